Source: an optimization exercise on an open RTL-to-GDS flow (aim: small area). Production flows keep margins and buffers that such runs may drop.
RTL that was checked went through simulation tests only; none was proved equivalent to the original.
The runs stand in the order in which they began. Some may have run side by side, so a run need not build on the results above it, and the first need not be the original design.
Not every run is shown, and edits may drop behaviour that the tests do not exercise.
Function not checked in run 1: the RTL went through the layout flow alone.
Power and IR drop assume default switching activity.

==> design/flow/design.v <==
module fifo #(
    parameter WIDTH         = 32,
    parameter DEPTH         = 64
)(
    input   logic                       clk,
    input   logic                       i_push,
    input   logic [WIDTH-1:0]           i_wdata,
    input   logic                       i_pop,
    output  logic [WIDTH-1:0]           o_rdata,
    output  logic                       o_full,
    output  logic                       o_empty,
    input   logic                       rst_n                
);
    localparam  PTR_W   = $clog2(DEPTH);
    logic [WIDTH-1:0]               mem [DEPTH];
    logic [PTR_W:0]                 wptr, rptr;
    always_comb begin
        o_empty     = 0;
        o_full      = 0;
        if (wptr[PTR_W-1:0] == rptr[PTR_W-1:0]) begin
            if (wptr[PTR_W] != rptr[PTR_W]) o_full = 1;
            else                            o_empty = 1;
        end 
    end
    assign o_rdata      = mem[rptr[PTR_W-1:0]];
    always_ff @ (posedge clk, negedge rst_n) begin
        if (~rst_n) begin
            for (int i = 0; i < DEPTH; i++)
                mem[i]                  <= '0;
            wptr                    <= '0;
        end else begin
            if (~o_full && i_push) begin
                mem[wptr[PTR_W-1:0]]    <= i_wdata;
                wptr                    <= wptr + 1'b1;
            end
        end
    end
    always_ff @ (posedge clk, negedge rst_n) begin
        if (~rst_n) begin
            rptr                    <= '0;
        end else begin
            if (~o_empty && i_pop) begin
                rptr                    <= rptr + 1'b1;
            end
        end
    end
endmodule
module uart_tx #(
    parameter DATA_WIDTH    = 8
)(
    input   logic                       clk,
    input   logic                       i_tx_en,
    input   logic [DATA_WIDTH-1:0]      i_tx_data,
    input   logic                       i_cfg_parity,
    input   logic [1:0]                 i_cfg_bits,
    input   logic [1:0]                 i_cfg_baud,
    output  logic                       o_tx_serial,
    output  logic                       o_tx_busy,
    output  logic                       o_tx_done,
    input   logic                       rst_n                
);
    enum {IDLE, START, DATA, PARITY, STOP} state;
    logic [15:0]                    baud_cnt;
    logic [15:0]                    baud_cnt_lmt;
    logic [2:0]                     bit_cnt;
    logic [2:0]                     bit_lmt;
    logic [7:0]                     tx_data_reg;
    logic                           tx_parity_reg;
    always_comb begin
        baud_cnt_lmt        = '0;
        case (i_cfg_baud)
            2'b00: baud_cnt_lmt     = 14'd867;       
            2'b01: baud_cnt_lmt     = 14'd5207;      
            2'b10: baud_cnt_lmt     = 14'd10415;     
        endcase
    end
    always_comb begin
        case (i_cfg_bits)
            2'b00: bit_lmt          = 3'd4;
            2'b01: bit_lmt          = 3'd5;
            2'b10: bit_lmt          = 3'd6;
            2'b11: bit_lmt          = 3'd7;
        endcase
    end
    always_comb begin
        o_tx_serial = 1'b1;
        case (state)
            IDLE:   o_tx_serial = 1'b1;
            START:  o_tx_serial = 1'b0;
            DATA:   o_tx_serial = tx_data_reg[bit_cnt];
            PARITY: o_tx_serial = tx_parity_reg;
            STOP:   o_tx_serial = 1'b1;
        endcase
    end
    assign o_tx_busy    = ~(state == IDLE);
    always_ff @ (posedge clk, negedge rst_n) begin
        if (~rst_n) begin
            state           <= IDLE;
            baud_cnt        <= '0;
            bit_cnt         <= '0;  
            tx_data_reg     <= '0;
            tx_parity_reg   <= 0; 
            o_tx_done       <= 1'b0; 
        end else begin
            case (state)
                IDLE: begin
                    o_tx_done       <= 1'b0;
                    if (~o_tx_busy && i_tx_en) begin
                        tx_data_reg     <= i_tx_data;
                        tx_parity_reg   <= 1'b0;
                        state           <= START;                        
                    end
                end
                START: begin
                    if (baud_cnt == baud_cnt_lmt) begin
                        baud_cnt        <= '0;
                        state           <= DATA;                        
                    end else begin
                        baud_cnt        <= baud_cnt + 1'b1;
                    end
                end
                DATA: begin
                    if (baud_cnt == baud_cnt_lmt) begin
                        baud_cnt        <= '0;
                        tx_parity_reg   <= tx_parity_reg ^ tx_data_reg[bit_cnt];
                        if (bit_cnt == bit_lmt) begin
                            bit_cnt         <= '0;
                            state           <= (i_cfg_parity) ? PARITY : STOP;
                        end else begin
                            bit_cnt         <= bit_cnt +1'b1;
                        end                      
                    end else begin
                        baud_cnt        <= baud_cnt + 1'b1;
                    end
                end
                PARITY: begin
                    if (baud_cnt == baud_cnt_lmt) begin
                        baud_cnt        <= '0;
                        state           <= STOP;                        
                    end else begin
                        baud_cnt        <= baud_cnt + 1'b1;
                    end
                end
                STOP: begin
                    if (baud_cnt == baud_cnt_lmt) begin
                        baud_cnt        <= '0;
                        state           <= IDLE;
                        o_tx_done       <= 1'b1;                        
                    end else begin
                        baud_cnt        <= baud_cnt + 1'b1;
                    end
                end
            endcase
        end
    end
endmodule
module uart_rx #(
    parameter DATA_WIDTH    = 8
)(
    input   logic                       clk,
    input   logic                       i_rx_en,
    input   logic                       i_rx_serial,
    input   logic                       i_cfg_parity,
    input   logic [1:0]                 i_cfg_bits,
    input   logic [1:0]                 i_cfg_baud,
    output  logic [DATA_WIDTH-1:0]      o_rx_data,
    output  logic                       o_rx_busy,
    output  logic                       o_rx_done,
    input   logic                       rst_n                
);
    enum {IDLE, START, DATA, PARITY, STOP} state;
    logic [15:0]                    baud_cnt;
    logic [15:0]                    baud_cnt_lmt;
    logic [2:0]                     bit_cnt;
    logic [2:0]                     bit_lmt;
    logic [7:0]                     rx_data_reg;
    logic                           rx_parity_err;
    always_comb begin
        baud_cnt_lmt        = '0;
        case (i_cfg_baud)
            2'b00: baud_cnt_lmt     = 14'd867;       
            2'b01: baud_cnt_lmt     = 14'd5207;      
            2'b10: baud_cnt_lmt     = 14'd10415;     
        endcase
    end
    always_comb begin
        case (i_cfg_bits)
            2'b00: bit_lmt          = 3'd4;
            2'b01: bit_lmt          = 3'd5;
            2'b10: bit_lmt          = 3'd6;
            2'b11: bit_lmt          = 3'd7;
        endcase
    end
    assign o_rx_busy    = ~(state == IDLE);
    always_ff @ (posedge clk, negedge rst_n) begin
        if (~rst_n) begin
            state           <= IDLE;
            baud_cnt        <= '0;
            bit_cnt         <= '0;  
            o_rx_data         <= '0;
            rx_data_reg     <= '0;
            rx_parity_err   <= 1'b0; 
            o_rx_done       <= 1'b0;
        end else begin
            case (state)
                IDLE: begin
                    rx_parity_err       <= 1'b0;
                    o_rx_done           <= 1'b0;
                    if (~o_rx_busy && i_rx_en && ~i_rx_serial) begin
                        state           <= START;
                    end
                end
                START: begin
                    if (baud_cnt == baud_cnt_lmt[13:1]) begin
                        baud_cnt        <= '0;
                        if (~i_rx_serial) state           <= DATA;
                    end else begin
                        baud_cnt        <= baud_cnt + 1'b1;
                    end
                end
                DATA: begin
                    if (baud_cnt == baud_cnt_lmt) begin
                        baud_cnt        <= '0;
                        rx_data_reg[bit_cnt] <= i_rx_serial;
                        rx_parity_err   <= rx_parity_err ^ i_rx_serial;
                        if (bit_cnt == bit_lmt) begin
                            bit_cnt         <= '0;
                            state           <= (i_cfg_parity) ? PARITY : STOP;
                        end else begin
                            bit_cnt         <= bit_cnt +1'b1;
                        end                      
                    end else begin
                        baud_cnt        <= baud_cnt + 1'b1;
                    end
                end
                PARITY: begin
                    if (baud_cnt == baud_cnt_lmt) begin
                        baud_cnt        <= '0;
                        state           <= STOP;
                        rx_parity_err   <= rx_parity_err ^ i_rx_serial;
                    end else begin
                        baud_cnt        <= baud_cnt + 1'b1;
                    end
                end
                STOP: begin
                    if (baud_cnt == baud_cnt_lmt + baud_cnt_lmt[13:1]) begin
                        baud_cnt        <= '0;
                        state           <= IDLE;
                        o_rx_data       <= rx_data_reg;
                        o_rx_done       <= 1'b1;
                    end else begin
                        baud_cnt        <= baud_cnt + 1'b1;
                    end
                end
            endcase
        end
    end
endmodule
module uart_fifo_top (
    input  logic        clk,
    input  logic        rst_n,
    input  logic        cfg_parity,
    input  logic [1:0]  cfg_bits,
    input  logic [1:0]  cfg_baud,
    input  logic        tx_push,
    input  logic [7:0]  tx_wdata,
    output logic        tx_full,
    output logic        tx_empty,
    output logic        tx_serial,
    output logic        tx_busy,
    output logic        tx_done,
    input  logic        rx_en,
    input  logic        rx_serial,
    input  logic        rx_pop,
    output logic [7:0]  rx_rdata,
    output logic        rx_full,
    output logic        rx_empty,
    output logic        rx_busy,
    output logic        rx_done
);
    logic [7:0] tx_fifo_rdata;
    logic       tx_start;
    logic [7:0] rx_data;
    assign tx_start = ~tx_empty & ~tx_busy;
    fifo #(.WIDTH(8), .DEPTH(64)) u_tx_fifo (
        .clk     (clk),
        .i_push  (tx_push),
        .i_wdata (tx_wdata),
        .i_pop   (tx_start),
        .o_rdata (tx_fifo_rdata),
        .o_full  (tx_full),
        .o_empty (tx_empty),
        .rst_n   (rst_n)
    );
    uart_tx #(.DATA_WIDTH(8)) u_uart_tx (
        .clk          (clk),
        .i_tx_en      (tx_start),
        .i_tx_data    (tx_fifo_rdata),
        .i_cfg_parity (cfg_parity),
        .i_cfg_bits   (cfg_bits),
        .i_cfg_baud   (cfg_baud),
        .o_tx_serial  (tx_serial),
        .o_tx_busy    (tx_busy),
        .o_tx_done    (tx_done),
        .rst_n        (rst_n)
    );
    uart_rx #(.DATA_WIDTH(8)) u_uart_rx (
        .clk          (clk),
        .i_rx_en      (rx_en),
        .i_rx_serial  (rx_serial),
        .i_cfg_parity (cfg_parity),
        .i_cfg_bits   (cfg_bits),
        .i_cfg_baud   (cfg_baud),
        .o_rx_data    (rx_data),
        .o_rx_busy    (rx_busy),
        .o_rx_done    (rx_done),
        .rst_n        (rst_n)
    );
    fifo #(.WIDTH(8), .DEPTH(64)) u_rx_fifo (
        .clk     (clk),
        .i_push  (rx_done),
        .i_wdata (rx_data),
        .i_pop   (rx_pop),
        .o_rdata (rx_rdata),
        .o_full  (rx_full),
        .o_empty (rx_empty),
        .rst_n   (rst_n)
    );
endmodule
==> design/flow/run.sh <==
#!/bin/bash
# synth_recipe.tcl (not shown) runs the flow's synth.tcl, then flattens the netlist and writes it again
# the make line also repeats each setting of config.mk as NAME=value (left out here)
make -C /OpenROAD-flow-scripts/flow DESIGN_CONFIG=/design/flow/config.mk WORK_HOME=/design/flow/orfs CLKGATE_MAP_FILE= SYNTH_SCRIPT=/design/flow/synth_recipe.tcl finish
==> design/flow/config.mk <==
export PLATFORM = sky130hd
export DESIGN_NAME = uart_fifo_top
export DESIGN_NICKNAME = uart_fifo_top
export VERILOG_FILES = /design/flow/design.v
export SDC_FILE = /design/flow/constraint.sdc
export NUM_CORES = 4
export LEC_CHECK = 0
export CAP_MARGIN = 20
export CORE_MARGIN = 2
export CORE_UTILIZATION = 40
export SLEW_MARGIN = 20
==> design/flow/constraint.sdc <==
create_clock -name core_clock -period 10.0 [get_ports {clk}]
set_input_delay 2.0000 -clock core_clock [delete_from_list [all_inputs] [get_ports {clk}]]
set_output_delay 2.0000 -clock core_clock [all_outputs]
set_load 0.01 [all_outputs]
==> results of run 1 <==
## worst max-delay path, cell delays in order (launching register included)
cell and delay (ps):
dfrtp_1 440, buf_4 270, nand2b_1 430, nor2_1 410, a22oi_1 600, nand2_1 100
nor4_1 690, nand4_1 470, mux2_2 400, clkdlybuf4s50_1 480
## metal layers
| layer | vias to the layer above | part of all wire (%) | global-route usage [%] |
|---|---|---|---|
| met2 | 2282 | 43 | 46.0 |
| met3 | 662 | 9.7 | 7.91 |
| met5 | - | 0.031 | 0 |
| met4 | 10 | 6.8 | 16.9 |
| li1 | 15500 | - | - |
| met1 | 20000 | 40 | 41.7 |
## layout make-up
class | count | area share, %
clock buffers | 179 | 5.95
clock inverters | 42 | 1.06
repair buffers | 163 | 2.30
diodes | 2 | 0.00853
inverters | 38 | 0.243
well taps | 1742 | 3.72
multi-input cells | 2729 | 38.8
flip-flops and latches | 1123 | 48.0
## Yosys cell counts (22+ instances only)
cell | number | area share [%]
and3_1 | 91 | 1.1
nand2_1 | 188 | 1.4
o21ai_0 | 41 | 0.40
a2111oi_0 | 24 | 0.41
a32oi_1 | 56 | 0.95
inv_1 | 36 | 0.26
a21oi_1 | 31 | 0.30
nand4_1 | 94 | 1.1
xnor2_1 | 41 | 0.69
nand3_1 | 96 | 0.93
buf_1 | 25 | 0.18
nor4_1 | 34 | 0.41
nand2b_1 | 22 | 0.27
nor2_2 | 45 | 0.54
clkbuf_1 | 178 | 1.3
buf_2 | 28 | 0.27
dfrtp_1 | 1123 | 54
mux2_2 | 1040 | 23
nor2_1 | 220 | 1.6
a22oi_1 | 347 | 5.0
xor2_1 | 41 | 0.69
ha_1 | 29 | 0.70
nor3_1 | 37 | 0.36
## final timing paths
kind | startpoint | to | slack, ps | cells past startpoint
max | u_rx_fifo.rptr[4] | rx_rdata[2] | 2950 | 9
min | u_uart_rx.rx_data_reg[4] | u_uart_rx.o_rx_data[4] | 470 | 2
max reg2reg | u_tx_fifo.rptr[0] | u_uart_tx.tx_data_reg[6] | 5280 | 11
min reg2reg | u_uart_rx.rx_data_reg[4] | u_uart_rx.o_rx_data[4] | 470 | 2
max in group asynchronous | rst_n | u_rx_fifo.mem[33][7] | 6570 | 3
min in group asynchronous | rst_n | u_uart_rx.baud_cnt[9] | 1250 | 1
## logic make-up after synthesis
kind of cell / count (synthesis) / synth area share (%)
AOI/OAI and AO/OA: 603 / 8.74
buffers and inverters: 284 / 2.25
muxes: 1056 / 22.9
and+or+nand+nor: 959 / 9.83
xor gates and xnor gates: 82 / 1.38
adders and majority gates: 29 / 0.699
DFF: 1123 / 54.1
## power groups by stage
| stage | Sequential, mW | Combinational [mW] | Clock [mW] |
|---|---|---|---|
| CTS | 5.63 | 1.86 | 4.73 |
| global placement | 5.69 | 1.82 | 0 |
| global route | 5.73 | 2.00 | 4.92 |
| finish | 5.66 | 1.90 | 4.68 |
| detailed placement | 5.72 | 1.85 | 0 |
| floorplan | 5.56 | 1.33 | 0 |
==> impl_metrics.env, run 1 <==
export IMPL_outcome="complete, no violations"
export IMPL_cap_violations=0
export IMPL_rows=132
export IMPL_yosys_warnings=4
export IMPL_dieArea_mm2=0.133
export IMPL_grt_pass1_vias=37300
export IMPL_pwr_share_clk_pct=38.2
export IMPL_cts_tree="yes"
export IMPL_postCtsSetupRepairBufs=0
export IMPL_post_place_cells=5793
export IMPL_cp_arrival_ps=5050
export IMPL_drc=0
export IMPL_synth_flop_cell="dfrtp_1"
export IMPL_p_sw_mw=3.49
export IMPL_ant_nets=0
export IMPL_insertion_delay_ps=800
export IMPL_stdcell_count=6018
export IMPL_stdcell_area_mm2=0.0586
export IMPL_placed_cell_area_mm2=0.0545
export IMPL_final_util_pct=45.4
export IMPL_vdd_drop_max_uv=164
export IMPL_grt_start_max_net_pins=173
export IMPL_p_seq_share_pct=46.2
export IMPL_syn_area_per_cell_um2=12.5
export IMPL_via_count=38400
export IMPL_worst_pin_slew_ps=1220
export IMPL_cts_root_buf="clkbuf_16"
export IMPL_worst_ep_required_time_ps=8000
export IMPL_clock_skew_ps=44.9
export IMPL_antenna_found_initial=8
export IMPL_fillers=11800
export IMPL_setup_ws_ps=2950
export IMPL_dp_hpwl_um=141000
export IMPL_synth_area_mm2=0.0519
export IMPL_grt_overflow_total=0
export IMPL_netlist_instances=4136
export IMPL_setup_tns_ps=0
export IMPL_gp_congestion=1.09
export IMPL_max_slew_margin_rel_pct=16.8
export IMPL_synth_seq_cells=1123
export IMPL_setup_viol_count_final=0
export IMPL_ctsResizeCount=0
export IMPL_nNetsFinal=4220
export IMPL_wirelength_um=207000
export IMPL_crit_type="reg -> out"
export IMPL_cts_buffer_depth=3
export IMPL_finalMaxSlewViolations=0
export IMPL_ioPinCount=36
export IMPL_hold_buffers=0
export IMPL_grtUsageTotal_pct=31.1
export IMPL_fin_crit_ps=7050
export IMPL_syn2layout_area_growth_pct=13.0
export IMPL_holdWs_ps=469
export IMPL_total_power_mw=12.2
export IMPL_synth_seq_area_share_pct=54.1
export IMPL_hold_violations=0
export IMPL_grt_pass1_wl_um=292000
export IMPL_internal_power_mw=8.74
export IMPL_p_sw_share_pct=28.6
export IMPL_cts_buffers=117
export IMPL_endpoint_kind="output pin"
export IMPL_fp_dieW_um=364
export IMPL_initial_utilization_pct=40.2
export IMPL_synth_edff_count=0
export IMPL_h_tree_depth=3
export IMPL_p_leak_nw=27.3
export IMPL_rsz0062_at_grt="false"
export IMPL_fin_crit_sh_pct=70.5
export IMPL_final_cell_mix="dfrtp_1 (1,114), mux2_2 (1,040), a22oi_1 (347), nor2_1 (201), nand2_1 (188)"
export IMPL_final_common_cell="dfrtp_1"
export IMPL_cts_sinks=1123
export IMPL_clk_pin_slew_ps=60
export IMPL_drive_gt1_share_pct=35.2
export IMPL_firstDrtPassIters=7
export IMPL_power_density_mw_per_mm2=209
export IMPL_async_flop_share_pct=100
export IMPL_drt_iter0_drc=5574
export IMPL_clock_fmax_mhz=142
export IMPL_coreArea_mm2=0.129
export IMPL_io_buffers=35
export IMPL_cp_max_fo=25
export IMPL_seqCellArea_mm2=0.0281
export IMPL_multiInputGateArea_mm2=0.0227
export IMPL_place_ws_ps=3930
export IMPL_hold_path_class="reg -> reg"
export IMPL_via_per_inst=6.38
export IMPL_synth_nets=4184
export IMPL_pwr_share_comb_pct=15.5
export IMPL_die_h_um=364
export IMPL_top_regs="u_rx_fifo.mem (512), u_tx_fifo.mem (512)"
export IMPL_ys_types=79
export IMPL_crit_path_start_kind="flip-flop"
export IMPL_wl_per_cell_um=34.5
==> inputs of run 2 (changes only) <==
==> design/flow/design.v (replaced) <==
module fifo_row #(
    parameter WIDTH = 8
)(
    input   logic                       clk,
    input   logic                       i_we,
    input   logic                       i_keep,
    input   logic [WIDTH-1:0]           i_d,
    output  logic [WIDTH-1:0]           o_q
);
    always_ff @ (posedge clk)
        o_q <= ({WIDTH{i_we}} & i_d) | ({WIDTH{i_keep}} & o_q);
endmodule
module fifo_wdec (
    input   logic [5:0]                 i_ptr,
    input   logic                       i_en,
    output  logic [63:0]                o_we,
    output  logic [63:0]                o_keep
);
    always_comb begin
        for (int k = 0; k < 64; k++) begin
            o_we[k]   = i_en & (i_ptr == k);
            o_keep[k] = ~(i_en & (i_ptr == k));
        end
    end
endmodule
module fifo_sel8 #(
    parameter WIDTH = 8
)(
    input   logic [7:0]                 i_sel_n,
    input   logic [8*WIDTH-1:0]         i_d,
    output  logic [WIDTH-1:0]           o_y
);
    logic [8*WIDTH-1:0] t;
    genvar k;
    generate
        for (k = 0; k < 8; k++) begin : g_t
            assign t[k*WIDTH +: WIDTH] = {WIDTH{i_sel_n[k]}} | i_d[k*WIDTH +: WIDTH];
        end
    endgenerate
    assign o_y = t[0*WIDTH +: WIDTH] & t[1*WIDTH +: WIDTH] & t[2*WIDTH +: WIDTH] & t[3*WIDTH +: WIDTH]
               & t[4*WIDTH +: WIDTH] & t[5*WIDTH +: WIDTH] & t[6*WIDTH +: WIDTH] & t[7*WIDTH +: WIDTH];
endmodule
module fifo #(
    parameter WIDTH         = 32,
    parameter DEPTH         = 64
)(
    input   logic                       clk,
    input   logic                       i_push,
    input   logic [WIDTH-1:0]           i_wdata,
    input   logic                       i_pop,
    output  logic [WIDTH-1:0]           o_rdata,
    output  logic                       o_full,
    output  logic                       o_empty,
    input   logic                       rst_n
);
    localparam  PTR_W   = 6;
    logic [PTR_W:0]                 wptr, rptr;
    logic [WIDTH*64-1:0]            mem;
    logic                           same;
    assign same     = (wptr[PTR_W-1:0] == rptr[PTR_W-1:0]);
    assign o_full   = same & (wptr[PTR_W] ^ rptr[PTR_W]);
    assign o_empty  = same & ~(wptr[PTR_W] ^ rptr[PTR_W]);
    logic                           wen, ren;
    assign wen      = i_push & ~o_full;
    assign ren      = i_pop & ~o_empty;
    logic [63:0]                    we, keep;
    fifo_wdec u_wdec (.i_ptr(wptr[PTR_W-1:0]), .i_en(wen), .o_we(we), .o_keep(keep));
    genvar i;
    generate
        for (i = 0; i < 64; i++) begin : g_row
            fifo_row #(.WIDTH(WIDTH)) u_row (
                .clk    (clk),
                .i_we   (we[i]),
                .i_keep (keep[i]),
                .i_d    (i_wdata),
                .o_q    (mem[i*WIDTH +: WIDTH])
            );
        end
    endgenerate
    logic [7:0]                     rlo_n, rhi_n;
    always_comb begin
        for (int k = 0; k < 8; k++) begin
            rlo_n[k] = (rptr[2:0] != k);
            rhi_n[k] = (rptr[5:3] != k);
        end
    end
    logic [8*WIDTH-1:0]             part;
    generate
        for (i = 0; i < 8; i++) begin : g_grp
            fifo_sel8 #(.WIDTH(WIDTH)) u_sel (
                .i_sel_n(rlo_n),
                .i_d    (mem[i*8*WIDTH +: 8*WIDTH]),
                .o_y    (part[i*WIDTH +: WIDTH])
            );
        end
    endgenerate
    fifo_sel8 #(.WIDTH(WIDTH)) u_sel_top (.i_sel_n(rhi_n), .i_d(part), .o_y(o_rdata));
    always_ff @ (posedge clk, negedge rst_n) begin
        if (~rst_n)     wptr <= '0;
        else if (wen)   wptr <= wptr + 1'b1;
    end
    always_ff @ (posedge clk, negedge rst_n) begin
        if (~rst_n)     rptr <= '0;
        else if (ren)   rptr <= rptr + 1'b1;
    end
endmodule
module uart_tx #(
    parameter DATA_WIDTH    = 8
)(
    input   logic                       clk,
    input   logic                       i_tx_en,
    input   logic [DATA_WIDTH-1:0]      i_tx_data,
    input   logic                       i_cfg_parity,
    input   logic [1:0]                 i_cfg_bits,
    input   logic [1:0]                 i_cfg_baud,
    output  logic                       o_tx_serial,
    output  logic                       o_tx_busy,
    output  logic                       o_tx_done,
    input   logic                       rst_n
);
    localparam logic [2:0] IDLE = 3'd0, START = 3'd1, DATA = 3'd2, PARITY = 3'd3, STOP = 3'd4;
    logic [2:0]     state;
    logic [13:0]    baud_cnt;
    logic [2:0]     bit_cnt;
    logic [7:0]     tx_data_reg;
    logic           tx_parity_reg;
    logic           tick;
    always_comb begin
        case (i_cfg_baud)
            2'd0:    tick = (baud_cnt == 14'd867);
            2'd1:    tick = (baud_cnt == 14'd5207);
            2'd2:    tick = (baud_cnt == 14'd10415);
            default: tick = 1'b1;
        endcase
    end
    logic           last_bit;
    assign last_bit = bit_cnt[2] & (bit_cnt[1:0] == i_cfg_bits);
    logic           cur_bit;
    assign cur_bit  = tx_data_reg[bit_cnt];
    assign o_tx_busy = (state != IDLE);
    always_comb begin
        case (state)
            START:   o_tx_serial = 1'b0;
            DATA:    o_tx_serial = cur_bit;
            PARITY:  o_tx_serial = tx_parity_reg;
            default: o_tx_serial = 1'b1;
        endcase
    end
    always_ff @ (posedge clk, negedge rst_n) begin
        if (~rst_n) begin
            state           <= IDLE;
            baud_cnt        <= '0;
            bit_cnt         <= '0;
            tx_data_reg     <= '0;
            tx_parity_reg   <= 1'b0;
            o_tx_done       <= 1'b0;
        end else begin
            o_tx_done       <= (state == STOP) & tick;
            if (state == IDLE || tick) baud_cnt <= '0;
            else                       baud_cnt <= baud_cnt + 1'b1;
            case (state)
                IDLE: begin
                    if (i_tx_en) begin
                        tx_data_reg     <= i_tx_data;
                        tx_parity_reg   <= 1'b0;
                        state           <= START;
                    end
                end
                START: begin
                    if (tick) state <= DATA;
                end
                DATA: begin
                    if (tick) begin
                        tx_parity_reg   <= tx_parity_reg ^ cur_bit;
                        if (last_bit) begin
                            bit_cnt     <= '0;
                            state       <= i_cfg_parity ? PARITY : STOP;
                        end else begin
                            bit_cnt     <= bit_cnt + 1'b1;
                        end
                    end
                end
                PARITY: begin
                    if (tick) state <= STOP;
                end
                default: begin
                    if (tick) state <= IDLE;
                end
            endcase
        end
    end
endmodule
module uart_rx #(
    parameter DATA_WIDTH    = 8
)(
    input   logic                       clk,
    input   logic                       i_rx_en,
    input   logic                       i_rx_serial,
    input   logic                       i_cfg_parity,
    input   logic [1:0]                 i_cfg_bits,
    input   logic [1:0]                 i_cfg_baud,
    output  logic [DATA_WIDTH-1:0]      o_rx_data,
    output  logic                       o_rx_busy,
    output  logic                       o_rx_done,
    input   logic                       rst_n
);
    localparam logic [2:0] IDLE = 3'd0, START = 3'd1, DATA = 3'd2, PARITY = 3'd3, STOP = 3'd4;
    logic [2:0]     state;
    logic [13:0]    baud_cnt;
    logic [2:0]     bit_cnt;
    logic           tick;
    always_comb begin
        tick = 1'b1;
        case (i_cfg_baud)
            2'd0: case (state)
                    START:   tick = (baud_cnt == 14'd433);
                    STOP:    tick = (baud_cnt == 14'd1300);
                    default: tick = (baud_cnt == 14'd867);
                  endcase
            2'd1: case (state)
                    START:   tick = (baud_cnt == 14'd2603);
                    STOP:    tick = (baud_cnt == 14'd7810);
                    default: tick = (baud_cnt == 14'd5207);
                  endcase
            2'd2: case (state)
                    START:   tick = (baud_cnt == 14'd5207);
                    STOP:    tick = (baud_cnt == 14'd15622);
                    default: tick = (baud_cnt == 14'd10415);
                  endcase
            default: tick = 1'b1;
        endcase
    end
    logic           last_bit;
    assign last_bit = bit_cnt[2] & (bit_cnt[1:0] == i_cfg_bits);
    assign o_rx_busy = (state != IDLE);
    always_ff @ (posedge clk, negedge rst_n) begin
        if (~rst_n) begin
            state           <= IDLE;
            baud_cnt        <= '0;
            bit_cnt         <= '0;
            o_rx_data       <= '0;
            o_rx_done       <= 1'b0;
        end else begin
            o_rx_done       <= (state == STOP) & tick;
            if (state == IDLE || tick) baud_cnt <= '0;
            else                       baud_cnt <= baud_cnt + 1'b1;
            case (state)
                IDLE: begin
                    if (i_rx_en && ~i_rx_serial) state <= START;
                end
                START: begin
                    if (tick && ~i_rx_serial) state <= DATA;
                end
                DATA: begin
                    if (tick) begin
                        o_rx_data[bit_cnt] <= i_rx_serial;
                        if (last_bit) begin
                            bit_cnt     <= '0;
                            state       <= i_cfg_parity ? PARITY : STOP;
                        end else begin
                            bit_cnt     <= bit_cnt + 1'b1;
                        end
                    end
                end
                PARITY: begin
                    if (tick) state <= STOP;
                end
                default: begin
                    if (tick) state <= IDLE;
                end
            endcase
        end
    end
endmodule
module uart_fifo_top (
    input  logic        clk,
    input  logic        rst_n,
    input  logic        cfg_parity,
    input  logic [1:0]  cfg_bits,
    input  logic [1:0]  cfg_baud,
    input  logic        tx_push,
    input  logic [7:0]  tx_wdata,
    output logic        tx_full,
    output logic        tx_empty,
    output logic        tx_serial,
    output logic        tx_busy,
    output logic        tx_done,
    input  logic        rx_en,
    input  logic        rx_serial,
    input  logic        rx_pop,
    output logic [7:0]  rx_rdata,
    output logic        rx_full,
    output logic        rx_empty,
    output logic        rx_busy,
    output logic        rx_done
);
    logic [7:0] tx_fifo_rdata;
    logic       tx_start;
    logic [7:0] rx_data;
    assign tx_start = ~tx_empty & ~tx_busy;
    fifo #(.WIDTH(8), .DEPTH(64)) u_tx_fifo (
        .clk     (clk),
        .i_push  (tx_push),
        .i_wdata (tx_wdata),
        .i_pop   (tx_start),
        .o_rdata (tx_fifo_rdata),
        .o_full  (tx_full),
        .o_empty (tx_empty),
        .rst_n   (rst_n)
    );
    uart_tx #(.DATA_WIDTH(8)) u_uart_tx (
        .clk          (clk),
        .i_tx_en      (tx_start),
        .i_tx_data    (tx_fifo_rdata),
        .i_cfg_parity (cfg_parity),
        .i_cfg_bits   (cfg_bits),
        .i_cfg_baud   (cfg_baud),
        .o_tx_serial  (tx_serial),
        .o_tx_busy    (tx_busy),
        .o_tx_done    (tx_done),
        .rst_n        (rst_n)
    );
    uart_rx #(.DATA_WIDTH(8)) u_uart_rx (
        .clk          (clk),
        .i_rx_en      (rx_en),
        .i_rx_serial  (rx_serial),
        .i_cfg_parity (cfg_parity),
        .i_cfg_bits   (cfg_bits),
        .i_cfg_baud   (cfg_baud),
        .o_rx_data    (rx_data),
        .o_rx_busy    (rx_busy),
        .o_rx_done    (rx_done),
        .rst_n        (rst_n)
    );
    fifo #(.WIDTH(8), .DEPTH(64)) u_rx_fifo (
        .clk     (clk),
        .i_push  (rx_done),
        .i_wdata (rx_data),
        .i_pop   (rx_pop),
        .o_rdata (rx_rdata),
        .o_full  (rx_full),
        .o_empty (rx_empty),
        .rst_n   (rst_n)
    );
endmodule
--- a/design/flow/config.mk
+++ b/design/flow/config.mk
@@ -9,3 +9,5 @@
 export CORE_MARGIN = 2
 export CORE_UTILIZATION = 40
 export SLEW_MARGIN = 20
+export SYNTH_HIERARCHICAL = 1
+export SYNTH_MINIMUM_KEEP_SIZE = 0
==> run 2 against run 1 <==
Against the previous run:
- global-route usage shrank 7.7 points
- final cell count shrank 10%
- synthesized area shrank 12%
- utilization shrank 2.4 points
- register-to-register slack gained 950 ps
- hold slack gained 1.2 ps
- first-iteration DRC count shrank 29%
- clock power shrank 6.8%
- critical path depth is the same
- still clean
- critical path type unchanged
- maximum frequency grew 5.5%
- die area shrank 12%
==> impl_metrics.env, run 2 <==
export IMPL_stdcell_count=5418
export IMPL_critical_path_top_delay_family="buffers and inverters"
export IMPL_synthTopCellsByCount="a22o_1 (1,024), dfxtp_1 (1,024), o22ai_1 (578)"
export IMPL_reg2reg_depth=9
export IMPL_cp_depth=9
export IMPL_setup_ws_ps=3320
export IMPL_place_ws_ps=4190
export IMPL_cp_slowest_cell="clkdlybuf4s50_1"
export IMPL_reg2reg_from="u_tx_fifo.rptr[2]"
export IMPL_final_util_pct=43.0
export IMPL_initial_utilization_pct=40.4
export IMPL_rsz0062_at_grt="false"
export IMPL_coreArea_mm2=0.113
export IMPL_cts_buffer_depth=3
export IMPL_crit_path_start_kind="flip-flop"
export IMPL_insertion_delay_ps=730
export IMPL_top_regs="u_rx_fifo.g_row.u_row.o_q (512), u_tx_fifo.g_row.u_row.o_q (512)"
export IMPL_async_flop_share_pct=7.83
export IMPL_ant_nets=0
export IMPL_cp_startpoint="u_rx_fifo.rptr[2]"
export IMPL_cpPeakStageDelay_ps=630
export IMPL_synth_nets=4162
export IMPL_yosys_warnings=11
export IMPL_via_count=34500
export IMPL_firstDrtPassIters=6
export IMPL_h_tree_depth=3
export IMPL_clk_pin_slew_ps=60
export IMPL_post_place_cells=5208
export IMPL_netlist_instances=4119
export IMPL_cts_tree="yes"
export IMPL_antenna_found_initial=0
export IMPL_worst_ep_required_time_ps=8000
export IMPL_crit_buf_inv=4
export IMPL_clock_fmax_mhz=150
export IMPL_finalMaxSlewViolations=0
export IMPL_r2r_end="u_uart_tx.tx_data_reg[0]"
export IMPL_fp_dieW_um=341
export IMPL_ctsResizeCount=0
export IMPL_crit_chain="inv_1 -> ha_1 -> inv_2 -> buf_4 -> o22ai_1 -> nor4_2 -> o22ai_1 -> nor4_2 -> clkdlybuf4s50_1"
export IMPL_setup_viol_count_final=0
export IMPL_postCtsSetupRepairBufs=0
export IMPL_power_density_mw_per_mm2=333
export IMPL_drt_iter0_drc=3955
export IMPL_io_buffers=35
export IMPL_cap_violations=0
export IMPL_final_cell_mix="a22o_1 (1,024), dfxtp_1 (1,024), o22ai_1 (578), nor2_1 (189), nand2_1 (165)"
export IMPL_wl_per_cell_um=26.1
export IMPL_cp_max_fo=33
export IMPL_hold_buffers=0
export IMPL_endpoint_kind="output pin"
export IMPL_rows=123
export IMPL_synth_edff_count=0
export IMPL_synth_area_mm2=0.0455
export IMPL_via_per_inst=6.37
export IMPL_grt_start_max_net_pins=66
export IMPL_max_slew_margin_rel_pct=16.0
export IMPL_yosysTopAreaCell="dfxtp_1"
export IMPL_grt_overflow_total=0
export IMPL_syn2layout_area_growth_pct=6.48
export IMPL_die_h_um=341
export IMPL_synth_seq_cells=1111
export IMPL_crit_path_end="rx_rdata[4]"
export IMPL_nNetsFinal=3865
export IMPL_wirelength_um=141000
export IMPL_drc=0
export IMPL_total_power_mw=16.1
export IMPL_drive_gt1_share_pct=12.1
export IMPL_p_leak_nw=18.4
export IMPL_synth_top_area_share_pct=45.1
export IMPL_synth_seq_area_share_pct=49.9
export IMPL_grtUsageTotal_pct=23.3
export IMPL_syn_area_per_cell_um2=11.0
export IMPL_cts_sinks=1111
export IMPL_worst_pin_slew_ps=1260
export IMPL_fin_crit_ps=6680
export IMPL_hold_path_class="reg -> reg"
export IMPL_setup_tns_ps=0
export IMPL_dp_hpwl_um=84500
export IMPL_outcome="complete, no violations"
export IMPL_grt_pass1_vias=32500
export IMPL_vdd_drop_max_uv=236
export IMPL_grt_pass1_wl_um=212000
export IMPL_crit_type="reg -> out"
export IMPL_yosys_top_cells_area="dfxtp_1 (45%), a22o_1 (20%), o22ai_1 (8.0%)"
export IMPL_synth_flop_cell="dfxtp_1"
export IMPL_ys_types=79
export IMPL_ioPinCount=36
export IMPL_cp_arrival_ps=4680
export IMPL_rrSetupSlack_ps=6230
export IMPL_clock_skew_ps=33.1
export IMPL_cts_root_buf="clkbuf_16"
export IMPL_fin_crit_sh_pct=66.8
export IMPL_gp_congestion=0.870
export IMPL_dieArea_mm2=0.116
export IMPL_hold_violations=0
export IMPL_cts_buffers=112
run 2: per-module statistics from Yosys, one instance, submodules excluded, excerpt:
module,cells inside,flops+latches,times used
fifo_wdec,195,0,2
uart_fifo_top,1,0,1
run 2: through the flow:
stage	cell area [um^2]	hold WS, ps
after floorplan	45500	440
after global placement	44600	452
after detailed placement	44600	454
after CTS	48400	473
after global routing	48400	478
final	48400	471
run 2: routing by layer:
metal	GRT usage, %	part of all wire (%)
met5	0	0
met4	9.46	4.2
met3	3.87	7.7
met2	34.9	43
met1	33.3	45
run 2: area by class of cell:
class                   count  area [um^2]
inverters                  31          116
well taps                1500         1880
fillers                 10700        64200
clock buffers             176         3410
diodes                      1         2.50
clock inverters            33          429
flip-flops and latches   1111        22700
repair buffers             70          581
multi-input cells        2496        19300
run 2: how the worst min path moves through the flow:
stage,from,endpoint,slack [ps],depth (start not counted)
6_report,u_tx_fifo.g_row[47].u_row.o_q[0],u_tx_fifo.g_row[47].u_row.o_q[0],470,1
5_1_grt,u_tx_fifo.g_row[23].u_row.o_q[7],u_tx_fifo.g_row[23].u_row.o_q[7],480,1
4_1_cts,u_tx_fifo.g_row[27].u_row.o_q[4],u_tx_fifo.g_row[27].u_row.o_q[4],470,1
3_5_place_dp,u_tx_fifo.g_row[24].u_row.o_q[6],u_tx_fifo.g_row[24].u_row.o_q[6],450,1
3_3_place_gp,u_tx_fifo.g_row[40].u_row.o_q[6],u_tx_fifo.g_row[40].u_row.o_q[6],450,1
2_1_floorplan,u_tx_fifo.g_row[0].u_row.o_q[6],u_tx_fifo.g_row[0].u_row.o_q[6],440,1
run 2: worst reg2reg max path, delay by kind of cell (launching register included):
family / cells / cell delay (ps)
flops: 1 / 620
buf+inv: 3 / 1230
simple gates: 2 / 820
fa+ha+maj: 1 / 270
compound gates: 2 / 580
mux: 1 / 190
run 2: power breakdown:
part | leakage (nW) | switching [mW] | total (mW) | internal (mW)
clock | 1.88 | 1.81 | 4.36 | 2.55
sequential | 9.44 | 0.730 | 6.13 | 5.40
combinational | 7.07 | 3.40 | 5.64 | 2.24
run 2: cell families (layout without fill, tap and decap cells):
kind of cell | after synthesis | count (layout) | synth area share [%]
compound gates | 1668 | 1668 | 28.9
xor+xnor | 66 | 66 | 1.34
fa+ha+maj | 24 | 24 | 0.661
buf+inv | 512 | 310 | 7.79
flops | 1111 | 1111 | 49.9
mux | 21 | 21 | 0.575
other cells | 0 | 1 | 0
simple gates | 717 | 717 | 10.8
==> inputs of run 3 (changes only) <==
--- a/design/flow/config.mk
+++ b/design/flow/config.mk
@@ -8,6 +8,7 @@
 export CAP_MARGIN = 20
 export CORE_MARGIN = 2
 export CORE_UTILIZATION = 40
+export CTS_BUF_LIST = sky130_fd_sc_hd__clkbuf_4
 export SLEW_MARGIN = 20
 export SYNTH_HIERARCHICAL = 1
 export SYNTH_MINIMUM_KEEP_SIZE = 0
==> run 3 against run 2 <==
Against the previous run:
- utilization shrank 0.25 points
- final cell count grew 5.2%
- flip-flop and latch count is the same
- count of clock-buffer cells in the layout grew 258
- synthesized area is the same
- critical path type unchanged
- sequential power is essentially flat
- still clean on timing, DRC and antenna
- non-clock buffer count is the same
- routed wire length grew 1.0%
- combinational power is essentially flat
- critical path depth is the same
==> impl_metrics.env, run 3 <==
export IMPL_synth_flop_cell="dfxtp_1"
export IMPL_clock_fmax_mhz=142
export IMPL_cts_root_buf="clkbuf_4"
export IMPL_grt_pass1_wl_um=214000
export IMPL_max_slew_margin_rel_pct=18.0
export IMPL_grt_start_max_net_pins=66
export IMPL_gp_congestion=0.870
export IMPL_drt_iter0_drc=3807
export IMPL_finalMaxSlewViolations=0
export IMPL_die_h_um=341
export IMPL_fp_dieW_um=341
export IMPL_synth_edff_count=0
export IMPL_worst_pin_slew_ps=1230
export IMPL_wirelength_um=143000
export IMPL_insertion_delay_ps=1180
export IMPL_wl_per_cell_um=25.1
export IMPL_grt_overflow_total=0
export IMPL_antenna_found_initial=2
export IMPL_reg2reg_from="u_tx_fifo.rptr[2]"
export IMPL_hold_start="u_tx_fifo.g_row[41].u_row.o_q[2]"
export IMPL_setup_tns_ps=0
export IMPL_cpPeakStageDelay_ps=630
export IMPL_crit_path_start_kind="flip-flop"
export IMPL_synth_seq_area_share_pct=49.9
export IMPL_drive_gt1_share_pct=17.8
export IMPL_cts_buffer_depth=4
export IMPL_r2r_end="u_uart_tx.tx_data_reg[0]"
export IMPL_initial_utilization_pct=40.4
export IMPL_dp_hpwl_um=84500
export IMPL_rsz0062_at_grt="false"
export IMPL_top_regs="u_rx_fifo.g_row.u_row.o_q (512), u_tx_fifo.g_row.u_row.o_q (512)"
export IMPL_io_buffers=35
export IMPL_dieArea_mm2=0.116
export IMPL_yosysTopAreaCell="dfxtp_1"
export IMPL_postCtsSetupRepairBufs=0
export IMPL_fillers=10900
export IMPL_setup_viol_count_final=0
export IMPL_via_per_inst=6.28
export IMPL_clock_skew_ps=93.0
export IMPL_nNetsFinal=4057
export IMPL_rows=123
export IMPL_h_tree_depth=5
export IMPL_cp_slowest_cell="clkdlybuf4s50_1"
export IMPL_grtUsageTotal_pct=23.7
export IMPL_hold_violations=0
export IMPL_endpoint_kind="output pin"
export IMPL_async_flop_share_pct=7.83
export IMPL_fin_crit_ps=7020
export IMPL_reg2reg_depth=9
export IMPL_synth_seq_cells=1111
export IMPL_critical_path_top_delay_family="buffers and inverters"
export IMPL_outcome="complete, no violations"
export IMPL_syn2layout_area_growth_pct=5.85
export IMPL_crit_type="reg -> out"
export IMPL_grt_pass1_vias=34100
export IMPL_p_leak_nw=18.6
export IMPL_holdPathStages=1
export IMPL_clk_pin_slew_ps=70
export IMPL_hold_path_class="reg -> reg"
export IMPL_power_density_mw_per_mm2=325
export IMPL_worst_ep_required_time_ps=8000
export IMPL_synth_top_area_share_pct=45.1
export IMPL_hold_buffers=0
export IMPL_synthTopCellsByCount="a22o_1 (1,024), dfxtp_1 (1,024), o22ai_1 (578)"
export IMPL_synth_area_mm2=0.0455
export IMPL_crit_buf_inv=4
export IMPL_yosys_top_cells_area="dfxtp_1 (45%), a22o_1 (20%), o22ai_1 (8.0%)"
export IMPL_drc=0
export IMPL_final_cell_mix="a22o_1 (1,024), dfxtp_1 (1,024), o22ai_1 (578), clkbuf_4 (434), nor2_1 (189)"
export IMPL_cts_tree="yes"
export IMPL_placed_cell_area_mm2=0.0446
export IMPL_synth_nets=4162
export IMPL_firstDrtPassIters=5
export IMPL_via_count=35800
export IMPL_rrSetupSlack_ps=6270
export IMPL_crit_chain="inv_1 -> ha_1 -> inv_2 -> buf_4 -> o22ai_1 -> nor4_2 -> o22ai_1 -> nor4_2 -> clkdlybuf4s50_1"
export IMPL_yosys_warnings=11
export IMPL_cts_buffers=304
export IMPL_ctsResizeCount=0
export IMPL_ys_types=79
export IMPL_min_to="u_tx_fifo.g_row[41].u_row.o_q[2]"
export IMPL_fin_crit_sh_pct=70.2
export IMPL_coreArea_mm2=0.113
export IMPL_cp_arrival_ps=5020
export IMPL_cap_violations=0
export IMPL_cp_max_fo=33
export IMPL_vdd_drop_max_uv=231
export IMPL_netlist_instances=4119
export IMPL_cts_sinks=1111
export IMPL_stdcell_area_mm2=0.0481
export IMPL_syn_area_per_cell_um2=11.0
export IMPL_ant_nets=0
export IMPL_ioPinCount=36
run 3: cell types whose count changed in the layout (fill, tap and decap cells not counted), sizes merged:
cell	delta
clkbuf	+258
clkinvlp	-2
diode	+2
bufinv	-5
clkinv	+28
run 3: how the worst max path moves through the flow:
stage / start / to / slack, ps / depth (start not counted)
3_5_place_dp: u_rx_fifo.rptr[2] / rx_rdata[4] / 4190 / 9
6_report: u_rx_fifo.rptr[2] / rx_rdata[4] / 2980 / 9
2_1_floorplan: u_rx_fifo.rptr[0] / rx_rdata[0] / 6010 / 8
4_1_cts: u_rx_fifo.rptr[2] / rx_rdata[4] / 2900 / 9
3_3_place_gp: u_rx_fifo.rptr[2] / rx_rdata[4] / 4210 / 9
5_1_grt: u_rx_fifo.rptr[2] / rx_rdata[5] / 2730 / 9
run 3: final cells by class:
cell class                 count  area, um^2  share of cell area [%]
antenna                        3        7.51                  0.0156
clock buffer                 434        3260                    6.77
clock inverter                54         290                   0.603
inverter                      31         116                   0.242
multi-input combinational   2496       19300                    40.1
sequential                  1111       22700                    47.1
tap                         1500        1880                    3.90
timing repair buffer          70         581                    1.21
run 3: report_power, final:
part	internal (mW)	switching [mW]	total, mW	leakage [nW]
Clock	2.05	1.83	3.88	2.14
Sequential	5.39	0.730	6.12	9.44
Combinational	2.24	3.39	5.64	7.07
run 3: routing by layer:
layer	vias up	part of all wire [%]	GRT usage [%]	wire length [um]
met5	-	0	0	0
met4	0	4.0	11.5	5750
met3	313	8.3	4.86	11800
met2	1841	43	34.8	62100
met1	17600	44	33.1	63200
li1	16000	-	-	-
run 3: per-stage QoR:
| stage | total power [mW] | util (%) | hold WS, ps | std cells | setup slack [ps] |
|---|---|---|---|---|---|
| finish | 15.6 | 42.7 | 470 | 5699 | 2980 |
| global route | 16.4 | 42.7 | 480 | 5699 | 2730 |
| CTS | 15.6 | 42.7 | 472 | 5696 | 2900 |
| detailed placement | 11.7 | 39.6 | 454 | 5208 | 4190 |
| global placement | 11.6 | 39.5 | 452 | 5208 | 4210 |
| floorplan | 10.1 | - | 440 | 4119 | 6010 |
run 3: kinds of logic after synthesis:
| logic type | after synthesis | synth area share (%) |
|---|---|---|
| AO/OA/AOI/OAI | 1668 | 28.9 |
| flip-flops | 1111 | 49.9 |
| AND/OR/NAND/NOR | 717 | 10.8 |
| buffers and inverters | 512 | 7.79 |
| XOR/XNOR | 66 | 1.34 |
| adder cells (fa/ha/maj) | 24 | 0.661 |
| multiplexers | 21 | 0.575 |
run 3: modules after synthesis, one instance, submodules excluded, a selection:
module | area [um^2] | times used | cells inside | flip-flops and latches
fifo_wdec | 1070 | 2 | 195 | 0
uart_fifo_top | 3.75 | 1 | 1 | 0
==> inputs of run 4 (changes only) <==
--- a/design/flow/design.v
+++ b/design/flow/design.v
@@ -120,16 +120,19 @@
 );
     localparam logic [2:0] IDLE = 3'd0, START = 3'd1, DATA = 3'd2, PARITY = 3'd3, STOP = 3'd4;
     logic [2:0]     state;
-    logic [13:0]    baud_cnt;
+    logic [13:0]    baud_cnt;        
     logic [2:0]     bit_cnt;
     logic [7:0]     tx_data_reg;
     logic           tx_parity_reg;
+    function automatic logic has(input logic [13:0] c, input logic [13:0] v);
+        has = ((c & v) == v);
+    endfunction
     logic           tick;
     always_comb begin
         case (i_cfg_baud)
-            2'd0:    tick = (baud_cnt == 14'd867);
-            2'd1:    tick = (baud_cnt == 14'd5207);
-            2'd2:    tick = (baud_cnt == 14'd10415);
+            2'd0:    tick = has(baud_cnt, 14'd867);
+            2'd1:    tick = has(baud_cnt, 14'd5207);
+            2'd2:    tick = has(baud_cnt, 14'd10415);
             default: tick = 1'b1;
         endcase
     end
@@ -146,32 +149,32 @@
             default: o_tx_serial = 1'b1;
         endcase
     end
+    always_ff @ (posedge clk) begin
+        if (state == IDLE || tick) baud_cnt <= '0;
+        else                       baud_cnt <= baud_cnt + 1'b1;
+        if (state == IDLE) begin
+            tx_data_reg     <= i_tx_data;
+            tx_parity_reg   <= 1'b0;
+        end else if (state == DATA && tick) begin
+            tx_parity_reg   <= tx_parity_reg ^ cur_bit;
+        end
+    end
     always_ff @ (posedge clk, negedge rst_n) begin
         if (~rst_n) begin
             state           <= IDLE;
-            baud_cnt        <= '0;
             bit_cnt         <= '0;
-            tx_data_reg     <= '0;
-            tx_parity_reg   <= 1'b0;
             o_tx_done       <= 1'b0;
         end else begin
             o_tx_done       <= (state == STOP) & tick;
-            if (state == IDLE || tick) baud_cnt <= '0;
-            else                       baud_cnt <= baud_cnt + 1'b1;
             case (state)
                 IDLE: begin
-                    if (i_tx_en) begin
-                        tx_data_reg     <= i_tx_data;
-                        tx_parity_reg   <= 1'b0;
-                        state           <= START;
-                    end
+                    if (i_tx_en) state <= START;
                 end
                 START: begin
                     if (tick) state <= DATA;
                 end
                 DATA: begin
                     if (tick) begin
-                        tx_parity_reg   <= tx_parity_reg ^ cur_bit;
                         if (last_bit) begin
                             bit_cnt     <= '0;
                             state       <= i_cfg_parity ? PARITY : STOP;
@@ -206,26 +209,32 @@
 );
     localparam logic [2:0] IDLE = 3'd0, START = 3'd1, DATA = 3'd2, PARITY = 3'd3, STOP = 3'd4;
     logic [2:0]     state;
-    logic [13:0]    baud_cnt;
+    logic [13:0]    baud_cnt;        
     logic [2:0]     bit_cnt;
+    logic [4:0]     data_lo;         
+    logic [7:5]     data_hi;         
+    assign o_rx_data = {data_hi, data_lo};
+    function automatic logic has(input logic [13:0] c, input logic [13:0] v);
+        has = ((c & v) == v);
+    endfunction
     logic           tick;
     always_comb begin
         tick = 1'b1;
         case (i_cfg_baud)
             2'd0: case (state)
-                    START:   tick = (baud_cnt == 14'd433);
-                    STOP:    tick = (baud_cnt == 14'd1300);
-                    default: tick = (baud_cnt == 14'd867);
+                    START:   tick = has(baud_cnt, 14'd433);
+                    STOP:    tick = has(baud_cnt, 14'd1300);
+                    default: tick = has(baud_cnt, 14'd867);
                   endcase
             2'd1: case (state)
-                    START:   tick = (baud_cnt == 14'd2603);
-                    STOP:    tick = (baud_cnt == 14'd7810);
-                    default: tick = (baud_cnt == 14'd5207);
+                    START:   tick = has(baud_cnt, 14'd2603);
+                    STOP:    tick = has(baud_cnt, 14'd7810);
+                    default: tick = has(baud_cnt, 14'd5207);
                   endcase
             2'd2: case (state)
-                    START:   tick = (baud_cnt == 14'd5207);
-                    STOP:    tick = (baud_cnt == 14'd15622);
-                    default: tick = (baud_cnt == 14'd10415);
+                    START:   tick = has(baud_cnt, 14'd5207);
+                    STOP:    tick = has(baud_cnt, 14'd15622);
+                    default: tick = has(baud_cnt, 14'd10415);
                   endcase
             default: tick = 1'b1;
         endcase
@@ -233,17 +242,20 @@
     logic           last_bit;
     assign last_bit = bit_cnt[2] & (bit_cnt[1:0] == i_cfg_bits);
     assign o_rx_busy = (state != IDLE);
+    always_ff @ (posedge clk) begin
+        if (state == IDLE || tick) baud_cnt <= '0;
+        else                       baud_cnt <= baud_cnt + 1'b1;
+        for (int k = 0; k < 5; k++)
+            if (state == DATA && tick && bit_cnt == k) data_lo[k] <= i_rx_serial;
+    end
     always_ff @ (posedge clk, negedge rst_n) begin
         if (~rst_n) begin
             state           <= IDLE;
-            baud_cnt        <= '0;
             bit_cnt         <= '0;
-            o_rx_data       <= '0;
+            data_hi         <= '0;
             o_rx_done       <= 1'b0;
         end else begin
             o_rx_done       <= (state == STOP) & tick;
-            if (state == IDLE || tick) baud_cnt <= '0;
-            else                       baud_cnt <= baud_cnt + 1'b1;
             case (state)
                 IDLE: begin
                     if (i_rx_en && ~i_rx_serial) state <= START;
@@ -253,7 +265,8 @@
                 end
                 DATA: begin
                     if (tick) begin
-                        o_rx_data[bit_cnt] <= i_rx_serial;
+                        for (int k = 5; k < 8; k++)
+                            if (bit_cnt == k) data_hi[k] <= i_rx_serial;
                         if (last_bit) begin
                             bit_cnt     <= '0;
                             state       <= i_cfg_parity ? PARITY : STOP;
--- a/design/flow/config.mk
+++ b/design/flow/config.mk
@@ -8,7 +8,9 @@
 export CAP_MARGIN = 20
 export CORE_MARGIN = 2
 export CORE_UTILIZATION = 40
-export CTS_BUF_LIST = sky130_fd_sc_hd__clkbuf_4
+export CTS_BUF_LIST = sky130_fd_sc_hd__clkbuf_16
+export CTS_CLUSTER_DIAMETER = 100
+export CTS_CLUSTER_SIZE = 30
 export SLEW_MARGIN = 20
 export SYNTH_HIERARCHICAL = 1
 export SYNTH_MINIMUM_KEEP_SIZE = 0
==> run 4 against run 3 <==
Against the previous run:
- still clean on timing, DRC and antenna
- sequential power is essentially flat
- first-iteration DRC count shrank 2.1%
- synthesized cell count shrank 1.7%
- setup slack gained 400 ps
- maximum frequency grew 6.1%
- utilization shrank 1.9 points
- routed wire length shrank 3.9%
- die area shrank 1.3%
- non-clock buffer count grew 8
- count of clock-buffer cells in the layout shrank 390
- critical path depth is the same
- final cell count shrank 8.7%
- critical endpoint unchanged
- largest power group unchanged
==> impl_metrics.env, run 4 <==
export IMPL_ant_nets=0
export IMPL_multiInputGateArea_mm2=0.0188
export IMPL_synth_edff_count=13
export IMPL_synth_top_area_share_pct=47.0
export IMPL_cp_max_fo=33
export IMPL_fp_dieW_um=339
export IMPL_fin_crit_ps=6620
export IMPL_max_slew_margin_rel_pct=17.4
export IMPL_netlist_instances=4047
export IMPL_ys_types=76
export IMPL_synth_xor_area_share_pct=1.32
export IMPL_grt_overflow_total=0
export IMPL_outcome="complete, no violations"
export IMPL_grt_start_max_net_pins=65
export IMPL_synth_area_mm2=0.0449
export IMPL_placed_cell_area_mm2=0.0440
export IMPL_cts_sinks=1111
export IMPL_finalMaxSlewViolations=0
export IMPL_initial_utilization_pct=40.4
export IMPL_clk_pin_slew_ps=120
export IMPL_hold_path_class="reg -> reg"
export IMPL_vdd_drop_max_uv=186
export IMPL_final_cell_mix="dfxtp_1 (1,053), a22o_1 (1,025), o22ai_1 (579), nor2_1 (181), nand2_1 (160)"
export IMPL_ioPinCount=36
export IMPL_grt_pass1_wl_um=207000
export IMPL_synth_flop_cell="dfxtp_1"
export IMPL_coreArea_mm2=0.111
export IMPL_wl_per_cell_um=26.4
export IMPL_yosys_top_cells_area="dfxtp_1 (47%), a22o_1 (20%), o22ai_1 (8.1%)"
export IMPL_die_h_um=339
export IMPL_fillers=10600
export IMPL_clock_skew_ps=27.2
export IMPL_synth_top_family_by_area="compound AO/OA/AOI/OAI gates"
export IMPL_drt_iter0_drc=3728
export IMPL_synth_seq_area_share_pct=50.4
export IMPL_cts_buffer_depth=3
export IMPL_syn_area_per_cell_um2=11.1
export IMPL_synth_seq_cells=1111
export IMPL_power_density_mw_per_mm2=304
export IMPL_top_regs="u_rx_fifo.g_row.u_row.o_q (512), u_tx_fifo.g_row.u_row.o_q (512)"
export IMPL_synth_compound_area_share_pct=28.9
export IMPL_syn2layout_area_growth_pct=0.923
export IMPL_yosys_warnings=11
export IMPL_rows=122
export IMPL_grtUsageTotal_pct=22.8
export IMPL_yosysTopAreaCell="dfxtp_1"
export IMPL_via_per_inst=6.41
export IMPL_yosys_area_share_simple_pct=10.5
export IMPL_firstDrtPassIters=5
export IMPL_drive_gt1_share_pct=9.23
export IMPL_h_tree_depth=2
export IMPL_crit_type="reg -> out"
export IMPL_synthTopCellsByCount="dfxtp_1 (1,053), a22o_1 (1,025), o22ai_1 (579)"
export IMPL_io_buffers=35
export IMPL_endpoint_kind="output pin"
export IMPL_dp_hpwl_um=85300
export IMPL_hold_buffers=0
export IMPL_yosysMostFrequentCell="dfxtp_1"
export IMPL_synth_mux_area_share_pct=0.513
export IMPL_n_antenna_cell=0
export IMPL_cts_root_buf="clkbuf_16"
export IMPL_cts_tree="yes"
export IMPL_synth_nets=4089
export IMPL_synthAdderAreaFrac_pct=0.641
export IMPL_dieArea_mm2=0.115
export IMPL_postCtsSetupRepairBufs=0
export IMPL_cts_buffers=44
export IMPL_seqCellArea_mm2=0.0226
export IMPL_fin_crit_sh_pct=66.2
export IMPL_worst_pin_slew_ps=1240
export IMPL_rsz0062_at_grt="false"
export IMPL_insertion_delay_ps=680
export IMPL_cap_violations=0
export IMPL_stdcell_area_mm2=0.0453
export IMPL_via_count=33400
export IMPL_setup_tns_ps=0
export IMPL_final_common_cell="dfxtp_1"
export IMPL_p_leak_nw=16.8
export IMPL_hold_violations=0
export IMPL_nNetsFinal=3741
export IMPL_crit_path_start_kind="flip-flop"
export IMPL_ctsResizeCount=0
export IMPL_gp_congestion=0.865
export IMPL_antenna_found_initial=0
export IMPL_grt_pass1_vias=31700
export IMPL_clock_fmax_mhz=151
export IMPL_async_flop_share_pct=4.05
export IMPL_cp_arrival_ps=4620
export IMPL_drc=0
export IMPL_wirelength_um=137000
export IMPL_worst_ep_required_time_ps=8000
export IMPL_setup_viol_count_final=0
[run 4: cell count changes after synthesis, moves of 7 or more]
cell and delta:
nand4_1 +8, dfrtp_1 -42, o211ai_1 -7, dfxtp_1 +29, nor2_1 -8, edfxtp_1 +13
[run 4: power breakdown]
group / total [mW] / switching [mW] / internal [mW]
Sequential: 6.10 / 0.671 / 5.43
Clock: 2.29 / 1.44 / 0.850
Combinational: 5.39 / 3.14 / 2.24
[run 4: area by class of cell]
class | count | share of cell area, %
Tap cell | 1488 | 4.11
Multi-Input combinational cell | 2438 | 41.6
Clock buffer | 44 | 2.43
Clock inverter | 18 | 0.359
Sequential cell | 1111 | 49.9
Timing Repair Buffer | 78 | 1.40
Inverter | 26 | 0.216
[run 4: critical path, stage by stage (launching register included)]
cell	delay (ps)
dfrtp_1	580
inv_1	190
ha_1	250
inv_2	460
buf_4	480
o22ai_1	160
nor4_2	490
o22ai_1	290
nor4_2	420
clkdlybuf4s50_1	610
[run 4: path summary, 6_finish.rpt]
kind	from	end	slack, ps	depth (start not counted)
worst max-delay path	u_rx_fifo.rptr[2]	rx_rdata[4]	3380	9
worst min-delay path	u_uart_tx.baud_cnt[0]	u_uart_tx.baud_cnt[0]	450	1
worst max register to register	u_tx_fifo.wptr[0]	u_tx_fifo.g_row[9].u_row.o_q[5]	6440	7
worst min register to register	u_uart_tx.baud_cnt[0]	u_uart_tx.baud_cnt[0]	450	1
max in group asynchronous	rst_n	u_uart_rx.data_hi[7]	8060	2
min in group asynchronous	rst_n	u_tx_fifo.rptr[6]	1410	2
[run 4: logic make-up after synthesis]
group                    count (synthesis)
XOR/XNOR                                64
adder cells (fa/ha/maj)                 23
multiplexers                            17
buffers and inverters                  498
AO/OA/AOI/OAI                         1648
flip-flops                            1111
AND/OR/NAND/NOR                        686
[run 4: metal layers]
layer  wire length (um)  track usage (%)  up-vias
li1                   -                -    15000
met1              61400             32.0    16700
met2              60500             35.0     1394
met3               9680             3.39      261
met4               5720             9.28        2
met5                 58            0.625        -
[run 4: per-stage QoR]
step	power, mW	worst slack (ps)	utilization [%]	hold WS [ps]	std cells
2_1_floorplan	9.98	6010	-	418	4047
3_3_place_gp	11.4	4240	39.7	437	5140
3_5_place_dp	11.5	4200	39.7	441	5140
4_1_cts	13.7	3460	40.8	459	5202
5_1_grt	14.4	3280	40.8	480	5203
6_report	13.8	3380	40.8	453	5203
[run 4: modules after synthesis (local to each module, per instance), excerpt]
module	cells inside	times used	cell area, um^2
fifo_wdec	195	2	1070
uart_fifo_top	1	1	3.75
==> inputs of run 5 (changes only) <==
--- a/design/flow/config.mk
+++ b/design/flow/config.mk
@@ -10,7 +10,7 @@
 export CORE_UTILIZATION = 40
 export CTS_BUF_LIST = sky130_fd_sc_hd__clkbuf_16
 export CTS_CLUSTER_DIAMETER = 100
-export CTS_CLUSTER_SIZE = 30
+export CTS_CLUSTER_SIZE = 24
 export SLEW_MARGIN = 20
 export SYNTH_HIERARCHICAL = 1
 export SYNTH_MINIMUM_KEEP_SIZE = 0
==> run 5 against run 4 <==
Against the previous run:
- via count is 0.24% higher
- non-clock buffer count did not move
- maximum frequency increased by 0.52%
==> impl_metrics.env, run 5 <==
export IMPL_via_count=33400
export IMPL_synth_nets=4089
export IMPL_place_ws_ps=4200
export IMPL_yosys_warnings=11
export IMPL_hold_start="u_uart_tx.baud_cnt[0]"
export IMPL_dp_hpwl_um=85300
export IMPL_finalMaxSlewViolations=0
export IMPL_netlist_instances=4047
export IMPL_cp_startpoint="u_rx_fifo.rptr[2]"
export IMPL_wl_per_cell_um=26.4
export IMPL_initial_utilization_pct=40.4
export IMPL_insertion_delay_ps=690
export IMPL_fp_dieW_um=339
export IMPL_yosys_area_share_simple_pct=10.5
export IMPL_wirelength_um=138000
export IMPL_total_power_mw=14.0
export IMPL_top_regs="u_rx_fifo.g_row.u_row.o_q (512), u_tx_fifo.g_row.u_row.o_q (512)"
export IMPL_synth_top_family_by_area="compound AO/OA/AOI/OAI gates"
export IMPL_yosys_top_cells_area="dfxtp_1 (47%), a22o_1 (20%), o22ai_1 (8.1%)"
export IMPL_p_sw_mw=5.30
export IMPL_internal_power_mw=8.66
export IMPL_async_flop_share_pct=4.05
export IMPL_crit_path_start_kind="flip-flop"
export IMPL_pwr_share_comb_pct=38.6
export IMPL_worst_ep_required_time_ps=8000
export IMPL_setup_tns_ps=0
export IMPL_synth_xor_area_share_pct=1.32
export IMPL_grtUsageTotal_pct=22.9
export IMPL_clock_fmax_mhz=152
export IMPL_grt_pass1_vias=31800
export IMPL_p_leak_nw=16.9
export IMPL_synth_top_area_share_pct=47.0
export IMPL_ctsResizeCount=0
export IMPL_drt_iter0_drc=3695
export IMPL_stdcell_count=5211
export IMPL_max_slew_margin_rel_pct=20.2
export IMPL_setup_viol_count_final=0
export IMPL_cts_buffers=54
export IMPL_clk_pin_slew_ps=100
export IMPL_placed_cell_area_mm2=0.0440
export IMPL_cp_max_fo=33
export IMPL_cts_root_buf="clkbuf_16"
export IMPL_die_h_um=339
export IMPL_coreArea_mm2=0.111
export IMPL_holdPathStages=1
export IMPL_h_tree_depth=2
export IMPL_worst_pin_slew_ps=1190
export IMPL_fillers=10600
export IMPL_crit_type="reg -> out"
export IMPL_final_cell_mix="dfxtp_1 (1,053), a22o_1 (1,025), o22ai_1 (579), nor2_1 (181), nand2_1 (160)"
export IMPL_hold_path_class="reg -> reg"
export IMPL_grt_pass1_wl_um=208000
export IMPL_io_buffers=35
export IMPL_postCtsSetupRepairBufs=0
export IMPL_hold_buffers=0
export IMPL_fin_crit_sh_pct=65.9
export IMPL_fin_crit_ps=6590
export IMPL_cts_buffer_depth=3
export IMPL_ys_types=76
export IMPL_final_common_cell="dfxtp_1"
export IMPL_outcome="complete, no violations"
export IMPL_synthTopCellsByCount="dfxtp_1 (1,053), a22o_1 (1,025), o22ai_1 (579)"
export IMPL_synth_seq_area_share_pct=50.4
export IMPL_hold_violations=0
export IMPL_cts_sinks=1111
export IMPL_n_antenna_cell=0
export IMPL_synth_flop_cell="dfxtp_1"
export IMPL_syn2layout_area_growth_pct=1.42
export IMPL_gp_congestion=0.865
export IMPL_antenna_found_initial=0
export IMPL_cts_tree="yes"
export IMPL_synth_seq_cells=1111
export IMPL_p_seq_share_pct=43.7
export IMPL_grt_overflow_total=0
export IMPL_synth_compound_area_share_pct=28.9
export IMPL_stdcell_area_mm2=0.0455
export IMPL_synth_mux_area_share_pct=0.513
export IMPL_yosysTopAreaCell="dfxtp_1"
export IMPL_endpoint_kind="output pin"
export IMPL_setup_ws_ps=3410
export IMPL_p_sw_share_pct=38.0
export IMPL_pwr_share_clk_pct=17.7
export IMPL_cap_violations=0
export IMPL_nNetsFinal=3751
export IMPL_rsz0062_at_grt="false"
export IMPL_reg2reg_from="u_tx_fifo.wptr[0]"
export IMPL_synth_area_mm2=0.0449
export IMPL_via_per_inst=6.42
export IMPL_vdd_drop_max_uv=171
export IMPL_yosysMostFrequentCell="dfxtp_1"
export IMPL_firstDrtPassIters=5
export IMPL_cp_arrival_ps=4590
export IMPL_drc=0
export IMPL_ant_nets=0
export IMPL_syn_area_per_cell_um2=11.1
export IMPL_synthAdderAreaFrac_pct=0.641
export IMPL_post_place_cells=5140
export IMPL_ioPinCount=36
export IMPL_drive_gt1_share_pct=9.43
export IMPL_reg2reg_depth=7
export IMPL_clock_skew_ps=40.5
export IMPL_dieArea_mm2=0.115
export IMPL_rows=122
export IMPL_synth_edff_count=13
export IMPL_power_density_mw_per_mm2=307
export IMPL_grt_start_max_net_pins=65
==> run 5: kinds of logic (layout without fill, tap and decap cells) <==
family                     Yosys count  after routing
AOI/OAI and AO/OA                 1648           1648
DFF                               1111           1111
and+or+nand+nor                    686            686
buffers and inverters              498            174
xor gates and xnor gates            64             64
adders and majority gates           23             23
muxes                               17             17
==> run 5: path summary, 6_finish.rpt <==
path,end,slack [ps]
setup / recovery,rx_rdata[7],3410
hold / removal,u_uart_tx.baud_cnt[0],450
setup reg to reg,u_tx_fifo.g_row[9].u_row.o_q[1],6390
hold reg to reg,u_uart_tx.baud_cnt[0],450
max in group asynchronous,u_uart_rx.data_hi[7],8050
min in group asynchronous,u_tx_fifo.rptr[6],1390
==> run 5: layer usage <==
| layer | vias to the layer above | global-route usage (%) | routed length (um) | share of wire, % |
|---|---|---|---|---|
| li1 | 15000 | - | - | - |
| met1 | 16700 | 31.9 | 60900 | 44 |
| met2 | 1454 | 35.3 | 60700 | 44 |
| met3 | 262 | 3.80 | 10600 | 7.7 |
| met4 | 2 | 8.94 | 5490 | 4.0 |
| met5 | - | 0.292 | 52 | 0.038 |
==> run 5: area by class of cell <==
cell class | count | area (um^2) | share of cell area (%)
repair buffers | 78 | 636 | 1.40
flip-flops and latches | 1111 | 22600 | 49.7
well taps | 1488 | 1860 | 4.09
clock buffers | 54 | 1350 | 2.97
inverters | 26 | 97.6 | 0.214
clock inverters | 16 | 138 | 0.302
multi-input cells | 2438 | 18800 | 41.4
==> run 5: modules after synthesis, one instance, submodules excluded, a selection <==
module	cell area [um^2]	times used	cells inside	flops+latches
fifo_wdec	1070	2	195	0
uart_fifo_top	3.75	1	1	0
==> run 5: per-stage QoR <==
| stage | hold WS, ps | util [%] |
|---|---|---|
| finish | 451 | 41.0 |
| CTS | 456 | 41.0 |
| global route | 477 | 41.0 |
| floorplan | 418 | - |
| detailed placement | 441 | 39.7 |
| global placement | 437 | 39.7 |
==> run 5: power groups by stage <==
| stage | Combinational [mW] | Sequential (mW) | Clock, mW |
|---|---|---|---|
| 3_3_place_gp | 5.24 | 6.15 | 0 |
| 6_report | 5.39 | 6.10 | 2.47 |
| 3_5_place_dp | 5.32 | 6.15 | 0 |
| 2_1_floorplan | 4.01 | 5.97 | 0 |
| 5_1_grt | 5.72 | 6.20 | 2.67 |
| 4_1_cts | 5.32 | 6.07 | 2.52 |
==> run 5: critical path, stage by stage (launching register included) <==
cell             delay, ps
dfrtp_1                580
inv_1                  180
ha_1                   250
inv_2                  450
buf_4                  480
o22ai_1                160
nor4_2                 410
o22ai_1                260
nor4_2                 490
clkdlybuf4s50_1        630
==> inputs of run 6 (changes only) <==
--- a/design/flow/config.mk
+++ b/design/flow/config.mk
@@ -8,9 +8,9 @@
 export CAP_MARGIN = 20
 export CORE_MARGIN = 2
 export CORE_UTILIZATION = 40
-export CTS_BUF_LIST = sky130_fd_sc_hd__clkbuf_16
-export CTS_CLUSTER_DIAMETER = 100
-export CTS_CLUSTER_SIZE = 24
+export CTS_BUF_LIST = sky130_fd_sc_hd__clkbuf_8
+export CTS_CLUSTER_DIAMETER = 80
+export CTS_CLUSTER_SIZE = 16
 export SLEW_MARGIN = 20
 export SYNTH_HIERARCHICAL = 1
 export SYNTH_MINIMUM_KEEP_SIZE = 0
==> run 6 against run 5 <==
Against the previous run:
- still clean on timing, DRC and antenna
- routed wire length up 0.27%
- flip-flop and latch count unchanged
- combinational power barely moved
- setup slack worse by 90 ps
- critical path depth unchanged
- via count rose by 0.33%
- global-route usage is 0.11 points higher
- first-iteration DRC count is 2.6% lower
- critical path type unchanged
- highest routed layer unchanged
==> impl_metrics.env, run 6 <==
export IMPL_outcome="complete, no violations"
export IMPL_cp_slowest_cell="clkdlybuf4s50_1"
export IMPL_nNetsFinal=3778
export IMPL_cap_violations=0
export IMPL_firstDrtPassIters=6
export IMPL_synthTopCellsByCount="dfxtp_1 (1,053), a22o_1 (1,025), o22ai_1 (579)"
export IMPL_yosysTopAreaCell="dfxtp_1"
export IMPL_coreArea_mm2=0.111
export IMPL_synth_area_mm2=0.0449
export IMPL_yosys_top_cells_area="dfxtp_1 (47%), a22o_1 (20%), o22ai_1 (8.1%)"
export IMPL_p_sw_mw=5.28
export IMPL_synth_flop_cell="dfxtp_1"
export IMPL_dieArea_mm2=0.115
export IMPL_power_density_mw_per_mm2=303
export IMPL_final_util_pct=40.8
export IMPL_fp_dieW_um=339
export IMPL_dp_hpwl_um=85300
export IMPL_grtUsageTotal_pct=23.0
export IMPL_setup_ws_ps=3320
export IMPL_top_regs="u_rx_fifo.g_row.u_row.o_q (512), u_tx_fifo.g_row.u_row.o_q (512)"
export IMPL_ant_nets=0
export IMPL_worst_pin_slew_ps=1300
export IMPL_via_per_inst=6.40
export IMPL_holdWs_ps=451
export IMPL_vdd_drop_max_uv=176
export IMPL_synth_top_area_share_pct=47.0
export IMPL_setup_tns_ps=0
export IMPL_total_power_mw=13.7
export IMPL_hold_buffers=0
export IMPL_grt_pass1_vias=32100
export IMPL_die_h_um=339
export IMPL_drc=0
export IMPL_crit_type="reg -> out"
export IMPL_synth_edff_count=13
export IMPL_cpPeakStageDelay_ps=610
export IMPL_wirelength_um=138000
export IMPL_insertion_delay_ps=760
export IMPL_cts_root_buf="clkbuf_8"
export IMPL_crit_path_start_kind="flip-flop"
export IMPL_clock_skew_ps=55.4
export IMPL_grt_overflow_total=0
export IMPL_cp_arrival_ps=4680
export IMPL_cts_tree="yes"
export IMPL_clock_fmax_mhz=150
export IMPL_final_common_cell="dfxtp_1"
export IMPL_place_ws_ps=4200
export IMPL_setup_viol_count_final=0
export IMPL_wl_per_cell_um=26.3
export IMPL_synth_seq_cells=1111
export IMPL_max_slew_margin_rel_pct=13.0
export IMPL_synth_nets=4089
export IMPL_drive_gt1_share_pct=10.2
export IMPL_internal_power_mw=8.43
export IMPL_hold_violations=0
export IMPL_pwr_share_comb_pct=39.3
export IMPL_cts_buffer_depth=3
export IMPL_yosys_warnings=11
export IMPL_final_cell_mix="dfxtp_1 (1,053), a22o_1 (1,025), o22ai_1 (579), nor2_1 (181), nand2_1 (160)"
export IMPL_io_buffers=35
export IMPL_crit_buf_inv=4
export IMPL_yosysMostFrequentCell="dfxtp_1"
export IMPL_finalMaxSlewViolations=0
export IMPL_endpoint_kind="output pin"
export IMPL_syn2layout_area_growth_pct=0.906
export IMPL_drt_iter0_drc=3598
export IMPL_syn_area_per_cell_um2=11.1
export IMPL_hold_path_class="reg -> reg"
export IMPL_h_tree_depth=3
export IMPL_ioPinCount=36
export IMPL_pwr_share_clk_pct=16.2
export IMPL_cp_max_fo=33
export IMPL_grt_pass1_wl_um=208000
export IMPL_antenna_found_initial=1
export IMPL_netlist_instances=4047
export IMPL_synth_seq_area_share_pct=50.4
export IMPL_rows=122
export IMPL_p_leak_nw=16.9
export IMPL_worst_ep_required_time_ps=8000
export IMPL_initial_utilization_pct=40.4
export IMPL_clk_pin_slew_ps=120
export IMPL_ys_types=76
export IMPL_rsz0062_at_grt="false"
export IMPL_ctsResizeCount=0
export IMPL_fillers=10700
export IMPL_p_sw_share_pct=38.5
export IMPL_fin_crit_sh_pct=66.8
export IMPL_p_seq_share_pct=44.5
export IMPL_gp_congestion=0.865
export IMPL_via_count=33600
export IMPL_fin_crit_ps=6680
export IMPL_cts_sinks=1111
export IMPL_grt_start_max_net_pins=65
export IMPL_cts_buffers=81
export IMPL_critical_path_top_delay_family="buffers and inverters"
export IMPL_async_flop_share_pct=4.05
export IMPL_crit_chain="inv_1 -> ha_1 -> inv_2 -> buf_4 -> o22ai_1 -> nor4_2 -> o22ai_1 -> nor4_2 -> clkdlybuf4s50_1"
export IMPL_postCtsSetupRepairBufs=0
-- run 6: cell counts after synthesis --
No cell type changed its count.
-- run 6: cells by family after synthesis --
family | Yosys count | synth area share [%]
AOI/OAI and AO/OA | 1648 | 28.9
xor gates and xnor gates | 64 | 1.32
adders and majority gates | 23 | 0.641
buffers and inverters | 498 | 7.75
DFF | 1111 | 50.4
muxes | 17 | 0.513
and+or+nand+nor | 686 | 10.5
-- run 6: area by class of cell --
type / instances / area, um^2 / area share [%]
Timing Repair Buffer: 78 / 636 / 1.40
Clock buffer: 82 / 1130 / 2.49
Multi-Input combinational cell: 2438 / 18800 / 41.6
Inverter: 26 / 97.6 / 0.216
Tap cell: 1488 / 1860 / 4.11
Clock inverter: 20 / 123 / 0.271
Antenna cell: 2 / 5.00 / 0.0111
Sequential cell: 1111 / 22600 / 49.9
-- run 6: routing by layer --
| layer | vias up | global-route usage, % | share of wire (%) |
|---|---|---|---|
| li1 | 15100 | - | - |
| met1 | 16700 | 31.9 | 44 |
| met2 | 1494 | 34.8 | 44 |
| met3 | 287 | 4.02 | 7.5 |
| met4 | 4 | 10.7 | 4.6 |
| met5 | - | 0.667 | 0.075 |
-- run 6: power groups by stage --
stage,Combinational [mW],Clock [mW],Sequential [mW]
2_1_floorplan,4.01,0,5.97
3_3_place_gp,5.24,0,6.15
3_5_place_dp,5.32,0,6.15
4_1_cts,5.32,2.28,6.07
5_1_grt,5.71,2.44,6.20
6_report,5.40,2.22,6.10
-- run 6: final timing paths --
check	cells past startpoint	slack (ps)	start	end
hold reg to reg	1	450	u_uart_tx.baud_cnt[0]	u_uart_tx.baud_cnt[0]
max in group asynchronous	2	8130	rst_n	u_uart_rx.data_hi[5]
min in group asynchronous	2	1320	rst_n	u_tx_fifo.rptr[6]
setup reg to reg	7	6360	u_tx_fifo.wptr[0]	u_tx_fifo.g_row[9].u_row.o_q[1]
setup / recovery	9	3320	u_rx_fifo.rptr[2]	rx_rdata[4]
hold / removal	1	450	u_uart_tx.baud_cnt[0]	u_uart_tx.baud_cnt[0]
-- run 6: Yosys stat by module (local to each module, per instance), a selection --
module | area, um^2 | times used | cells
fifo_wdec | 1070 | 2 | 195
uart_fifo_top | 3.75 | 1 | 1
-- run 6: per-stage QoR --
| stage | area, um^2 | cells |
|---|---|---|
| floorplan | 44900 | 4047 |
| global placement | 44000 | 5140 |
| detailed placement | 44000 | 5140 |
| CTS | 45300 | 5242 |
| global route | 45300 | 5245 |
| finish | 45300 | 5245 |
-- run 6: worst reg2reg max path, cell delays in order (launching register included) --
cell	delay, ps
dfrtp_1	1050
xnor2_1	220
nand4_4	170
o21ai_4	130
inv_1	220
or3b_1	710
nor2_1	810
a22o_1	270
==> inputs of run 7 (changes only) <==
==> design/flow/flow/run.sh (new file) <==
#!/bin/bash
# Standard layout, with one extra step after placement-time resizing: every
# logic cell and register is set to the smallest drive strength of its own
# function, and the port buffers to buf_1 (the later repair steps upsize
# whatever then needs it). Each tool's output goes to a log of its own.
set -euo pipefail
R=orfs/results/${FLOW_PLATFORM}/uart_fifo_top/base
bash standard.sh synth > synth.log 2>&1
bash standard.sh 3_4_place_resized > place.log 2>&1
RESULTS=$R openroad -no_init -exit flow/downsize.tcl > downsize.log 2>&1
bash standard.sh finish > finish.log 2>&1
==> design/flow/flow/downsize.tcl (new file) <==
# Set every logic cell and register of the placed design to the smallest
# cell of the same function (same name but the drive-strength suffix), and
# the port buffers to buf_1.
set odb $::env(RESULTS)/3_4_place_resized.odb
read_db $odb
set db [ord::get_db]
set block [ord::get_db_block]
set skip {^sky130_fd_sc_hd__(tap|fill|decap|diode|conb|clk|buf|inv|dly|lpflow|probe)}
set saved 0
set n 0
foreach inst [$block getInsts] {
    set m [$inst getMaster]
    set name [$m getName]
    set iname [$inst getName]
    if {[regexp {^(input|output)[0-9]+$} $iname] && [regexp {^sky130_fd_sc_hd__(buf|clkbuf|clkdlybuf4s[0-9]+)_[0-9]+$} $name]} {
        set best [$db findMaster sky130_fd_sc_hd__buf_1]
    } elseif {[regexp $skip $name]} {
        continue
    } elseif {[regexp {^(sky130_fd_sc_hd__\w+?)_(\d+)$} $name -> fam drv]} {
        set best $m
        foreach d {0 1 2} {
            set c [$db findMaster ${fam}_$d]
            if {$c ne "NULL" && $c ne "" && [$c getWidth] < [$best getWidth]} {
                set best $c
            }
        }
    } else {
        continue
    }
    if {[$best getName] ne $name} {
        set saved [expr {$saved + [$m getWidth] - [$best getWidth]}]
        incr n
        puts "swap $iname $name -> [$best getName]"
        $inst swapMaster $best
    }
}
puts "downsized $n instances, width saved [expr {$saved / 1000.0}] um"
write_db $odb
==> design/flow/standard.sh (new file) <==
#!/bin/bash
# synth_recipe.tcl (not shown) runs the flow's synth.tcl, then flattens the netlist and writes it again
# the make line also repeats each setting of config.mk as NAME=value (left out here)
make -C /OpenROAD-flow-scripts/flow DESIGN_CONFIG=/design/flow/config.mk WORK_HOME=/design/flow/orfs CLKGATE_MAP_FILE= SYNTH_SCRIPT=/design/flow/synth_recipe.tcl "${@:-finish}"
--- a/design/flow/config.mk
+++ b/design/flow/config.mk
@@ -7,10 +7,10 @@
 export LEC_CHECK = 0
 export CAP_MARGIN = 20
 export CORE_MARGIN = 2
-export CORE_UTILIZATION = 40
-export CTS_BUF_LIST = sky130_fd_sc_hd__clkbuf_8
+export CORE_UTILIZATION = 60
+export CTS_BUF_LIST = sky130_fd_sc_hd__clkbuf_16
 export CTS_CLUSTER_DIAMETER = 80
-export CTS_CLUSTER_SIZE = 16
+export CTS_CLUSTER_SIZE = 28
 export SLEW_MARGIN = 20
 export SYNTH_HIERARCHICAL = 1
 export SYNTH_MINIMUM_KEEP_SIZE = 0
removed: design/flow/run.sh
==> run 7 against run 6 <==
Against the previous run:
- final cell count decreased by 10%
- setup slack better by 430 ps
- synthesized cell count is the same
- global-route usage up 11 points
- largest cell class unchanged
- design area shrank 3.8%
- utilization rose by 18 points
- first-iteration DRC count is 16% higher
- still clean on timing, DRC and antenna
- flip-flop and latch count stayed put
- synthesized area unchanged
- combinational power decreased by about 10%
==> impl_metrics.env, run 7 <==
export IMPL_via_count=34400
export IMPL_yosysMostFrequentCell="dfxtp_1"
export IMPL_firstDrtPassIters=6
export IMPL_clock_skew_ps=33.9
export IMPL_grt_pass1_vias=32300
export IMPL_cp_max_fo=64
export IMPL_wirelength_um=138000
export IMPL_h_tree_depth=2
export IMPL_postCtsSetupRepairBufs=0
export IMPL_crit_chain="ha_1 -> ha_1 -> inv_2 -> buf_4 -> o22ai_1 -> nor4_1 -> o22ai_1 -> nor4_1 -> buf_1"
export IMPL_crit_buf_inv=3
export IMPL_rsz0062_at_grt="false"
export IMPL_synth_edff_count=13
export IMPL_final_util_pct=58.7
export IMPL_cts_tree="yes"
export IMPL_place_ws_ps=4590
export IMPL_dp_hpwl_um=87200
export IMPL_critical_path_top_delay_family="simple AND/OR/NAND/NOR gates"
export IMPL_cpPeakStageDelay_ps=710
export IMPL_nNetsFinal=3754
export IMPL_n_antenna_cell=0
export IMPL_synth_nets=4089
export IMPL_drive_gt1_share_pct=4.18
export IMPL_ys_types=76
export IMPL_clk_pin_slew_ps=100
export IMPL_async_flop_share_pct=4.05
export IMPL_grtUsageTotal_pct=34.4
export IMPL_gp_congestion=0.944
export IMPL_via_per_inst=7.30
export IMPL_yosysTopAreaCell="dfxtp_1"
export IMPL_setup_viol_count_final=0
export IMPL_dieArea_mm2=0.0770
export IMPL_vdd_drop_max_uv=202
export IMPL_crit_path_start_kind="flip-flop"
export IMPL_antenna_found_initial=0
export IMPL_hold_start="u_uart_tx.tx_parity_reg"
export IMPL_synth_top_area_share_pct=47.0
export IMPL_endpoint_kind="output pin"
export IMPL_fp_dieW_um=277
export IMPL_worst_ep_required_time_ps=8000
export IMPL_io_buffers=35
export IMPL_worst_pin_slew_ps=1220
export IMPL_synth_seq_area_share_pct=50.4
export IMPL_syn_area_per_cell_um2=11.1
export IMPL_final_cell_mix="dfxtp_1 (1,053), a22o_1 (1,025), o22ai_1 (580), nor2_1 (189), nand2_1 (172)"
export IMPL_hold_path_class="reg -> reg"
export IMPL_rows=100
export IMPL_final_common_cell="dfxtp_1"
export IMPL_max_slew_margin_rel_pct=17.6
export IMPL_coreArea_mm2=0.0742
export IMPL_ioPinCount=36
export IMPL_power_density_mw_per_mm2=309
export IMPL_r2r_end="u_tx_fifo.g_row[30].u_row.o_q[7]"
export IMPL_grt_overflow_total=0
export IMPL_cts_buffer_depth=3
export IMPL_initial_utilization_pct=60.5
export IMPL_synth_seq_cells=1111
export IMPL_clock_fmax_mhz=160
export IMPL_crit_type="reg -> out"
export IMPL_grt_start_max_net_pins=65
export IMPL_ant_nets=0
export IMPL_holdPathStages=1
export IMPL_cts_buffers=49
export IMPL_yosys_warnings=11
export IMPL_top_regs="u_rx_fifo.g_row.u_row.o_q (512), u_tx_fifo.g_row.u_row.o_q (512)"
export IMPL_cts_root_buf="clkbuf_16"
export IMPL_setup_ws_ps=3750
export IMPL_fillers=6228
export IMPL_synth_flop_cell="dfxtp_1"
export IMPL_p_leak_nw=16.6
export IMPL_yosys_top_cells_area="dfxtp_1 (47%), a22o_1 (20%), o22ai_1 (8.1%)"
export IMPL_die_h_um=277
export IMPL_hold_buffers=0
export IMPL_reg2reg_depth=7
export IMPL_hold_violations=0
export IMPL_outcome="complete, no violations"
export IMPL_cts_sinks=1111
export IMPL_reg2reg_from="u_tx_fifo.wptr[0]"
export IMPL_drt_iter0_drc=4159
export IMPL_insertion_delay_ps=660
export IMPL_setup_tns_ps=0
export IMPL_cp_slowest_cell="nor4_1"
export IMPL_min_to="u_uart_tx.tx_parity_reg"
export IMPL_netlist_instances=4047
export IMPL_finalMaxSlewViolations=0
export IMPL_synthTopCellsByCount="dfxtp_1 (1,053), a22o_1 (1,025), o22ai_1 (579)"
export IMPL_rrSetupSlack_ps=5580
export IMPL_ctsResizeCount=0
export IMPL_cap_violations=0
export IMPL_holdWs_ps=454
export IMPL_fin_crit_ps=6250
export IMPL_grt_pass1_wl_um=207000
export IMPL_wl_per_cell_um=29.4
export IMPL_syn2layout_area_growth_pct=-2.97
export IMPL_synth_area_mm2=0.0449
export IMPL_cp_arrival_ps=4250
export IMPL_drc=0
export IMPL_fin_crit_sh_pct=62.5
## run 7: final cells by class
cell class / count / area (um^2) / share of cell area, %
Inverter: 26 / 97.6 / 0.224
Sequential cell: 1111 / 22600 / 51.9
Timing Repair Buffer: 86 / 507 / 1.16
Tap cell: 969 / 1210 / 2.78
Multi-Input combinational cell: 2438 / 17600 / 40.5
Clock inverter: 20 / 165 / 0.379
Clock buffer: 53 / 1330 / 3.05
## run 7: how the worst max path moves through the flow
stage / slack, ps / cells past startpoint / startpoint / to
after floorplan: 6010 / 8 / u_rx_fifo.rptr[0] / rx_rdata[0]
after global placement: 4430 / 9 / u_rx_fifo.rptr[2] / rx_rdata[2]
after detailed placement: 4590 / 9 / u_rx_fifo.rptr[0] / rx_rdata[2]
after CTS: 3860 / 9 / u_rx_fifo.rptr[0] / rx_rdata[2]
after global routing: 3620 / 9 / u_rx_fifo.rptr[0] / rx_rdata[2]
final: 3750 / 9 / u_rx_fifo.rptr[0] / rx_rdata[2]
## run 7: Yosys stat by module (local to each module, per instance), a selection
module / cells / times used
fifo_wdec: 195 / 2
uart_fifo_top: 1 / 1
## run 7: routing by layer
metal	global-route usage (%)	wire length [um]	vias to the layer above	share of wire, %
met2	53.5	61600	1921	44
met5	0	0	-	0
met4	17.8	8040	0	5.8
met3	5.69	11500	353	8.3
met1	46.2	57400	17100	41
li1	-	-	15000	-
## run 7: logic make-up after synthesis
| family | count (synthesis) | synth area share, % |
|---|---|---|
| AO/OA/AOI/OAI | 1648 | 28.9 |
| AND/OR/NAND/NOR | 686 | 10.5 |
| buffers and inverters | 498 | 7.75 |
| multiplexers | 17 | 0.513 |
| flip-flops | 1111 | 50.4 |
| adder cells (fa/ha/maj) | 23 | 0.641 |
| XOR/XNOR | 64 | 1.32 |
## run 7: per-stage QoR
stage	instance area [um^2]	instances	total power, mW
2_1_floorplan	44900	4047	9.98
3_3_place_gp	43400	4623	11.4
3_5_place_dp	42000	4623	10.9
4_1_cts	43400	4696	13.3
5_1_grt	43500	4703	13.9
6_report	43500	4703	13.4
## run 7: power by group
part / total [mW] / switching (mW) / leakage (nW) / internal (mW)
combinational: 4.85 / 3.00 / 6.62 / 1.86
clock: 2.44 / 1.45 / 0.751 / 0.985
sequential: 6.14 / 0.716 / 9.26 / 5.43
==> inputs of run 8 (changes only) <==
--- a/design/flow/config.mk
+++ b/design/flow/config.mk
@@ -7,10 +7,10 @@
 export LEC_CHECK = 0
 export CAP_MARGIN = 20
 export CORE_MARGIN = 2
-export CORE_UTILIZATION = 60
+export CORE_UTILIZATION = 40
 export CTS_BUF_LIST = sky130_fd_sc_hd__clkbuf_16
-export CTS_CLUSTER_DIAMETER = 80
-export CTS_CLUSTER_SIZE = 28
+export CTS_CLUSTER_DIAMETER = 100
+export CTS_CLUSTER_SIZE = 24
 export SLEW_MARGIN = 20
 export SYNTH_HIERARCHICAL = 1
 export SYNTH_MINIMUM_KEEP_SIZE = 0
==> run 8 against run 7 <==
Against the previous run:
- synthesized area unchanged
- die area increased by 49%
- utilization decreased by 19 points
- largest power group unchanged
- synthesized cell count unchanged
- critical endpoint is now rx_rdata[4]
- still clean on timing, DRC and antenna
==> impl_metrics.env, run 8 <==
export IMPL_outcome="complete, no violations"
export IMPL_cts_sinks=1111
export IMPL_cts_root_buf="clkbuf_16"
export IMPL_clock_fmax_mhz=156
export IMPL_yosysTopAreaCell="dfxtp_1"
export IMPL_hold_path_class="reg -> reg"
export IMPL_synth_edff_count=13
export IMPL_power_density_mw_per_mm2=302
export IMPL_drive_gt1_share_pct=4.23
export IMPL_grt_start_max_net_pins=65
export IMPL_hold_buffers=0
export IMPL_p_seq_share_pct=45.6
export IMPL_insertion_delay_ps=690
export IMPL_pwr_share_comb_pct=35.7
export IMPL_firstDrtPassIters=5
export IMPL_yosysMostFrequentCell="dfxtp_1"
export IMPL_worst_ep_required_time_ps=8000
export IMPL_hold_violations=0
export IMPL_coreArea_mm2=0.111
export IMPL_postCtsSetupRepairBufs=0
export IMPL_clock_skew_ps=28.8
export IMPL_yosys_warnings=11
export IMPL_wirelength_um=139000
export IMPL_dieArea_mm2=0.115
export IMPL_synth_nets=4089
export IMPL_synth_seq_cells=1111
export IMPL_holdWs_ps=457
export IMPL_crit_type="reg -> out"
export IMPL_synth_seq_area_share_pct=50.4
export IMPL_clk_pin_slew_ps=100
export IMPL_initial_utilization_pct=40.4
export IMPL_fin_crit_sh_pct=64.0
export IMPL_async_flop_share_pct=4.05
export IMPL_rows=122
export IMPL_setup_tns_ps=0
export IMPL_yosys_top_cells_area="dfxtp_1 (47%), a22o_1 (20%), o22ai_1 (8.1%)"
export IMPL_max_slew_margin_rel_pct=23.9
export IMPL_min_to="u_uart_tx.baud_cnt[0]"
export IMPL_worst_pin_slew_ps=1130
export IMPL_grt_pass1_wl_um=208000
export IMPL_internal_power_mw=8.29
export IMPL_fp_dieW_um=339
export IMPL_crit_path_start_kind="flip-flop"
export IMPL_cp_max_fo=33
export IMPL_reg2reg_from="u_rx_fifo.wptr[3]"
export IMPL_synth_area_mm2=0.0449
export IMPL_drc=0
export IMPL_io_buffers=35
export IMPL_p_sw_share_pct=37.9
export IMPL_cp_slowest_cell="nor4_1"
export IMPL_finalMaxSlewViolations=0
export IMPL_reg2reg_depth=7
export IMPL_synthTopCellsByCount="dfxtp_1 (1,053), a22o_1 (1,025), o22ai_1 (579)"
export IMPL_ant_nets=0
export IMPL_crit_chain="ha_1 -> ha_1 -> inv_2 -> buf_4 -> o22ai_1 -> nor4_1 -> o22ai_1 -> nor4_1 -> buf_1"
export IMPL_grt_overflow_total=0
export IMPL_pwr_share_clk_pct=18.7
export IMPL_dp_hpwl_um=85200
export IMPL_synth_flop_cell="dfxtp_1"
export IMPL_die_h_um=339
export IMPL_syn_area_per_cell_um2=11.1
export IMPL_final_common_cell="dfxtp_1"
export IMPL_antenna_found_initial=0
export IMPL_hold_start="u_uart_tx.baud_cnt[0]"
export IMPL_holdPathStages=1
export IMPL_syn2layout_area_growth_pct=-1.44
export IMPL_synth_top_area_share_pct=47.0
export IMPL_grtUsageTotal_pct=23.0
export IMPL_netlist_instances=4047
export IMPL_cts_tree="yes"
export IMPL_ctsResizeCount=0
export IMPL_setup_viol_count_final=0
export IMPL_h_tree_depth=2
export IMPL_rrSetupSlack_ps=5780
export IMPL_top_regs="u_rx_fifo.g_row.u_row.o_q (512), u_tx_fifo.g_row.u_row.o_q (512)"
export IMPL_grt_pass1_vias=31500
export IMPL_ys_types=76
export IMPL_cap_violations=0
export IMPL_p_leak_nw=16.7
export IMPL_gp_congestion=0.865
export IMPL_p_sw_mw=5.06
export IMPL_via_count=33700
export IMPL_r2r_end="u_rx_fifo.g_row[54].u_row.o_q[5]"
export IMPL_final_cell_mix="dfxtp_1 (1,053), a22o_1 (1,025), o22ai_1 (580), nor2_1 (189), nand2_1 (168)"
export IMPL_rsz0062_at_grt="false"
export IMPL_wl_per_cell_um=26.5
export IMPL_fin_crit_ps=6400
export IMPL_cts_buffer_depth=3
export IMPL_drt_iter0_drc=4091
export IMPL_via_per_inst=6.45
export IMPL_cp_arrival_ps=4400
export IMPL_vdd_drop_max_uv=184
export IMPL_ioPinCount=36
export IMPL_endpoint_kind="output pin"
export IMPL_cts_buffers=53
export IMPL_nNetsFinal=3759
export IMPL_cpPeakStageDelay_ps=650
export IMPL_cp_startpoint="u_rx_fifo.rptr[0]"
[run 8: cell count changes in the layout (fill, tap and decap cells not counted), moves of 2 or more]
cell      delta
buf_4        -2
clkbuf_2     +5
clkbuf_4     -3
clkinv_1     -2
clkinv_2     -2
inv_1        +7
inv_12       -2
inv_8        -2
nand2_1      -4
nand2_2      +4
[run 8: through the flow]
step	area (um^2)	std cells	worst slack, ps	power, mW	util, %
floorplan	44900	4047	6010	9.98	-
global placement	44000	5140	4240	11.4	39.7
detailed placement	42600	5140	4020	10.8	38.4
CTS	44100	5212	3270	13.2	39.7
global route	44200	5222	3540	13.9	39.8
finish	44200	5223	3600	13.4	39.8
[run 8: logic make-up (layout without fill, tap and decap cells)]
logic type / after synthesis / count (layout) / share of synthesized area [%]
AO/OA/AOI/OAI: 1648 / 1648 / 28.9
flip-flops: 1111 / 1111 / 50.4
AND/OR/NAND/NOR: 686 / 686 / 10.5
buffers and inverters: 498 / 185 / 7.75
XOR/XNOR: 64 / 64 / 1.32
adder cells (fa/ha/maj): 23 / 23 / 0.641
multiplexers: 17 / 17 / 0.513
other: 0 / 1 / 0
[run 8: area by class of cell]
type / count / area, um^2
Tap cell: 1488 / 1860
Clock buffer: 54 / 1350
Antenna cell: 1 / 2.50
Timing Repair Buffer: 87 / 499
Multi-Input combinational cell: 2438 / 17700
Sequential cell: 1111 / 22600
Fill cell: 10800 / 66800
Inverter: 26 / 97.6
Clock inverter: 18 / 155
[run 8: worst max-delay path: cells and delay by family (launching register included)]
| kind | cells | cell delay (ps) |
|---|---|---|
| adder cells (fa/ha/maj) | 2 | 470 |
| AND/OR/NAND/NOR | 2 | 1150 |
| flip-flops | 1 | 470 |
| buffers and inverters | 3 | 1140 |
| AO/OA/AOI/OAI | 2 | 480 |
[run 8: power groups by stage]
| stage | registers, mW | clock network, mW | logic (mW) |
|---|---|---|---|
| final | 6.09 | 2.50 | 4.76 |
| after global placement | 6.15 | 0 | 5.24 |
| after floorplan | 5.97 | 0 | 4.01 |
| after CTS | 6.06 | 2.54 | 4.63 |
| after detailed placement | 6.14 | 0 | 4.61 |
| after global routing | 6.19 | 2.69 | 5.03 |
[run 8: layer usage]
layer  wire length [um]  track usage [%]
met1              62200             32.8
met2              60100             34.4
met3              10700             3.50
met4               5510             9.38
met5                 49            0.333
[run 8: modules after synthesis (local to each module, per instance), a selection]
module / times used / cells / area, um^2 / flops+latches
uart_fifo_top: 1 / 1 / 3.75 / 0
fifo_wdec: 2 / 195 / 1070 / 0
[run 8: worst max path at each step]
stage	end	slack, ps	cells after the start
after global routing	rx_rdata[3]	3540	9
after global placement	rx_rdata[4]	4240	9
after CTS	rx_rdata[7]	3270	9
final	rx_rdata[4]	3600	9
after detailed placement	rx_rdata[7]	4020	9
after floorplan	rx_rdata[0]	6010	8
==> inputs of run 9 (changes only) <==
--- a/design/flow/config.mk
+++ b/design/flow/config.mk
@@ -7,10 +7,10 @@
 export LEC_CHECK = 0
 export CAP_MARGIN = 20
 export CORE_MARGIN = 2
-export CORE_UTILIZATION = 40
+export CORE_UTILIZATION = 60
 export CTS_BUF_LIST = sky130_fd_sc_hd__clkbuf_16
-export CTS_CLUSTER_DIAMETER = 100
-export CTS_CLUSTER_SIZE = 24
+export CTS_CLUSTER_DIAMETER = 60
+export CTS_CLUSTER_SIZE = 34
 export SLEW_MARGIN = 20
 export SYNTH_HIERARCHICAL = 1
 export SYNTH_MINIMUM_KEEP_SIZE = 0
==> run 9 against run 8 <==
Against the previous run:
- setup slack better by 180 ps
- clock power rose by 35%
- critical endpoint is now rx_rdata[2]
- flip-flop and latch count unchanged
- synthesized area unchanged
- still clean
==> impl_metrics.env, run 9 <==
export IMPL_outcome="complete, no violations"
export IMPL_syn2layout_area_growth_pct=-0.371
export IMPL_rsz0062_at_grt="false"
export IMPL_gp_congestion=0.944
export IMPL_synth_edff_count=13
export IMPL_min_to="u_uart_tx.tx_parity_reg"
export IMPL_p_leak_nw=17.2
export IMPL_r2r_end="u_tx_fifo.g_row[30].u_row.o_q[5]"
export IMPL_yosys_top_cells_area="dfxtp_1 (47%), a22o_1 (20%), o22ai_1 (8.1%)"
export IMPL_yosysMostFrequentCell="dfxtp_1"
export IMPL_ys_types=76
export IMPL_ctsResizeCount=0
export IMPL_nNetsFinal=3781
export IMPL_finalMaxSlewViolations=0
export IMPL_worst_ep_required_time_ps=8000
export IMPL_cts_root_buf="clkbuf_16"
export IMPL_grt_overflow_total=0
export IMPL_io_buffers=35
export IMPL_netlist_instances=4047
export IMPL_syn_area_per_cell_um2=11.1
export IMPL_insertion_delay_ps=660
export IMPL_clk_pin_slew_ps=80
export IMPL_rrSetupSlack_ps=5570
export IMPL_grtUsageTotal_pct=34.6
export IMPL_fin_crit_sh_pct=62.2
export IMPL_endpoint_kind="output pin"
export IMPL_setup_viol_count_final=0
export IMPL_cp_slowest_cell="nor4_1"
export IMPL_postCtsSetupRepairBufs=0
export IMPL_ant_nets=0
export IMPL_wirelength_um=139000
export IMPL_firstDrtPassIters=7
export IMPL_yosysTopAreaCell="dfxtp_1"
export IMPL_max_slew_margin_rel_pct=21.3
export IMPL_wl_per_cell_um=29.2
export IMPL_clock_fmax_mhz=161
export IMPL_cts_buffer_depth=3
export IMPL_holdPathStages=1
export IMPL_synth_nets=4089
export IMPL_antenna_found_initial=1
export IMPL_dp_hpwl_um=87200
export IMPL_drive_gt1_share_pct=5.92
export IMPL_ioPinCount=36
export IMPL_fp_dieW_um=277
export IMPL_fin_crit_ps=6220
export IMPL_cts_tree="yes"
export IMPL_final_util_pct=60.2
export IMPL_synthTopCellsByCount="dfxtp_1 (1,053), a22o_1 (1,025), o22ai_1 (579)"
export IMPL_place_ws_ps=4590
export IMPL_via_per_inst=7.31
export IMPL_cts_sinks=1111
export IMPL_setup_ws_ps=3780
export IMPL_dieArea_mm2=0.0770
export IMPL_synth_seq_cells=1111
export IMPL_cap_violations=0
export IMPL_grt_start_max_net_pins=65
export IMPL_synth_area_mm2=0.0449
export IMPL_reg2reg_from="u_tx_fifo.wptr[0]"
export IMPL_final_common_cell="dfxtp_1"
export IMPL_rows=100
export IMPL_top_regs="u_rx_fifo.g_row.u_row.o_q (512), u_tx_fifo.g_row.u_row.o_q (512)"
export IMPL_cpPeakStageDelay_ps=680
export IMPL_clock_skew_ps=23.0
export IMPL_h_tree_depth=3
export IMPL_coreArea_mm2=0.0742
export IMPL_synth_flop_cell="dfxtp_1"
export IMPL_cp_arrival_ps=4220
export IMPL_synth_top_area_share_pct=47.0
export IMPL_synth_seq_area_share_pct=50.4
export IMPL_die_h_um=277
export IMPL_hold_start="u_uart_tx.tx_parity_reg"
export IMPL_async_flop_share_pct=4.05
export IMPL_hold_buffers=0
export IMPL_vdd_drop_max_uv=201
export IMPL_drc=0
export IMPL_crit_path_start_kind="flip-flop"
export IMPL_cp_max_fo=64
export IMPL_initial_utilization_pct=60.5
export IMPL_yosys_warnings=11
export IMPL_grt_pass1_wl_um=207000
export IMPL_final_cell_mix="dfxtp_1 (1,053), a22o_1 (1,025), o22ai_1 (580), nor2_1 (189), nand2_1 (172)"
export IMPL_hold_violations=0
export IMPL_cts_buffers=76
export IMPL_worst_pin_slew_ps=1180
export IMPL_grt_pass1_vias=32600
export IMPL_power_density_mw_per_mm2=322
export IMPL_hold_path_class="reg -> reg"
export IMPL_setup_tns_ps=0
export IMPL_crit_chain="ha_1 -> ha_1 -> inv_2 -> buf_4 -> o22ai_1 -> nor4_1 -> o22ai_1 -> nor4_1 -> buf_1"
export IMPL_via_count=34900
export IMPL_drt_iter0_drc=4012
export IMPL_reg2reg_depth=7
export IMPL_crit_type="reg -> out"
## run 9: how the worst max path moves through the flow
stage	end	slack [ps]	from
floorplan	rx_rdata[0]	6010	u_rx_fifo.rptr[0]
finish	rx_rdata[2]	3780	u_rx_fifo.rptr[0]
global placement	rx_rdata[2]	4430	u_rx_fifo.rptr[2]
detailed placement	rx_rdata[2]	4590	u_rx_fifo.rptr[0]
CTS	rx_rdata[2]	3870	u_rx_fifo.rptr[0]
global route	rx_rdata[2]	3660	u_rx_fifo.rptr[0]
## run 9: metrics by stage
stage,hold slack [ps],std cells,total power [mW],area (um^2)
2_1_floorplan,418,4047,9.98,44900
6_report,453,4771,14.4,44700
3_3_place_gp,433,4623,11.4,43400
3_5_place_dp,440,4623,10.9,42000
5_1_grt,488,4770,14.9,44700
4_1_cts,458,4763,14.2,44600
## run 9: area by class of cell
| type | instances | area [um^2] |
|---|---|---|
| Tap cell | 969 | 1210 |
| Clock inverter | 62 | 702 |
| Sequential cell | 1111 | 22600 |
| Clock buffer | 78 | 1950 |
| Inverter | 26 | 97.6 |
| Multi-Input combinational cell | 2438 | 17600 |
| Antenna cell | 1 | 2.50 |
| Timing Repair Buffer | 86 | 507 |
| Fill cell | 6144 | 29500 |
## run 9: kinds of logic (layout without fill, tap and decap cells)
family / count (synthesis) / after routing / share of synthesized area (%)
AOI/OAI and AO/OA: 1648 / 1648 / 28.9
xor gates and xnor gates: 64 / 64 / 1.32
adders and majority gates: 23 / 23 / 0.641
buffers and inverters: 498 / 252 / 7.75
DFF: 1111 / 1111 / 50.4
muxes: 17 / 17 / 0.513
other: 0 / 1 / 0
and+or+nand+nor: 686 / 686 / 10.5
## run 9: Yosys stat by module (local to each module, per instance), a selection
module / copies in the design / area [um^2]
fifo_wdec: 2 / 1070
uart_fifo_top: 1 / 3.75
## run 9: metal layers
metal  global-route usage [%]  wire length [um]  vias to the layer above
met2                     53.8             61700                     2078
met1                     45.9             56900                    17200
met3                     6.67             12200                      423
li1                         -                 -                    15100
met4                     18.2              8560                        2
met5                    0.188                11                        -
## run 9: power by group
part           leakage (nW)  internal [mW]  switching, mW
clock                  1.28           1.59           1.79
combinational          6.62           1.86           2.99
sequential             9.26           5.43          0.718
total                  17.2           8.87           5.50
## run 9: worst max-delay path, delay by kind of cell (launching register included)
family                   cells  cell delay [ps]
flip-flops                   1              470
AO/OA/AOI/OAI                2              490
adder cells (fa/ha/maj)      2              490
AND/OR/NAND/NOR              2             1200
buffers and inverters        3              890
==> inputs of run 10 (changes only) <==
--- a/design/flow/design.v
+++ b/design/flow/design.v
@@ -2,24 +2,24 @@
     parameter WIDTH = 8
 )(
     input   logic                       clk,
-    input   logic                       i_we,
-    input   logic                       i_keep,
+    input   logic                       i_we_n,      
+    input   logic                       i_keep_n,    
     input   logic [WIDTH-1:0]           i_d,
     output  logic [WIDTH-1:0]           o_q
 );
     always_ff @ (posedge clk)
-        o_q <= ({WIDTH{i_we}} & i_d) | ({WIDTH{i_keep}} & o_q);
+        o_q <= ~(({WIDTH{i_we_n}} | i_d) & ({WIDTH{i_keep_n}} | o_q));
 endmodule
 module fifo_wdec (
     input   logic [5:0]                 i_ptr,
     input   logic                       i_en,
-    output  logic [63:0]                o_we,
-    output  logic [63:0]                o_keep
+    output  logic [63:0]                o_we_n,
+    output  logic [63:0]                o_keep_n
 );
     always_comb begin
         for (int k = 0; k < 64; k++) begin
-            o_we[k]   = i_en & (i_ptr == k);
-            o_keep[k] = ~(i_en & (i_ptr == k));
+            o_we_n[k]   = ~(i_en & (i_ptr == k));
+            o_keep_n[k] = i_en & (i_ptr == k);
         end
     end
 endmodule
@@ -63,16 +63,23 @@
     logic                           wen, ren;
     assign wen      = i_push & ~o_full;
     assign ren      = i_pop & ~o_empty;
-    logic [63:0]                    we, keep;
-    fifo_wdec u_wdec (.i_ptr(wptr[PTR_W-1:0]), .i_en(wen), .o_we(we), .o_keep(keep));
+    logic                           phase;
+    always_ff @ (posedge clk, negedge rst_n) begin
+        if (~rst_n) phase <= 1'b0;
+        else        phase <= ~phase;
+    end
+    logic [WIDTH-1:0]               wdata;
+    assign wdata    = i_wdata ^ {WIDTH{phase}};
+    logic [63:0]                    we_n, keep_n;
+    fifo_wdec u_wdec (.i_ptr(wptr[PTR_W-1:0]), .i_en(wen), .o_we_n(we_n), .o_keep_n(keep_n));
     genvar i;
     generate
         for (i = 0; i < 64; i++) begin : g_row
             fifo_row #(.WIDTH(WIDTH)) u_row (
                 .clk    (clk),
-                .i_we   (we[i]),
-                .i_keep (keep[i]),
-                .i_d    (i_wdata),
+                .i_we_n   (we_n[i]),
+                .i_keep_n (keep_n[i]),
+                .i_d      (wdata),
                 .o_q    (mem[i*WIDTH +: WIDTH])
             );
         end
@@ -94,7 +101,9 @@
             );
         end
     endgenerate
-    fifo_sel8 #(.WIDTH(WIDTH)) u_sel_top (.i_sel_n(rhi_n), .i_d(part), .o_y(o_rdata));
+    logic [WIDTH-1:0]               rdata;
+    fifo_sel8 #(.WIDTH(WIDTH)) u_sel_top (.i_sel_n(rhi_n), .i_d(part), .o_y(rdata));
+    assign o_rdata  = rdata ^ {WIDTH{phase}};
     always_ff @ (posedge clk, negedge rst_n) begin
         if (~rst_n)     wptr <= '0;
         else if (wen)   wptr <= wptr + 1'b1;
--- a/design/flow/config.mk
+++ b/design/flow/config.mk
@@ -7,10 +7,10 @@
 export LEC_CHECK = 0
 export CAP_MARGIN = 20
 export CORE_MARGIN = 2
-export CORE_UTILIZATION = 60
+export CORE_UTILIZATION = 40
 export CTS_BUF_LIST = sky130_fd_sc_hd__clkbuf_16
-export CTS_CLUSTER_DIAMETER = 60
-export CTS_CLUSTER_SIZE = 34
+export CTS_CLUSTER_DIAMETER = 100
+export CTS_CLUSTER_SIZE = 24
 export SLEW_MARGIN = 20
 export SYNTH_HIERARCHICAL = 1
 export SYNTH_MINIMUM_KEEP_SIZE = 0
==> run 10 against run 9 <==
Against the previous run:
- still clean on timing, DRC and antenna
- clock power shrank 27%
- clock skew grew 6.3 ps
- sequential power shrank 2%
- non-clock buffer count grew 9
- routed wire length grew 1.7%
- flip-flop and latch count grew 2
- via count shrank 3.9%
- design area shrank 5.1%
- count of clock-buffer cells in the layout shrank 23
- setup slack lost 820 ps
==> impl_metrics.env, run 10 <==
export IMPL_outcome="complete, no violations"
export IMPL_ctsResizeCount=0
export IMPL_antenna_found_initial=0
export IMPL_grt_overflow_total=0
export IMPL_synth_area_mm2=0.0493
export IMPL_n_antenna_cell=0
export IMPL_cts_buffers=53
export IMPL_max_slew_margin_rel_pct=26.0
export IMPL_synthTopCellsByCount="dfxtp_1 (1,053), o22ai_2 (1,025), o22ai_1 (579)"
export IMPL_setup_viol_count_final=0
export IMPL_p_sw_share_pct=36.8
export IMPL_ys_types=74
export IMPL_syn_area_per_cell_um2=12.0
export IMPL_pwr_share_comb_pct=29.9
export IMPL_initial_utilization_pct=40.4
export IMPL_postCtsSetupRepairBufs=0
export IMPL_stdcell_count=5409
export IMPL_synth_seq_cells=1113
export IMPL_vdd_drop_max_uv=202
export IMPL_dp_hpwl_um=90500
export IMPL_async_flop_share_pct=4.22
export IMPL_rows=128
export IMPL_pwr_share_clk_pct=20.4
export IMPL_yosysMostFrequentCell="dfxtp_1"
export IMPL_nNetsFinal=3810
export IMPL_via_per_inst=6.20
export IMPL_synth_edff_count=13
export IMPL_synth_seq_area_share_pct=45.9
export IMPL_crit_type="reg -> out"
export IMPL_gp_congestion=0.897
export IMPL_insertion_delay_ps=690
export IMPL_cpPeakStageDelay_ps=760
export IMPL_top_regs="u_rx_fifo.g_row.u_row.o_q (512), u_tx_fifo.g_row.u_row.o_q (512)"
export IMPL_setup_tns_ps=0
export IMPL_yosys_top_cells_area="dfxtp_1 (43%), o22ai_2 (26%), o22ai_1 (7.3%)"
export IMPL_post_place_cells=5327
export IMPL_worst_pin_slew_ps=1110
export IMPL_p_leak_nw=15.0
export IMPL_drt_iter0_drc=3484
export IMPL_final_common_cell="o22ai_1"
export IMPL_cts_sinks=1113
export IMPL_cp_arrival_ps=5040
export IMPL_clock_skew_ps=29.3
export IMPL_cts_tree="yes"
export IMPL_drive_gt1_share_pct=4.49
export IMPL_cts_root_buf="clkbuf_16"
export IMPL_cap_violations=0
export IMPL_fin_crit_ps=7040
export IMPL_ioPinCount=36
export IMPL_internal_power_mw=7.64
export IMPL_hold_buffers=0
export IMPL_synth_top_area_share_pct=42.7
export IMPL_yosys_warnings=11
export IMPL_power_density_mw_per_mm2=285
export IMPL_placed_cell_area_mm2=0.0406
export IMPL_p_seq_share_pct=49.7
export IMPL_crit_chain="inv_1 -> nand2_1 -> buf_4 -> o22ai_1 -> nor4_1 -> o22ai_1 -> nor4_1 -> xor2_1 -> buf_1"
export IMPL_grt_start_max_net_pins=65
export IMPL_firstDrtPassIters=6
export IMPL_cts_buffer_depth=3
export IMPL_drc=0
export IMPL_netlist_instances=4095
export IMPL_io_buffers=35
export IMPL_clk_pin_slew_ps=100
export IMPL_die_h_um=355
export IMPL_finalMaxSlewViolations=0
export IMPL_wirelength_um=142000
export IMPL_coreArea_mm2=0.122
export IMPL_fp_dieW_um=355
export IMPL_h_tree_depth=2
export IMPL_clock_fmax_mhz=142
export IMPL_grt_pass1_wl_um=213000
export IMPL_hold_path_class="reg -> reg"
export IMPL_dieArea_mm2=0.126
export IMPL_yosysTopAreaCell="dfxtp_1"
export IMPL_grt_pass1_vias=32200
export IMPL_endpoint_kind="output pin"
export IMPL_via_count=33500
export IMPL_ant_nets=0
export IMPL_synth_nets=4137
export IMPL_grtUsageTotal_pct=21.6
export IMPL_place_ws_ps=3170
export IMPL_synth_flop_cell="dfxtp_1"
export IMPL_setup_ws_ps=2960
export IMPL_cp_slowest_cell="nand2_1"
export IMPL_stdcell_area_mm2=0.0424
export IMPL_syn2layout_area_growth_pct=-14.0
export IMPL_final_util_pct=34.8
export IMPL_holdWs_ps=449
export IMPL_worst_ep_required_time_ps=8000
export IMPL_final_cell_mix="o22ai_1 (1,604), dfxtp_1 (1,053), nor2_1 (190), nand2_1 (167), nor4_1 (144)"
export IMPL_hold_violations=0
export IMPL_total_power_mw=12.1
export IMPL_cp_max_fo=40
export IMPL_wl_per_cell_um=26.2
export IMPL_crit_path_start_kind="flip-flop"
export IMPL_p_sw_mw=4.45
export IMPL_fin_crit_sh_pct=70.4
export IMPL_rsz0062_at_grt="false"
[run 10: cell families after synthesis]
group | after synthesis | share of synthesized area [%]
AO/OA/AOI/OAI | 1654 | 34.1
XOR/XNOR | 96 | 1.73
adder cells (fa/ha/maj) | 23 | 0.583
buffers and inverters | 504 | 7.73
flip-flops | 1113 | 45.9
multiplexers | 13 | 0.335
AND/OR/NAND/NOR | 692 | 9.60
[run 10: layer usage]
| metal | GRT usage, % | part of all wire, % |
|---|---|---|
| met5 | 0 | 0 |
| met4 | 8.58 | 4.1 |
| met3 | 3.20 | 6.7 |
| met2 | 33.7 | 45 |
| met1 | 30.0 | 44 |
[run 10: worst paths after layout]
check | startpoint | end | slack (ps) | cells past startpoint
worst min register to register | u_tx_fifo.g_row[59].u_row.o_q[6] | u_tx_fifo.g_row[59].u_row.o_q[6] | 450 | 1
worst max-delay path | u_rx_fifo.rptr[2] | rx_rdata[3] | 2960 | 9
max in group asynchronous | rst_n | u_rx_fifo.wptr[6] | 8010 | 2
min in group asynchronous | rst_n | u_tx_fifo.wptr[6] | 1430 | 2
worst min-delay path | u_tx_fifo.g_row[59].u_row.o_q[6] | u_tx_fifo.g_row[59].u_row.o_q[6] | 450 | 1
worst max register to register | u_tx_fifo.rptr[2] | u_uart_tx.tx_data_reg[7] | 5500 | 9
[run 10: worst max-delay path: cells and delay by family (launching register included)]
family | cells | cell delay, ps
compound gates | 2 | 510
xor+xnor | 1 | 190
buf+inv | 3 | 980
flops | 1 | 620
simple gates | 3 | 1990
[run 10: power groups by stage]
stage | Combinational (mW) | Sequential [mW] | Clock (mW)
after global placement | 4.22 | 6.22 | 0
after global routing | 3.82 | 6.12 | 2.67
after CTS | 3.47 | 5.98 | 2.53
after detailed placement | 3.47 | 6.07 | 0
after floorplan | 3.29 | 6.05 | 0
final | 3.62 | 6.01 | 2.47
[run 10: cell type report]
class,instances,area [um^2]
Fill cell,12400,79600
Sequential cell,1113,22600
Multi-Input combinational cell,2478,15500
Tap cell,1625,2030
Clock buffer,55,1380
Timing Repair Buffer,95,664
Inverter,27,101
Clock inverter,16,97.6
[run 10: Yosys stat by module (local to each module, per instance), excerpt]
| module | cells inside | area (um^2) | flops+latches | times used |
|---|---|---|---|---|
| uart_fifo_top | 1 | 3.75 | 0 | 1 |
| fifo_wdec | 195 | 1070 | 0 | 2 |
==> inputs of run 11 (changes only) <==
--- a/design/flow/config.mk
+++ b/design/flow/config.mk
@@ -7,10 +7,10 @@
 export LEC_CHECK = 0
 export CAP_MARGIN = 20
 export CORE_MARGIN = 2
-export CORE_UTILIZATION = 40
+export CORE_UTILIZATION = 55
 export CTS_BUF_LIST = sky130_fd_sc_hd__clkbuf_16
-export CTS_CLUSTER_DIAMETER = 100
-export CTS_CLUSTER_SIZE = 24
+export CTS_CLUSTER_DIAMETER = 150
+export CTS_CLUSTER_SIZE = 30
 export SLEW_MARGIN = 20
 export SYNTH_HIERARCHICAL = 1
 export SYNTH_MINIMUM_KEEP_SIZE = 0
==> run 11 against run 10 <==
Against the previous run:
- still clean
- clock skew up 23 ps
- first-iteration DRC count fell by 4.2%
- utilization grew 12 points
- non-clock buffer count up 3
- synthesized area unchanged
- largest cell class unchanged
- highest routed layer unchanged
==> impl_metrics.env, run 11 <==
export IMPL_clock_fmax_mhz=145
export IMPL_synth_seq_cells=1113
export IMPL_synth_flop_cell="dfxtp_1"
export IMPL_fillers=8350
export IMPL_dp_hpwl_um=94100
export IMPL_rrSetupSlack_ps=5300
export IMPL_cts_root_buf="clkbuf_16"
export IMPL_reg2reg_depth=9
export IMPL_power_density_mw_per_mm2=287
export IMPL_syn_area_per_cell_um2=12.0
export IMPL_wirelength_um=141000
export IMPL_seqCellArea_mm2=0.0226
export IMPL_netlist_instances=4095
export IMPL_rows=109
export IMPL_p_leak_nw=14.8
export IMPL_synth_seq_area_share_pct=45.9
export IMPL_cp_startpoint="u_rx_fifo.rptr[2]"
export IMPL_antenna_found_initial=1
export IMPL_cp_max_fo=41
export IMPL_insertion_delay_ps=650
export IMPL_drive_gt1_share_pct=4.11
export IMPL_rsz0062_at_grt="false"
export IMPL_setup_viol_count_final=0
export IMPL_cap_violations=0
export IMPL_max_slew_margin_rel_pct=14.0
export IMPL_cp_arrival_ps=4910
export IMPL_async_flop_share_pct=4.22
export IMPL_worst_ep_required_time_ps=8000
export IMPL_gp_congestion=0.910
export IMPL_via_per_inst=6.86
export IMPL_setup_tns_ps=0
export IMPL_finalMaxSlewViolations=0
export IMPL_cts_tree="yes"
export IMPL_final_common_cell="o22ai_1"
export IMPL_drt_iter0_drc=3338
export IMPL_hold_path_class="reg -> reg"
export IMPL_top_regs="u_rx_fifo.g_row.u_row.o_q (512), u_tx_fifo.g_row.u_row.o_q (512)"
export IMPL_clk_pin_slew_ps=120
export IMPL_vdd_drop_max_uv=259
export IMPL_outcome="complete, no violations"
export IMPL_yosysMostFrequentCell="dfxtp_1"
export IMPL_ant_nets=0
export IMPL_fp_dieW_um=303
export IMPL_yosysTopAreaCell="dfxtp_1"
export IMPL_coreArea_mm2=0.0886
export IMPL_crit_path_start_kind="flip-flop"
export IMPL_cts_buffer_depth=3
export IMPL_grt_pass1_wl_um=210000
export IMPL_crit_path_end="rx_rdata[2]"
export IMPL_via_count=33900
export IMPL_h_tree_depth=2
export IMPL_dieArea_mm2=0.0921
export IMPL_placed_cell_area_mm2=0.0400
export IMPL_r2r_end="u_uart_tx.tx_data_reg[3]"
export IMPL_drc=0
export IMPL_endpoint_kind="output pin"
export IMPL_nNetsFinal=3803
export IMPL_postCtsSetupRepairBufs=0
export IMPL_synth_edff_count=13
export IMPL_cts_buffers=43
export IMPL_ys_types=74
export IMPL_crit_type="reg -> out"
export IMPL_die_h_um=303
export IMPL_yosys_top_cells_area="dfxtp_1 (43%), o22ai_2 (26%), o22ai_1 (7.3%)"
export IMPL_hold_violations=0
export IMPL_grtUsageTotal_pct=29.8
export IMPL_reg2reg_from="u_tx_fifo.rptr[0]"
export IMPL_holdPathStages=1
export IMPL_grt_start_max_net_pins=65
export IMPL_n_antenna_cell=0
export IMPL_stdcell_area_mm2=0.0415
export IMPL_final_cell_mix="o22ai_1 (1,604), dfxtp_1 (1,053), nor2_1 (190), nand2_1 (171), nor4_1 (143)"
export IMPL_grt_pass1_vias=32300
export IMPL_grt_overflow_total=0
export IMPL_fin_crit_sh_pct=69.1
export IMPL_multiInputGateArea_mm2=0.0155
export IMPL_firstDrtPassIters=8
export IMPL_final_util_pct=46.8
export IMPL_synthTopCellsByCount="dfxtp_1 (1,053), o22ai_2 (1,025), o22ai_1 (579)"
export IMPL_wl_per_cell_um=28.7
export IMPL_clock_skew_ps=52.3
export IMPL_fin_crit_ps=6910
export IMPL_yosys_warnings=11
export IMPL_synth_top_area_share_pct=42.7
export IMPL_synth_area_mm2=0.0493
export IMPL_syn2layout_area_growth_pct=-15.9
export IMPL_initial_utilization_pct=55.6
export IMPL_cts_sinks=1113
export IMPL_synth_nets=4137
export IMPL_io_buffers=35
export IMPL_ioPinCount=36
export IMPL_hold_buffers=0
export IMPL_worst_pin_slew_ps=1280
export IMPL_ctsResizeCount=0
[run 11: Yosys stat by module (local to each module, per instance), excerpt]
module / times used / flops+latches / cells inside
fifo_wdec: 2 / 0 / 195
uart_fifo_top: 1 / 0 / 1
[run 11: critical path, cell delays in order (launching register included)]
cell,delay [ps]
dfrtp_1,630
inv_1,180
ha_1,250
inv_2,710
buf_4,460
o22ai_1,110
nor4_1,610
o22ai_1,220
nor4_1,670
xor2_1,190
buf_1,190
[run 11: stage by stage]
stage          setup WS [ps]  power, mW  std cells  hold slack [ps]
2_1_floorplan           3400       9.34       4095              428
3_3_place_gp            3720       10.5       4869              435
3_5_place_dp            3060       9.63       4869              442
4_1_cts                 2350       11.8       4925              452
5_1_grt                 2990       12.4       4937              465
6_report                3090       11.9       4937              449
[run 11: cell type report]
class,count,area share [%]
tap,1165,3.51
multi-input combinational,2478,37.2
timing repair buffer,98,1.53
clock inverter,11,0.163
clock buffer,45,2.71
sequential,1113,54.6
inverter,27,0.244
[run 11: power by group]
group | switching [mW] | leakage, nW | internal, mW
clock network | 1.38 | 0.619 | 0.825
registers | 0.636 | 9.82 | 5.41
logic | 2.43 | 4.38 | 1.22
total | 4.45 | 14.8 | 7.45
[run 11: kinds of logic after synthesis]
logic type / Yosys count / synth area share, %
compound gates: 1654 / 34.1
xor+xnor: 96 / 1.73
fa+ha+maj: 23 / 0.583
buf+inv: 504 / 7.73
flops: 1113 / 45.9
mux: 13 / 0.335
simple gates: 692 / 9.60
[run 11: worst min-delay path by stage]
stage | slack [ps] | start | endpoint
6_report | 450 | u_tx_fifo.g_row[41].u_row.o_q[2] | u_tx_fifo.g_row[41].u_row.o_q[2]
5_1_grt | 460 | u_tx_fifo.g_row[7].u_row.o_q[6] | u_tx_fifo.g_row[7].u_row.o_q[6]
4_1_cts | 450 | u_tx_fifo.g_row[41].u_row.o_q[2] | u_tx_fifo.g_row[41].u_row.o_q[2]
3_5_place_dp | 440 | u_rx_fifo.g_row[44].u_row.o_q[6] | u_rx_fifo.g_row[44].u_row.o_q[6]
3_3_place_gp | 430 | u_tx_fifo.g_row[52].u_row.o_q[7] | u_tx_fifo.g_row[52].u_row.o_q[7]
2_1_floorplan | 430 | u_rx_fifo.g_row[0].u_row.o_q[0] | u_rx_fifo.g_row[0].u_row.o_q[0]
[run 11: per-layer routing]
layer  vias to the layer above  global-route usage [%]  share of wire (%)  wire (um)
li1                      15300                       -                  -          -
met4                         0                    14.8                5.3       7530
met1                     16700                    37.9                 41      57800
met3                       333                    3.86                6.2       8770
met2                      1583                    49.8                 48      67400
met5                         -                       0                  0          0
==> inputs of run 12 (changes only) <==
--- a/design/flow/design.v
+++ b/design/flow/design.v
@@ -10,18 +10,47 @@
     always_ff @ (posedge clk)
         o_q <= ~(({WIDTH{i_we_n}} | i_d) & ({WIDTH{i_keep_n}} | o_q));
 endmodule
-module fifo_wdec (
-    input   logic [5:0]                 i_ptr,
+module fifo_bit_r (
+    input   logic                       clk,
+    input   logic                       rst_n,
+    input   logic                       i_we_n,
+    input   logic                       i_keep_n,
+    input   logic                       i_d,
+    output  logic                       o_q
+);
+    always_ff @ (posedge clk, negedge rst_n)
+        if (~rst_n) o_q <= 1'b0;
+        else        o_q <= ~((i_we_n | i_d) & (i_keep_n | o_q));
+endmodule
+module fifo_pdec_en (
+    input   logic [2:0]                 i_p,
     input   logic                       i_en,
-    output  logic [63:0]                o_we_n,
-    output  logic [63:0]                o_keep_n
+    output  logic [7:0]                 o_y_n
 );
-    always_comb begin
-        for (int k = 0; k < 64; k++) begin
-            o_we_n[k]   = ~(i_en & (i_ptr == k));
-            o_keep_n[k] = i_en & (i_ptr == k);
-        end
-    end
+    always_comb
+        for (int k = 0; k < 8; k++)
+            o_y_n[k] = ~(i_en & (i_p == k));
+endmodule
+module fifo_pdec (
+    input   logic [2:0]                 i_p,
+    output  logic [7:0]                 o_y_n
+);
+    always_comb
+        for (int k = 0; k < 8; k++)
+            o_y_n[k] = ~(i_p == k);
+endmodule
+module fifo_wsel (
+    input   logic                       i_a_n,
+    input   logic                       i_b_n,
+    output  logic                       o_y
+);
+    assign o_y = ~(i_a_n | i_b_n);
+endmodule
+module fifo_inv (
+    input   logic                       i_a,
+    output  logic                       o_y
+);
+    assign o_y = ~i_a;
 endmodule
 module fifo_sel8 #(
     parameter WIDTH = 8
@@ -63,23 +92,20 @@
     logic                           wen, ren;
     assign wen      = i_push & ~o_full;
     assign ren      = i_pop & ~o_empty;
-    logic                           phase;
-    always_ff @ (posedge clk, negedge rst_n) begin
-        if (~rst_n) phase <= 1'b0;
-        else        phase <= ~phase;
-    end
-    logic [WIDTH-1:0]               wdata;
-    assign wdata    = i_wdata ^ {WIDTH{phase}};
+    logic [7:0]                     wlo_n, whi_n;
+    fifo_pdec_en u_wlo (.i_p(wptr[2:0]), .i_en(wen), .o_y_n(wlo_n));
+    fifo_pdec    u_whi (.i_p(wptr[5:3]), .o_y_n(whi_n));
     logic [63:0]                    we_n, keep_n;
-    fifo_wdec u_wdec (.i_ptr(wptr[PTR_W-1:0]), .i_en(wen), .o_we_n(we_n), .o_keep_n(keep_n));
     genvar i;
     generate
         for (i = 0; i < 64; i++) begin : g_row
+            fifo_wsel u_wsel (.i_a_n(wlo_n[i%8]), .i_b_n(whi_n[i/8]), .o_y(keep_n[i]));
+            fifo_inv  u_winv (.i_a(keep_n[i]), .o_y(we_n[i]));
             fifo_row #(.WIDTH(WIDTH)) u_row (
                 .clk    (clk),
                 .i_we_n   (we_n[i]),
                 .i_keep_n (keep_n[i]),
-                .i_d      (wdata),
+                .i_d      (i_wdata),
                 .o_q    (mem[i*WIDTH +: WIDTH])
             );
         end
@@ -101,9 +127,7 @@
             );
         end
     endgenerate
-    logic [WIDTH-1:0]               rdata;
-    fifo_sel8 #(.WIDTH(WIDTH)) u_sel_top (.i_sel_n(rhi_n), .i_d(part), .o_y(rdata));
-    assign o_rdata  = rdata ^ {WIDTH{phase}};
+    fifo_sel8 #(.WIDTH(WIDTH)) u_sel_top (.i_sel_n(rhi_n), .i_d(part), .o_y(o_rdata));
     always_ff @ (posedge clk, negedge rst_n) begin
         if (~rst_n)     wptr <= '0;
         else if (wen)   wptr <= wptr + 1'b1;
@@ -118,7 +142,8 @@
 )(
     input   logic                       clk,
     input   logic                       i_tx_en,
-    input   logic [DATA_WIDTH-1:0]      i_tx_data,
+    input   logic [DATA_WIDTH-1:0]      i_tx_data,       
+    input   logic                       i_phase,         
     input   logic                       i_cfg_parity,
     input   logic [1:0]                 i_cfg_bits,
     input   logic [1:0]                 i_cfg_baud,
@@ -131,7 +156,7 @@
     logic [2:0]     state;
     logic [13:0]    baud_cnt;        
     logic [2:0]     bit_cnt;
-    logic [7:0]     tx_data_reg;
+    logic [7:0]     tx_data_reg;     
     logic           tx_parity_reg;
     function automatic logic has(input logic [13:0] c, input logic [13:0] v);
         has = ((c & v) == v);
@@ -148,7 +173,7 @@
     logic           last_bit;
     assign last_bit = bit_cnt[2] & (bit_cnt[1:0] == i_cfg_bits);
     logic           cur_bit;
-    assign cur_bit  = tx_data_reg[bit_cnt];
+    assign cur_bit  = tx_data_reg[bit_cnt] ^ i_phase;
     assign o_tx_busy = (state != IDLE);
     always_comb begin
         case (state)
@@ -158,11 +183,19 @@
             default: o_tx_serial = 1'b1;
         endcase
     end
+    logic           idle;
+    assign idle = (state == IDLE);
+    fifo_row #(.WIDTH(8)) u_data (
+        .clk      (clk),
+        .i_we_n   (o_tx_busy),
+        .i_keep_n (idle),
+        .i_d      (i_tx_data),
+        .o_q      (tx_data_reg)
+    );
     always_ff @ (posedge clk) begin
         if (state == IDLE || tick) baud_cnt <= '0;
         else                       baud_cnt <= baud_cnt + 1'b1;
         if (state == IDLE) begin
-            tx_data_reg     <= i_tx_data;
             tx_parity_reg   <= 1'b0;
         end else if (state == DATA && tick) begin
             tx_parity_reg   <= tx_parity_reg ^ cur_bit;
@@ -208,10 +241,11 @@
     input   logic                       clk,
     input   logic                       i_rx_en,
     input   logic                       i_rx_serial,
+    input   logic                       i_phase,         
     input   logic                       i_cfg_parity,
     input   logic [1:0]                 i_cfg_bits,
     input   logic [1:0]                 i_cfg_baud,
-    output  logic [DATA_WIDTH-1:0]      o_rx_data,
+    output  logic [DATA_WIDTH-1:0]      o_rx_data,       
     output  logic                       o_rx_busy,
     output  logic                       o_rx_done,
     input   logic                       rst_n
@@ -220,13 +254,28 @@
     logic [2:0]     state;
     logic [13:0]    baud_cnt;        
     logic [2:0]     bit_cnt;
-    logic [4:0]     data_lo;         
-    logic [7:5]     data_hi;         
-    assign o_rx_data = {data_hi, data_lo};
+    logic           tick;            
+    logic [7:0]     wr;
+    logic           sample;
+    assign sample = i_rx_serial ^ i_phase;
+    genvar k;
+    generate
+        for (k = 0; k < 8; k++) begin : g_bit
+            assign wr[k] = (state == DATA) & tick & (bit_cnt == k);
+            if (k < 5) begin : g_lo
+                fifo_row #(.WIDTH(1)) u_bit (
+                    .clk (clk), .i_we_n (~wr[k]), .i_keep_n (wr[k]),
+                    .i_d (sample), .o_q (o_rx_data[k]));
+            end else begin : g_hi
+                fifo_bit_r u_bit (
+                    .clk (clk), .rst_n (rst_n), .i_we_n (~wr[k]), .i_keep_n (wr[k]),
+                    .i_d (sample), .o_q (o_rx_data[k]));
+            end
+        end
+    endgenerate
     function automatic logic has(input logic [13:0] c, input logic [13:0] v);
         has = ((c & v) == v);
     endfunction
-    logic           tick;
     always_comb begin
         tick = 1'b1;
         case (i_cfg_baud)
@@ -254,14 +303,11 @@
     always_ff @ (posedge clk) begin
         if (state == IDLE || tick) baud_cnt <= '0;
         else                       baud_cnt <= baud_cnt + 1'b1;
-        for (int k = 0; k < 5; k++)
-            if (state == DATA && tick && bit_cnt == k) data_lo[k] <= i_rx_serial;
     end
     always_ff @ (posedge clk, negedge rst_n) begin
         if (~rst_n) begin
             state           <= IDLE;
             bit_cnt         <= '0;
-            data_hi         <= '0;
             o_rx_done       <= 1'b0;
         end else begin
             o_rx_done       <= (state == STOP) & tick;
@@ -274,8 +320,6 @@
                 end
                 DATA: begin
                     if (tick) begin
-                        for (int k = 5; k < 8; k++)
-                            if (bit_cnt == k) data_hi[k] <= i_rx_serial;
                         if (last_bit) begin
                             bit_cnt     <= '0;
                             state       <= i_cfg_parity ? PARITY : STOP;
@@ -319,11 +363,17 @@
     logic [7:0] tx_fifo_rdata;
     logic       tx_start;
     logic [7:0] rx_data;
+    logic [7:0] rx_fifo_rdata;
+    logic       phase;
+    always_ff @ (posedge clk, negedge rst_n) begin
+        if (~rst_n) phase <= 1'b0;
+        else        phase <= ~phase;
+    end
     assign tx_start = ~tx_empty & ~tx_busy;
     fifo #(.WIDTH(8), .DEPTH(64)) u_tx_fifo (
         .clk     (clk),
         .i_push  (tx_push),
-        .i_wdata (tx_wdata),
+        .i_wdata (tx_wdata ^ {8{phase}}),
         .i_pop   (tx_start),
         .o_rdata (tx_fifo_rdata),
         .o_full  (tx_full),
@@ -334,6 +384,7 @@
         .clk          (clk),
         .i_tx_en      (tx_start),
         .i_tx_data    (tx_fifo_rdata),
+        .i_phase      (phase),
         .i_cfg_parity (cfg_parity),
         .i_cfg_bits   (cfg_bits),
         .i_cfg_baud   (cfg_baud),
@@ -346,6 +397,7 @@
         .clk          (clk),
         .i_rx_en      (rx_en),
         .i_rx_serial  (rx_serial),
+        .i_phase      (phase),
         .i_cfg_parity (cfg_parity),
         .i_cfg_bits   (cfg_bits),
         .i_cfg_baud   (cfg_baud),
@@ -359,9 +411,10 @@
         .i_push  (rx_done),
         .i_wdata (rx_data),
         .i_pop   (rx_pop),
-        .o_rdata (rx_rdata),
+        .o_rdata (rx_fifo_rdata),
         .o_full  (rx_full),
         .o_empty (rx_empty),
         .rst_n   (rst_n)
     );
+    assign rx_rdata = rx_fifo_rdata ^ {8{phase}};
 endmodule
==> run 12 against run 11 <==
Against the previous run:
- hold slack better by 1.5 ps
- final cell count down 1.5%
- design area down 2.3%
==> impl_metrics.env, run 12 <==
export IMPL_drt_iter0_drc=3468
export IMPL_hold_buffers=0
export IMPL_synth_mux_area_share_pct=0.349
export IMPL_grt_overflow_total=0
export IMPL_cp_max_fo=48
export IMPL_die_h_um=300
export IMPL_synth_compound_area_share_pct=35.0
export IMPL_vdd_drop_max_uv=267
export IMPL_grt_pass1_vias=31400
export IMPL_grt_start_max_net_pins=65
export IMPL_setup_viol_count_final=0
export IMPL_worst_pin_slew_ps=1200
export IMPL_h_tree_depth=2
export IMPL_wirelength_um=132000
export IMPL_cts_buffer_depth=3
export IMPL_drive_gt1_share_pct=3.13
export IMPL_io_buffers=35
export IMPL_grt_pass1_wl_um=199000
export IMPL_fin_crit_sh_pct=67.7
export IMPL_setup_tns_ps=0
export IMPL_hold_violations=0
export IMPL_final_common_cell="o22ai_1"
export IMPL_outcome="complete, no violations"
export IMPL_synth_area_mm2=0.0483
export IMPL_cts_tree="yes"
export IMPL_via_count=32700
export IMPL_ctsResizeCount=0
export IMPL_async_flop_share_pct=4.14
export IMPL_ant_nets=0
export IMPL_insertion_delay_ps=640
export IMPL_grtUsageTotal_pct=28.2
export IMPL_initial_utilization_pct=55.6
export IMPL_syn2layout_area_growth_pct=-16.2
export IMPL_max_slew_margin_rel_pct=19.8
export IMPL_wl_per_cell_um=27.2
export IMPL_coreArea_mm2=0.0869
export IMPL_rsz0062_at_grt="false"
export IMPL_netlist_instances=3994
export IMPL_synth_flop_cell="dfxtp_1"
export IMPL_gp_congestion=0.912
export IMPL_antenna_found_initial=0
export IMPL_synth_top_area_share_pct=44.1
export IMPL_final_cell_mix="o22ai_1 (1,617), dfxtp_1 (1,062), nor2_1 (190), inv_1 (164), nor4_1 (145)"
export IMPL_final_util_pct=46.6
export IMPL_holdWs_ps=451
export IMPL_via_per_inst=6.73
export IMPL_endpoint_kind="output pin"
export IMPL_postCtsSetupRepairBufs=0
export IMPL_ys_types=61
export IMPL_top_regs="u_rx_fifo.g_row.u_row.o_q (512), u_tx_fifo.g_row.u_row.o_q (512)"
export IMPL_synth_nets=4036
export IMPL_synthAdderAreaFrac_pct=0.595
export IMPL_synthTopCellsByCount="dfxtp_1 (1,066), o22ai_2 (1,033), o22ai_1 (584)"
export IMPL_dp_hpwl_um=83700
export IMPL_synth_seq_area_share_pct=46.5
export IMPL_crit_path_start_kind="flip-flop"
export IMPL_hold_path_class="reg -> reg"
export IMPL_yosys_top_cells_area="dfxtp_1 (44%), o22ai_2 (27%), o22ai_1 (7.6%)"
export IMPL_dieArea_mm2=0.0903
export IMPL_worst_ep_required_time_ps=8000
export IMPL_cap_violations=0
export IMPL_p_leak_nw=14.7
export IMPL_clk_pin_slew_ps=110
export IMPL_yosys_warnings=15
export IMPL_crit_type="reg -> out"
export IMPL_yosysTopAreaCell="dfxtp_1"
export IMPL_firstDrtPassIters=6
export IMPL_rows=108
export IMPL_cp_arrival_ps=4770
export IMPL_fillers=8154
export IMPL_power_density_mw_per_mm2=294
export IMPL_cts_sinks=1112
export IMPL_finalMaxSlewViolations=0
export IMPL_ioPinCount=36
export IMPL_yosysMostFrequentCell="dfxtp_1"
export IMPL_fin_crit_ps=6770
export IMPL_synth_xor_area_share_pct=1.57
export IMPL_fp_dieW_um=300
export IMPL_yosys_area_share_simple_pct=7.46
export IMPL_cts_root_buf="clkbuf_16"
export IMPL_syn_area_per_cell_um2=12.1
export IMPL_synth_edff_count=0
export IMPL_synth_seq_cells=1112
export IMPL_clock_fmax_mhz=148
export IMPL_drc=0
export IMPL_clock_skew_ps=44.3
export IMPL_synth_top_family_by_area="compound AO/OA/AOI/OAI gates"
export IMPL_nNetsFinal=3741
export IMPL_cts_buffers=43
run 12: metrics by stage:
stage	worst slack [ps]	total power, mW	instances	cell area (um^2)
4_1_cts	3250	11.9	4862	40500
5_1_grt	3140	12.4	4862	40500
3_3_place_gp	4020	10.7	4809	47200
6_report	3230	11.9	4863	40500
3_5_place_dp	3970	9.70	4809	39300
2_1_floorplan	3400	9.53	3994	48300
run 12: path summary, 6_finish.rpt:
path	start	to	slack (ps)	depth (start not counted)
max	u_rx_fifo.rptr[0]	rx_rdata[2]	3230	10
min	u_rx_fifo.g_row[25].u_row.o_q[2]	u_rx_fifo.g_row[25].u_row.o_q[2]	450	1
max reg2reg	u_rx_fifo.wptr[4]	u_rx_fifo.g_row[62].u_row.o_q[0]	5720	8
min reg2reg	u_rx_fifo.g_row[25].u_row.o_q[2]	u_rx_fifo.g_row[25].u_row.o_q[2]	450	1
max in group asynchronous	rst_n	u_uart_rx.g_bit[7].g_hi.u_bit.o_q	8050	2
min in group asynchronous	rst_n	u_uart_tx.state[0]	1430	2
run 12: power breakdown:
part / total (mW) / switching [mW] / internal [mW] / leakage (nW)
Sequential: 6.30 / 0.868 / 5.43 / 9.77
Clock: 2.20 / 1.38 / 0.824 / 0.603
Combinational: 3.42 / 2.25 / 1.17 / 4.37
run 12: metal layers:
layer | global-route usage [%] | vias up | share of wire, %
li1 | - | 14800 | -
met1 | 37.9 | 16200 | 43
met2 | 46.4 | 1447 | 47
met3 | 3.67 | 254 | 6.5
met4 | 10.3 | 0 | 3.8
met5 | 0 | - | 0
run 12: modules after synthesis (local to each module, per instance), excerpt:
module	copies in the design	area (um^2)	flops+latches
fifo_pdec_en	2	76.3	0
fifo_wsel	128	3.75	0
fifo_inv	128	3.75	0
fifo_bit_r	3	31.3	1
fifo_pdec	2	60.1	0
uart_fifo_top	1	204	1
run 12: logic make-up after synthesis:
kind of cell,Yosys count
multiplexers,12
AO/OA/AOI/OAI,1661
flip-flops,1112
adder cells (fa/ha/maj),23
buffers and inverters,585
AND/OR/NAND/NOR,518
XOR/XNOR,83
run 12: final cells by class:
| cell class | count | area, um^2 | area share [%] |
|---|---|---|---|
| clock inverter | 8 | 56.3 | 0.139 |
| tap | 1155 | 1450 | 3.57 |
| antenna | 1 | 2.50 | 0.00617 |
| inverter | 161 | 604 | 1.49 |
| timing repair buffer | 84 | 499 | 1.23 |
| multi-input combinational | 2297 | 14300 | 35.3 |
| clock buffer | 45 | 1130 | 2.78 |
| sequential | 1112 | 22500 | 55.5 |
run 12: worst max-delay path: stages, from the launching register on:
cell and delay (ps):
dfrtp_1 480, ha_1 270, ha_1 210, inv_2 280
buf_4 590, o22ai_1 160, nor4_1 740, o22ai_1 170
nor4_1 800, xor2_1 210, buf_1 180
==> inputs of run 13 (changes only) <==
--- a/design/flow/config.mk
+++ b/design/flow/config.mk
@@ -8,7 +8,7 @@
 export CAP_MARGIN = 20
 export CORE_MARGIN = 2
 export CORE_UTILIZATION = 55
-export CTS_BUF_LIST = sky130_fd_sc_hd__clkbuf_16
+export CTS_BUF_LIST = sky130_fd_sc_hd__clkbuf_8 sky130_fd_sc_hd__clkbuf_16
 export CTS_CLUSTER_DIAMETER = 150
 export CTS_CLUSTER_SIZE = 30
 export SLEW_MARGIN = 20
==> run 13 against run 12 <==
Against the previous run:
- still clean
- total power unchanged
- routed wire length unchanged
- register-to-register slack about the same
- synthesized cell count unchanged
- critical path type unchanged
- critical endpoint unchanged
==> impl_metrics.env, run 13 <==
export IMPL_pwr_share_clk_pct=18.5
export IMPL_grt_start_max_net_pins=65
export IMPL_cts_buffer_depth=3
export IMPL_cp_arrival_ps=4770
export IMPL_netlist_instances=3994
export IMPL_ioPinCount=36
export IMPL_gp_congestion=0.912
export IMPL_synth_seq_area_share_pct=46.5
export IMPL_yosysMostFrequentCell="dfxtp_1"
export IMPL_synthTopCellsByCount="dfxtp_1 (1,066), o22ai_2 (1,033), o22ai_1 (584)"
export IMPL_via_count=32700
export IMPL_crit_type="reg -> out"
export IMPL_ant_nets=0
export IMPL_grtUsageTotal_pct=28.2
export IMPL_initial_utilization_pct=55.6
export IMPL_setup_viol_count_final=0
export IMPL_yosys_top_cells_area="dfxtp_1 (44%), o22ai_2 (27%), o22ai_1 (7.6%)"
export IMPL_synth_top_area_share_pct=44.1
export IMPL_ys_types=61
export IMPL_vdd_drop_max_uv=267
export IMPL_wirelength_um=132000
export IMPL_rows=108
export IMPL_power_density_mw_per_mm2=294
export IMPL_p_sw_mw=4.50
export IMPL_fin_crit_sh_pct=67.7
export IMPL_synth_area_mm2=0.0483
export IMPL_holdWs_ps=451
export IMPL_cp_max_fo=48
export IMPL_fp_dieW_um=300
export IMPL_rsz0062_at_grt="false"
export IMPL_clk_pin_slew_ps=110
export IMPL_synth_flop_cell="dfxtp_1"
export IMPL_final_cell_mix="o22ai_1 (1,617), dfxtp_1 (1,062), nor2_1 (190), inv_1 (164), nor4_1 (145)"
export IMPL_insertion_delay_ps=640
export IMPL_nNetsFinal=3741
export IMPL_hold_buffers=0
export IMPL_wl_per_cell_um=27.2
export IMPL_grt_overflow_total=0
export IMPL_clock_skew_ps=44.3
export IMPL_cp_slowest_cell="nor4_1"
export IMPL_dieArea_mm2=0.0903
export IMPL_fin_crit_ps=6770
export IMPL_hold_path_class="reg -> reg"
export IMPL_firstDrtPassIters=6
export IMPL_r2r_end="u_rx_fifo.g_row[62].u_row.o_q[0]"
export IMPL_cts_buffers=43
export IMPL_reg2reg_depth=8
export IMPL_synth_seq_cells=1112
export IMPL_reg2reg_from="u_rx_fifo.wptr[4]"
export IMPL_yosysTopAreaCell="dfxtp_1"
export IMPL_clock_fmax_mhz=148
export IMPL_syn_area_per_cell_um2=12.1
export IMPL_h_tree_depth=2
export IMPL_coreArea_mm2=0.0869
export IMPL_antenna_found_initial=0
export IMPL_worst_pin_slew_ps=1200
export IMPL_hold_violations=0
export IMPL_crit_path_end="rx_rdata[2]"
export IMPL_final_common_cell="o22ai_1"
export IMPL_postCtsSetupRepairBufs=0
export IMPL_endpoint_kind="output pin"
export IMPL_cpPeakStageDelay_ps=800
export IMPL_pwr_share_comb_pct=28.7
export IMPL_outcome="complete, no violations"
export IMPL_drc=0
export IMPL_die_h_um=300
export IMPL_cap_violations=0
export IMPL_internal_power_mw=7.42
export IMPL_grt_pass1_wl_um=199000
export IMPL_yosys_warnings=15
export IMPL_crit_chain="ha_1 -> ha_1 -> inv_2 -> buf_4 -> o22ai_1 -> nor4_1 -> o22ai_1 -> nor4_1 -> xor2_1 -> buf_1"
export IMPL_io_buffers=35
export IMPL_setup_tns_ps=0
export IMPL_synth_edff_count=0
export IMPL_syn2layout_area_growth_pct=-16.2
export IMPL_cts_root_buf="clkbuf_16"
export IMPL_post_place_cells=4809
export IMPL_max_slew_margin_rel_pct=19.8
export IMPL_synth_nets=4036
export IMPL_rrSetupSlack_ps=5720
export IMPL_stdcell_count=4863
export IMPL_grt_pass1_vias=31400
export IMPL_drt_iter0_drc=3468
export IMPL_p_sw_share_pct=37.7
export IMPL_worst_ep_required_time_ps=8000
export IMPL_drive_gt1_share_pct=3.13
export IMPL_cts_tree="yes"
export IMPL_top_regs="u_rx_fifo.g_row.u_row.o_q (512), u_tx_fifo.g_row.u_row.o_q (512)"
export IMPL_cts_sinks=1112
export IMPL_dp_hpwl_um=83700
export IMPL_fillers=8154
export IMPL_async_flop_share_pct=4.14
export IMPL_ctsResizeCount=0
export IMPL_crit_path_start_kind="flip-flop"
export IMPL_finalMaxSlewViolations=0
export IMPL_p_leak_nw=14.7
export IMPL_cp_startpoint="u_rx_fifo.rptr[0]"
export IMPL_p_seq_share_pct=52.8
export IMPL_via_per_inst=6.73
-- run 13: cell counts after synthesis --
Identical to the previous run, type by type.
-- run 13: worst min-delay path by stage --
stage                                startpoint                               end  slack [ps]  cells after the start
5_1_grt        u_rx_fifo.g_row[10].u_row.o_q[4]  u_rx_fifo.g_row[10].u_row.o_q[4]         460                      1
4_1_cts        u_tx_fifo.g_row[49].u_row.o_q[1]  u_tx_fifo.g_row[49].u_row.o_q[1]         460                      1
6_report       u_rx_fifo.g_row[25].u_row.o_q[2]  u_rx_fifo.g_row[25].u_row.o_q[2]         450                      1
2_1_floorplan           u_uart_tx.u_data.o_q[1]           u_uart_tx.u_data.o_q[1]         420                      1
3_5_place_dp            u_uart_tx.u_data.o_q[0]           u_uart_tx.u_data.o_q[0]         440                      1
3_3_place_gp            u_uart_tx.u_data.o_q[7]           u_uart_tx.u_data.o_q[7]         430                      1
-- run 13: cell type report --
type	instances	area [um^2]	area share (%)
repair buffers	84	499	1.23
clock inverters	8	56.3	0.139
diodes	1	2.50	0.00617
clock buffers	45	1130	2.78
inverters	161	604	1.49
flip-flops and latches	1112	22500	55.5
multi-input cells	2297	14300	35.3
well taps	1155	1450	3.57
-- run 13: modules after synthesis, one instance, submodules excluded, excerpt --
| module | flip-flops and latches | times used | cell area [um^2] |
|---|---|---|---|
| fifo_pdec | 0 | 2 | 60.1 |
| uart_fifo_top | 1 | 1 | 204 |
| fifo_pdec_en | 0 | 2 | 76.3 |
| fifo_bit_r | 1 | 3 | 31.3 |
| fifo_inv | 0 | 128 | 3.75 |
| fifo_wsel | 0 | 128 | 3.75 |
-- run 13: cell families after synthesis --
family | after synthesis | share of synthesized area, %
flops | 1112 | 46.5
simple gates | 518 | 7.46
compound gates | 1661 | 35.0
fa+ha+maj | 23 | 0.595
xor+xnor | 83 | 1.57
buf+inv | 585 | 8.47
mux | 12 | 0.349
-- run 13: critical path: cells and delay by family, from the launching register on --
family,cells,cell delay [ps]
AO/OA/AOI/OAI,2,330
flip-flops,1,480
XOR/XNOR,1,210
AND/OR/NAND/NOR,2,1540
adder cells (fa/ha/maj),2,480
buffers and inverters,3,1050
-- run 13: power by group through the flow --
stage / sequential [mW] / combinational, mW / clock (mW)
global placement: 6.52 / 4.17 / 0
finish: 6.30 / 3.42 / 2.20
global route: 6.39 / 3.64 / 2.40
CTS: 6.26 / 3.37 / 2.25
floorplan: 6.38 / 3.15 / 0
detailed placement: 6.34 / 3.36 / 0
-- run 13: metrics by stage --
stage / cell area (um^2) / util [%] / setup slack (ps) / power (mW)
2_1_floorplan: 48300 / - / 3400 / 9.53
3_3_place_gp: 47200 / 54.3 / 4020 / 10.7
3_5_place_dp: 39300 / 45.2 / 3970 / 9.70
4_1_cts: 40500 / 46.6 / 3250 / 11.9
5_1_grt: 40500 / 46.6 / 3140 / 12.4
6_report: 40500 / 46.6 / 3230 / 11.9
-- run 13: metal layers --
| metal | wire [um] | global-route usage (%) | up-vias |
|---|---|---|---|
| met3 | 8550 | 3.67 | 254 |
| met1 | 56900 | 37.9 | 16200 |
| met5 | 0 | 0 | - |
| met2 | 61800 | 46.4 | 1447 |
| met4 | 5070 | 10.3 | 0 |
| li1 | - | - | 14800 |
==> inputs of run 14 (changes only) <==
--- a/design/flow/design.v
+++ b/design/flow/design.v
@@ -10,6 +10,17 @@
     always_ff @ (posedge clk)
         o_q <= ~(({WIDTH{i_we_n}} | i_d) & ({WIDTH{i_keep_n}} | o_q));
 endmodule
+module fifo_row_f #(
+    parameter WIDTH = 8
+)(
+    input   logic                       clk,
+    input   logic                       i_x,
+    input   logic [WIDTH-1:0]           i_y,
+    output  logic [WIDTH-1:0]           o_q
+);
+    always_ff @ (posedge clk)
+        o_q <= ~(o_q | ({WIDTH{i_x}} & i_y));
+endmodule
 module fifo_bit_r (
     input   logic                       clk,
     input   logic                       rst_n,
@@ -71,9 +82,11 @@
 endmodule
 module fifo #(
     parameter WIDTH         = 32,
-    parameter DEPTH         = 64
+    parameter DEPTH         = 64,
+    parameter FORCE         = 0
 )(
     input   logic                       clk,
+    input   logic                       i_pre,
     input   logic                       i_push,
     input   logic [WIDTH-1:0]           i_wdata,
     input   logic                       i_pop,
@@ -92,22 +105,39 @@
     logic                           wen, ren;
     assign wen      = i_push & ~o_full;
     assign ren      = i_pop & ~o_empty;
+    logic                           wsel;
+    generate
+        if (FORCE) begin : g_wsel_f
+            assign wsel = (i_pre & (~o_full | i_pop)) | wen;
+        end else begin : g_wsel
+            assign wsel = wen;
+        end
+    endgenerate
     logic [7:0]                     wlo_n, whi_n;
-    fifo_pdec_en u_wlo (.i_p(wptr[2:0]), .i_en(wen), .o_y_n(wlo_n));
+    fifo_pdec_en u_wlo (.i_p(wptr[2:0]), .i_en(wsel), .o_y_n(wlo_n));
     fifo_pdec    u_whi (.i_p(wptr[5:3]), .o_y_n(whi_n));
     logic [63:0]                    we_n, keep_n;
     genvar i;
     generate
         for (i = 0; i < 64; i++) begin : g_row
             fifo_wsel u_wsel (.i_a_n(wlo_n[i%8]), .i_b_n(whi_n[i/8]), .o_y(keep_n[i]));
-            fifo_inv  u_winv (.i_a(keep_n[i]), .o_y(we_n[i]));
-            fifo_row #(.WIDTH(WIDTH)) u_row (
-                .clk    (clk),
-                .i_we_n   (we_n[i]),
-                .i_keep_n (keep_n[i]),
-                .i_d      (i_wdata),
-                .o_q    (mem[i*WIDTH +: WIDTH])
-            );
+            if (FORCE) begin : g_f
+                fifo_row_f #(.WIDTH(WIDTH)) u_row (
+                    .clk    (clk),
+                    .i_x    (keep_n[i]),
+                    .i_y    (i_wdata),
+                    .o_q    (mem[i*WIDTH +: WIDTH])
+                );
+            end else begin : g_t
+                fifo_inv  u_winv (.i_a(keep_n[i]), .o_y(we_n[i]));
+                fifo_row #(.WIDTH(WIDTH)) u_row (
+                    .clk      (clk),
+                    .i_we_n   (we_n[i]),
+                    .i_keep_n (keep_n[i]),
+                    .i_d      (i_wdata),
+                    .o_q      (mem[i*WIDTH +: WIDTH])
+                );
+            end
         end
     endgenerate
     logic [7:0]                     rlo_n, rhi_n;
@@ -248,6 +278,7 @@
     output  logic [DATA_WIDTH-1:0]      o_rx_data,       
     output  logic                       o_rx_busy,
     output  logic                       o_rx_done,
+    output  logic                       o_rx_done_next,  
     input   logic                       rst_n
 );
     localparam logic [2:0] IDLE = 3'd0, START = 3'd1, DATA = 3'd2, PARITY = 3'd3, STOP = 3'd4;
@@ -300,6 +331,7 @@
     logic           last_bit;
     assign last_bit = bit_cnt[2] & (bit_cnt[1:0] == i_cfg_bits);
     assign o_rx_busy = (state != IDLE);
+    assign o_rx_done_next = (state == STOP) & tick;
     always_ff @ (posedge clk) begin
         if (state == IDLE || tick) baud_cnt <= '0;
         else                       baud_cnt <= baud_cnt + 1'b1;
@@ -310,7 +342,7 @@
             bit_cnt         <= '0;
             o_rx_done       <= 1'b0;
         end else begin
-            o_rx_done       <= (state == STOP) & tick;
+            o_rx_done       <= o_rx_done_next;
             case (state)
                 IDLE: begin
                     if (i_rx_en && ~i_rx_serial) state <= START;
@@ -364,14 +396,16 @@
     logic       tx_start;
     logic [7:0] rx_data;
     logic [7:0] rx_fifo_rdata;
+    logic       rx_done_next;
     logic       phase;
     always_ff @ (posedge clk, negedge rst_n) begin
         if (~rst_n) phase <= 1'b0;
         else        phase <= ~phase;
     end
     assign tx_start = ~tx_empty & ~tx_busy;
-    fifo #(.WIDTH(8), .DEPTH(64)) u_tx_fifo (
+    fifo #(.WIDTH(8), .DEPTH(64), .FORCE(0)) u_tx_fifo (
         .clk     (clk),
+        .i_pre   (1'b0),
         .i_push  (tx_push),
         .i_wdata (tx_wdata ^ {8{phase}}),
         .i_pop   (tx_start),
@@ -404,10 +438,12 @@
         .o_rx_data    (rx_data),
         .o_rx_busy    (rx_busy),
         .o_rx_done    (rx_done),
+        .o_rx_done_next (rx_done_next),
         .rst_n        (rst_n)
     );
-    fifo #(.WIDTH(8), .DEPTH(64)) u_rx_fifo (
+    fifo #(.WIDTH(8), .DEPTH(64), .FORCE(1)) u_rx_fifo (
         .clk     (clk),
+        .i_pre   (rx_done_next),
         .i_push  (rx_done),
         .i_wdata (rx_data),
         .i_pop   (rx_pop),
--- a/design/flow/config.mk
+++ b/design/flow/config.mk
@@ -8,7 +8,7 @@
 export CAP_MARGIN = 20
 export CORE_MARGIN = 2
 export CORE_UTILIZATION = 55
-export CTS_BUF_LIST = sky130_fd_sc_hd__clkbuf_8 sky130_fd_sc_hd__clkbuf_16
+export CTS_BUF_LIST = sky130_fd_sc_hd__clkbuf_16
 export CTS_CLUSTER_DIAMETER = 150
 export CTS_CLUSTER_SIZE = 30
 export SLEW_MARGIN = 20
==> run 14 against run 13 <==
Against the previous run:
- final cell count shrank 3.5%
- first-iteration DRC count down 18%
- maximum frequency down 1.6%
- largest power group unchanged
==> impl_metrics.env, run 14 <==
export IMPL_wirelength_um=119000
export IMPL_cp_arrival_ps=4880
export IMPL_postCtsSetupRepairBufs=0
export IMPL_nNetsFinal=3674
export IMPL_cts_tree="yes"
export IMPL_reg2reg_from="u_uart_rx.state[0]"
export IMPL_cp_max_fo=40
export IMPL_final_cell_mix="o22ai_1 (1,105), dfxtp_1 (1,065), a21oi_1 (516), nor2_1 (188), nor4_1 (147)"
export IMPL_fin_crit_sh_pct=68.8
export IMPL_finalMaxSlewViolations=0
export IMPL_drc=0
export IMPL_power_density_mw_per_mm2=325
export IMPL_vdd_drop_max_uv=210
export IMPL_crit_type="reg -> out"
export IMPL_netlist_instances=3867
export IMPL_worst_pin_slew_ps=1120
export IMPL_syn_area_per_cell_um2=11.4
export IMPL_rsz0062_at_grt="false"
export IMPL_firstDrtPassIters=6
export IMPL_cap_violations=0
export IMPL_hold_path_class="reg -> reg"
export IMPL_hold_violations=0
export IMPL_post_place_cells=4633
export IMPL_crit_path_start_kind="flip-flop"
export IMPL_stdcell_count=4693
export IMPL_syn2layout_area_growth_pct=-10.2
export IMPL_grt_pass1_vias=29500
export IMPL_synth_nets=3909
export IMPL_yosys_warnings=17
export IMPL_ctsResizeCount=0
export IMPL_holdPathStages=1
export IMPL_final_common_cell="o22ai_1"
export IMPL_via_count=30800
export IMPL_p_leak_nw=14.3
export IMPL_ioPinCount=36
export IMPL_top_regs="u_rx_fifo.g_row.g_f.u_row.o_q (512), u_tx_fifo.g_row.g_t.u_row.o_q (512)"
export IMPL_n_antenna_cell=0
export IMPL_drive_gt1_share_pct=3.02
export IMPL_io_buffers=35
export IMPL_ant_nets=0
export IMPL_cts_root_buf="clkbuf_16"
export IMPL_hold_buffers=0
export IMPL_clock_skew_ps=49.3
export IMPL_fp_dieW_um=287
export IMPL_holdWs_ps=413
export IMPL_outcome="complete, no violations"
export IMPL_coreArea_mm2=0.0791
export IMPL_rows=103
export IMPL_wl_per_cell_um=25.5
export IMPL_setup_viol_count_final=0
export IMPL_via_per_inst=6.56
export IMPL_hold_start="u_rx_fifo.g_row[13].g_f.u_row.o_q[3]"
export IMPL_grt_start_max_net_pins=66
export IMPL_cts_buffers=43
export IMPL_synth_area_mm2=0.0440
export IMPL_clock_fmax_mhz=145
export IMPL_dp_hpwl_um=76300
export IMPL_endpoint_kind="output pin"
export IMPL_rrSetupSlack_ps=5100
export IMPL_drt_iter0_drc=2846
export IMPL_clk_pin_slew_ps=110
export IMPL_final_util_pct=49.9
export IMPL_gp_congestion=0.882
export IMPL_antenna_found_initial=0
export IMPL_grt_pass1_wl_um=181000
export IMPL_max_slew_margin_rel_pct=24.6
export IMPL_total_power_mw=12.8
export IMPL_cts_sinks=1112
export IMPL_setup_tns_ps=0
export IMPL_grtUsageTotal_pct=28.1
export IMPL_r2r_end="u_rx_fifo.g_row[11].g_f.u_row.o_q[5]"
export IMPL_h_tree_depth=2
export IMPL_insertion_delay_ps=640
export IMPL_die_h_um=287
export IMPL_reg2reg_depth=11
export IMPL_min_to="u_rx_fifo.g_row[13].g_f.u_row.o_q[3]"
export IMPL_worst_ep_required_time_ps=8000
export IMPL_initial_utilization_pct=55.6
export IMPL_cts_buffer_depth=3
export IMPL_grt_overflow_total=0
export IMPL_fin_crit_ps=6880
export IMPL_fillers=7302
export IMPL_dieArea_mm2=0.0823
-- run 14: worst max-delay path: stages (launching register included) --
cell and delay (ps):
dfrtp_1 520, inv_1 110, ha_1 220, nand2_1 740
buf_4 570, o22ai_1 220, nor4_1 650, o22ai_1 250
nor4_1 530, xor2_1 230, buf_1 170
-- run 14: area by class of cell --
| class | instances | area, um^2 | share of cell area (%) |
|---|---|---|---|
| clock buffers | 45 | 1130 | 2.85 |
| clock inverters | 11 | 67.6 | 0.171 |
| inverters | 95 | 357 | 0.902 |
| multi-input cells | 2300 | 13700 | 34.5 |
| flip-flops and latches | 1112 | 22500 | 56.9 |
| well taps | 1050 | 1310 | 3.32 |
| repair buffers | 80 | 503 | 1.27 |
-- run 14: worst max path at each step --
stage | startpoint | endpoint | slack [ps] | cells after the start
6_report | u_rx_fifo.rptr[0] | rx_rdata[4] | 3120 | 10
4_1_cts | u_rx_fifo.rptr[0] | rx_rdata[5] | 3190 | 10
3_3_place_gp | cfg_baud[1] | u_rx_fifo.g_row[11].g_f.u_row.o_q[7] | 3970 | 10
2_1_floorplan | tx_wdata[5] | u_tx_fifo.g_row[0].g_t.u_row.o_q[5] | 3400 | 2
5_1_grt | u_rx_fifo.rptr[0] | rx_rdata[2] | 2970 | 10
3_5_place_dp | u_rx_fifo.rptr[0] | rx_rdata[5] | 3860 | 10
-- run 14: metrics by stage --
step           area [um^2]  setup WS [ps]
2_1_floorplan        44000           3400
4_1_cts              39400           3190
6_report             39500           3120
3_3_place_gp         43200           3970
5_1_grt              39500           2970
3_5_place_dp         38200           3860
-- run 14: routing by layer --
| layer | up-vias | GRT usage (%) | wire [um] |
|---|---|---|---|
| met5 | - | 0 | 0 |
| met4 | 0 | 10.7 | 4780 |
| met3 | 224 | 3.11 | 6730 |
| met2 | 1239 | 47.3 | 56900 |
| met1 | 15200 | 37.2 | 51100 |
| li1 | 14200 | - | - |
-- run 14: report_power, final --
group          internal, mW  switching [mW]
Sequential             5.40           0.737
Combinational          1.59            2.95
Clock                 0.825            1.35
Total                  7.82            5.03
==> inputs of run 15 (changes only) <==
--- a/design/flow/config.mk
+++ b/design/flow/config.mk
@@ -7,10 +7,10 @@
 export LEC_CHECK = 0
 export CAP_MARGIN = 20
 export CORE_MARGIN = 2
-export CORE_UTILIZATION = 55
+export CORE_UTILIZATION = 65
 export CTS_BUF_LIST = sky130_fd_sc_hd__clkbuf_16
 export CTS_CLUSTER_DIAMETER = 150
-export CTS_CLUSTER_SIZE = 30
+export CTS_CLUSTER_SIZE = 32
 export SLEW_MARGIN = 20
 export SYNTH_HIERARCHICAL = 1
 export SYNTH_MINIMUM_KEEP_SIZE = 0
==> run 15 against run 14 <==
Against the previous run:
- still clean on timing, DRC and antenna
- register-to-register slack worse by 550 ps
- clock skew decreased by 27 ps
- flip-flop and latch count unchanged
- synthesized cell count stayed put
- design area decreased by 0.91%
- via count grew 0.64%
- critical path type unchanged
- critical endpoint is now rx_rdata[2]
- largest cell class unchanged
- largest power group unchanged
==> impl_metrics.env, run 15 <==
export IMPL_outcome="complete, no violations"
export IMPL_wl_met3_um=7640
export IMPL_antenna_found_initial=0
export IMPL_synth_area_mm2=0.0440
export IMPL_h_tree_depth=2
export IMPL_coreArea_mm2=0.0672
export IMPL_crit_type="reg -> out"
export IMPL_power_density_mw_per_mm2=324
export IMPL_fin_crit_sh_pct=67.3
export IMPL_setup_ws_ps=3270
export IMPL_initial_utilization_pct=65.5
export IMPL_via_count=31000
export IMPL_dp_hpwl_um=73300
export IMPL_seqCellArea_mm2=0.0225
export IMPL_cts_buffers=40
export IMPL_rows=95
export IMPL_worst_ep_required_time_ps=8000
export IMPL_finalMaxSlewViolations=0
export IMPL_wl_per_cell_um=25.6
export IMPL_p_leak_nw=14.2
export IMPL_ant_nets=0
export IMPL_clock_fmax_mhz=148
export IMPL_dieArea_mm2=0.0698
export IMPL_top_regs="u_rx_fifo.g_row.g_f.u_row.o_q (512), u_tx_fifo.g_row.g_t.u_row.o_q (512)"
export IMPL_cp_arrival_ps=4730
export IMPL_grt_pass1_wl_um=176000
export IMPL_cp_max_fo=48
export IMPL_hold_violations=0
export IMPL_stdcell_count=4511
export IMPL_multiInputGateArea_mm2=0.0137
export IMPL_grt_overflow_total=0
export IMPL_endpoint_kind="output pin"
export IMPL_drive_gt1_share_pct=2.86
export IMPL_gp_congestion=1.07
export IMPL_hold_buffers=0
export IMPL_io_buffers=35
export IMPL_setup_tns_ps=0
export IMPL_top_layer="met4"
export IMPL_yosys_warnings=17
export IMPL_rsz0062_at_grt="false"
export IMPL_grt_pass1_vias=29000
export IMPL_hold_path_class="reg -> reg"
export IMPL_ctsResizeCount=0
export IMPL_ioPinCount=36
export IMPL_worst_pin_slew_ps=1280
export IMPL_placed_cell_area_mm2=0.0380
export IMPL_synth_nets=3909
export IMPL_clk_pin_slew_ps=120
export IMPL_grtUsageTotal_pct=31.9
export IMPL_max_slew_margin_rel_pct=14.2
export IMPL_cts_tree="yes"
export IMPL_vdd_drop_max_uv=222
export IMPL_stdcell_area_mm2=0.0392
export IMPL_wl_met2_um=52400
export IMPL_cts_root_buf="clkbuf_16"
export IMPL_grt_start_max_net_pins=66
export IMPL_syn2layout_area_growth_pct=-11.0
export IMPL_fillers=5724
export IMPL_netlist_instances=3867
export IMPL_post_place_cells=4457
export IMPL_firstDrtPassIters=6
export IMPL_cap_violations=0
export IMPL_via_per_inst=6.87
export IMPL_insertion_delay_ps=640
export IMPL_final_util_pct=58.3
export IMPL_crit_path_start_kind="flip-flop"
export IMPL_postCtsSetupRepairBufs=0
export IMPL_nNetsFinal=3669
export IMPL_final_common_cell="o22ai_1"
export IMPL_drc=0
export IMPL_cts_buffer_depth=3
export IMPL_clock_skew_ps=22.7
export IMPL_drt_iter0_drc=3495
export IMPL_final_cell_mix="o22ai_1 (1,105), dfxtp_1 (1,066), a21oi_1 (516), nor2_1 (188), nor4_1 (147)"
export IMPL_fin_crit_ps=6730
export IMPL_n_antenna_cell=0
export IMPL_wirelength_um=115000
export IMPL_cts_sinks=1112
export IMPL_wl_met1_um=49900
export IMPL_syn_area_per_cell_um2=11.4
export IMPL_place_ws_ps=3770
export IMPL_setup_viol_count_final=0
export IMPL_die_h_um=264
export IMPL_fp_dieW_um=264
[run 15: path summary, 6_finish.rpt]
kind,from,slack [ps],endpoint,cells after the start
setup / recovery,u_rx_fifo.rptr[0],3270,rx_rdata[2],10
hold / removal,u_rx_fifo.g_row[63].g_f.u_row.o_q[2],410,u_rx_fifo.g_row[63].g_f.u_row.o_q[2],1
setup reg to reg,u_uart_rx.state[0],4550,u_rx_fifo.g_row[50].g_f.u_row.o_q[1],10
hold reg to reg,u_rx_fifo.g_row[63].g_f.u_row.o_q[2],410,u_rx_fifo.g_row[63].g_f.u_row.o_q[2],1
max in group asynchronous,rst_n,8050,u_rx_fifo.rptr[5],2
min in group asynchronous,rst_n,1480,u_uart_tx.o_tx_done,2
[run 15: report_power, final]
| part | internal [mW] | switching, mW | leakage (nW) |
|---|---|---|---|
| sequential | 5.40 | 0.697 | 10.2 |
| combinational | 1.57 | 2.95 | 3.47 |
| clock | 0.757 | 1.33 | 0.567 |
[run 15: critical path, cell delays in order, from the launching register on]
cell and delay, ps:
dfrtp_1 520, inv_1 120, ha_1 230, nand2_1 580, buf_4 600, o22ai_1 200
nor4_1 550, o22ai_1 350, nor4_1 460, xor2_1 240, buf_1 190
[run 15: stage by stage]
step           hold slack [ps]  total power, mW
6_report                   414             12.7
5_1_grt                    423             13.2
4_1_cts                    416             12.6
3_5_place_dp               399             10.6
3_3_place_gp               398             11.7
2_1_floorplan              389             10.2
[run 15: final cells by class]
| type | count | share of cell area, % |
|---|---|---|
| multi-input combinational | 2300 | 34.9 |
| sequential | 1112 | 57.4 |
| tap | 873 | 2.79 |
| inverter | 95 | 0.911 |
| clock buffer | 41 | 2.62 |
| timing repair buffer | 78 | 1.18 |
| clock inverter | 12 | 0.153 |
[run 15: layer usage]
layer  global-route usage, %  vias to the layer above
met2                    50.2                     1369
met4                    14.0                        0
met3                    3.97                      264
met1                    44.1                    15200
met5                       0                        -
li1                        -                    14200
==> inputs of run 16 (changes only) <==
--- a/design/flow/design.v
+++ b/design/flow/design.v
@@ -80,6 +80,15 @@
     assign o_y = t[0*WIDTH +: WIDTH] & t[1*WIDTH +: WIDTH] & t[2*WIDTH +: WIDTH] & t[3*WIDTH +: WIDTH]
                & t[4*WIDTH +: WIDTH] & t[5*WIDTH +: WIDTH] & t[6*WIDTH +: WIDTH] & t[7*WIDTH +: WIDTH];
 endmodule
+module fifo_pdec2_en (
+    input   logic [1:0]                 i_p,
+    input   logic                       i_en,
+    output  logic [3:0]                 o_y_n
+);
+    always_comb
+        for (int k = 0; k < 4; k++)
+            o_y_n[k] = ~(i_en & (i_p == k));
+endmodule
 module fifo #(
     parameter WIDTH         = 32,
     parameter DEPTH         = 64,
@@ -97,6 +106,7 @@
 );
     localparam  PTR_W   = 6;
     logic [PTR_W:0]                 wptr, rptr;
+    logic [PTR_W:0]                 wptr_inc;
     logic [WIDTH*64-1:0]            mem;
     logic                           same;
     assign same     = (wptr[PTR_W-1:0] == rptr[PTR_W-1:0]);
@@ -105,38 +115,61 @@
     logic                           wen, ren;
     assign wen      = i_push & ~o_full;
     assign ren      = i_pop & ~o_empty;
-    logic                           wsel;
-    generate
-        if (FORCE) begin : g_wsel_f
-            assign wsel = (i_pre & (~o_full | i_pop)) | wen;
-        end else begin : g_wsel
-            assign wsel = wen;
-        end
-    endgenerate
-    logic [7:0]                     wlo_n, whi_n;
-    fifo_pdec_en u_wlo (.i_p(wptr[2:0]), .i_en(wsel), .o_y_n(wlo_n));
-    fifo_pdec    u_whi (.i_p(wptr[5:3]), .o_y_n(whi_n));
-    logic [63:0]                    we_n, keep_n;
+    assign wptr_inc = wptr + 1'b1;
     genvar i;
     generate
-        for (i = 0; i < 64; i++) begin : g_row
-            fifo_wsel u_wsel (.i_a_n(wlo_n[i%8]), .i_b_n(whi_n[i/8]), .o_y(keep_n[i]));
-            if (FORCE) begin : g_f
-                fifo_row_f #(.WIDTH(WIDTH)) u_row (
-                    .clk    (clk),
-                    .i_x    (keep_n[i]),
-                    .i_y    (i_wdata),
-                    .o_q    (mem[i*WIDTH +: WIDTH])
-                );
-            end else begin : g_t
-                fifo_inv  u_winv (.i_a(keep_n[i]), .o_y(we_n[i]));
-                fifo_row #(.WIDTH(WIDTH)) u_row (
-                    .clk      (clk),
-                    .i_we_n   (we_n[i]),
-                    .i_keep_n (keep_n[i]),
-                    .i_d      (i_wdata),
-                    .o_q      (mem[i*WIDTH +: WIDTH])
-                );
+        if (FORCE == 2) begin : g_f2
+            logic c63, f_w, f_w1, en_e, en_o, wr_e, wr_o;
+            assign c63  = (wptr_inc[PTR_W-1:0] == rptr[PTR_W-1:0]);
+            assign f_w  = ~o_full | ren;
+            assign f_w1 = ~o_full & (~c63 | ren);
+            assign en_e = wptr[0] ? f_w1 : f_w;
+            assign en_o = wptr[0] ? f_w  : f_w1;
+            assign wr_e = wen & rst_n & ~wptr[0];
+            assign wr_o = wen & rst_n &  wptr[0];
+            logic [WIDTH-1:0] y_e, y_o;
+            assign y_e = i_wdata | {WIDTH{~wr_e}};
+            assign y_o = i_wdata | {WIDTH{~wr_o}};
+            logic [3:0] elo_n, olo_n;
+            logic [7:0] ehi_n, ohi_n;
+            fifo_pdec2_en u_elo (.i_p(wptr_inc[2:1]), .i_en(en_e), .o_y_n(elo_n));
+            fifo_pdec     u_ehi (.i_p(wptr_inc[5:3]), .o_y_n(ehi_n));
+            fifo_pdec2_en u_olo (.i_p(wptr[2:1]),     .i_en(en_o), .o_y_n(olo_n));
+            fifo_pdec     u_ohi (.i_p(wptr[5:3]),     .o_y_n(ohi_n));
+            for (i = 0; i < 64; i++) begin : g_row
+                logic x;
+                if (i % 2 == 0) begin : g_e
+                    fifo_wsel u_wsel (.i_a_n(elo_n[(i/2)%4]), .i_b_n(ehi_n[i/8]), .o_y(x));
+                    fifo_row_f #(.WIDTH(WIDTH)) u_row (
+                        .clk (clk), .i_x (x), .i_y (y_e), .o_q (mem[i*WIDTH +: WIDTH]));
+                end else begin : g_o
+                    fifo_wsel u_wsel (.i_a_n(olo_n[(i/2)%4]), .i_b_n(ohi_n[i/8]), .o_y(x));
+                    fifo_row_f #(.WIDTH(WIDTH)) u_row (
+                        .clk (clk), .i_x (x), .i_y (y_o), .o_q (mem[i*WIDTH +: WIDTH]));
+                end
+            end
+        end else begin : g_f01
+            logic wsel;
+            if (FORCE == 1) begin : g_wsel_f
+                assign wsel = (i_pre & (~o_full | i_pop)) | wen;
+            end else begin : g_wsel
+                assign wsel = wen;
+            end
+            logic [7:0] wlo_n, whi_n;
+            fifo_pdec_en u_wlo (.i_p(wptr[2:0]), .i_en(wsel), .o_y_n(wlo_n));
+            fifo_pdec    u_whi (.i_p(wptr[5:3]), .o_y_n(whi_n));
+            for (i = 0; i < 64; i++) begin : g_row
+                logic keep_n, we_n;
+                fifo_wsel u_wsel (.i_a_n(wlo_n[i%8]), .i_b_n(whi_n[i/8]), .o_y(keep_n));
+                if (FORCE == 1) begin : g_f
+                    fifo_row_f #(.WIDTH(WIDTH)) u_row (
+                        .clk (clk), .i_x (keep_n), .i_y (i_wdata), .o_q (mem[i*WIDTH +: WIDTH]));
+                end else begin : g_t
+                    fifo_inv  u_winv (.i_a(keep_n), .o_y(we_n));
+                    fifo_row #(.WIDTH(WIDTH)) u_row (
+                        .clk (clk), .i_we_n (we_n), .i_keep_n (keep_n),
+                        .i_d (i_wdata), .o_q (mem[i*WIDTH +: WIDTH]));
+                end
             end
         end
     endgenerate
@@ -160,7 +193,7 @@
     fifo_sel8 #(.WIDTH(WIDTH)) u_sel_top (.i_sel_n(rhi_n), .i_d(part), .o_y(o_rdata));
     always_ff @ (posedge clk, negedge rst_n) begin
         if (~rst_n)     wptr <= '0;
-        else if (wen)   wptr <= wptr + 1'b1;
+        else if (wen)   wptr <= wptr_inc;
     end
     always_ff @ (posedge clk, negedge rst_n) begin
         if (~rst_n)     rptr <= '0;
@@ -403,7 +436,7 @@
         else        phase <= ~phase;
     end
     assign tx_start = ~tx_empty & ~tx_busy;
-    fifo #(.WIDTH(8), .DEPTH(64), .FORCE(0)) u_tx_fifo (
+    fifo #(.WIDTH(8), .DEPTH(64), .FORCE(2)) u_tx_fifo (
         .clk     (clk),
         .i_pre   (1'b0),
         .i_push  (tx_push),
--- a/design/flow/config.mk
+++ b/design/flow/config.mk
@@ -7,10 +7,10 @@
 export LEC_CHECK = 0
 export CAP_MARGIN = 20
 export CORE_MARGIN = 2
-export CORE_UTILIZATION = 65
+export CORE_UTILIZATION = 55
 export CTS_BUF_LIST = sky130_fd_sc_hd__clkbuf_16
 export CTS_CLUSTER_DIAMETER = 150
-export CTS_CLUSTER_SIZE = 32
+export CTS_CLUSTER_SIZE = 30
 export SLEW_MARGIN = 20
 export SYNTH_HIERARCHICAL = 1
 export SYNTH_MINIMUM_KEEP_SIZE = 0
==> run 16 against run 15 <==
Against the previous run:
- critical path type unchanged
- die area increased by 7.3%
- still clean on timing, DRC and antenna
- hold slack got worse by 4.8 ps
- synthesized area decreased by 9.1%
- combinational power increased by about 10%
- critical path depth unchanged
- synthesized cell count decreased by 2.2%
- maximum frequency increased by 5.6%
- highest routed layer unchanged
==> impl_metrics.env, run 16 <==
export IMPL_firstDrtPassIters=6
export IMPL_grt_pass1_vias=28600
export IMPL_hold_path_class="reg -> reg"
export IMPL_final_common_cell="dfxtp_1"
export IMPL_cts_root_buf="clkbuf_16"
export IMPL_p_seq_share_pct=46.9
export IMPL_via_per_inst=6.58
export IMPL_crit_path_start_kind="flip-flop"
export IMPL_postCtsSetupRepairBufs=0
export IMPL_dp_hpwl_um=71700
export IMPL_grt_pass1_wl_um=177000
export IMPL_top_regs="u_rx_fifo.g_f01.g_row.g_f.u_row.o_q (512), u_tx_fifo.g_f2.g_row.g_e.u_row.o_q (256), u_tx_fifo.g_f2.g_row.g_o.u_row.o_q (256)"
export IMPL_via_count=30000
export IMPL_vdd_drop_max_uv=440
export IMPL_syn2layout_area_growth_pct=-2.63
export IMPL_ctsResizeCount=0
export IMPL_outcome="complete, no violations"
export IMPL_gp_congestion=0.881
export IMPL_ant_nets=0
export IMPL_cts_tree="yes"
export IMPL_die_h_um=274
export IMPL_max_slew_margin_rel_pct=20.5
export IMPL_cp_slowest_cell="nor4_1"
export IMPL_largest_reg_flops=512
export IMPL_rows=98
export IMPL_cp_max_fo=64
export IMPL_cts_buffers=43
export IMPL_yosys_warnings=18
export IMPL_synth_area_mm2=0.0400
export IMPL_crit_type="reg -> out"
export IMPL_top_register="u_rx_fifo.g_f01.g_row.g_f.u_row.o_q"
export IMPL_finalMaxSlewViolations=0
export IMPL_clk_pin_slew_ps=110
export IMPL_clock_skew_ps=45.1
export IMPL_h_tree_depth=2
export IMPL_post_place_cells=4495
export IMPL_initial_utilization_pct=55.8
export IMPL_drc=0
export IMPL_drive_gt1_share_pct=3.30
export IMPL_hold_buffers=0
export IMPL_internal_power_mw=7.96
export IMPL_cap_violations=0
export IMPL_pwr_share_clk_pct=16.1
export IMPL_setup_tns_ps=0
export IMPL_p_sw_mw=5.45
export IMPL_fp_dieW_um=274
export IMPL_pwr_share_comb_pct=37.0
export IMPL_endpoint_kind="output pin"
export IMPL_crit_chain="ha_1 -> ha_1 -> inv_2 -> buf_4 -> o22ai_1 -> nor4_1 -> o22ai_1 -> nor4_1 -> xor2_1 -> buf_1"
export IMPL_p_sw_share_pct=40.6
export IMPL_p_leak_nw=14.5
export IMPL_cpPeakStageDelay_ps=600
export IMPL_cp_arrival_ps=4380
export IMPL_nNetsFinal=3645
export IMPL_worst_ep_required_time_ps=8000
export IMPL_wl_per_cell_um=25.8
export IMPL_io_buffers=35
export IMPL_setup_viol_count_final=0
export IMPL_final_cell_mix="dfxtp_1 (1,066), a21oi_1 (1,030), o22ai_1 (595), nor2_1 (185), nor4_1 (147)"
export IMPL_ioPinCount=36
export IMPL_syn_area_per_cell_um2=10.6
export IMPL_worst_pin_slew_ps=1190
export IMPL_netlist_instances=3782
export IMPL_fin_crit_sh_pct=63.8
export IMPL_grtUsageTotal_pct=30.5
export IMPL_power_density_mw_per_mm2=344
export IMPL_insertion_delay_ps=640
export IMPL_cts_buffer_depth=3
export IMPL_fin_crit_ps=6380
export IMPL_clock_fmax_mhz=157
export IMPL_drt_iter0_drc=3247
export IMPL_coreArea_mm2=0.0717
export IMPL_rsz0062_at_grt="false"
export IMPL_cts_sinks=1112
export IMPL_dieArea_mm2=0.0749
export IMPL_reg2reg_depth=11
export IMPL_holdPathStages=1
export IMPL_stdcell_count=4561
export IMPL_wirelength_um=117000
export IMPL_grt_start_max_net_pins=66
export IMPL_hold_violations=0
export IMPL_synth_nets=3824
export IMPL_antenna_found_initial=1
export IMPL_grt_overflow_total=0
==> run 16: final timing paths <==
kind / startpoint / endpoint / slack, ps
setup / recovery: u_rx_fifo.rptr[0] / rx_rdata[3] / 3620
hold / removal: u_tx_fifo.g_f2.g_row[15].g_o.u_row.o_q[7] / u_tx_fifo.g_f2.g_row[15].g_o.u_row.o_q[7] / 410
setup reg to reg: u_uart_rx.baud_cnt[0] / u_rx_fifo.g_f01.g_row[50].g_f.u_row.o_q[4] / 5260
hold reg to reg: u_tx_fifo.g_f2.g_row[15].g_o.u_row.o_q[7] / u_tx_fifo.g_f2.g_row[15].g_o.u_row.o_q[7] / 410
max in group asynchronous: rst_n / u_uart_rx.g_bit[6].g_hi.u_bit.o_q / 8040
min in group asynchronous: rst_n / u_uart_tx.state[0] / 1460
==> run 16: power groups by stage <==
stage / sequential (mW) / combinational [mW] / clock (mW)
2_1_floorplan: 6.27 / 3.88 / 0
3_3_place_gp: 6.36 / 5.38 / 0
3_5_place_dp: 6.36 / 4.76 / 0
4_1_cts: 6.27 / 4.77 / 2.20
5_1_grt: 6.40 / 5.27 / 2.36
6_report: 6.29 / 4.97 / 2.16
==> run 16: area by class of cell <==
class	instances	area (um^2)
multi-input cells	2347	13400
well taps	950	1190
inverters	25	96.3
flip-flops and latches	1112	22500
clock inverters	7	52.6
diodes	1	2.50
clock buffers	45	1130
fillers	6366	32800
repair buffers	74	607
==> run 16: through the flow <==
stage | util [%] | cell area, um^2 | hold WS [ps] | power (mW) | worst slack (ps)
4_1_cts | 53.8 | 38600 | 411 | 13.2 | 3660
6_report | 54.3 | 39000 | 409 | 13.4 | 3620
5_1_grt | 54.3 | 39000 | 421 | 14.0 | 3480
3_3_place_gp | 54.8 | 39300 | 397 | 11.7 | 3490
3_5_place_dp | 52.2 | 37400 | 399 | 11.1 | 3840
2_1_floorplan | - | 40000 | 389 | 10.2 | 5710
==> run 16: worst max-delay path, delay by kind of cell, from the launching register on <==
family / cells / cell delay, ps
AOI/OAI and AO/OA: 2 / 530
xor gates and xnor gates: 1 / 190
adders and majority gates: 2 / 500
buffers and inverters: 3 / 800
DFF: 1 / 500
and+or+nand+nor: 2 / 1130
==> run 16: metal layers <==
metal  routed length, um  global-route usage [%]
met3                7960                    3.93
met5                   0                       0
met1               49600                    40.7
met4                6160                    15.3
met2               53800                    48.7
==> inputs of run 17 (changes only) <==
--- a/design/flow/config.mk
+++ b/design/flow/config.mk
@@ -7,7 +7,7 @@
 export LEC_CHECK = 0
 export CAP_MARGIN = 20
 export CORE_MARGIN = 2
-export CORE_UTILIZATION = 55
+export CORE_UTILIZATION = 62
 export CTS_BUF_LIST = sky130_fd_sc_hd__clkbuf_16
 export CTS_CLUSTER_DIAMETER = 150
 export CTS_CLUSTER_SIZE = 30
==> run 17 against run 16 <==
Against the previous run:
- count of clock-buffer cells in the layout unchanged
- flip-flop and latch count unchanged
- synthesized area unchanged
- utilization up 6.2 points
- routed wire length down 3.0%
- final cell count down 2.0%
- die area down 11%
- non-clock buffer count unchanged
- critical path type unchanged
- critical endpoint is now rx_rdata[4]
==> impl_metrics.env, run 17 <==
export IMPL_clock_skew_ps=41.7
export IMPL_max_slew_margin_rel_pct=29.7
export IMPL_rows=93
export IMPL_holdPathStages=1
export IMPL_crit_path_start_kind="flip-flop"
export IMPL_postCtsSetupRepairBufs=0
export IMPL_syn_area_per_cell_um2=10.6
export IMPL_vdd_drop_max_uv=199
export IMPL_total_power_mw=13.3
export IMPL_clk_pin_slew_ps=120
export IMPL_fin_crit_ps=6340
export IMPL_seqCellArea_mm2=0.0225
export IMPL_multiInputGateArea_mm2=0.0134
export IMPL_netlist_instances=3782
export IMPL_firstDrtPassIters=8
export IMPL_h_tree_depth=2
export IMPL_worst_ep_required_time_ps=8000
export IMPL_worst_pin_slew_ps=1050
export IMPL_grt_start_max_net_pins=66
export IMPL_fillers=5363
export IMPL_insertion_delay_ps=630
export IMPL_final_cell_mix="dfxtp_1 (1,066), a21oi_1 (1,030), o22ai_1 (595), nor2_1 (185), nor4_1 (147)"
export IMPL_drc=0
export IMPL_cts_sinks=1112
export IMPL_cp_max_fo=64
export IMPL_cts_buffer_depth=3
export IMPL_drt_iter0_drc=3502
export IMPL_fin_crit_sh_pct=63.4
export IMPL_largest_reg_flops=512
export IMPL_ioPinCount=36
export IMPL_rrSetupSlack_ps=5220
export IMPL_syn2layout_area_growth_pct=-3.10
export IMPL_cts_root_buf="clkbuf_16"
export IMPL_wl_per_cell_um=25.5
export IMPL_place_ws_ps=3950
export IMPL_crit_type="reg -> out"
export IMPL_setup_tns_ps=0
export IMPL_reg2reg_from="u_tx_fifo.wptr[4]"
export IMPL_grt_busiest_layer="met2"
export IMPL_cts_tree="yes"
export IMPL_final_common_cell="dfxtp_1"
export IMPL_synth_nets=3824
export IMPL_placed_cell_area_mm2=0.0374
export IMPL_setup_viol_count_final=0
export IMPL_clock_fmax_mhz=158
export IMPL_grt_overflow_total=0
export IMPL_use_met2_pct=53.4
export IMPL_cts_buffers=43
export IMPL_stdcell_area_mm2=0.0388
export IMPL_top_register="u_rx_fifo.g_f01.g_row.g_f.u_row.o_q"
export IMPL_dieArea_mm2=0.0666
export IMPL_hold_violations=0
export IMPL_rsz0062_at_grt="false"
export IMPL_outcome="complete, no violations"
export IMPL_use_met1_pct=43.8
export IMPL_reg2reg_depth=10
export IMPL_yosys_warnings=18
export IMPL_coreArea_mm2=0.0641
export IMPL_ant_nets=0
export IMPL_wirelength_um=114000
export IMPL_die_h_um=258
export IMPL_cap_violations=0
export IMPL_cp_arrival_ps=4340
export IMPL_holdWs_ps=413
export IMPL_top_regs="u_rx_fifo.g_f01.g_row.g_f.u_row.o_q (512), u_tx_fifo.g_f2.g_row.g_e.u_row.o_q (256), u_tx_fifo.g_f2.g_row.g_o.u_row.o_q (256)"
export IMPL_drive_gt1_share_pct=3.27
export IMPL_nNetsFinal=3645
export IMPL_grt_pass1_vias=28900
export IMPL_use_met3_pct=4.60
export IMPL_power_density_mw_per_mm2=343
export IMPL_r2r_end="u_tx_fifo.g_f2.g_row[9].g_o.u_row.o_q[1]"
export IMPL_fp_dieW_um=258
export IMPL_setup_ws_ps=3660
export IMPL_hold_buffers=0
export IMPL_grtUsageTotal_pct=33.1
export IMPL_hold_start="u_tx_fifo.g_f2.g_row[7].g_o.u_row.o_q[4]"
export IMPL_initial_utilization_pct=62.4
export IMPL_ctsResizeCount=0
export IMPL_gp_congestion=0.934
export IMPL_p_leak_nw=14.5
export IMPL_endpoint_kind="output pin"
export IMPL_via_per_inst=6.72
export IMPL_via_count=30000
export IMPL_hold_path_class="reg -> reg"
export IMPL_min_to="u_tx_fifo.g_f2.g_row[7].g_o.u_row.o_q[4]"
export IMPL_synth_area_mm2=0.0400
export IMPL_dp_hpwl_um=68400
export IMPL_finalMaxSlewViolations=0
export IMPL_io_buffers=35
export IMPL_antenna_found_initial=1
export IMPL_grt_pass1_wl_um=172000
[run 17: final cells by class]
| type | instances | area share, % |
|---|---|---|
| antenna | 1 | 0.00645 |
| clock buffer | 45 | 2.90 |
| clock inverter | 11 | 0.174 |
| inverter | 25 | 0.248 |
| multi-input combinational | 2347 | 34.5 |
| sequential | 1112 | 58.0 |
| tap | 855 | 2.76 |
| timing repair buffer | 74 | 1.41 |
[run 17: through the flow]
step / instances / utilization (%)
CTS: 4459 / 60.1
floorplan: 3782 / -
finish: 4470 / 60.5
detailed placement: 4403 / 58.3
global route: 4470 / 60.5
global placement: 4403 / 61.1
[run 17: per-layer routing]
layer	wire length (um)	share of wire (%)
met1	47200	41
met2	52700	46
met3	8380	7.4
met4	5660	5.0
met5	0	0
[run 17: worst max path at each step]
stage | slack (ps) | end | start | cells after the start
floorplan | 5710 | u_rx_fifo.g_f01.g_row[0].g_f.u_row.o_q[5] | cfg_baud[0] | 10
global placement | 3700 | u_rx_fifo.g_f01.g_row[20].g_f.u_row.o_q[2] | cfg_baud[0] | 10
detailed placement | 3950 | u_rx_fifo.g_f01.g_row[19].g_f.u_row.o_q[6] | cfg_baud[0] | 10
CTS | 3770 | rx_rdata[4] | u_rx_fifo.rptr[0] | 10
global route | 3480 | rx_rdata[4] | u_rx_fifo.rptr[0] | 10
finish | 3660 | rx_rdata[4] | u_rx_fifo.rptr[0] | 10
[run 17: critical path: stages (launching register included)]
cell     delay (ps)
dfrtp_1         500
ha_1            290
ha_1            200
inv_2            50
buf_4           620
o22ai_1         190
nor4_1          630
o22ai_1         320
nor4_1          500
xor2_1          220
buf_1           170
[run 17: power breakdown]
group | internal (mW) | switching [mW]
Clock | 0.825 | 1.33
Combinational | 1.61 | 3.29
Sequential | 5.50 | 0.734
Total | 7.94 | 5.35
==> inputs of run 18 (changes only) <==
--- a/design/flow/design.v
+++ b/design/flow/design.v
@@ -217,19 +217,16 @@
 );
     localparam logic [2:0] IDLE = 3'd0, START = 3'd1, DATA = 3'd2, PARITY = 3'd3, STOP = 3'd4;
     logic [2:0]     state;
-    logic [13:0]    baud_cnt;        
+    logic [13:0]    baud_cnt;
     logic [2:0]     bit_cnt;
     logic [7:0]     tx_data_reg;     
     logic           tx_parity_reg;
-    function automatic logic has(input logic [13:0] c, input logic [13:0] v);
-        has = ((c & v) == v);
-    endfunction
     logic           tick;
     always_comb begin
         case (i_cfg_baud)
-            2'd0:    tick = has(baud_cnt, 14'd867);
-            2'd1:    tick = has(baud_cnt, 14'd5207);
-            2'd2:    tick = has(baud_cnt, 14'd10415);
+            2'd0:    tick = (baud_cnt == 14'd4787);
+            2'd1:    tick = (baud_cnt == 14'd15640);
+            2'd2:    tick = (baud_cnt == 14'd1833);
             default: tick = 1'b1;
         endcase
     end
@@ -257,7 +254,7 @@
     );
     always_ff @ (posedge clk) begin
         if (state == IDLE || tick) baud_cnt <= '0;
-        else                       baud_cnt <= baud_cnt + 1'b1;
+        else                       baud_cnt <= {baud_cnt[12:0], ~(baud_cnt[13] ^ baud_cnt[12])};
         if (state == IDLE) begin
             tx_parity_reg   <= 1'b0;
         end else if (state == DATA && tick) begin
--- a/design/flow/config.mk
+++ b/design/flow/config.mk
@@ -10,7 +10,7 @@
 export CORE_UTILIZATION = 62
 export CTS_BUF_LIST = sky130_fd_sc_hd__clkbuf_16
 export CTS_CLUSTER_DIAMETER = 150
-export CTS_CLUSTER_SIZE = 30
+export CTS_CLUSTER_SIZE = 31
 export SLEW_MARGIN = 20
 export SYNTH_HIERARCHICAL = 1
 export SYNTH_MINIMUM_KEEP_SIZE = 0
==> run 18 against run 17 <==
Against the previous run:
- sequential power grew 1%
- synthesized cell count decreased by 0.34%
- routed wire length increased by 1.6%
- count of clock-buffer cells in the layout decreased by 2
- clock power about the same
==> impl_metrics.env, run 18 <==
export IMPL_stdcell_count=4447
export IMPL_top_register="u_rx_fifo.g_f01.g_row.g_f.u_row.o_q"
export IMPL_outcome="complete, no violations"
export IMPL_grt_pass1_vias=28900
export IMPL_drt_iter0_drc=3731
export IMPL_setup_tns_ps=0
export IMPL_ioPinCount=36
export IMPL_coreArea_mm2=0.0642
export IMPL_antenna_found_initial=0
export IMPL_endpoint_kind="output pin"
export IMPL_firstDrtPassIters=8
export IMPL_die_h_um=258
export IMPL_power_density_mw_per_mm2=348
export IMPL_cpPeakStageDelay_ps=650
export IMPL_cts_root_buf="clkbuf_16"
export IMPL_cp_startpoint="u_rx_fifo.rptr[0]"
export IMPL_cap_violations=0
export IMPL_ctsResizeCount=0
export IMPL_crit_path_end="rx_rdata[2]"
export IMPL_syn2layout_area_growth_pct=-3.60
export IMPL_placed_cell_area_mm2=0.0374
export IMPL_rrSetupSlack_ps=4510
export IMPL_post_place_cells=4391
export IMPL_cp_slowest_cell="nor4_1"
export IMPL_final_util_pct=60.1
export IMPL_nNetsFinal=3627
export IMPL_max_slew_margin_rel_pct=18.8
export IMPL_setup_ws_ps=3270
export IMPL_largest_reg_flops=512
export IMPL_worst_ep_required_time_ps=8000
export IMPL_fin_crit_ps=6730
export IMPL_io_buffers=35
export IMPL_wl_per_cell_um=26.0
export IMPL_cts_buffer_depth=3
export IMPL_vdd_drop_max_uv=357
export IMPL_insertion_delay_ps=640
export IMPL_via_count=30500
export IMPL_reg2reg_from="u_uart_rx.baud_cnt[0]"
export IMPL_gp_congestion=0.943
export IMPL_final_common_cell="dfxtp_1"
export IMPL_drc=0
export IMPL_yosys_warnings=18
export IMPL_cts_sinks=1112
export IMPL_hold_start="u_rx_fifo.g_f01.g_row[53].g_f.u_row.o_q[7]"
export IMPL_grt_pass1_wl_um=174000
export IMPL_hold_violations=0
export IMPL_h_tree_depth=2
export IMPL_via_per_inst=6.86
export IMPL_place_ws_ps=3410
export IMPL_clock_skew_ps=21.4
export IMPL_ant_nets=0
export IMPL_initial_utilization_pct=62.4
export IMPL_p_leak_nw=14.4
export IMPL_synth_nets=3813
export IMPL_drive_gt1_share_pct=3.23
export IMPL_cts_buffers=41
export IMPL_dieArea_mm2=0.0667
export IMPL_hold_path_class="reg -> reg"
export IMPL_postCtsSetupRepairBufs=0
export IMPL_crit_type="reg -> out"
export IMPL_reg2reg_depth=11
export IMPL_cp_max_fo=33
export IMPL_holdPathStages=1
export IMPL_cp_arrival_ps=4730
export IMPL_crit_chain="ha_1 -> ha_1 -> inv_2 -> buf_4 -> o22ai_1 -> nor4_1 -> o22ai_1 -> nor4_1 -> xor2_1 -> buf_1"
export IMPL_grt_start_max_net_pins=66
export IMPL_cts_tree="yes"
export IMPL_wirelength_um=116000
export IMPL_netlist_instances=3769
export IMPL_crit_path_start_kind="flip-flop"
export IMPL_top_regs="u_rx_fifo.g_f01.g_row.g_f.u_row.o_q (512), u_tx_fifo.g_f2.g_row.g_e.u_row.o_q (256), u_tx_fifo.g_f2.g_row.g_o.u_row.o_q (256)"
export IMPL_fp_dieW_um=258
export IMPL_rsz0062_at_grt="false"
export IMPL_grt_overflow_total=0
export IMPL_clk_pin_slew_ps=110
export IMPL_rows=93
export IMPL_dp_hpwl_um=71200
export IMPL_syn_area_per_cell_um2=10.6
export IMPL_setup_viol_count_final=0
export IMPL_hold_buffers=0
export IMPL_final_cell_mix="dfxtp_1 (1,064), a21oi_1 (1,028), o22ai_1 (594), nor2_1 (150), nor4_1 (149)"
export IMPL_fin_crit_sh_pct=67.3
export IMPL_worst_pin_slew_ps=1210
export IMPL_stdcell_area_mm2=0.0386
export IMPL_synth_area_mm2=0.0401
export IMPL_clock_fmax_mhz=149
export IMPL_r2r_end="u_rx_fifo.g_f01.g_row[26].g_f.u_row.o_q[5]"
export IMPL_finalMaxSlewViolations=0
export IMPL_grtUsageTotal_pct=33.5
## run 18: worst min path at each step
stage,end,slack [ps]
after detailed placement,u_tx_fifo.g_f2.g_row[0].g_e.u_row.o_q[6],400
after global placement,u_tx_fifo.g_f2.g_row[10].g_e.u_row.o_q[6],400
after floorplan,u_rx_fifo.g_f01.g_row[0].g_f.u_row.o_q[6],390
after global routing,u_tx_fifo.g_f2.g_row[1].g_o.u_row.o_q[3],420
final,u_rx_fifo.g_f01.g_row[53].g_f.u_row.o_q[7],410
after CTS,u_rx_fifo.g_f01.g_row[47].g_f.u_row.o_q[1],420
## run 18: layer usage
metal	part of all wire, %	vias up	track usage [%]
li1	-	13600	-
met1	44	15100	49.9
met5	0	-	0
met4	2.6	0	9.28
met3	10	211	7.07
met2	43	1607	49.2
## run 18: through the flow
| step | total power, mW | hold slack [ps] |
|---|---|---|
| after floorplan | 10.2 | 389 |
| after global placement | 11.8 | 397 |
| after detailed placement | 11.1 | 399 |
| after CTS | 13.2 | 416 |
| after global routing | 14.0 | 422 |
| final | 13.5 | 412 |
## run 18: cell type report
class / count / area (um^2)
Antenna cell: 1 / 2.50
Clock buffer: 43 / 1080
Clock inverter: 8 / 61.3
Fill cell: 5412 / 25600
Inverter: 29 / 109
Multi-Input combinational cell: 2323 / 13300
Sequential cell: 1112 / 22500
Tap cell: 855 / 1070
Timing Repair Buffer: 76 / 497
## run 18: where the power goes
part	internal [mW]	leakage [nW]	total [mW]	switching, mW
sequential	5.50	10.1	6.31	0.809
clock	0.811	0.581	2.13	1.32
combinational	1.65	3.67	5.01	3.36
## run 18: worst max-delay path, delay by kind of cell (launching register included)
family / cells / cell delay, ps
compound gates: 2 / 470
simple gates: 2 / 1090
fa+ha+maj: 2 / 500
buf+inv: 3 / 1240
xor+xnor: 1 / 240
flops: 1 / 510

[static timing again, ports no longer ideal]
In the flow no input, the clock included, has a driving cell. The finished layouts below were timed again as built, in two steps. Step 1 (the two cells are an assumption about what drives the block):
set clk [get_ports {clk}]
set_driving_cell -lib_cell sky130_fd_sc_hd__clkbuf_16 $clk
set_driving_cell -lib_cell sky130_fd_sc_hd__buf_2 [delete_from_list [all_inputs] $clk]
Step 2, shift: input delay + t, output delay - t, t = (earliest + latest rising clock arrival at the registers) / 2. This alone moves slack from input paths to output paths. Three values: no drivers, after step 1, after step 2; two values: the first two.
| run | t (ns) | setup WS [ns] | worst setup path after step 2 | worst register clock-pin slew, ns | worst data-port slew with drivers (ns) |
|---|---|---|---|---|---|
| run 1 | 0.846 | 2.951 / 2.877 / 3.723 | register to output | 0.08 / 0.08 | 0.05 |
| run 2 | 0.779 | 3.322 / 3.256 / 4.035 | register to output | 0.07 / 0.07 | 0.07 |
| run 3 | 1.213 | 2.977 / 2.909 / 4.122 | register to output | 0.07 / 0.07 | 0.07 |
| run 4 | 0.736 | 3.378 / 3.310 / 4.047 | register to output | 0.12 / 0.12 | 0.04 |
| run 5 | 0.742 | 3.413 / 3.344 / 4.085 | register to output | 0.11 / 0.11 | 0.04 |
| run 6 | 0.807 | 3.323 / 3.252 / 4.059 | register to output | 0.12 / 0.12 | 0.04 |
| run 7 | 0.710 | 3.750 / 3.685 / 4.395 | register to output | 0.11 / 0.11 | 0.08 |
| run 8 | 0.750 | 3.599 / 3.528 / 4.278 | register to output | 0.11 / 0.11 | 0.04 |
| run 9 | 0.708 | 3.781 / 3.715 / 4.423 | register to output | 0.11 / 0.11 | 0.08 |
| run 10 | 0.740 | 2.958 / 2.892 / 3.631 | register to output | 0.11 / 0.11 | 0.04 |
| run 11 | 0.686 | 3.093 / 3.028 / 3.714 | register to output | 0.12 / 0.12 | 0.13 |
| run 12 | 0.691 | 3.234 / 3.160 / 3.851 | register to output | 0.12 / 0.12 | 0.07 |
| run 13 | 0.691 | 3.234 / 3.160 / 3.851 | register to output | 0.12 / 0.12 | 0.07 |
| run 14 | 0.685 | 3.122 / 3.050 / 3.736 | register to output | 0.12 / 0.12 | 0.05 |
| run 15 | 0.692 | 3.265 / 3.197 / 3.469 | input to register | 0.12 / 0.12 | 0.05 |
| run 16 | 0.681 | 3.621 / 3.556 / 3.771 | input to register | 0.12 / 0.12 | 0.08 |
| run 17 | 0.676 | 3.658 / 3.591 / 3.848 | input to register | 0.12 / 0.12 | 0.07 |
| run 18 | 0.691 | 3.273 / 3.205 / 3.247 | input to register | 0.12 / 0.12 | 0.06 |
After both steps setup and hold are still met in every run listed. For run 18, which loses most, drivers alone change the setup slack by -0.068 ns; drivers and shift together by -0.026 ns.
